Background: an optimization exercise with open tools, aiming at small area. Do not read the settings as production practice. RTL that was checked went through simulation tests only; none was proved equivalent to the original. The runs stand in the order in which they began. Some may have run side by side, so a run need not build on the results above it, and the first need not be the original design. Not every run is shown, and edits may drop behaviour that the tests do not exercise. For runs 4, 6, 14, 17 and 18, only the layout was checked, not whether the RTL still works. Power figures rest on the tool's default switching activity, not on a simulated workload. No driver is modelled on the clock port, so clocking that relies on it looks cheaper here than on a real chip.

### flow/constraint.sdc
create_clock -name core_clock -period 18.0 [get_ports {clk}]
set_input_delay 3.6000 -clock core_clock [delete_from_list [all_inputs] [get_ports {clk}]]
set_output_delay 3.6000 -clock core_clock [all_outputs]
set_load 0.01 [all_outputs]
### flow/config.mk
export PLATFORM = sky130hd
export DESIGN_NAME = riscv_core
export DESIGN_NICKNAME = riscv_core
export VERILOG_FILES = /design/flow/design.v
export SDC_FILE = /design/flow/constraint.sdc
export NUM_CORES = 4
export LEC_CHECK = 0
export ABC_AREA = 1
export CAP_MARGIN = 20
export CORE_MARGIN = 2
export CORE_UTILIZATION = 30
export SLEW_MARGIN = 20
### flow/design.v
module riscv_core (
    input clk,
    input reset,
    output [31:0] imem_addr,
    input  [31:0] imem_rdata,
    output [31:0] dmem_addr,
    output [31:0] dmem_wdata,
    output [1:0]  dmem_size,
    output        dmem_we,
    input  [31:0] dmem_rdata
);
    reg  [1:0]  ph;       
    reg  [1:0]  pass;     
    reg         clr;      
    reg  [29:0] pc;       
    reg  [31:0] T;        
    reg  [31:0] A;        
    reg         c;        
    reg         z;        
    reg         flag;     
    reg  [31:0] rf [1:31];
    wire [31:0] ins = imem_rdata;
    wire [2:0]  f3  = ins[14:12];
    wire c_lui   = ~ins[6] &  ins[4] &  ins[2] &  ins[5];
    wire c_auipc = ~ins[6] &  ins[4] &  ins[2] & ~ins[5];
    wire c_jal   =  ins[6] &  ins[3];
    wire c_jalr  =  ins[6] & ~ins[3] &  ins[2];
    wire c_br    =  ins[6] & ~ins[2];
    wire c_ld    = ~ins[6] & ~ins[4] & ~ins[5];
    wire c_st    = ~ins[6] & ~ins[4] &  ins[5];
    wire c_opi   = ~ins[6] &  ins[4] & ~ins[2] & ~ins[5];
    wire c_op    = ~ins[6] &  ins[4] & ~ins[2] &  ins[5];
    wire c_alu   = c_opi | c_op;
    wire k_sh    = f3[1:0] == 2'b01;
    wire k_slt   = f3[2:1] == 2'b01;
    reg [31:0] imm;
    always @* begin
        if (c_lui | c_auipc)      imm = {ins[31:12], 12'b0};
        else if (c_jal)           imm = {{12{ins[31]}}, ins[19:12], ins[20], ins[30:21], 1'b0};
        else if (c_br)            imm = {{20{ins[31]}}, ins[7], ins[30:25], ins[11:8], 1'b0};
        else if (c_st)            imm = {{21{ins[31]}}, ins[30:25], ins[11:7]};
        else                      imm = {{21{ins[31]}}, ins[30:20]};
    end
    reg [7:0] imm_b, pc_b, t_b;
    always @* begin
        case (ph)
            2'd0: imm_b = imm[7:0];
            2'd1: imm_b = imm[15:8];
            2'd2: imm_b = imm[23:16];
            default: imm_b = imm[31:24];
        endcase
        case (ph)
            2'd0: pc_b = {pc[5:0], 2'b00};
            2'd1: pc_b = pc[13:6];
            2'd2: pc_b = pc[21:14];
            default: pc_b = pc[29:22];
        endcase
    end
    reg       rs2sel, rzero, opa_pc, inv, ashift, tload, wen, last, fcap;
    reg [1:0] opb;        
    reg [1:0] wsel;       
    always @* begin
        rs2sel = 1'b0; rzero = 1'b0; opa_pc = 1'b0; inv = 1'b0; ashift = 1'b0;
        tload = 1'b0; wen = 1'b0; last = 1'b0; fcap = 1'b0; opb = 2'd0; wsel = 2'd0;
        if (c_lui) begin
            rzero = 1'b1; wen = 1'b1; last = 1'b1;
        end else if (c_auipc) begin
            opa_pc = 1'b1; wen = 1'b1; last = 1'b1;
        end else if (c_jal | c_jalr) begin
            if (pass == 2'd0) begin
                opa_pc = c_jal; ashift = 1'b1;
            end else begin
                opa_pc = 1'b1; opb = 2'd2; wen = 1'b1; last = 1'b1;
            end
        end else if (c_br) begin
            if (pass == 2'd0) begin
                rs2sel = 1'b1; tload = 1'b1; opa_pc = 1'b1; ashift = 1'b1;
            end else begin
                opb = 2'd1; inv = 1'b1; last = 1'b1;
            end
        end else if (c_ld) begin
            if (pass == 2'd0) ashift = 1'b1;
            else begin wsel = 2'd2; wen = 1'b1; last = 1'b1; end
        end else if (c_st) begin
            if (pass == 2'd0) ashift = 1'b1;
            else begin rs2sel = 1'b1; tload = 1'b1; last = 1'b1; end
        end else if (c_opi) begin
            if (k_sh) begin
                if (pass == 2'd0) tload = 1'b1;
                else begin wsel = 2'd1; wen = 1'b1; last = 1'b1; end
            end else if (k_slt) begin
                if (pass == 2'd0) begin inv = 1'b1; fcap = 1'b1; end
                else begin wsel = 2'd3; wen = 1'b1; last = 1'b1; end
            end else begin
                wen = 1'b1; last = 1'b1;
            end
        end else begin  
            if (k_sh) begin
                if (pass == 2'd0) begin rs2sel = 1'b1; opb = 2'd3; ashift = 1'b1; end
                else if (pass == 2'd1) tload = 1'b1;
                else begin wsel = 2'd1; wen = 1'b1; last = 1'b1; end
            end else if (k_slt) begin
                if (pass == 2'd0) begin rs2sel = 1'b1; tload = 1'b1; end
                else if (pass == 2'd1) begin opb = 2'd1; inv = 1'b1; fcap = 1'b1; end
                else begin wsel = 2'd3; wen = 1'b1; last = 1'b1; end
            end else begin
                if (pass == 2'd0) begin rs2sel = 1'b1; tload = 1'b1; end
                else begin opb = 2'd1; inv = ~f3[2] & ins[30]; wen = 1'b1; last = 1'b1; end
            end
        end
    end
    wire [4:0] rsel = rzero ? 5'd0 : rs2sel ? ins[24:20] : ins[19:15];
    reg  [7:0] port;
    integer j;
    always @* begin
        port = 8'd0;
        for (j = 1; j < 32; j = j + 1)
            if (rsel == j) port = rf[j][7:0];
    end
    wire [7:0] opa  = opa_pc ? pc_b : port;
    wire [7:0] opbv = (opb == 2'd0) ? imm_b :
                      (opb == 2'd1) ? T[7:0] :
                      {5'b0, (opb == 2'd2) & (ph == 2'd0), 2'b00};
    wire       cin  = (ph == 2'd0) ? inv : c;
    wire [8:0] sum9 = {1'b0, opa} + {1'b0, opbv ^ {8{inv}}} + {8'b0, cin};
    wire [7:0] sum  = sum9[7:0];
    wire       co   = sum9[8];
    wire       logic_op = c_alu & f3[2];
    wire [7:0] alu_out = ~logic_op ? sum :
                         (f3[1:0] == 2'b00) ? (opa ^ opbv) :
                         (f3[1:0] == 2'b10) ? (opa | opbv) : (opa & opbv);
    wire uns = c_br ? f3[1] : f3[0];
    wire lt  = (uns | (opa[7] == opbv[7])) ? ~co : opa[7];
    wire eq  = z & (sum == 8'd0);
    wire taken = f3[2] ? (lt ^ f3[0]) : (eq ^ f3[0]);
    wire [4:0] shamt = c_op ? A[4:0] : ins[24:20];
    wire       right = f3[2];
    wire       left  = ~right & (shamt != 5'd0);
    wire [4:0] m     = left ? (5'd0 - shamt) : shamt;    
    wire [1:0] q     = m[4:3];
    wire [2:0] r     = m[2:0];
    wire [1:0] q1    = q + 2'd1;
    wire [7:0] lo_t  = T[q*8 +: 8];
    wire [7:0] hi_t  = T[q1*8 +: 8];
    wire [1:0] sidx  = 2'd3 - ph;
    wire       sign  = T[sidx*8 + 7];
    wire [2:0] kq    = {1'b0, ph} + {1'b0, q};
    wire       lo_wr = kq >= 3'd4;
    wire       hi_wr = kq >= 3'd3;
    wire [7:0] fill  = {8{right & ins[30] & sign}};
    wire [7:0] lo_b  = (lo_wr ^ left) ? fill : lo_t;
    wire [7:0] hi_b  = (hi_wr ^ left) ? fill : hi_t;
    wire [15:0] win  = {hi_b, lo_b} >> r;
    wire [7:0] sh_out = win[7:0];
    reg [7:0] ld_raw;
    always @* begin
        case (ph)
            2'd0: ld_raw = dmem_rdata[7:0];
            2'd1: ld_raw = dmem_rdata[15:8];
            2'd2: ld_raw = dmem_rdata[23:16];
            default: ld_raw = dmem_rdata[31:24];
        endcase
    end
    wire ld_in  = (ph == 2'd0) | f3[1] | (f3[0] & (ph == 2'd1));
    wire ld_sgn = ~f3[2] & (f3[0] ? dmem_rdata[15] : dmem_rdata[7]);
    wire [7:0] ld_b = ld_in ? ld_raw : {8{ld_sgn}};
    reg [7:0] wd;
    always @* begin
        case (wsel)
            2'd0: wd = alu_out;
            2'd1: wd = sh_out;
            2'd2: wd = ld_b;
            default: wd = {7'b0, flag & (ph == 2'd0)};
        endcase
        if (clr) wd = 8'd0;
    end
    wire [4:0] rd = ins[11:7];
    wire       rf_we = wen & ~clr;
    always @(posedge clk or posedge reset) begin
        if (reset) begin
            ph <= 2'd0;
            pass <= 2'd0;
            clr <= 1'b1;
            pc <= 30'd0;
        end else begin
            ph <= ph + 2'd1;
            if (ph == 2'd3) begin
                if (clr) clr <= 1'b0;
                else if (last) begin
                    pass <= 2'd0;
                    pc <= (c_jal | c_jalr | (c_br & taken)) ? A[31:2] : pc + 30'd1;
                end else
                    pass <= pass + 2'd1;
            end
        end
    end
    integer i;
    always @(posedge clk) begin
        c <= co;
        z <= ((ph == 2'd0) | z) & (sum == 8'd0);
        if (fcap & (ph == 2'd3)) flag <= lt;
        if (ashift) A <= {sum, A[31:8]};
        T <= {tload ? port : T[7:0], T[31:8]};
        for (i = 1; i < 32; i = i + 1)
            rf[i] <= {(clr | (rf_we & (rd == i))) ? wd : rf[i][7:0], rf[i][31:8]};
    end
    assign imem_addr  = {pc, 2'b00};
    assign dmem_addr  = A;
    assign dmem_wdata = {port, T[31:8]};
    assign dmem_size  = f3[1:0];
    assign dmem_we    = c_st & (pass == 2'd1) & (ph == 2'd3);
endmodule
### flow/run.sh
#!/bin/bash
# synth_recipe.tcl (not shown) runs the flow's synth.tcl, then flattens the netlist and writes it again
# the make line also repeats each setting of config.mk as NAME=value (left out here)
make -C /OpenROAD-flow-scripts/flow DESIGN_CONFIG=/design/flow/config.mk WORK_HOME=/design/flow/orfs CLKGATE_MAP_FILE= SYNTH_SCRIPT=/design/flow/synth_recipe.tcl finish
==> impl_metrics.ini, run 1 <==
[power_and_ir_drop]
power_frac_clock_pct = 29.7
p_seq_share_pct = 46.5
p_switching_mw = 2.40
p_int_mw = 4.92
combPwrFrac_pct = 23.8
leakagePower_nw = 16.7
p_per_area_nw_per_um2 = 183
switching_share_pct = 32.8
ir_drop_v = 0.000170

[synthesis]
syn-instance-count = 3373
ys_seq_elements = 1094
syn_area_um2 = 33400
async_flop_share_pct = 3.20
synth_edf_count = 33
ys_warn_count = 2
synth.distinct_cells = 66
synthTopCellsByArea = dfxtp_1 61%, nand2_1 8.4%, o21ai_0 4.7%
synth-main-ff-cell = dfxtp_1
syn_area_per_cell_um2 = 9.90
yosysSeqAreaShare_pct = 67.1
yosysTopAreaCellShare_pct = 61.5
synth_area_leader_cell = dfxtp_1

[grt]
grtUsageMet1_pct = 20.1
grtUsageTotal_pct = 15.0
antenna_found_initial = 3
top_usage_layer = met2
grt_use_met3_pct = 2.47
met2_usage_pct = 23.8
grt_first_pass_wirelength_um = 131000
grt-ovfl-total = 0
grt_pass1_vias = 21662
grt_max_degree = 54

[floorplanning]
num_io_pins = 165
core_area_um2 = 111000
die-width_um = 338
rows = 122
fp.dieH_um = 338
die_area_um2 = 114000
initial_core_util_pct = 30.2

[final_layout]
regArea_um2 = 22400
syn2layout_area_growth_pct = 19.6
final_nets = 3637
multiInputGateArea_um2 = 9260
layout_common_cells = 1026 x dfxtp_1, 748 x nand2_1, 312 x o21ai_0, 279 x inv_1, 192 x nand3_1
mostFrequentLayoutCell = dfxtp_1
finalNonFillerCells = 5100
antenna_cells = 0
drive_gt1_share_pct = 7.67
fillers = 11027

[timing]
slew_headroom_pct = 26.0
min_period_over_period_pct = 75.5
skew_ps = 43.7
fmax_mhz = 73.6
setup_ws_ps = 4420
setup_violations = 0
tightest_slew_ps = 1110
tns_ps = 0
rsz0062_at_grt = no
hold-worst-slack_ps = 290
slew_viol_final = 0
post-route-min-period_ps = 13580
hold_violations = 0

[critical_path]
cp.required_ps = 14400
endpoint_kind = primary output
startpoint_type = primary input
criticalPathCategory = primary input to primary output
cp_slowest_stage_delay_ps = 640
slowest_stage = clkdlybuf4s50_1
cp_common_cell = nand3_1
arrival_ps = 9980
crit_fanout = 39

[clocking]
cts_sinks = 1094
insertion_delay_ps = 670
cts_max_level = 3
cts_buffers = 98
cts_hold_buf = 0
cts-resized-gates = 0
cts_tree = built
cts_setup_buffers = 0
clock_path_buffers = 3
cts_root_buf = clkbuf_16
path_clk_slew_ps = 60

[hold_path]
hp-class = flop to flop

[placement]
pre_cts_slack_ps = 4020
io_buffers = 160
place_inst = 4922
dp_hpwl_um = 61100
place_congestion = 0.921

[drt]
wire_per_inst_um = 17.1
routed_wl_um = 87000
drt-initial-drc-count = 1623
dr.pass1.iters = 5
postRouteAntennaNets = 0
viasPerCell = 4.43
routed-via-count = 22578
drc = 0

[run_status]
status = finished clean

[job]
max_cap_violations = 0
==> power groups by stage <==
stage	registers [mW]	logic, mW	clock network (mW)
finish	3.41	1.74	2.17
global placement	3.43	1.75	0
floorplan	3.36	0.909	0
global route	3.47	1.90	2.31
detailed placement	3.45	1.75	0
CTS	3.41	1.76	2.22
==> cell families after synthesis <==
| kind of cell | share of synthesized area [%] |
|---|---|
| multiplexers | 0.472 |
| buffers and inverters | 5.30 |
| AND/OR/NAND/NOR | 15.3 |
| adder cells (fa/ha/maj) | 1.45 |
| XOR/XNOR | 1.05 |
| flip-flops | 67.1 |
| other | 0.0112 |
| AO/OA/AOI/OAI | 9.33 |
==> layout make-up <==
cell class	instances	area share (%)
clock buffer	146	7.46
clock inverter	32	1.16
inverter	305	2.88
multi-input combinational	1844	23.2
sequential	1094	56.1
tap	1488	4.66
timing repair buffer	191	4.59
==> path summary, 6_finish.rpt <==
path | start | to | slack, ps | cells past startpoint
worst max-delay path | imem_rdata[6] | dmem_wdata[30] | 4420 | 29
worst min-delay path | rf[28][19] | rf[28][11] | 290 | 0
worst max register to register | pass[0] | pc[12] | 7710 | 46
worst min register to register | rf[28][19] | rf[28][11] | 290 | 0
max in group asynchronous | reset | pass[0] | 14220 | 3
min in group asynchronous | reset | pc[7] | 3370 | 3
==> layer usage <==
layer	vias to the layer above	share of wire (%)
met5	-	0.041
met4	6	3.7
met3	173	5.2
met2	572	44
met1	10589	47
li1	11238	-
==> sequential cells by signal, summed over array words and instances, names as in the netlist <==
register / cells
c: 1
flag: 1
T: 32
clr: 1
z: 1
A: 32
ph: 2
rf: 992
pass: 2
pc: 30
==> per-stage QoR <==
step | power (mW) | utilization (%) | instance area, µm²
floorplan | 4.27 | - | 33400
CTS | 7.39 | 36.2 | 40000
global placement | 5.18 | 33.0 | 36500
detailed placement | 5.20 | 33.0 | 36500
finish | 7.32 | 36.2 | 40000
global route | 7.68 | 36.2 | 40000
==> synthesized netlist by cell type (6+ instances only) <==
master / number
nand3_1: 192
clkbuf_1: 79
o22ai_1: 25
nor3_1: 13
dfxtp_1: 1026
buf_2: 11
o21ai_0: 313
o2111ai_1: 6
nor2_1: 135
xor2_1: 29
dfrtp_1: 34
inv_1: 280
buf_4: 31
nor2_2: 9
nand4_1: 38
nand2_2: 10
inv_2: 20
edfxtp_1: 33
xnor2_1: 11
a31oi_1: 8
buf_1: 10
o211ai_1: 12
a211oi_1: 7
a21oi_1: 110
mux2_2: 14
ha_1: 34
nand2_1: 748
nand3_4: 7
or2_2: 6
o221ai_1: 13
o21ai_1: 39
==> critical path: cells and delay by family <==
kind | cells | cell delay (ps)
AO/OA/AOI/OAI | 8 | 1600
AND/OR/NAND/NOR | 18 | 3040
buffers and inverters | 3 | 1700
==> run 2: changes to the inputs <==
--- a/flow/config.mk
+++ b/flow/config.mk
@@ -8,5 +8,8 @@
 export ABC_AREA = 1
 export CAP_MARGIN = 20
 export CORE_MARGIN = 2
-export CORE_UTILIZATION = 30
+export CORE_UTILIZATION = 55
+export CTS_BUF_LIST = sky130_fd_sc_hd__clkbuf_4 sky130_fd_sc_hd__clkbuf_8
+export CTS_CLUSTER_DIAMETER = 60
+export CTS_CLUSTER_SIZE = 20
 export SLEW_MARGIN = 20
==> run 2 against run 1 <==
Net effect:
- highest routed layer unchanged
- still clean
- synthesized cell count is the same
- register-to-register slack gained 50 ps
- critical endpoint is now dmem_wdata[26]
- largest power group unchanged
- non-clock buffer count is the same
- die area shrank 45%
==> impl_metrics.ini, run 2 <==
[clocking]
cts-resized-gates = 0
cts_setup_buffers = 0
cts_sinks = 1094
cts_root_buf = clkbuf_8
clock_path_buffers = 3
path_clk_slew_ps = 110
cts_hold_buf = 0
cts_buffers = 70
insertion_delay_ps = 700
cts_max_level = 3
cts_tree = built

[placement]
dp_hpwl_um = 61800
place_congestion = 0.934
place_inst = 4216
io_buffers = 160

[synthesis]
synth.distinct_cells = 66
syn_area_um2 = 33400
ys_seq_elements = 1094
synth_edf_count = 33
ys_warn_count = 2
async_flop_share_pct = 3.20
synth-main-ff-cell = dfxtp_1
synth_area_leader_cell = dfxtp_1
syn_area_per_cell_um2 = 9.90
synthTopCellsByArea = dfxtp_1 61%, nand2_1 8.4%, o21ai_0 4.7%
yosysSeqAreaShare_pct = 67.1
yosys-top-cells-count = 1026 x dfxtp_1, 748 x nand2_1, 313 x o21ai_0
yosysTopAreaCellShare_pct = 61.5
synthMostInstantiatedCell = dfxtp_1
syn-instance-count = 3373

[timing]
fmax_mhz = 74.6
slew_viol_final = 0
tns_ps = 0
rsz0062_at_grt = no
setup_violations = 0
min_period_over_period_pct = 74.5
tightest_slew_ps = 1060
skew_ps = 45.7
post-route-min-period_ps = 13410
slew_headroom_pct = 29.1
hold_violations = 0

[drt]
drt-initial-drc-count = 1786
routed_wl_um = 86200
drc = 0
viasPerCell = 5.32
postRouteAntennaNets = 0
dr.pass1.iters = 5
routed-via-count = 22913
wire_per_inst_um = 20.0

[critical_path]
crit_family = simple AND/OR/NAND/NOR gates
rr_startpoint = pass[0]
startpoint_type = primary input
slowest_stage = o211ai_4
cp.required_ps = 14400
cp-startpoint = imem_rdata[2]
crit_fanout = 39
arrival_ps = 9810
endpoint_kind = primary output
cp_slowest_stage_delay_ps = 660
criticalPathCategory = primary input to primary output
cp_num_buf_inv = 5

[final_layout]
syn2layout_area_growth_pct = 10.3
final_nets = 3609
regMostFlops = rf
reg.largest.list = rf x992, A x32, T x32
mostFrequentLayoutCell = dfxtp_1
drive_gt1_share_pct = 6.01
finalNonFillerCells = 4310
largest_reg_flops = 992
layout_common_cells = 1026 x dfxtp_1, 747 x nand2_1, 312 x o21ai_0, 280 x inv_1, 192 x nand3_1

[grt]
grt-ovfl-total = 0
top_usage_layer = met2
grt_first_pass_wirelength_um = 132000
met2_usage_pct = 42.3
antenna_found_initial = 4
grt_max_degree = 57
grtUsageMet1_pct = 39.8
grtUsageTotal_pct = 27.4
grt_pass1_vias = 22117
grt_use_met3_pct = 4.92

[floorplanning]
num_io_pins = 165
core_area_um2 = 60200
die-width_um = 250
initial_core_util_pct = 55.4
fp.dieH_um = 250
rows = 90
die_area_um2 = 62700

[hold_path]
hold_start = rf[31][26]
hp-class = flop to flop

[power_and_ir_drop]
ir_drop_v = 0.000163
p_per_area_nw_per_um2 = 172
leakagePower_nw = 15.7

[job]
max_cap_violations = 0

[run_status]
status = finished clean
## run 2: cell counts after synthesis
Identical to the previous run, type by type.
## run 2: stage by stage
| stage | hold slack [ps] | power (mW) | utilization (%) | setup WS, ps | cell area, µm² |
|---|---|---|---|---|---|
| floorplan | 310 | 4.27 | - | 8070 | 33400 |
| global placement | 310 | 5.18 | 59.1 | 4310 | 35600 |
| detailed placement | 312 | 5.22 | 59.1 | 4200 | 35600 |
| CTS | 307 | 6.37 | 61.2 | 4670 | 36800 |
| global route | 312 | 6.66 | 61.2 | 4030 | 36900 |
| finish | 300 | 6.33 | 61.2 | 4590 | 36900 |
## run 2: path summary, 6_finish.rpt
path,endpoint,slack [ps],depth (start not counted)
setup / recovery,dmem_wdata[26],4590,26
hold / removal,rf[31][18],300,0
setup reg to reg,pc[18],7760,46
hold reg to reg,rf[31][18],300,0
max in group asynchronous,clr,14310,3
min in group asynchronous,pc[15],3320,3
## run 2: kinds of logic after synthesis
family / count (synthesis) / synth area share [%]
other: 1 / 0.0112
multiplexers: 14 / 0.472
adder cells (fa/ha/maj): 37 / 1.45
flip-flops: 1094 / 67.1
AO/OA/AOI/OAI: 566 / 9.33
AND/OR/NAND/NOR: 1185 / 15.3
XOR/XNOR: 40 / 1.05
buffers and inverters: 436 / 5.30
## run 2: per-layer routing
metal | vias up | share of wire [%]
met5 | - | 0.026
met4 | 4 | 2.3
met3 | 129 | 6.1
met2 | 674 | 44
met1 | 10995 | 47
li1 | 11111 | -
## run 2: final cells by class
| class | count | area (µm²) |
|---|---|---|
| timing repair buffer | 191 | 1830 |
| clock inverter | 19 | 238 |
| antenna | 3 | 7.51 |
| sequential | 1094 | 22400 |
| inverter | 305 | 1150 |
| tap | 782 | 978 |
| multi-input combinational | 1844 | 9260 |
| clock buffer | 72 | 978 |
| fill | 5149 | 23400 |
## run 2: worst reg2reg max path, delay by kind of cell (launching register included)
kind,cells,cell delay [ps]
simple gates,29,5970
xor+xnor,1,160
flops,1,420
buf+inv,5,750
compound gates,9,2140
fa+ha+maj,2,710
## run 2: report_power, final
| part | switching [mW] | total (mW) | internal (mW) |
|---|---|---|---|
| Clock | 0.749 | 1.15 | 0.399 |
| Sequential | 0.292 | 3.40 | 3.11 |
| Combinational | 1.24 | 1.78 | 0.540 |
==> run 3: changes to the inputs <==
==> flow/flow/run.sh (new file) <==
#!/bin/bash
# The standard layout, with plain buf_1 cells as the port buffers.
set -euo pipefail
bash standard.sh "BUFFER_PORTS_ARGS=-buffer_cell sky130_fd_sc_hd__buf_1" finish > standard_flow.log 2>&1
==> flow/standard.sh (new file) <==
#!/bin/bash
# synth_recipe.tcl (not shown) runs the flow's synth.tcl, then flattens the netlist and writes it again
# the make line also repeats each setting of config.mk as NAME=value (left out here)
make -C /OpenROAD-flow-scripts/flow DESIGN_CONFIG=/design/flow/config.mk WORK_HOME=/design/flow/orfs CLKGATE_MAP_FILE= SYNTH_SCRIPT=/design/flow/synth_recipe.tcl "${@:-finish}"
removed: flow/run.sh
==> run 3 against run 2 <==
Net effect:
- clock power is essentially flat
- combinational power down 7%
- final area is 2.6% lower
- clock-buffer cell count unchanged
- total power down 2.3%
- critical endpoint is now pc[12]
- highest routed layer unchanged
- largest cell class unchanged
- largest power group unchanged
- first-iteration DRC count up 4.3%
==> impl_metrics.ini, run 3 <==
[synthesis]
synthMuxAreaShare_pct = 0.472
synth_simple_gate_area_share_pct = 15.3
synth_top_family_by_area = simple AND/OR/NAND/NOR gates
syn_area_um2 = 33400
syn_area_per_cell_um2 = 9.90
synthTopCellsByArea = dfxtp_1 61%, nand2_1 8.4%, o21ai_0 4.7%
synth_edf_count = 33
yosysSeqAreaShare_pct = 67.1
synth_area_leader_cell = dfxtp_1
syn-instance-count = 3373
synthMostInstantiatedCell = dfxtp_1
ys_warn_count = 2
yosys-top-cells-count = 1026 x dfxtp_1, 748 x nand2_1, 313 x o21ai_0
synth-main-ff-cell = dfxtp_1
async_flop_share_pct = 3.20
synth_xor_area_share_pct = 1.05
ys_seq_elements = 1094
synth_compound_area_share_pct = 9.33
synthAdderAreaFrac_pct = 1.45
synth.distinct_cells = 66
yosysTopAreaCellShare_pct = 61.5

[critical_path]
arrival_ps = 13430
cp.required_ps = 18590
endpoint_kind = flop
crit_family = simple AND/OR/NAND/NOR gates
cp_slowest_stage_delay_ps = 790
crit_fanout = 31
startpoint_type = primary input
criticalPathCategory = primary input to flop
cp_num_buf_inv = 3
slowest_stage = nand2_2
cp_common_cell = nand2_1

[timing]
tns_ps = 0
tightest_slew_ps = 1060
slew_headroom_pct = 29.4
fmax_mhz = 77.8
rsz0062_at_grt = no
post-route-min-period_ps = 12850
hold_violations = 0
min_period_over_period_pct = 71.4
slew_viol_final = 0
setup_violations = 0
skew_ps = 37.0

[final_layout]
largest_reg_flops = 992
layout_common_cells = 1026 x dfxtp_1, 747 x nand2_1, 312 x o21ai_0, 280 x inv_1, 192 x nand3_1
final_nets = 3615
mostFrequentLayoutCell = dfxtp_1
fillers = 5296
regMostFlops = rf
reg.largest.list = rf x992, A x32, T x32
drive_gt1_share_pct = 6.15
syn2layout_area_growth_pct = 7.42

[power_and_ir_drop]
p_switching_mw = 2.27
p_per_area_nw_per_um2 = 172
combPwrFrac_pct = 26.8
p_seq_share_pct = 54.9
leakagePower_nw = 15.2
p_int_mw = 3.92
switching_share_pct = 36.6
power.total_mw = 6.19
power_frac_clock_pct = 18.3
ir_drop_v = 0.000125

[job]
max_cap_violations = 0

[floorplanning]
rows = 90
die-width_um = 250
core_area_um2 = 60200
die_area_um2 = 62700
fp.dieH_um = 250
num_io_pins = 165
initial_core_util_pct = 55.4

[grt]
grt_pass1_vias = 21975
grtUsageTotal_pct = 27.2
grt_first_pass_wirelength_um = 130000
grt_max_degree = 67
grt-ovfl-total = 0
antenna_found_initial = 10

[drt]
viasPerCell = 5.29
drt-initial-drc-count = 1863
postRouteAntennaNets = 0
wire_per_inst_um = 19.8
drc = 0
dr.pass1.iters = 6
routed_wl_um = 85700
routed-via-count = 22873

[run_status]
status = finished clean

[clocking]
cts_setup_buffers = 0
cts_root_buf = clkbuf_8
clock_path_buffers = 3
path_clk_slew_ps = 120
cts_max_level = 3
cts_hold_buf = 0
cts_buffers = 69
cts_tree = built
cts-resized-gates = 0
cts_sinks = 1094
insertion_delay_ps = 710

[hold_path]
hp-class = flop to flop

[placement]
place_congestion = 0.945
dp_hpwl_um = 61100
io_buffers = 160
## run 3: cell counts after synthesis
Identical to the previous run, type by type.
## run 3: cell type report
type | count | area, µm² | share of cell area (%)
multi-input combinational | 1844 | 9260 | 25.8
clock buffer | 72 | 978 | 2.73
clock inverter | 18 | 204 | 0.568
antenna | 8 | 20.0 | 0.0558
tap | 782 | 978 | 2.73
sequential | 1094 | 22400 | 62.4
inverter | 305 | 1150 | 3.20
timing repair buffer | 198 | 886 | 2.47
## run 3: worst paths after layout
kind                               start         to  slack (ps)  cells after the start
setup / recovery           imem_rdata[6]     pc[12]        5150                     43
hold / removal                rf[26][17]  rf[26][9]         320                      0
setup reg to reg                 pass[0]     pc[12]        7810                     46
hold reg to reg               rf[26][17]  rf[26][9]         320                      0
max in group asynchronous          reset        clr       14640                      3
min in group asynchronous          reset     pc[16]        3000                      3
## run 3: layer usage
| layer | vias to the layer above | routed length [µm] | track usage [%] | part of all wire (%) |
|---|---|---|---|---|
| met5 | - | 38 | 0 | 0.044 |
| met2 | 722 | 37000 | 41.0 | 43 |
| met4 | 6 | 2840 | 9.56 | 3.3 |
| met1 | 10841 | 39900 | 38.7 | 47 |
| li1 | 11138 | - | - | - |
| met3 | 166 | 5920 | 5.79 | 6.9 |
## run 3: logic make-up after synthesis
| logic type | count (synthesis) |
|---|---|
| other | 1 |
| buffers and inverters | 436 |
| AO/OA/AOI/OAI | 566 |
| adder cells (fa/ha/maj) | 37 |
| AND/OR/NAND/NOR | 1185 |
| multiplexers | 14 |
| flip-flops | 1094 |
| XOR/XNOR | 40 |
## run 3: power groups by stage
stage | registers [mW] | clock network [mW] | logic [mW]
2_1_floorplan | 3.36 | 0 | 0.909
3_3_place_gp | 3.42 | 0 | 1.64
3_5_place_dp | 3.44 | 0 | 1.65
4_1_cts | 3.40 | 1.16 | 1.66
5_1_grt | 3.46 | 1.25 | 1.81
6_report | 3.40 | 1.13 | 1.66
## run 3: per-stage QoR
| stage | instances | utilization (%) | instance area (µm²) | setup WS (ps) | hold WS, ps |
|---|---|---|---|---|---|
| 5_1_grt | 4315 | 59.5 | 35900 | 4320 | 322 |
| 2_1_floorplan | 3374 | - | 33400 | 8070 | 310 |
| 4_1_cts | 4313 | 59.5 | 35900 | 5290 | 320 |
| 3_3_place_gp | 4223 | 57.6 | 34700 | 4760 | 310 |
| 3_5_place_dp | 4223 | 57.6 | 34700 | 4550 | 312 |
| 6_report | 4321 | 59.6 | 35900 | 5150 | 319 |
==> run 4: changes to the inputs <==
--- a/flow/design.v
+++ b/flow/design.v
@@ -1,3 +1,19 @@
+module rf_wbit (input we, input we_n, input q, input wd, output d);
+    assign d = ~((we | q) & (we_n | wd));
+endmodule
+module rf_aoi3 (input [2:0] s, input [2:0] d, output y);
+    assign y = ~|(s & d);
+endmodule
+module rf_rbit (input [30:0] sel, input [30:0] d, output o);
+    wire [32:0] s = {2'b00, sel};
+    wire [32:0] x = {2'b00, d};
+    wire [10:0] y;
+    genvar g;
+    generate for (g = 0; g < 11; g = g + 1) begin : g_a
+        rf_aoi3 u (.s(s[3*g +: 3]), .d(x[3*g +: 3]), .y(y[g]));
+    end endgenerate
+    assign o = ~&y;
+endmodule
 module riscv_core (
     input clk,
     input reset,
@@ -19,6 +35,7 @@
     reg         z;        
     reg         flag;     
     reg  [31:0] rf [1:31];
+    reg         sp;       
     wire [31:0] ins = imem_rdata;
     wire [2:0]  f3  = ins[14:12];
     wire c_lui   = ~ins[6] &  ins[4] &  ins[2] &  ins[5];
@@ -110,13 +127,22 @@
         end
     end
     wire [4:0] rsel = rzero ? 5'd0 : rs2sel ? ins[24:20] : ins[19:15];
-    reg  [7:0] port;
-    integer j;
-    always @* begin
-        port = 8'd0;
-        for (j = 1; j < 32; j = j + 1)
-            if (rsel == j) port = rf[j][7:0];
-    end
+    wire [30:0] rsel_h;
+    wire [7:0]  port_raw;
+    genvar gr, gb;
+    generate
+        for (gr = 1; gr < 32; gr = gr + 1) begin : g_rsel
+            assign rsel_h[gr-1] = rsel == gr;
+        end
+        for (gb = 0; gb < 8; gb = gb + 1) begin : g_rport
+            wire [30:0] col;
+            for (gr = 1; gr < 32; gr = gr + 1) begin : g_c
+                assign col[gr-1] = rf[gr][gb];
+            end
+            rf_rbit u_r (.sel(rsel_h), .d(col), .o(port_raw[gb]));
+        end
+    endgenerate
+    wire [7:0] port = port_raw ^ {8{sp & (rsel != 5'd0)}};
     wire [7:0] opa  = opa_pc ? pc_b : port;
     wire [7:0] opbv = (opb == 2'd0) ? imm_b :
                       (opb == 2'd1) ? T[7:0] :
@@ -174,35 +200,52 @@
         endcase
         if (clr) wd = 8'd0;
     end
+    wire [7:0] wdx = wd ^ {8{sp}};
     wire [4:0] rd = ins[11:7];
+    wire [30:0] pcy; wire [29:0] pc_inc;
+    assign pcy[0] = 1'b1;
+    genvar gi;
+    generate for (gi = 0; gi < 30; gi = gi + 1) begin : g_inc
+        assign pc_inc[gi] = pc[gi] ^ pcy[gi];
+        assign pcy[gi+1] = pc[gi] & pcy[gi];
+    end endgenerate
     wire       rf_we = wen & ~clr;
+    generate
+        for (gr = 1; gr < 32; gr = gr + 1) begin : g_rf
+            wire       we = clr | (rf_we & (rd == gr));
+            wire [7:0] top;
+            for (gb = 0; gb < 8; gb = gb + 1) begin : g_w
+                rf_wbit u_w (.we(we), .we_n(~we), .q(rf[gr][gb]), .wd(wdx[gb]), .d(top[gb]));
+            end
+            always @(posedge clk) rf[gr] <= {top, rf[gr][31:8]};
+        end
+    endgenerate
     always @(posedge clk or posedge reset) begin
         if (reset) begin
             ph <= 2'd0;
             pass <= 2'd0;
             clr <= 1'b1;
             pc <= 30'd0;
+            sp <= 1'b0;
         end else begin
             ph <= ph + 2'd1;
+            if (ph == 2'd3) sp <= ~sp;
             if (ph == 2'd3) begin
                 if (clr) clr <= 1'b0;
                 else if (last) begin
                     pass <= 2'd0;
-                    pc <= (c_jal | c_jalr | (c_br & taken)) ? A[31:2] : pc + 30'd1;
+                    pc <= (c_jal | c_jalr | (c_br & taken)) ? A[31:2] : pc_inc;
                 end else
                     pass <= pass + 2'd1;
             end
         end
     end
-    integer i;
     always @(posedge clk) begin
         c <= co;
         z <= ((ph == 2'd0) | z) & (sum == 8'd0);
         if (fcap & (ph == 2'd3)) flag <= lt;
         if (ashift) A <= {sum, A[31:8]};
         T <= {tload ? port : T[7:0], T[31:8]};
-        for (i = 1; i < 32; i = i + 1)
-            rf[i] <= {(clr | (rf_we & (rd == i))) ? wd : rf[i][7:0], rf[i][31:8]};
     end
     assign imem_addr  = {pc, 2'b00};
     assign dmem_addr  = A;
--- a/flow/config.mk
+++ b/flow/config.mk
@@ -5,7 +5,7 @@
 export SDC_FILE = /design/flow/constraint.sdc
 export NUM_CORES = 4
 export LEC_CHECK = 0
-export ABC_AREA = 1
+export ABC_AREA = 0
 export CAP_MARGIN = 20
 export CORE_MARGIN = 2
 export CORE_UTILIZATION = 55
@@ -13,3 +13,4 @@
 export CTS_CLUSTER_DIAMETER = 60
 export CTS_CLUSTER_SIZE = 20
 export SLEW_MARGIN = 20
+export SYNTH_HIERARCHICAL = 1
==> run 4 against run 3 <==
Net effect:
- cell count is 20% lower
- area after synthesis is 5.1% lower
- worst setup slack better by 610 ps
- first-iteration DRC count is 4.7% lower
- critical path type is now primary input to primary output
- critical endpoint is now dmem_wdata[24]
- largest cell class unchanged
==> impl_metrics.ini, run 4 <==
[clocking]
cts_tree = built
clock_path_buffers = 3
cts_hold_buf = 0
cts_setup_buffers = 0
path_clk_slew_ps = 110
cts_buffers = 69
cts_max_level = 3
cts_root_buf = clkbuf_8
cts-resized-gates = 0
insertion_delay_ps = 690
cts_sinks = 1095

[drt]
viasPerCell = 5.73
wire_per_inst_um = 22.7
dr.pass1.iters = 6
routed_wl_um = 78000
routed-via-count = 19717
drc = 0
drt-initial-drc-count = 1776
postRouteAntennaNets = 0

[floorplanning]
fp.dieH_um = 244
die-width_um = 244
num_io_pins = 165
die_area_um2 = 59600
initial_core_util_pct = 55.3
rows = 88
core_area_um2 = 57400

[final_layout]
largest_reg_flops = 992
final_nets = 2786
layout_common_cells = 1026 x dfxtp_1, 254 x o22ai_1, 160 x buf_1, 127 x nor2_1, 102 x a222oi_1
regMostFlops = rf
drive_gt1_share_pct = 6.99
finalNonFillerCells = 3442
reg.largest.list = rf x992, A x32, T x32
mostFrequentLayoutCell = dfxtp_1
fillers = 4828
syn2layout_area_growth_pct = 8.19

[placement]
place_inst = 3351
dp_hpwl_um = 53900
io_buffers = 160
place_congestion = 0.952

[hold_path]
hp-class = flop to flop

[critical_path]
startpoint_type = primary input
crit_fanout = 20
cp.required_ps = 14400
cp_common_cell = nor2_1
criticalPathCategory = primary input to primary output
slowest_stage = o21ai_0
endpoint_kind = primary output
cp_num_buf_inv = 3
crit_chain = buf_1 > buf_4 > nor2_1 > and3_1 > nor2_1 > and3_1 > o21ai_0 > or2_2 > nor2_1 > a222oi_1 > nand4_1 > or3_1 > xnor2_1 > buf_1
cp_slowest_stage_delay_ps = 740
crit_family = simple AND/OR/NAND/NOR gates
arrival_ps = 8640

[timing]
min_period_over_period_pct = 68.0
slew_headroom_pct = 24.8
fmax_mhz = 81.7
tightest_slew_ps = 1130
skew_ps = 62.5
slew_viol_final = 0
tns_ps = 0
setup_violations = 0
post-route-min-period_ps = 12240
rsz0062_at_grt = no
hold_violations = 0

[synthesis]
syn-instance-count = 2465
syn_area_per_cell_um2 = 12.9
syn_area_um2 = 31700
synthTopCellsByArea = dfxtp_1 65%, o22ai_1 5.0%, a222oi_1 3.2%
synthMostInstantiatedCell = dfxtp_1
yosysSeqAreaShare_pct = 70.8
synth_edf_count = 33
synth-main-ff-cell = dfxtp_1
yosysTopAreaCellShare_pct = 64.8
async_flop_share_pct = 3.29
yosys-top-cells-count = 1026 x dfxtp_1, 254 x o22ai_1, 127 x nor2_1
synth_area_leader_cell = dfxtp_1
ys_warn_count = 9
ys_seq_elements = 1095
synth.distinct_cells = 90

[grt]
grt_first_pass_wirelength_um = 117000
grt_max_degree = 59
grt_pass1_vias = 19465
antenna_found_initial = 2
grtUsageTotal_pct = 25.9
grt-ovfl-total = 0

[run_status]
status = finished clean

[power_and_ir_drop]
power.total_mw = 6.14
ir_drop_v = 0.000227
leakagePower_nw = 13.6
p_per_area_nw_per_um2 = 179

[job]
max_cap_violations = 0
==> run 4: layout make-up <==
class	count	area [µm²]	share of cell area, %
antenna	2	5.00	0.0146
clock buffer	74	993	2.90
clock inverter	15	173	0.503
inverter	69	259	0.755
multi-input combinational	1231	8650	25.2
sequential	1095	22400	65.4
tap	765	957	2.79
timing repair buffer	191	833	2.43
==> run 4: logic make-up after synthesis <==
kind of cell | after synthesis | share of synthesized area, %
XOR/XNOR | 33 | 0.935
buffers and inverters | 164 | 2.41
AND/OR/NAND/NOR | 375 | 5.92
adder cells (fa/ha/maj) | 63 | 2.53
AO/OA/AOI/OAI | 629 | 14.1
flip-flops | 1095 | 70.8
multiplexers | 97 | 3.28
other | 9 | 0.107
==> run 4: path summary, 6_finish.rpt <==
kind	from	endpoint	slack (ps)	depth (start not counted)
min in group asynchronous	reset	pc[28]	3020	3
worst max-delay path	imem_rdata[2]	dmem_wdata[24]	5760	14
max in group asynchronous	reset	pc[16]	14550	3
worst min-delay path	rf[27][11]	rf[27][3]	300	0
worst min register to register	rf[27][11]	rf[27][3]	300	0
worst max register to register	pass[0]	rf[1][31]	8810	26
==> run 4: power breakdown <==
part | internal, mW | switching [mW]
logic | 0.524 | 1.10
registers | 3.11 | 0.294
clock network | 0.394 | 0.716
==> run 4: metal layers <==
metal  global-route usage, %  vias up  wire length, µm
li1                        -     9350                -
met1                    35.1     9597            34900
met2                    41.3      612            35400
met3                    4.17      158             4290
met4                    11.2        0             3360
met5                       0        -                0
==> run 4: Yosys stat by module (local to each module, per instance) <==
module,times used,cells inside,flip-flops and latches
rf_rbit,8,5,0
rf_aoi3,88,1,0
rf_wbit,248,1,0
riscv_core,1,2089,1095
==> run 4: metrics by stage <==
step,utilization [%],hold slack (ps),setup slack [ps],instance area (µm²)
4_1_cts,59.8,301,5940,34300
6_report,59.8,304,5760,34300
5_1_grt,59.8,306,5670,34300
3_5_place_dp,57.7,312,5970,33100
3_3_place_gp,57.7,310,5970,33100
2_1_floorplan,-,310,7080,31800
==> run 5: changes to the inputs <==
--- a/flow/design.v
+++ b/flow/design.v
@@ -13,6 +13,10 @@
         rf_aoi3 u (.s(s[3*g +: 3]), .d(x[3*g +: 3]), .y(y[g]));
     end endgenerate
     assign o = ~&y;
+endmodule
+module pc_bit (input pc, input cy, input jump, input a, output d, output cy_out);
+    assign d = jump ? a : pc ^ cy;
+    assign cy_out = pc & cy;
 endmodule
 module riscv_core (
     input clk,
@@ -202,12 +206,13 @@
     end
     wire [7:0] wdx = wd ^ {8{sp}};
     wire [4:0] rd = ins[11:7];
-    wire [30:0] pcy; wire [29:0] pc_inc;
-    assign pcy[0] = 1'b1;
+    wire       pc_end  = (ph == 2'd3) & ~clr & last;
+    wire       pc_jump = pc_end & (c_jal | c_jalr | (c_br & taken));
+    wire [30:0] pcy; wire [29:0] pc_nx;
+    assign pcy[0] = pc_end & ~pc_jump;
     genvar gi;
     generate for (gi = 0; gi < 30; gi = gi + 1) begin : g_inc
-        assign pc_inc[gi] = pc[gi] ^ pcy[gi];
-        assign pcy[gi+1] = pc[gi] & pcy[gi];
+        pc_bit u_pc (.pc(pc[gi]), .cy(pcy[gi]), .jump(pc_jump), .a(A[gi+2]), .d(pc_nx[gi]), .cy_out(pcy[gi+1]));
     end endgenerate
     wire       rf_we = wen & ~clr;
     generate
@@ -222,20 +227,25 @@
     endgenerate
     always @(posedge clk or posedge reset) begin
         if (reset) begin
+            pc <= 30'd0;
+        end else begin
+            pc <= pc_nx;
+        end
+    end
+    always @(posedge clk or posedge reset) begin
+        if (reset) begin
             ph <= 2'd0;
             pass <= 2'd0;
             clr <= 1'b1;
-            pc <= 30'd0;
             sp <= 1'b0;
         end else begin
             ph <= ph + 2'd1;
             if (ph == 2'd3) sp <= ~sp;
             if (ph == 2'd3) begin
                 if (clr) clr <= 1'b0;
-                else if (last) begin
+                else if (last)
                     pass <= 2'd0;
-                    pc <= (c_jal | c_jalr | (c_br & taken)) ? A[31:2] : pc_inc;
-                end else
+                else
                     pass <= pass + 2'd1;
             end
         end
==> run 5 against run 4 <==
Net effect:
- still clean
- sequential share of layout area up 0.22 points
- final area down 0.33%
- non-clock buffer count up 12
- critical path type is now primary input to flop
==> impl_metrics.ini, run 5 <==
[run_status]
status = finished clean

[timing]
hold_violations = 0
post-route-min-period_ps = 16190
fmax_mhz = 61.8
slew_headroom_pct = 27.1
tightest_slew_ps = 1090
skew_ps = 48.4
min_period_over_period_pct = 90.0
hold-worst-slack_ps = 319
tns_ps = 0
rsz0062_at_grt = no
setup_violations = 0
slew_viol_final = 0

[drt]
wire_per_inst_um = 23.0
routed_wl_um = 77800
drt-initial-drc-count = 2006
postRouteAntennaNets = 0
dr.pass1.iters = 7
viasPerCell = 5.77
drc = 0
routed-via-count = 19505

[floorplanning]
die_area_um2 = 59100
core_area_um2 = 56500
rows = 87
num_io_pins = 165
initial_core_util_pct = 55.6
fp.dieH_um = 243
die-width_um = 243

[final_layout]
multiInputGateArea_um2 = 8450
largest_reg_flops = 992
reg.largest.list = rf x992, A x32, T x32
fillers = 4614
mostFrequentLayoutCell = dfxtp_1
regArea_um2 = 22400
final_nets = 2739
drive_gt1_share_pct = 8.27
syn2layout_area_growth_pct = 8.77
regMostFlops = rf
layout_common_cells = 1026 x dfxtp_1, 251 x o22ai_1, 160 x buf_1, 102 x a222oi_1, 91 x nor2_1

[grt]
grtUsageTotal_pct = 25.8
grt_max_degree = 39
grt_pass1_vias = 18597
antenna_found_initial = 1
grt-ovfl-total = 0
grt_first_pass_wirelength_um = 115000

[power_and_ir_drop]
p_seq_share_pct = 56.6
p_per_area_nw_per_um2 = 174
switching_share_pct = 33.2
ir_drop_v = 0.000219
power_frac_clock_pct = 18.8
p_int_mw = 3.97
p_switching_mw = 1.97
leakagePower_nw = 13.6
combPwrFrac_pct = 24.6

[synthesis]
synthAdderAreaFrac_pct = 2.64
synth_area_leader_cell = dfxtp_1
ys_warn_count = 9
synthTopCellsByArea = dfxtp_1 65%, o22ai_1 5.0%, a222oi_1 3.2%
yosysSeqAreaShare_pct = 71.4
synth_xor_area_share_pct = 0.999
synth_edf_count = 33
synth_compound_area_share_pct = 14.3
syn_area_per_cell_um2 = 13.1
syn_area_um2 = 31400
synth-main-ff-cell = dfxtp_1
synth_top_family_by_area = compound AO/OA/AOI/OAI gates
synth.distinct_cells = 85
yosysTopAreaCellShare_pct = 65.4
yosys-top-cells-count = 1026 x dfxtp_1, 251 x o22ai_1, 102 x a222oi_1
syn-instance-count = 2393
synthMuxAreaShare_pct = 3.29
synthMostInstantiatedCell = dfxtp_1
async_flop_share_pct = 3.29
ys_seq_elements = 1095
synth_simple_gate_area_share_pct = 5.01

[clocking]
cts_setup_buffers = 0
cts_root_buf = clkbuf_8
cts_sinks = 1095
path_clk_slew_ps = 110
insertion_delay_ps = 710
clock_path_buffers = 3
cts_max_level = 3
cts_tree = built
cts_hold_buf = 0
cts_buffers = 69
cts-resized-gates = 0

[critical_path]
slowest_stage = a222oi_1
cp.required_ps = 18590
endpoint_kind = flop
crit_fanout = 14
criticalPathCategory = primary input to flop
cp_slowest_stage_delay_ps = 600
cp-startpoint = imem_rdata[2]
cp_common_cell = ha_1
startpoint_type = primary input
rr_startpoint = pass[1]
arrival_ps = 16780
r2r_slack_ps = 4160

[job]
max_cap_violations = 0

[hold_path]
hp-class = flop to flop
hold_start = rf[7][18]

[placement]
place_congestion = 0.974
dp_hpwl_um = 54400
io_buffers = 160
run 5: cell count changes in the layout (fill, tap and decap cells not counted), moves of 10 or more:
cell     delta
mux2_2     +10
buf_4      +12
mux2i_1    -50
a21oi_1    -20
mux2_4     +30
nor2_1     -36
nand3_1    -12
run 5: stage by stage:
step | total power, mW | cells | worst slack [ps] | instance area (µm²) | util (%)
floorplan | 4.17 | 2418 | 3830 | 31500 | -
global placement | 4.82 | 3293 | 1440 | 33000 | 58.4
detailed placement | 4.86 | 3293 | 1240 | 33000 | 58.4
CTS | 5.97 | 3380 | 1960 | 34200 | 60.5
global route | 6.21 | 3381 | 1260 | 34200 | 60.5
finish | 5.94 | 3382 | 1810 | 34200 | 60.5
run 5: layout make-up:
class / count / share of cell area [%]
antenna: 2 / 0.0146
tap: 756 / 2.77
clock buffer: 71 / 2.82
inverter: 71 / 0.780
sequential: 1095 / 65.6
multi-input combinational: 1168 / 24.7
timing repair buffer: 203 / 2.70
clock inverter: 16 / 0.597
run 5: worst max-delay path, delay by kind of cell:
kind,cells,cell delay [ps]
AND/OR/NAND/NOR,9,2580
multiplexers,2,400
XOR/XNOR,3,610
adder cells (fa/ha/maj),31,6400
AO/OA/AOI/OAI,9,2670
buffers and inverters,1,520
run 5: layer usage:
layer,wire (µm),vias to the layer above,GRT usage (%),part of all wire (%)
li1,-,9146,-,-
met1,35000,9521,35.6,45
met2,35000,704,40.6,45
met3,4580,134,4.21,5.9
met4,3100,0,10.8,4.0
met5,0,-,0,0
run 5: logic make-up (layout without fill, tap and decap cells):
kind of cell,count (synthesis),count (layout)
simple gates,319,319
buf+inv,155,361
compound gates,631,631
fa+ha+maj,65,65
flops,1095,1095
other cells,9,36
xor+xnor,35,35
mux,84,84
run 5: final timing paths:
kind	cells after the start	end
max	55	pc[29]
min	0	rf[7][10]
max reg2reg	56	pc[29]
min reg2reg	0	rf[7][10]
max in group asynchronous	3	pc[8]
min in group asynchronous	3	pc[29]
run 5: power groups by stage:
stage | Combinational [mW] | Clock, mW | Sequential, mW
floorplan | 0.840 | 0 | 3.33
global placement | 1.43 | 0 | 3.39
detailed placement | 1.45 | 0 | 3.42
CTS | 1.45 | 1.15 | 3.37
global route | 1.55 | 1.24 | 3.42
finish | 1.46 | 1.12 | 3.36
run 5: per-module statistics from Yosys, one instance, submodules excluded:
module | times used | cells inside | area (µm²)
pc_bit | 30 | 2 | 27.5
riscv_core | 1 | 1957 | 28000
rf_wbit | 248 | 1 | 6.26
rf_rbit | 8 | 5 | 27.5
rf_aoi3 | 88 | 1 | 10.0
==> run 6: changes to the inputs <==
--- a/flow/design.v
+++ b/flow/design.v
@@ -5,14 +5,20 @@
     assign y = ~|(s & d);
 endmodule
 module rf_rbit (input [30:0] sel, input [30:0] d, output o);
-    wire [32:0] s = {2'b00, sel};
-    wire [32:0] x = {2'b00, d};
     wire [10:0] y;
     genvar g;
-    generate for (g = 0; g < 11; g = g + 1) begin : g_a
-        rf_aoi3 u (.s(s[3*g +: 3]), .d(x[3*g +: 3]), .y(y[g]));
-    end endgenerate
+    generate for (g = 0; g < 10; g = g + 1) begin : g_a
+        rf_aoi3 u (.s(sel[3*g +: 3]), .d(d[3*g +: 3]), .y(y[g]));
+    end endgenerate
+    assign y[10] = ~(sel[30] & d[30]);
     assign o = ~&y;
+endmodule
+module fa_bit (input a, input b, input ci, output s, output co);
+    assign s  = a ^ b ^ ci;
+    assign co = (a & b) | (ci & (a ^ b));
+endmodule
+module sel4_bit (input [3:0] s, input [3:0] d, output y);
+    assign y = |(s & d);
 endmodule
 module pc_bit (input pc, input cy, input jump, input a, output d, output cy_out);
     assign d = jump ? a : pc ^ cy;
@@ -152,9 +158,15 @@
                       (opb == 2'd1) ? T[7:0] :
                       {5'b0, (opb == 2'd2) & (ph == 2'd0), 2'b00};
     wire       cin  = (ph == 2'd0) ? inv : c;
-    wire [8:0] sum9 = {1'b0, opa} + {1'b0, opbv ^ {8{inv}}} + {8'b0, cin};
-    wire [7:0] sum  = sum9[7:0];
-    wire       co   = sum9[8];
+    wire [7:0] opbx = opbv ^ {8{inv}};
+    wire [8:0] acy;
+    wire [7:0] sum;
+    assign acy[0] = cin;
+    genvar ga;
+    generate for (ga = 0; ga < 8; ga = ga + 1) begin : g_add
+        fa_bit u_fa (.a(opa[ga]), .b(opbx[ga]), .ci(acy[ga]), .s(sum[ga]), .co(acy[ga+1]));
+    end endgenerate
+    wire       co   = acy[8];
     wire       logic_op = c_alu & f3[2];
     wire [7:0] alu_out = ~logic_op ? sum :
                          (f3[1:0] == 2'b00) ? (opa ^ opbv) :
@@ -169,9 +181,12 @@
     wire [4:0] m     = left ? (5'd0 - shamt) : shamt;    
     wire [1:0] q     = m[4:3];
     wire [2:0] r     = m[2:0];
-    wire [1:0] q1    = q + 2'd1;
-    wire [7:0] lo_t  = T[q*8 +: 8];
-    wire [7:0] hi_t  = T[q1*8 +: 8];
+    wire [3:0] qh    = {q == 2'd3, q == 2'd2, q == 2'd1, q == 2'd0};
+    wire [7:0] lo_t, hi_t;
+    generate for (ga = 0; ga < 8; ga = ga + 1) begin : g_tap
+        sel4_bit u_lo (.s(qh), .d({T[24+ga], T[16+ga], T[8+ga], T[ga]}), .y(lo_t[ga]));
+        sel4_bit u_hi (.s(qh), .d({T[ga], T[24+ga], T[16+ga], T[8+ga]}), .y(hi_t[ga]));
+    end endgenerate
     wire [1:0] sidx  = 2'd3 - ph;
     wire       sign  = T[sidx*8 + 7];
     wire [2:0] kq    = {1'b0, ph} + {1'b0, q};
==> flow/flow/run.sh (replaced) <==
#!/bin/bash
# The standard layout, with plain buf_1 cells as the port buffers and a clock tree
# built without dummy loads.
set -euo pipefail
bash standard.sh "BUFFER_PORTS_ARGS=-buffer_cell sky130_fd_sc_hd__buf_1" \
  "CTS_ARGS=-sink_clustering_enable -repair_clock_nets -sink_clustering_size 20 -sink_clustering_max_diameter 60 -buf_list {sky130_fd_sc_hd__clkbuf_4 sky130_fd_sc_hd__clkbuf_8} -dont_use_dummy_load" \
  finish > standard_flow.log 2>&1
--- a/flow/config.mk
+++ b/flow/config.mk
@@ -8,7 +8,7 @@
 export ABC_AREA = 0
 export CAP_MARGIN = 20
 export CORE_MARGIN = 2
-export CORE_UTILIZATION = 55
+export CORE_UTILIZATION = 50
 export CTS_BUF_LIST = sky130_fd_sc_hd__clkbuf_4 sky130_fd_sc_hd__clkbuf_8
 export CTS_CLUSTER_DIAMETER = 60
 export CTS_CLUSTER_SIZE = 20
==> run 6 against run 5 <==
Net effect:
- synthesized cell count shrank 1.1%
- register-to-register slack got worse by 1500 ps
- wire length increased by 1.5%
- total power shrank 3.3%
- hold slack worse by 27 ps
- critical path type unchanged
- critical endpoint unchanged
- largest cell class unchanged
- largest power group unchanged
- highest routed layer is now met5
==> impl_metrics.ini, run 6 <==
[synthesis]
synthMostInstantiatedCell = dfxtp_1
yosysSeqAreaShare_pct = 71.4
synthTopCellsByArea = dfxtp_1 65%, o22ai_1 5.0%, edfxtp_1 3.2%
syn_area_um2 = 31400
yosysTopAreaCellShare_pct = 65.4
syn-instance-count = 2366
syn_area_per_cell_um2 = 13.3
synth.distinct_cells = 95
synth_area_leader_cell = dfxtp_1
synth-main-ff-cell = dfxtp_1
async_flop_share_pct = 3.29
yosys-top-cells-count = 1026 x dfxtp_1, 250 x o22ai_1, 94 x a222oi_1
synth_edf_count = 33
ys_seq_elements = 1095
ys_warn_count = 9

[final_layout]
largest_reg_flops = 992
regMostFlops = rf
mostFrequentLayoutCell = dfxtp_1
final_nets = 2677
layout_common_cells = 1026 x dfxtp_1, 250 x o22ai_1, 160 x buf_1, 94 x a222oi_1, 87 x nand2_1
syn2layout_area_growth_pct = 8.17
post-route-util_pct = 54.9
reg.largest.list = rf x992, A x32, T x32
drive_gt1_share_pct = 8.49
fillers = 5262

[clocking]
cts_setup_buffers = 0
cts_sinks = 1095
path_clk_slew_ps = 110
cts_buffers = 69
cts_tree = built
insertion_delay_ps = 700
cts_hold_buf = 0
cts_max_level = 3
cts-resized-gates = 0
cts_root_buf = clkbuf_8
clock_path_buffers = 3

[timing]
min_period_over_period_pct = 96.8
rsz0062_at_grt = no
slew_viol_final = 0
tns_ps = 0
hold_violations = 0
tightest_slew_ps = 1080
post-route-min-period_ps = 17420
slew_headroom_pct = 26.9
skew_ps = 117
fmax_mhz = 57.4
setup_violations = 0

[critical_path]
crit_fanout = 11
cp.required_ps = 18540
criticalPathCategory = primary input to flop
cp_slowest_stage_delay_ps = 610
startpoint_type = primary input
endpoint_kind = flop
arrival_ps = 17950
cp_common_cell = ha_1
slowest_stage = a222oi_1

[run_status]
status = finished clean

[floorplanning]
num_io_pins = 165
die_area_um2 = 64800
initial_core_util_pct = 50.7
core_area_um2 = 61900
fp.dieH_um = 255
rows = 91
die-width_um = 255

[job]
max_cap_violations = 0

[grt]
grt_first_pass_wirelength_um = 117000
antenna_found_initial = 4
grt_pass1_vias = 18919
grtUsageTotal_pct = 24.0
grt_max_degree = 57
grt-ovfl-total = 0

[drt]
dr.pass1.iters = 6
postRouteAntennaNets = 0
drc = 0
routed-via-count = 19513
wire_per_inst_um = 23.3
drt-initial-drc-count = 1892
routed_wl_um = 79000
viasPerCell = 5.75

[placement]
place_congestion = 0.932
dp_hpwl_um = 55300
io_buffers = 160

[power_and_ir_drop]
p_per_area_nw_per_um2 = 169
power.total_mw = 5.74
leakagePower_nw = 13.5
ir_drop_v = 0.000137

[hold_path]
hp-class = flop to flop
[run 6: cell count changes in the layout (fill, tap and decap cells not counted), moves of 9 or more]
| cell | previous run | this run |
|---|---|---|
| a2111o_1 | 1 | 11 |
| a21o_1 | 27 | 39 |
| a22oi_1 | 10 | 32 |
| buf_4 | 43 | 52 |
| conb_1 | 34 | 2 |
| ha_1 | 63 | 44 |
| inv_1 | 70 | 41 |
| nand3_1 | 17 | 26 |
| nor2_1 | 91 | 72 |
| nor4b_1 | 0 | 9 |
| o21ai_0 | 56 | 42 |
[run 6: area by class of cell]
class / instances / area (µm²) / area share (%)
inverters: 42 / 158 / 0.464
well taps: 837 / 1050 / 3.08
clock buffers: 69 / 950 / 2.79
repair buffers: 212 / 991 / 2.92
multi-input cells: 1138 / 8400 / 24.7
flip-flops and latches: 1095 / 22400 / 66.0
diodes: 2 / 5.00 / 0.0147
[run 6: kinds of logic (layout without fill, tap and decap cells)]
| kind of cell | Yosys count | after routing | synth area share, % |
|---|---|---|---|
| AOI/OAI and AO/OA | 641 | 641 | 14.8 |
| xor gates and xnor gates | 23 | 23 | 0.641 |
| adders and majority gates | 53 | 53 | 2.33 |
| buffers and inverters | 134 | 323 | 2.08 |
| DFF | 1095 | 1095 | 71.4 |
| muxes | 75 | 75 | 2.99 |
| other | 1 | 4 | 0.0119 |
| and+or+nand+nor | 344 | 344 | 5.78 |
[run 6: stage by stage]
step	worst slack (ps)	cell area (µm²)	std cells	hold slack [ps]
detailed placement	20.0	33000	3323	312
CTS	713	34000	3392	293
floorplan	1740	31400	2367	310
global placement	290	33000	3323	310
finish	584	34000	3395	292
global route	159	34000	3394	292
[run 6: path summary, 6_finish.rpt]
kind	cells past startpoint	end	from	slack, ps
setup / recovery	58	pc[29]	imem_rdata[6]	580
hold / removal	0	rf[29][15]	rf[29][23]	290
setup reg to reg	59	pc[29]	pass[0]	2710
hold reg to reg	0	rf[29][15]	rf[29][23]	290
max in group asynchronous	3	pc[8]	reset	14570
min in group asynchronous	3	pc[10]	reset	3040
[run 6: critical path, delay by kind of cell]
family	cells	cell delay [ps]
mux	1	260
fa+ha+maj	38	9180
simple gates	9	2500
buf+inv	3	440
compound gates	7	1960
[run 6: routing by layer]
layer	global-route usage, %	part of all wire [%]
met1	33.0	45
met2	37.7	45
met3	4.13	6.6
met4	9.79	3.8
met5	0	0.041
[run 6: Yosys stat by module (local to each module, per instance)]
module      cells  area (µm²)  flops+latches
rf_rbit         4        27.5              0
pc_bit          2        27.5              0
riscv_core   1893       27600           1095
rf_wbit         1        6.26              0
sel4_bit        3        18.8              0
fa_bit          1        20.0              0
rf_aoi3         1        10.0              0
[run 6: power breakdown]
part	switching (mW)	total [mW]	internal (mW)
combinational	0.900	1.37	0.469
sequential	0.279	3.35	3.07
clock	0.678	1.03	0.347
==> run 7: changes to the inputs <==
--- a/flow/design.v
+++ b/flow/design.v
@@ -224,7 +224,7 @@
     wire       pc_end  = (ph == 2'd3) & ~clr & last;
     wire       pc_jump = pc_end & (c_jal | c_jalr | (c_br & taken));
     wire [30:0] pcy; wire [29:0] pc_nx;
-    assign pcy[0] = pc_end & ~pc_jump;
+    assign pcy[0] = pc_end;
     genvar gi;
     generate for (gi = 0; gi < 30; gi = gi + 1) begin : g_inc
         pc_bit u_pc (.pc(pc[gi]), .cy(pcy[gi]), .jump(pc_jump), .a(A[gi+2]), .d(pc_nx[gi]), .cy_out(pcy[gi+1]));
==> run 7 against run 6 <==
Net effect:
- combinational power rose by 7%
- clock power about the same
- still clean on timing, DRC and antenna
- largest cell class unchanged
- clock skew grew 6.7 ps
- largest power group unchanged
- non-clock buffer count down 17
- synthesized cell count is 1.7% lower
- via count is 2.2% lower
- core utilization is 0.45 points lower
==> impl_metrics.ini, run 7 <==
[synthesis]
synth.distinct_cells = 80
syn_area_um2 = 31000
synth_top_family_by_area = compound AO/OA/AOI/OAI gates
ys_seq_elements = 1095
yosysTopAreaCellShare_pct = 66.3
synth_xor_area_share_pct = 0.929
synth-main-ff-cell = dfxtp_1
syn_area_per_cell_um2 = 13.3
async_flop_share_pct = 3.29
synthMuxAreaShare_pct = 2.89
synthMostInstantiatedCell = dfxtp_1
synth_area_leader_cell = dfxtp_1
synth_edf_count = 33
synthTopCellsByArea = dfxtp_1 66%, o22ai_1 5.1%, edfxtp_1 3.2%
ys_warn_count = 9
synthAdderAreaFrac_pct = 2.36
yosysSeqAreaShare_pct = 72.4
synth_compound_area_share_pct = 14.5
syn-instance-count = 2326
synth_simple_gate_area_share_pct = 5.07
yosys-top-cells-count = 1026 x dfxtp_1, 251 x o22ai_1, 94 x a222oi_1

[job]
max_cap_violations = 0

[critical_path]
startpoint_type = primary input
cp_num_buf_inv = 5
criticalPathCategory = primary input to flop
arrival_ps = 13400
slowest_stage = a211oi_1
crit_fanout = 30
cp.required_ps = 18500
cp_slowest_stage_delay_ps = 800
cp_common_cell = fa_1
endpoint_kind = flop
crit_family = adder cells

[placement]
dp_hpwl_um = 53500
io_buffers = 160
place_congestion = 0.921

[timing]
min_period_over_period_pct = 71.7
tns_ps = 0
slew_viol_final = 0
skew_ps = 124
rsz0062_at_grt = no
setup_violations = 0
fmax_mhz = 77.5
tightest_slew_ps = 1160
hold_violations = 0
post-route-min-period_ps = 12900
slew_headroom_pct = 21.7

[floorplanning]
num_io_pins = 165
fp.dieH_um = 253
rows = 91
die_area_um2 = 64000
die-width_um = 253
initial_core_util_pct = 50.4
core_area_um2 = 61500

[clocking]
cts_tree = built
path_clk_slew_ps = 110
insertion_delay_ps = 690
cts_max_level = 3
cts_root_buf = clkbuf_8
cts_buffers = 70
cts_hold_buf = 0
cts-resized-gates = 0
clock_path_buffers = 3
cts_setup_buffers = 0
cts_sinks = 1095

[drt]
wire_per_inst_um = 23.4
postRouteAntennaNets = 0
routed-via-count = 19079
drt-initial-drc-count = 1859
routed_wl_um = 77000
dr.pass1.iters = 6
drc = 0
viasPerCell = 5.80

[final_layout]
syn2layout_area_growth_pct = 7.95
drive_gt1_share_pct = 7.45
fillers = 5173
mostFrequentLayoutCell = dfxtp_1
multiInputGateArea_um2 = 8080
largest_reg_flops = 992
final_nets = 2618
post-route-util_pct = 54.4
reg.largest.list = rf x992, A x32, T x32
regArea_um2 = 22400
regMostFlops = rf
layout_common_cells = 1026 x dfxtp_1, 251 x o22ai_1, 160 x buf_1, 94 x a222oi_1, 80 x nand2_1

[hold_path]
hp-class = flop to flop

[power_and_ir_drop]
p_seq_share_pct = 57.4
p_switching_mw = 1.93
power_frac_clock_pct = 17.5
p_per_area_nw_per_um2 = 175
switching_share_pct = 32.9
p_int_mw = 3.94
leakagePower_nw = 13.3
ir_drop_v = 0.000248
combPwrFrac_pct = 25.1

[run_status]
status = finished clean

[grt]
grt_max_degree = 38
grtUsageTotal_pct = 23.7
grt_first_pass_wirelength_um = 115000
grt-ovfl-total = 0
grt_pass1_vias = 18820
antenna_found_initial = 2
==> run 7: changes by cell type after synthesis, moves of 11 or more <==
| cell | change |
|---|---|
| a21oi_1 | +20 |
| clkbuf_1 | +11 |
| inv_1 | -14 |
| o21ai_0 | +11 |
| xor2_1 | +11 |
==> run 7: worst paths after layout <==
kind / start / end / slack (ps) / depth (start not counted)
setup / recovery: imem_rdata[6] / pc[3] / 5100 / 31
hold / removal: rf[31][19] / rf[31][11] / 240 / 0
setup reg to reg: pass[1] / pc[3] / 7130 / 31
hold reg to reg: rf[31][19] / rf[31][11] / 240 / 0
max in group asynchronous: reset / clr / 14550 / 3
min in group asynchronous: reset / pc[11] / 3010 / 3
==> run 7: power groups by stage <==
stage	combinational (mW)	clock [mW]	sequential (mW)
CTS	1.46	1.06	3.37
detailed placement	1.45	0	3.43
floorplan	0.817	0	3.35
finish	1.47	1.03	3.37
global route	1.56	1.15	3.44
global placement	1.44	0	3.40
==> run 7: metrics by stage <==
step           area, µm²  power (mW)  instances  hold slack (ps)  worst slack, ps
3_3_place_gp       32500        4.84       3216              310             4170
5_1_grt            33500        6.14       3288              233             4780
3_5_place_dp       32500        4.88       3216              312             4550
4_1_cts            33400        5.90       3286              239             5210
2_1_floorplan      31000        4.16       2327              310             4260
6_report           33500        5.87       3288              242             5100
==> run 7: cell type report <==
type | count | share of cell area [%]
tap | 790 | 2.95
antenna | 1 | 0.00748
inverter | 29 | 0.325
sequential | 1095 | 67.1
multi-input combinational | 1108 | 24.1
clock buffer | 70 | 2.88
timing repair buffer | 195 | 2.64
==> run 7: kinds of logic (layout without fill, tap and decap cells) <==
logic type	Yosys count	after routing
AND/OR/NAND/NOR	315	315
XOR/XNOR	32	32
other	1	3
flip-flops	1095	1095
buffers and inverters	124	294
multiplexers	70	70
adder cells (fa/ha/maj)	53	53
AO/OA/AOI/OAI	636	636
==> run 7: worst reg2reg max path: cells and delay by family (launching register included) <==
family | cells | cell delay [ps]
xor+xnor | 2 | 410
simple gates | 9 | 2160
flops | 1 | 410
compound gates | 5 | 1830
buf+inv | 4 | 1080
fa+ha+maj | 9 | 4080
mux | 2 | 740
==> run 7: layer usage <==
metal | vias up | part of all wire (%) | global-route usage (%)
li1 | 8894 | - | -
met1 | 9382 | 45 | 32.1
met2 | 655 | 46 | 38.1
met3 | 148 | 5.1 | 3.48
met4 | 0 | 4.0 | 10.1
met5 | - | 0 | 0
==> run 7: Yosys stat by module (local to each module, per instance), a selection <==
module,flops+latches,cells,area (µm²)
rf_wbit,0,1,6.26
sel4_bit,0,3,18.8
fa_bit,0,1,20.0
rf_aoi3,0,1,10.0
riscv_core,1095,1853,27200
pc_bit,0,2,27.5
==> run 8: changes to the inputs <==
==> flow/flow/run.sh (replaced) <==
#!/bin/bash
# The standard layout, with plain buf_1 cells as the port buffers and a clock tree
# built without dummy loads.
set -euo pipefail
bash standard.sh "BUFFER_PORTS_ARGS=-buffer_cell sky130_fd_sc_hd__buf_1" \
  "CTS_ARGS=-sink_clustering_enable -repair_clock_nets -sink_clustering_size 30 -sink_clustering_max_diameter 60 -buf_list {sky130_fd_sc_hd__clkbuf_8 sky130_fd_sc_hd__clkbuf_16} -dont_use_dummy_load" \
  finish > standard_flow.log 2>&1
==> run 8 against run 7 <==
Net effect:
- sequential share of layout area fell by 0.67 points
- combinational power is essentially flat
- global-route usage decreased by 0.096 points
- synthesized cell count is the same
- still clean on timing, DRC and antenna
- core utilization rose by 0.55 points
- clock power is 17% higher
- critical path depth did not move
- first-iteration DRC count up 4.9%
- largest cell class unchanged
==> impl_metrics.ini, run 8 <==
[run_status]
status = finished clean

[floorplanning]
die-width_um = 253
fp.dieH_um = 253
initial_core_util_pct = 50.4
num_io_pins = 165
die_area_um2 = 64000
core_area_um2 = 61500
rows = 91

[critical_path]
arrival_ps = 13430
cp_common_cell = fa_1
cp.required_ps = 18460
startpoint_type = primary input
cp_slowest_stage_delay_ps = 820
endpoint_kind = flop
r2r_slack_ps = 7130
crit_fanout = 30
criticalPathCategory = primary input to flop
slowest_stage = a211oi_1

[power_and_ir_drop]
power.total_mw = 6.05
p_per_area_nw_per_um2 = 179
p_seq_share_pct = 55.7
p_int_mw = 4.10
power_frac_clock_pct = 19.9
combPwrFrac_pct = 24.4
p_switching_mw = 1.95
switching_share_pct = 32.3
leakagePower_nw = 13.4
ir_drop_v = 0.000242

[grt]
grt_first_pass_wirelength_um = 115000
grt_max_degree = 38
grt-ovfl-total = 0
grtUsageTotal_pct = 23.6
grt_pass1_vias = 18727
antenna_found_initial = 1

[drt]
dr.max_layer_used = met4
wire_per_inst_um = 23.6
routed-via-count = 18965
routed_wl_um = 77100
met1Wirelength_um = 34600
drt-initial-drc-count = 1951
wl_met3_um = 4230
drc = 0
viasPerCell = 5.80
postRouteAntennaNets = 0
dr.pass1.iters = 10
met2RoutedLength_um = 35200

[final_layout]
final_nets = 2600
largest_reg_flops = 992
antenna_cells = 0
regMostFlops = rf
mostFrequentLayoutCell = dfxtp_1
finalNonFillerCells = 3269
reg.largest.list = rf x992, A x32, T x32
layout_common_cells = 1026 x dfxtp_1, 251 x o22ai_1, 160 x buf_1, 94 x a222oi_1, 80 x nand2_1
drive_gt1_share_pct = 6.78
post-route-util_pct = 55.0
design_area_um2 = 33800
syn2layout_area_growth_pct = 9.03

[synthesis]
yosys-top-cells-count = 1026 x dfxtp_1, 251 x o22ai_1, 94 x a222oi_1
ys_warn_count = 9
syn_area_per_cell_um2 = 13.3
syn-instance-count = 2326
ys_seq_elements = 1095
synthTopCellsByArea = dfxtp_1 66%, o22ai_1 5.1%, edfxtp_1 3.2%
syn_area_um2 = 31000
synth_area_leader_cell = dfxtp_1
synth_edf_count = 33
synth-main-ff-cell = dfxtp_1
synthMostInstantiatedCell = dfxtp_1
synth.distinct_cells = 80
yosysSeqAreaShare_pct = 72.4
async_flop_share_pct = 3.29
yosysTopAreaCellShare_pct = 66.3

[placement]
io_buffers = 160
pre_cts_slack_ps = 4550
dp_hpwl_um = 53500
dpl_cell_area_um2 = 32500
place_inst = 3216
place_congestion = 0.921

[timing]
tightest_slew_ps = 1110
slew_headroom_pct = 24.8
setup_ws_ps = 5030
setup_violations = 0
post-route-min-period_ps = 12970
hold_violations = 0
hold-worst-slack_ps = 269
tns_ps = 0
fmax_mhz = 77.1
skew_ps = 111
slew_viol_final = 0
min_period_over_period_pct = 72.1
rsz0062_at_grt = no

[clocking]
cts_setup_buffers = 0
cts_tree = built
cts_hold_buf = 0
insertion_delay_ps = 650
cts_buffers = 52
cts_sinks = 1095
cts_max_level = 2
path_clk_slew_ps = 100
clock_path_buffers = 3
cts_root_buf = clkbuf_16
cts-resized-gates = 0

[job]
max_cap_violations = 0

[hold_path]
hp-class = flop to flop
==> run 8: cell counts after synthesis <==
Identical to the previous run, type by type.
==> run 8: path summary, 6_finish.rpt <==
kind                          startpoint  cells past startpoint    endpoint
max                        imem_rdata[6]                     31      pc[12]
min                           rf[24][19]                      0  rf[24][11]
max reg2reg                      pass[1]                     31      pc[12]
min reg2reg                   rf[24][19]                      0  rf[24][11]
max in group asynchronous          reset                      3         clr
min in group asynchronous          reset                      3      pc[19]
==> run 8: layer usage <==
metal,up-vias,GRT usage [%]
met5,-,0
met2,680,38.3
met3,141,2.88
met1,9286,32.3
met4,0,9.60
li1,8858,-
==> run 8: kinds of logic (layout without fill, tap and decap cells) <==
| logic type | Yosys count | after routing | synth area share [%] |
|---|---|---|---|
| other | 1 | 2 | 0.0121 |
| multiplexers | 70 | 70 | 2.89 |
| adder cells (fa/ha/maj) | 53 | 53 | 2.36 |
| buffers and inverters | 124 | 276 | 1.90 |
| XOR/XNOR | 32 | 32 | 0.929 |
| AND/OR/NAND/NOR | 315 | 315 | 5.07 |
| AO/OA/AOI/OAI | 636 | 636 | 14.5 |
| flip-flops | 1095 | 1095 | 72.4 |
==> run 8: final cells by class <==
cell class	instances	area, µm²
flip-flops and latches	1095	22400
repair buffers	195	883
well taps	790	988
clock buffers	52	1300
fillers	5113	27700
inverters	29	109
multi-input cells	1108	8080
==> run 8: power by group through the flow <==
stage,clock network (mW),logic (mW),registers (mW)
2_1_floorplan,0,0.817,3.35
3_5_place_dp,0,1.45,3.43
6_report,1.21,1.48,3.37
5_1_grt,1.33,1.56,3.44
4_1_cts,1.24,1.46,3.38
3_3_place_gp,0,1.44,3.40
==> run 8: worst max-delay path, delay by kind of cell <==
family	cells	cell delay [ps]
mux	2	720
fa+ha+maj	8	3450
compound gates	5	2140
simple gates	9	1700
xor+xnor	2	400
buf+inv	5	1380
==> run 8: modules after synthesis (local to each module, per instance) <==
module	cells	times used
pc_bit	2	30
riscv_core	1853	1
rf_wbit	1	248
rf_aoi3	1	80
rf_rbit	4	8
fa_bit	1	8
sel4_bit	3	15
==> run 9: changes to the inputs <==
==> flow/flow/run.sh (replaced) <==
#!/bin/bash
# The standard layout, with plain buf_1 cells as the port buffers and a clock tree
# built without dummy loads.
set -euo pipefail
bash standard.sh "BUFFER_PORTS_ARGS=-buffer_cell sky130_fd_sc_hd__buf_1" \
  "CTS_ARGS=-sink_clustering_enable -repair_clock_nets -sink_clustering_size 20 -sink_clustering_max_diameter 60 -buf_list {sky130_fd_sc_hd__clkbuf_4 sky130_fd_sc_hd__clkbuf_8} -dont_use_dummy_load" \
  finish > standard_flow.log 2>&1
--- a/flow/config.mk
+++ b/flow/config.mk
@@ -8,7 +8,7 @@
 export ABC_AREA = 0
 export CAP_MARGIN = 20
 export CORE_MARGIN = 2
-export CORE_UTILIZATION = 50
+export CORE_UTILIZATION = 40
 export CTS_BUF_LIST = sky130_fd_sc_hd__clkbuf_4 sky130_fd_sc_hd__clkbuf_8
 export CTS_CLUSTER_DIAMETER = 60
 export CTS_CLUSTER_SIZE = 20
==> run 9 against run 8 <==
Net effect:
- worst setup slack better by 38 ps
- first-iteration DRC count rose by 1.3%
- clock power shrank 14%
- via count increased by 0.38%
- clock-buffer cell count is 20 higher
- flip-flop and latch count stayed put
- clock skew down 12 ps
- fmax up 0.29%
- non-clock buffer count is 3 lower
- sequential power hardly changed
- largest cell class unchanged
- highest routed layer is now met5
==> impl_metrics.ini, run 9 <==
[clocking]
cts_buffers = 72
cts_hold_buf = 0
cts_setup_buffers = 0
clock_path_buffers = 3
cts_tree = built
cts-resized-gates = 0
insertion_delay_ps = 700
cts_sinks = 1095
cts_root_buf = clkbuf_8
path_clk_slew_ps = 100
cts_max_level = 3

[grt]
grt-ovfl-total = 0
grtUsageTotal_pct = 18.8
grt_pass1_vias = 18564
grt_max_degree = 61
antenna_found_initial = 1
grt_first_pass_wirelength_um = 114000

[final_layout]
finalNonFillerCells = 3536
final_nets = 2617
mostFrequentLayoutCell = dfxtp_1
layout_common_cells = 1026 x dfxtp_1, 251 x o22ai_1, 160 x buf_1, 94 x a222oi_1, 80 x nand2_1
antenna_cells = 0
regMostFlops = rf
drive_gt1_share_pct = 7.41
syn2layout_area_growth_pct = 8.98
largest_reg_flops = 992
reg.largest.list = rf x992, A x32, T x32

[critical_path]
cp_common_cell = fa_1
criticalPathCategory = primary input to flop
reg2reg_depth = 30
cp.required_ps = 18510
crit_fanout = 30
slowest_stage = a211oi_1
r2r-end = pc[13]
rr_startpoint = pass[0]
r2r_slack_ps = 7130
endpoint_kind = flop
cp_slowest_stage_delay_ps = 830
cp-startpoint = imem_rdata[6]
startpoint_type = primary input
cp-endpoint = pc[13]
arrival_ps = 13440

[synthesis]
yosysSeqAreaShare_pct = 72.4
yosys-top-cells-count = 1026 x dfxtp_1, 251 x o22ai_1, 94 x a222oi_1
syn_area_per_cell_um2 = 13.3
yosysTopAreaCellShare_pct = 66.3
synthMostInstantiatedCell = dfxtp_1
synth_edf_count = 33
ys_warn_count = 9
synth-main-ff-cell = dfxtp_1
ys_seq_elements = 1095
synthTopCellsByArea = dfxtp_1 66%, o22ai_1 5.1%, edfxtp_1 3.2%
syn_area_um2 = 31000
synth_area_leader_cell = dfxtp_1
async_flop_share_pct = 3.29
syn-instance-count = 2326
synth.distinct_cells = 80

[power_and_ir_drop]
power.total_mw = 5.88
p_per_area_nw_per_um2 = 174
leakagePower_nw = 13.3
ir_drop_v = 0.000219

[floorplanning]
core_area_um2 = 77100
rows = 102
initial_core_util_pct = 40.2
num_io_pins = 165
die-width_um = 282
die_area_um2 = 79700
fp.dieH_um = 282

[timing]
tightest_slew_ps = 1090
tns_ps = 0
skew_ps = 98.5
min_period_over_period_pct = 71.8
slew_headroom_pct = 27.3
hold_violations = 0
fmax_mhz = 77.3
rsz0062_at_grt = no
post-route-min-period_ps = 12930
slew_viol_final = 0
setup_violations = 0

[placement]
place_inst = 3463
io_buffers = 160
place_congestion = 0.955
dp_hpwl_um = 53700

[run_status]
status = finished clean

[drt]
routed-via-count = 19038
dr.pass1.iters = 6
drc = 0
drt-initial-drc-count = 1977
wire_per_inst_um = 21.8
postRouteAntennaNets = 0
viasPerCell = 5.38
routed_wl_um = 77000

[job]
max_cap_violations = 0

[hold_path]
hp-class = flop to flop
[run 9: cell counts after synthesis]
No cell type changed its count.
[run 9: cells by family (layout without fill, tap and decap cells)]
| kind of cell | Yosys count | after routing | share of synthesized area [%] |
|---|---|---|---|
| other | 1 | 2 | 0.0121 |
| multiplexers | 70 | 70 | 2.89 |
| flip-flops | 1095 | 1095 | 72.4 |
| XOR/XNOR | 32 | 32 | 0.929 |
| adder cells (fa/ha/maj) | 53 | 53 | 2.36 |
| AO/OA/AOI/OAI | 636 | 636 | 14.5 |
| buffers and inverters | 124 | 293 | 1.90 |
| AND/OR/NAND/NOR | 315 | 315 | 5.07 |
[run 9: final cells by class]
class	instances	area, µm²
fillers	7155	43300
flip-flops and latches	1095	22400
multi-input cells	1108	8080
well taps	1040	1300
clock buffers	72	991
repair buffers	192	861
inverters	29	109
[run 9: Yosys stat by module, one instance, submodules excluded]
module | cells inside | flip-flops and latches | cell area [µm²]
sel4_bit | 3 | 0 | 18.8
riscv_core | 1853 | 1095 | 27200
rf_wbit | 1 | 0 | 6.26
rf_aoi3 | 1 | 0 | 10.0
rf_rbit | 4 | 0 | 27.5
fa_bit | 1 | 0 | 20.0
pc_bit | 2 | 0 | 27.5
[run 9: per-stage QoR]
step                      worst slack, ps  utilization (%)  hold WS [ps]  area, µm²
final                                5070             43.8           252      33800
after CTS                            5250             43.8           250      33700
after global routing                 4750             43.8           254      33800
after global placement               4630             42.5           310      32700
after floorplan                      4260                -           310      31000
after detailed placement             4600             42.5           312      32700
[run 9: how the worst min path moves through the flow]
stage	slack (ps)	start	cells after the start	endpoint
2_1_floorplan	310	rf[10][8]	0	rf[10][0]
3_3_place_gp	310	rf[27][20]	0	rf[27][12]
3_5_place_dp	310	rf[16][22]	0	rf[16][14]
4_1_cts	250	rf[23][12]	0	rf[23][4]
5_1_grt	250	rf[23][12]	0	rf[23][4]
6_report	250	rf[23][12]	0	rf[23][4]
[run 9: power breakdown]
part / switching (mW) / total (mW) / internal [mW] / leakage, nW
clock: 0.680 / 1.04 / 0.361 / 0.518
combinational: 0.970 / 1.46 / 0.494 / 3.37
sequential: 0.282 / 3.37 / 3.09 / 9.37
total: 1.93 / 5.88 / 3.95 / 13.3
[run 9: routing by layer]
metal / global-route usage (%) / part of all wire (%) / vias up
met5: 0 / 0.017 / -
met4: 6.66 / 3.1 / 2
met3: 3.17 / 6.0 / 141
met2: 30.1 / 45 / 692
met1: 25.7 / 46 / 9325
li1: - / - / 8878
[run 9: worst max-delay path: cells and delay by family]
family / cells / cell delay [ps]
compound gates: 5 / 2220
mux: 2 / 710
fa+ha+maj: 8 / 3450
simple gates: 9 / 1840
buf+inv: 4 / 1130
xor+xnor: 2 / 410
==> run 10: changes to the inputs <==
--- a/flow/config.mk
+++ b/flow/config.mk
@@ -8,7 +8,7 @@
 export ABC_AREA = 0
 export CAP_MARGIN = 20
 export CORE_MARGIN = 2
-export CORE_UTILIZATION = 40
+export CORE_UTILIZATION = 62
 export CTS_BUF_LIST = sky130_fd_sc_hd__clkbuf_4 sky130_fd_sc_hd__clkbuf_8
 export CTS_CLUSTER_DIAMETER = 60
 export CTS_CLUSTER_SIZE = 20
==> run 10 against run 9 <==
Net effect:
- fmax down 3.0%
- combinational power about the same
- synthesized cell count unchanged
- sequential power about the same
- global-route usage up 11 points
- still clean on timing, DRC and antenna
- worst setup slack worse by 400 ps
- cell count down 11%
- area after synthesis unchanged
- total power about the same
- wire length about the same
- final area down 1.6%
==> impl_metrics.ini, run 10 <==
[run_status]
status = finished clean

[final_layout]
regMostFlops = rf
drive_gt1_share_pct = 7.15
reg.largest.list = rf x992, A x32, T x32
final_nets = 2611
syn2layout_area_growth_pct = 7.21
largest_reg_flops = 992
post-route-util_pct = 67.6
layout_common_cells = 1026 x dfxtp_1, 251 x o22ai_1, 160 x buf_1, 94 x a222oi_1, 80 x nand2_1
fillers = 3616
mostFrequentLayoutCell = dfxtp_1

[critical_path]
crit_fanout = 30
endpoint_kind = flop
reg2reg_depth = 30
r2r-end = pc[16]
cp.required_ps = 18560
rr_startpoint = pass[1]
criticalPathCategory = primary input to flop
startpoint_type = primary input
arrival_ps = 13890
cp_slowest_stage_delay_ps = 800
cp_common_cell = fa_1
r2r_slack_ps = 6960
slowest_stage = o21ai_0

[clocking]
cts_tree = built
path_clk_slew_ps = 110
insertion_delay_ps = 690
clock_path_buffers = 3
cts_buffers = 67
cts_setup_buffers = 0
cts_hold_buf = 0
cts_root_buf = clkbuf_8
cts_sinks = 1095
cts_max_level = 3
cts-resized-gates = 0

[timing]
skew_ps = 87.0
post-route-min-period_ps = 13330
tns_ps = 0
hold_violations = 0
min_period_over_period_pct = 74.1
slew_viol_final = 0
slew_headroom_pct = 28.2
setup_ws_ps = 4670
rsz0062_at_grt = no
fmax_mhz = 75.0
setup_violations = 0
tightest_slew_ps = 1070

[grt]
antenna_found_initial = 0
grtUsageTotal_pct = 29.7
grt_pass1_vias = 18305
grt_first_pass_wirelength_um = 114000
grt-ovfl-total = 0
grt_max_degree = 61

[floorplanning]
num_io_pins = 165
core_area_um2 = 49200
fp.dieH_um = 228
die-width_um = 228
rows = 81
die_area_um2 = 51800
initial_core_util_pct = 63.1

[synthesis]
synth_area_leader_cell = dfxtp_1
synthTopCellsByArea = dfxtp_1 66%, o22ai_1 5.1%, edfxtp_1 3.2%
syn_area_um2 = 31000
synth.distinct_cells = 80
ys_warn_count = 9
synth-main-ff-cell = dfxtp_1
synthMostInstantiatedCell = dfxtp_1
yosysTopAreaCellShare_pct = 66.3
async_flop_share_pct = 3.29
synth_edf_count = 33
yosysSeqAreaShare_pct = 72.4
syn-instance-count = 2326
ys_seq_elements = 1095
yosys-top-cells-count = 1026 x dfxtp_1, 251 x o22ai_1, 94 x a222oi_1
syn_area_per_cell_um2 = 13.3

[power_and_ir_drop]
ir_drop_v = 0.000187
power_frac_clock_pct = 17.2
leakagePower_nw = 13.2
p_seq_share_pct = 57.5
p_int_mw = 3.92
combPwrFrac_pct = 25.3
p_switching_mw = 1.96
p_per_area_nw_per_um2 = 177
switching_share_pct = 33.3

[placement]
io_buffers = 160
place_congestion = 1.02
pre_cts_slack_ps = 4130
dp_hpwl_um = 52800

[drt]
drc = 0
viasPerCell = 6.13
routed-via-count = 19352
drt-initial-drc-count = 2136
wire_per_inst_um = 24.4
postRouteAntennaNets = 0
dr.pass1.iters = 7
routed_wl_um = 77100

[hold_path]
holdPathStages = 0
hold_start = rf[31][9]
hp-class = flop to flop
hold-path-endpoint = rf[31][1]

[job]
max_cap_violations = 0
## run 10: power groups by stage
stage          Sequential, mW  Combinational [mW]  Clock, mW
6_report                 3.38                1.49       1.01
4_1_cts                  3.38                1.46       1.03
5_1_grt                  3.44                1.56       1.12
2_1_floorplan            3.35               0.817          0
3_5_place_dp             3.43                1.45          0
3_3_place_gp             3.40                1.42          0
## run 10: logic make-up after synthesis
group,synth area share [%]
flip-flops,72.4
AO/OA/AOI/OAI,14.5
AND/OR/NAND/NOR,5.07
buffers and inverters,1.90
multiplexers,2.89
adder cells (fa/ha/maj),2.36
XOR/XNOR,0.929
other,0.0121
## run 10: layer usage
layer	vias to the layer above	GRT usage (%)	wire [µm]
met1	9441	44.1	35400
met4	0	11.6	2690
li1	8871	-	-
met2	896	43.9	32800
met5	-	0	0
met3	144	4.54	6260
## run 10: stage by stage
stage	hold WS [ps]	power [mW]	area, µm²	cells
floorplan	310	4.16	31000	2327
global placement	309	4.82	32300	3086
detailed placement	312	4.88	32300	3087
CTS	233	5.87	33200	3154
global route	239	6.11	33200	3154
finish	246	5.88	33200	3156
## run 10: critical path: cells and delay by family
| family | cells | cell delay [ps] |
|---|---|---|
| multiplexers | 2 | 750 |
| XOR/XNOR | 2 | 430 |
| buffers and inverters | 3 | 1390 |
| AO/OA/AOI/OAI | 5 | 2120 |
| AND/OR/NAND/NOR | 9 | 2210 |
| adder cells (fa/ha/maj) | 8 | 3320 |
## run 10: final cells by class
class | count | area, µm² | area share [%]
Antenna cell | 2 | 5.00 | 0.0151
Clock buffer | 67 | 922 | 2.78
Inverter | 29 | 109 | 0.328
Multi-Input combinational cell | 1108 | 8080 | 24.3
Sequential cell | 1095 | 22400 | 67.5
Tap cell | 664 | 831 | 2.50
Timing Repair Buffer | 191 | 853 | 2.57
## run 10: Yosys stat by module (local to each module, per instance)
module,cell area [µm²],cells inside,copies in the design
rf_rbit,27.5,4,8
fa_bit,20.0,1,8
riscv_core,27200,1853,1
rf_aoi3,10.0,1,80
sel4_bit,18.8,3,15
rf_wbit,6.26,1,248
pc_bit,27.5,2,30
## run 10: worst max path at each step
stage	from	end	slack, ps	cells past startpoint
after floorplan	imem_rdata[4]	pc[0]	4260	29
after global placement	imem_rdata[4]	pc[18]	4140	29
after detailed placement	imem_rdata[4]	pc[11]	4130	29
after CTS	imem_rdata[4]	pc[21]	4770	29
after global routing	imem_rdata[4]	pc[21]	4220	29
final	imem_rdata[4]	pc[16]	4670	29
==> run 11: changes to the inputs <==
--- a/flow/design.v
+++ b/flow/design.v
@@ -20,8 +20,8 @@
 module sel4_bit (input [3:0] s, input [3:0] d, output y);
     assign y = |(s & d);
 endmodule
-module pc_bit (input pc, input cy, input jump, input a, output d, output cy_out);
-    assign d = jump ? a : pc ^ cy;
+module pc_bit (input pc, input cy, input jump, input jump_n, input a, output d, output cy_out);
+    assign d = (jump & a) | (jump_n & (pc ^ cy));
     assign cy_out = pc & cy;
 endmodule
 module riscv_core (
@@ -227,7 +227,7 @@
     assign pcy[0] = pc_end;
     genvar gi;
     generate for (gi = 0; gi < 30; gi = gi + 1) begin : g_inc
-        pc_bit u_pc (.pc(pc[gi]), .cy(pcy[gi]), .jump(pc_jump), .a(A[gi+2]), .d(pc_nx[gi]), .cy_out(pcy[gi+1]));
+        pc_bit u_pc (.pc(pc[gi]), .cy(pcy[gi]), .jump(pc_jump), .jump_n(~pc_jump), .a(A[gi+2]), .d(pc_nx[gi]), .cy_out(pcy[gi+1]));
     end endgenerate
     wire       rf_we = wen & ~clr;
     generate
--- a/flow/config.mk
+++ b/flow/config.mk
@@ -8,7 +8,7 @@
 export ABC_AREA = 0
 export CAP_MARGIN = 20
 export CORE_MARGIN = 2
-export CORE_UTILIZATION = 62
+export CORE_UTILIZATION = 55
 export CTS_BUF_LIST = sky130_fd_sc_hd__clkbuf_4 sky130_fd_sc_hd__clkbuf_8
 export CTS_CLUSTER_DIAMETER = 60
 export CTS_CLUSTER_SIZE = 20
==> run 11 against run 10 <==
Net effect:
- first-iteration DRC count down 13%
- fmax increased by 2.1%
- register-to-register slack improved by 110 ps
- largest power group unchanged
- wire length is 1.2% higher
- die area up 12%
- final area grew 0.28%
==> impl_metrics.ini, run 11 <==
[final_layout]
syn2layout_area_growth_pct = 8.27
mostFrequentLayoutCell = dfxtp_1
reg.largest.list = rf x992, A x32, T x32
largest_reg_flops = 992
post-route-util_pct = 60.4
layout_common_cells = 1026 x dfxtp_1, 251 x o22ai_1, 160 x buf_1, 103 x nor2_1, 95 x a222oi_1
regMostFlops = rf
fillers = 4501
finalNonFillerCells = 3271
final_nets = 2641
drive_gt1_share_pct = 6.90

[floorplanning]
core_area_um2 = 55200
num_io_pins = 165
die-width_um = 241
fp.dieH_um = 241
initial_core_util_pct = 55.8
rows = 86
die_area_um2 = 57900

[hold_path]
hold_start = rf[13][22]
hold-path-endpoint = rf[13][14]
holdPathStages = 0
hp-class = flop to flop

[job]
max_cap_violations = 0

[timing]
rsz0062_at_grt = no
tns_ps = 0
hold_violations = 0
fmax_mhz = 76.6
tightest_slew_ps = 1230
slew_headroom_pct = 17.6
skew_ps = 111
slew_viol_final = 0
min_period_over_period_pct = 72.6
setup_violations = 0
post-route-min-period_ps = 13060

[synthesis]
synth_edf_count = 33
async_flop_share_pct = 3.29
yosysSeqAreaShare_pct = 72.9
synth_area_leader_cell = dfxtp_1
syn_area_per_cell_um2 = 13.2
synthMostInstantiatedCell = dfxtp_1
syn_area_um2 = 30800
yosys-top-cells-count = 1026 x dfxtp_1, 251 x o22ai_1, 103 x nor2_1
synth-main-ff-cell = dfxtp_1
synthTopCellsByArea = dfxtp_1 67%, o22ai_1 5.1%, edfxtp_1 3.2%
ys_seq_elements = 1095
ys_warn_count = 9
syn-instance-count = 2323
yosysTopAreaCellShare_pct = 66.7
synth.distinct_cells = 86

[critical_path]
reg2reg_depth = 29
startpoint_type = primary input
cp_common_cell = fa_1
slowest_stage = o21ai_1
r2r_slack_ps = 7070
endpoint_kind = flop
cp_num_buf_inv = 4
r2r-end = rf[28][31]
crit_cells = 29
criticalPathCategory = primary input to flop
cp.required_ps = 18510
cp_slowest_stage_delay_ps = 940
arrival_ps = 13580
crit_family = adder cells
crit_fanout = 33
rr_startpoint = pass[0]

[drt]
viasPerCell = 5.87
postRouteAntennaNets = 0
routed_wl_um = 78000
met2RoutedLength_um = 33500
wl_met3_um = 5310
dr.pass1.iters = 6
dr.max_layer_used = met5
drc = 0
wire_per_inst_um = 23.9
met1Wirelength_um = 36800
drt-initial-drc-count = 1850
routed-via-count = 19213

[clocking]
cts_hold_buf = 0
cts_buffers = 67
cts_root_buf = clkbuf_8
cts_tree = built
cts-resized-gates = 0
cts_sinks = 1095
clock_path_buffers = 3
insertion_delay_ps = 700
path_clk_slew_ps = 110
cts_setup_buffers = 0
cts_max_level = 3

[power_and_ir_drop]
p_per_area_nw_per_um2 = 172
p_int_mw = 3.89
switching_share_pct = 32.3
p_switching_mw = 1.85
combPwrFrac_pct = 23.2
power_frac_clock_pct = 17.7
ir_drop_v = 0.000185
p_seq_share_pct = 59.0
leakagePower_nw = 13.3

[placement]
dp_hpwl_um = 54400
place_inst = 3201
place_congestion = 0.949
io_buffers = 160

[grt]
grt_max_degree = 37
grt-ovfl-total = 0
grt_first_pass_wirelength_um = 114000
grt_pass1_vias = 17984
grtUsageTotal_pct = 26.6
antenna_found_initial = 4

[run_status]
status = finished clean
run 11: changes by cell type after synthesis, sizes merged, moves of 8 or more:
cell,delta
a31o,-9
a22o,+30
mux2,-32
a21o,-22
clkbuf,-16
nor2,+25
inv,+26
nor3,+8
o21ai,-23
nand3,-13
run 11: area by class of cell:
class | count | area (µm²) | area share [%]
flip-flops and latches | 1095 | 22400 | 67.3
well taps | 748 | 936 | 2.81
multi-input cells | 1090 | 7810 | 23.4
clock buffers | 67 | 922 | 2.77
inverters | 53 | 199 | 0.597
repair buffers | 215 | 1010 | 3.04
diodes | 3 | 7.51 | 0.0225
run 11: through the flow:
step | worst slack [ps] | power [mW] | hold slack [ps] | instance area, µm²
after floorplan | 5200 | 4.11 | 310 | 30800
after global placement | 3910 | 4.72 | 310 | 32400
after detailed placement | 4210 | 4.76 | 312 | 32400
after CTS | 4920 | 5.77 | 275 | 33300
after global routing | 4480 | 6.00 | 271 | 33300
final | 4940 | 5.74 | 275 | 33300
run 11: how the worst max path moves through the flow:
| stage | startpoint | to | slack [ps] |
|---|---|---|---|
| final | imem_rdata[6] | rf[28][31] | 4940 |
| after floorplan | imem_rdata[5] | pc[0] | 5200 |
| after detailed placement | imem_rdata[6] | rf[11][31] | 4210 |
| after global routing | imem_rdata[6] | rf[11][31] | 4480 |
| after global placement | imem_rdata[6] | pc[6] | 3910 |
| after CTS | imem_rdata[6] | pc[5] | 4920 |
run 11: cell families (layout without fill, tap and decap cells):
kind of cell	Yosys count	in the layout	share of synthesized area, %
flip-flops	1095	1095	72.9
AO/OA/AOI/OAI	622	622	14.6
AND/OR/NAND/NOR	340	340	5.58
buffers and inverters	139	335	2.16
adder cells (fa/ha/maj)	56	56	2.47
multiplexers	42	42	1.52
XOR/XNOR	28	28	0.797
other	1	5	0.0122
run 11: Yosys stat by module, one instance, submodules excluded:
module,flops+latches,area [µm²],cells,copies in the design
sel4_bit,0,18.8,3,15
rf_rbit,0,27.5,4,8
rf_aoi3,0,10.0,1,80
rf_wbit,0,6.26,1,248
fa_bit,0,20.0,1,8
pc_bit,0,21.3,2,30
riscv_core,1095,27100,1850,1
run 11: routing by layer:
metal  vias to the layer above  GRT usage, %
met3                       120          4.86
met1                      9518          39.0
met5                         -             0
met4                         4          9.62
met2                       653          39.5
li1                       8918             -
run 11: power by group through the flow:
stage | combinational, mW | clock, mW | sequential (mW)
6_report | 1.34 | 1.02 | 3.39
5_1_grt | 1.42 | 1.13 | 3.45
4_1_cts | 1.33 | 1.05 | 3.39
3_5_place_dp | 1.32 | 0 | 3.44
3_3_place_gp | 1.31 | 0 | 3.41
2_1_floorplan | 0.748 | 0 | 3.36
==> run 12: changes to the inputs <==
--- a/flow/design.v
+++ b/flow/design.v
@@ -17,8 +17,11 @@
     assign s  = a ^ b ^ ci;
     assign co = (a & b) | (ci & (a ^ b));
 endmodule
-module sel4_bit (input [3:0] s, input [3:0] d, output y);
-    assign y = |(s & d);
+module sel4_bit (input [3:0] s, input [3:0] d, input f, output y);
+    assign y = (|(s & d)) | f;
+endmodule
+module sel2_bit (input s, input s_n, input a, input b, output y);
+    assign y = (s & a) | (s_n & b);
 endmodule
 module pc_bit (input pc, input cy, input jump, input jump_n, input a, output d, output cy_out);
     assign d = (jump & a) | (jump_n & (pc ^ cy));
@@ -123,9 +126,11 @@
             end
         end else begin  
             if (k_sh) begin
-                if (pass == 2'd0) begin rs2sel = 1'b1; opb = 2'd3; ashift = 1'b1; end
-                else if (pass == 2'd1) tload = 1'b1;
-                else begin wsel = 2'd1; wen = 1'b1; last = 1'b1; end
+                if (pass == 2'd0) tload = 1'b1;
+                else begin
+                    rs2sel = 1'b1; opb = 2'd3; ashift = ph == 2'd0;
+                    wsel = 2'd1; wen = 1'b1; last = 1'b1;
+                end
             end else if (k_slt) begin
                 if (pass == 2'd0) begin rs2sel = 1'b1; tload = 1'b1; end
                 else if (pass == 2'd1) begin opb = 2'd1; inv = 1'b1; fcap = 1'b1; end
@@ -175,26 +180,27 @@
     wire lt  = (uns | (opa[7] == opbv[7])) ? ~co : opa[7];
     wire eq  = z & (sum == 8'd0);
     wire taken = f3[2] ? (lt ^ f3[0]) : (eq ^ f3[0]);
-    wire [4:0] shamt = c_op ? A[4:0] : ins[24:20];
+    wire [4:0] shamt = ~c_op ? ins[24:20] : (ph == 2'd0) ? port[4:0] : A[28:24];
     wire       right = f3[2];
     wire       left  = ~right & (shamt != 5'd0);
     wire [4:0] m     = left ? (5'd0 - shamt) : shamt;    
     wire [1:0] q     = m[4:3];
     wire [2:0] r     = m[2:0];
     wire [3:0] qh    = {q == 2'd3, q == 2'd2, q == 2'd1, q == 2'd0};
-    wire [7:0] lo_t, hi_t;
-    generate for (ga = 0; ga < 8; ga = ga + 1) begin : g_tap
-        sel4_bit u_lo (.s(qh), .d({T[24+ga], T[16+ga], T[8+ga], T[ga]}), .y(lo_t[ga]));
-        sel4_bit u_hi (.s(qh), .d({T[ga], T[24+ga], T[16+ga], T[8+ga]}), .y(hi_t[ga]));
-    end endgenerate
     wire [1:0] sidx  = 2'd3 - ph;
     wire       sign  = T[sidx*8 + 7];
     wire [2:0] kq    = {1'b0, ph} + {1'b0, q};
     wire       lo_wr = kq >= 3'd4;
     wire       hi_wr = kq >= 3'd3;
-    wire [7:0] fill  = {8{right & ins[30] & sign}};
-    wire [7:0] lo_b  = (lo_wr ^ left) ? fill : lo_t;
-    wire [7:0] hi_b  = (hi_wr ^ left) ? fill : hi_t;
+    wire       fill  = right & ins[30] & sign;
+    wire       lo_out = lo_wr ^ left, hi_out = hi_wr ^ left;
+    wire [3:0] qlo   = qh & {4{~lo_out}};
+    wire [3:0] qhi   = qh & {4{~hi_out}};
+    wire [7:0] lo_b, hi_b;
+    generate for (ga = 0; ga < 8; ga = ga + 1) begin : g_tap
+        sel4_bit u_lo (.s(qlo), .d({T[24+ga], T[16+ga], T[8+ga], T[ga]}), .f(lo_out & fill), .y(lo_b[ga]));
+        sel4_bit u_hi (.s(qhi), .d({T[ga], T[24+ga], T[16+ga], T[8+ga]}), .f(hi_out & fill), .y(hi_b[ga]));
+    end endgenerate
     wire [15:0] win  = {hi_b, lo_b} >> r;
     wire [7:0] sh_out = win[7:0];
     reg [7:0] ld_raw;
@@ -221,6 +227,10 @@
     end
     wire [7:0] wdx = wd ^ {8{sp}};
     wire [4:0] rd = ins[11:7];
+    wire [7:0] t_top;
+    generate for (ga = 0; ga < 8; ga = ga + 1) begin : g_ttop
+        sel2_bit u_t (.s(tload), .s_n(~tload), .a(port[ga]), .b(T[ga]), .y(t_top[ga]));
+    end endgenerate
     wire       pc_end  = (ph == 2'd3) & ~clr & last;
     wire       pc_jump = pc_end & (c_jal | c_jalr | (c_br & taken));
     wire [30:0] pcy; wire [29:0] pc_nx;
@@ -270,7 +280,7 @@
         z <= ((ph == 2'd0) | z) & (sum == 8'd0);
         if (fcap & (ph == 2'd3)) flag <= lt;
         if (ashift) A <= {sum, A[31:8]};
-        T <= {tload ? port : T[7:0], T[31:8]};
+        T <= {t_top, T[31:8]};
     end
     assign imem_addr  = {pc, 2'b00};
     assign dmem_addr  = A;
--- a/flow/config.mk
+++ b/flow/config.mk
@@ -6,11 +6,11 @@
 export NUM_CORES = 4
 export LEC_CHECK = 0
 export ABC_AREA = 0
-export CAP_MARGIN = 20
+export CAP_MARGIN = 0
 export CORE_MARGIN = 2
 export CORE_UTILIZATION = 55
 export CTS_BUF_LIST = sky130_fd_sc_hd__clkbuf_4 sky130_fd_sc_hd__clkbuf_8
 export CTS_CLUSTER_DIAMETER = 60
 export CTS_CLUSTER_SIZE = 20
-export SLEW_MARGIN = 20
+export SLEW_MARGIN = 0
 export SYNTH_HIERARCHICAL = 1
==> run 12 against run 11 <==
Net effect:
- total power grew 0.60%
- die area grew 0.68%
- global-route usage shrank 0.79 points
- still clean
- combinational power grew 3%
- wire length shrank 2.8%
- cell count grew 1.6%
- fmax shrank 12%
- critical path depth grew 4
- largest cell class unchanged
- clock power is essentially flat
- via count grew 0.35%
- critical endpoint is now rf[21][31]
- first-iteration DRC count grew 3.7%
==> impl_metrics.ini, run 12 <==
[synthesis]
ys_seq_elements = 1095
synth-main-ff-cell = dfxtp_1
synth_area_leader_cell = dfxtp_1
syn_area_um2 = 31000
syn-instance-count = 2393
ys_warn_count = 9
yosysSeqAreaShare_pct = 72.4
synth_edf_count = 33
yosysTopAreaCellShare_pct = 66.3
synthTopCellsByArea = dfxtp_1 66%, o22ai_1 5.0%, a222oi_1 3.5%
syn_area_per_cell_um2 = 12.9
synthMostInstantiatedCell = dfxtp_1
synth.distinct_cells = 76
async_flop_share_pct = 3.29
yosys-top-cells-count = 1026 x dfxtp_1, 248 x o22ai_1, 162 x nor2_1

[placement]
place_congestion = 0.932
io_buffers = 160
dpl_cell_area_um2 = 32400
dp_hpwl_um = 52800

[hold_path]
hp-class = flop to flop
holdPathStages = 0

[critical_path]
cp_slowest_stage_delay_ps = 970
slowest_stage = nor4bb_2
criticalPathCategory = primary input to flop
startpoint_type = primary input
cp.required_ps = 18510
arrival_ps = 15290
crit_fanout = 28
cp_common_cell = nor2_1
reg2reg_depth = 36
endpoint_kind = flop

[clocking]
cts_buffers = 66
cts_setup_buffers = 0
cts-resized-gates = 0
cts_max_level = 3
path_clk_slew_ps = 110
cts_sinks = 1095
cts_tree = built
cts_root_buf = clkbuf_8
insertion_delay_ps = 690
clock_path_buffers = 3
cts_hold_buf = 0

[final_layout]
final_nets = 2700
layout_common_cells = 1026 x dfxtp_1, 248 x o22ai_1, 162 x nor2_1, 160 x buf_1, 109 x a222oi_1
design_area_um2 = 33300
reg.largest.list = rf x992, A x32, T x32
fillers = 4641
mostFrequentLayoutCell = dfxtp_1
regMostFlops = rf
post-route-util_pct = 59.4
largest_reg_flops = 992
syn2layout_area_growth_pct = 7.45
drive_gt1_share_pct = 6.24

[job]
max_cap_violations = 0

[timing]
post-route-min-period_ps = 14780
fmax_mhz = 67.6
min_period_over_period_pct = 82.1
hold_violations = 0
hold-worst-slack_ps = 293
skew_ps = 108
slew_headroom_pct = 30.1
tightest_slew_ps = 1040
tns_ps = 0
rsz0062_at_grt = no
slew_viol_final = 0
setup_violations = 0

[drt]
dr.pass1.iters = 10
postRouteAntennaNets = 0
wire_per_inst_um = 22.8
drt-initial-drc-count = 1918
drc = 0
routed_wl_um = 75800
viasPerCell = 5.80
routed-via-count = 19280

[floorplanning]
fp.dieH_um = 241
num_io_pins = 165
initial_core_util_pct = 55.3
rows = 87
die-width_um = 241
die_area_um2 = 58300
core_area_um2 = 56100

[run_status]
status = finished clean

[grt]
grtUsageTotal_pct = 25.8
antenna_found_initial = 3
grt-ovfl-total = 0
grt_pass1_vias = 18136
grt_max_degree = 65
grt_first_pass_wirelength_um = 112000

[power_and_ir_drop]
power.total_mw = 5.78
ir_drop_v = 0.000103
p_per_area_nw_per_um2 = 174
leakagePower_nw = 13.4
==> run 12: cell types whose count changed in the layout (fill, tap and decap cells not counted), moves of 10 or more <==
cell,previous run,this run
nor2b_1,17,4
o21ai_0,27,50
buf_4,55,28
a222oi_1,95,109
a22oi_1,39,6
nand2_1,77,104
nor3_1,24,14
ha_1,44,58
nor2_1,103,162
or2_2,7,35
==> run 12: worst paths after layout <==
kind	slack (ps)	startpoint	end
worst max-delay path	3220	imem_rdata[4]	rf[21][31]
worst min-delay path	290	rf[12][25]	rf[12][17]
worst max register to register	6140	pass[1]	rf[21][31]
worst min register to register	290	rf[12][25]	rf[12][17]
max in group asynchronous	14510	reset	pass[0]
min in group asynchronous	3020	reset	pass[1]
==> run 12: report_power, final <==
group | switching, mW | internal [mW]
combinational | 0.938 | 0.446
sequential | 0.284 | 3.11
clock | 0.670 | 0.333
==> run 12: per-layer routing <==
metal | GRT usage, % | up-vias | routed length (µm)
met5 | 0 | - | 23
met1 | 37.8 | 9412 | 36000
li1 | - | 9038 | -
met3 | 4.24 | 133 | 4780
met4 | 10.0 | 4 | 2860
met2 | 38.4 | 693 | 32100
==> run 12: layout make-up <==
| type | count | area [µm²] | share of cell area (%) |
|---|---|---|---|
| flip-flops and latches | 1095 | 22400 | 67.4 |
| multi-input cells | 1165 | 8010 | 24.0 |
| well taps | 756 | 946 | 2.84 |
| clock buffers | 66 | 908 | 2.73 |
| repair buffers | 188 | 811 | 2.43 |
| inverters | 51 | 191 | 0.575 |
| diodes | 1 | 2.50 | 0.00752 |
==> run 12: kinds of logic after synthesis <==
group / after synthesis / share of synthesized area [%]
AO/OA/AOI/OAI: 616 / 14.1
XOR/XNOR: 32 / 0.977
adder cells (fa/ha/maj): 67 / 2.92
buffers and inverters: 134 / 2.05
flip-flops: 1095 / 72.4
multiplexers: 42 / 1.44
other: 1 / 0.0121
AND/OR/NAND/NOR: 406 / 6.13
==> run 12: through the flow <==
step	std cells	setup slack [ps]
4_1_cts	3321	3470
3_5_place_dp	3255	2760
5_1_grt	3322	2620
6_report	3322	3220
3_3_place_gp	3255	2970
2_1_floorplan	2394	5590
==> run 12: Yosys stat by module (local to each module, per instance) <==
| module | cells inside | area, µm² | flip-flops and latches | times used |
|---|---|---|---|---|
| pc_bit | 2 | 21.3 | 0 | 30 |
| riscv_core | 1912 | 27300 | 1095 | 1 |
| rf_wbit | 1 | 6.26 | 0 | 248 |
| sel4_bit | 3 | 18.8 | 0 | 15 |
| fa_bit | 1 | 20.0 | 0 | 8 |
| rf_aoi3 | 1 | 10.0 | 0 | 80 |
| sel2_bit | 1 | 8.76 | 0 | 8 |
| rf_rbit | 4 | 27.5 | 0 | 8 |
==> run 12: critical path: cells and delay by family <==
family          cells  cell delay (ps)
compound gates      8             2970
xor+xnor            2              560
fa+ha+maj           3              960
buf+inv             3             1210
mux                 4             1310
simple gates       13             4650
==> run 13: changes to the inputs <==
--- a/flow/config.mk
+++ b/flow/config.mk
@@ -6,11 +6,11 @@
 export NUM_CORES = 4
 export LEC_CHECK = 0
 export ABC_AREA = 0
-export CAP_MARGIN = 0
+export CAP_MARGIN = 20
 export CORE_MARGIN = 2
 export CORE_UTILIZATION = 55
 export CTS_BUF_LIST = sky130_fd_sc_hd__clkbuf_4 sky130_fd_sc_hd__clkbuf_8
 export CTS_CLUSTER_DIAMETER = 60
 export CTS_CLUSTER_SIZE = 20
-export SLEW_MARGIN = 0
+export SLEW_MARGIN = 20
 export SYNTH_HIERARCHICAL = 1
==> run 13 against run 12 <==
Net effect:
- still clean
- clock power is essentially flat
- final area is the same
- register-to-register slack is essentially flat
- combinational power is essentially flat
- wire length is the same
- hold slack is the same
- clock skew is the same
- worst setup slack is the same
- synthesized cell count is the same
- first-iteration DRC count is the same
- critical path type unchanged
- critical endpoint unchanged
- largest cell class unchanged
- highest routed layer unchanged
==> impl_metrics.ini, run 13 <==
[run_status]
status = finished clean

[hold_path]
hp-class = flop to flop

[final_layout]
regMostFlops = rf
layout_common_cells = 1026 x dfxtp_1, 248 x o22ai_1, 162 x nor2_1, 160 x buf_1, 109 x a222oi_1
final_nets = 2700
syn2layout_area_growth_pct = 7.45
largest_reg_flops = 992
drive_gt1_share_pct = 6.24
post-route-util_pct = 59.4
mostFrequentLayoutCell = dfxtp_1
reg.largest.list = rf x992, A x32, T x32

[critical_path]
arrival_ps = 15290
cp_slowest_stage_delay_ps = 970
cp.required_ps = 18510
cp-startpoint = imem_rdata[4]
rr_startpoint = pass[1]
crit_fanout = 28
startpoint_type = primary input
crit_cells = 33
crit_family = simple AND/OR/NAND/NOR gates
cp_num_buf_inv = 3
slowest_stage = nor4bb_2
endpoint_kind = flop
r2r_slack_ps = 6140
criticalPathCategory = primary input to flop
cp_common_cell = nor2_1
cp-endpoint = rf[21][31]
reg2reg_depth = 36
r2r-end = rf[21][31]

[clocking]
cts_root_buf = clkbuf_8
cts_max_level = 3
cts-resized-gates = 0
cts_sinks = 1095
cts_buffers = 66
path_clk_slew_ps = 110
cts_setup_buffers = 0
insertion_delay_ps = 690
cts_hold_buf = 0
clock_path_buffers = 3
cts_tree = built

[power_and_ir_drop]
combPwrFrac_pct = 23.9
p_seq_share_pct = 58.7
p_int_mw = 3.89
power_frac_clock_pct = 17.4
ir_drop_v = 0.000103
p_switching_mw = 1.89
switching_share_pct = 32.7
leakagePower_nw = 13.4
p_per_area_nw_per_um2 = 174

[floorplanning]
initial_core_util_pct = 55.3
core_area_um2 = 56100
rows = 87
num_io_pins = 165
die_area_um2 = 58300
fp.dieH_um = 241
die-width_um = 241

[drt]
drc = 0
wire_per_inst_um = 22.8
drt-initial-drc-count = 1918
routed-via-count = 19280
routed_wl_um = 75800
postRouteAntennaNets = 0
dr.pass1.iters = 10
viasPerCell = 5.80

[synthesis]
syn-instance-count = 2393
synth_area_leader_cell = dfxtp_1
synthTopCellsByArea = dfxtp_1 66%, o22ai_1 5.0%, a222oi_1 3.5%
synth_edf_count = 33
synth.distinct_cells = 76
ys_warn_count = 9
yosysTopAreaCellShare_pct = 66.3
syn_area_per_cell_um2 = 12.9
yosysSeqAreaShare_pct = 72.4
async_flop_share_pct = 3.29
syn_area_um2 = 31000
yosys-top-cells-count = 1026 x dfxtp_1, 248 x o22ai_1, 162 x nor2_1
ys_seq_elements = 1095
synthMostInstantiatedCell = dfxtp_1
synth-main-ff-cell = dfxtp_1

[timing]
tightest_slew_ps = 1040
slew_viol_final = 0
tns_ps = 0
fmax_mhz = 67.6
skew_ps = 108
slew_headroom_pct = 30.1
hold_violations = 0
rsz0062_at_grt = no
min_period_over_period_pct = 82.1
post-route-min-period_ps = 14780
setup_violations = 0

[grt]
grt_first_pass_wirelength_um = 112000
grt-ovfl-total = 0
grtUsageTotal_pct = 25.8
grt_pass1_vias = 18136
antenna_found_initial = 3
grt_max_degree = 65

[placement]
dp_hpwl_um = 52800
place_congestion = 0.932
io_buffers = 160

[job]
max_cap_violations = 0
==> run 13: cell counts after synthesis <==
No cell type changed its count.
==> run 13: logic make-up after synthesis <==
group                    synth area share (%)
AO/OA/AOI/OAI                            14.1
XOR/XNOR                                0.977
adder cells (fa/ha/maj)                  2.92
buffers and inverters                    2.05
flip-flops                               72.4
multiplexers                             1.44
other                                  0.0121
AND/OR/NAND/NOR                          6.13
==> run 13: area by class of cell <==
type	count	area, µm²
fillers	4641	22800
flip-flops and latches	1095	22400
multi-input cells	1165	8010
well taps	756	946
clock buffers	66	908
repair buffers	188	811
inverters	51	191
diodes	1	2.50
==> run 13: stage by stage <==
| step | cells | area [µm²] | hold slack (ps) | setup WS [ps] | total power, mW |
|---|---|---|---|---|---|
| after CTS | 3321 | 33300 | 277 | 3470 | 5.81 |
| after global routing | 3322 | 33300 | 285 | 2620 | 6.05 |
| after detailed placement | 3255 | 32400 | 312 | 2760 | 4.81 |
| final | 3322 | 33300 | 293 | 3220 | 5.78 |
| after floorplan | 2394 | 31000 | 310 | 5590 | 4.13 |
| after global placement | 3255 | 32400 | 310 | 2970 | 4.77 |
==> run 13: per-module statistics from Yosys, one instance, submodules excluded <==
module | copies in the design | flip-flops and latches
fa_bit | 8 | 0
pc_bit | 30 | 0
rf_aoi3 | 80 | 0
rf_rbit | 8 | 0
rf_wbit | 248 | 0
riscv_core | 1 | 1095
sel2_bit | 8 | 0
sel4_bit | 15 | 0
==> run 13: worst min path at each step <==
stage	startpoint	to	cells after the start	slack [ps]
after floorplan	rf[10][8]	rf[10][0]	0	310
after global placement	rf[9][20]	rf[9][12]	0	310
after detailed placement	rf[28][10]	rf[28][2]	0	310
after CTS	rf[12][25]	rf[12][17]	0	280
after global routing	rf[2][27]	rf[2][19]	0	280
final	rf[12][25]	rf[12][17]	0	290
==> run 13: power by group through the flow <==
stage          Sequential [mW]  Clock [mW]  Combinational [mW]
6_report                  3.39        1.00                1.38
5_1_grt                   3.46        1.12                1.47
4_1_cts                   3.39        1.04                1.37
3_5_place_dp              3.45           0                1.37
3_3_place_gp              3.42           0                1.35
2_1_floorplan             3.36           0               0.766
==> run 13: routing by layer <==
metal / global-route usage (%) / wire length (µm) / share of wire [%]
met1: 37.8 / 36000 / 48
met4: 10.0 / 2860 / 3.8
met5: 0 / 23 / 0.030
met3: 4.24 / 4780 / 6.3
met2: 38.4 / 32100 / 42
==> run 13: worst register-to-register path, delay by kind of cell, from the launching register on <==
family | cells | cell delay (ps)
flops | 1 | 390
simple gates | 11 | 3220
buf+inv | 6 | 1350
compound gates | 9 | 3460
fa+ha+maj | 5 | 1830
mux | 3 | 900
xor+xnor | 2 | 560
==> run 14: changes to the inputs <==
--- a/flow/design.v
+++ b/flow/design.v
@@ -1,3 +1,10 @@
+module rf_wdec (input a, input b, input clr, output we, output we_n);
+    assign we_n = ~(clr | (a & b));
+    rf_inv u_i (.a(we_n), .y(we));
+endmodule
+module rf_inv (input a, output y);
+    assign y = ~a;
+endmodule
 module rf_wbit (input we, input we_n, input q, input wd, output d);
     assign d = ~((we | q) & (we_n | wd));
 endmodule
@@ -143,11 +150,13 @@
     end
     wire [4:0] rsel = rzero ? 5'd0 : rs2sel ? ins[24:20] : ins[19:15];
     wire [30:0] rsel_h;
+    wire [3:0] rs_lo = 4'b0001 << rsel[1:0];
+    wire [7:0] rs_hi = 8'b00000001 << rsel[4:2];
     wire [7:0]  port_raw;
     genvar gr, gb;
     generate
         for (gr = 1; gr < 32; gr = gr + 1) begin : g_rsel
-            assign rsel_h[gr-1] = rsel == gr;
+            assign rsel_h[gr-1] = rs_lo[gr % 4] & rs_hi[gr / 4];
         end
         for (gb = 0; gb < 8; gb = gb + 1) begin : g_rport
             wire [30:0] col;
@@ -227,6 +236,14 @@
     end
     wire [7:0] wdx = wd ^ {8{sp}};
     wire [4:0] rd = ins[11:7];
+    wire [31:0] a_nx;
+    generate for (ga = 0; ga < 32; ga = ga + 1) begin : g_anx
+        if (ga < 24) begin : g_lo
+            sel2_bit u_a (.s(ashift), .s_n(~ashift), .a(A[ga+8]), .b(A[ga]), .y(a_nx[ga]));
+        end else begin : g_hi
+            sel2_bit u_a (.s(ashift), .s_n(~ashift), .a(sum[ga-24]), .b(A[ga]), .y(a_nx[ga]));
+        end
+    end endgenerate
     wire [7:0] t_top;
     generate for (ga = 0; ga < 8; ga = ga + 1) begin : g_ttop
         sel2_bit u_t (.s(tload), .s_n(~tload), .a(port[ga]), .b(T[ga]), .y(t_top[ga]));
@@ -237,26 +254,23 @@
     assign pcy[0] = pc_end;
     genvar gi;
     generate for (gi = 0; gi < 30; gi = gi + 1) begin : g_inc
-        pc_bit u_pc (.pc(pc[gi]), .cy(pcy[gi]), .jump(pc_jump), .jump_n(~pc_jump), .a(A[gi+2]), .d(pc_nx[gi]), .cy_out(pcy[gi+1]));
+        pc_bit u_pc (.pc(pc[gi]), .cy(pcy[gi]), .jump(pc_jump), .jump_n(~pc_jump & ~clr), .a(A[gi+2]), .d(pc_nx[gi]), .cy_out(pcy[gi+1]));
     end endgenerate
     wire       rf_we = wen & ~clr;
+    wire [3:0] rd_lo = {4{rf_we}} & (4'b0001 << rd[1:0]);
+    wire [7:0] rd_hi = 8'b00000001 << rd[4:2];
     generate
         for (gr = 1; gr < 32; gr = gr + 1) begin : g_rf
-            wire       we = clr | (rf_we & (rd == gr));
+            wire       we, we_n;
+            rf_wdec u_d (.a(rd_lo[gr % 4]), .b(rd_hi[gr / 4]), .clr(clr), .we(we), .we_n(we_n));
             wire [7:0] top;
             for (gb = 0; gb < 8; gb = gb + 1) begin : g_w
-                rf_wbit u_w (.we(we), .we_n(~we), .q(rf[gr][gb]), .wd(wdx[gb]), .d(top[gb]));
+                rf_wbit u_w (.we(we), .we_n(we_n), .q(rf[gr][gb]), .wd(wdx[gb]), .d(top[gb]));
             end
             always @(posedge clk) rf[gr] <= {top, rf[gr][31:8]};
         end
     endgenerate
-    always @(posedge clk or posedge reset) begin
-        if (reset) begin
-            pc <= 30'd0;
-        end else begin
-            pc <= pc_nx;
-        end
-    end
+    always @(posedge clk) pc <= pc_nx;
     always @(posedge clk or posedge reset) begin
         if (reset) begin
             ph <= 2'd0;
@@ -279,7 +293,7 @@
         c <= co;
         z <= ((ph == 2'd0) | z) & (sum == 8'd0);
         if (fcap & (ph == 2'd3)) flag <= lt;
-        if (ashift) A <= {sum, A[31:8]};
+        A <= a_nx;
         T <= {t_top, T[31:8]};
     end
     assign imem_addr  = {pc, 2'b00};
==> run 14 against run 13 <==
Net effect:
- fmax is 1.7% higher
- die area about the same
- clock skew shrank 19 ps
- synthesized cell count about the same
- sequential share of layout area decreased by 1.8 points
- final area up 0.52%
- core utilization grew 0.31 points
- first-iteration DRC count is 11% lower
- still clean on timing, DRC and antenna
==> impl_metrics.ini, run 14 <==
[timing]
slew_headroom_pct = 22.4
rsz0062_at_grt = no
tightest_slew_ps = 1160
slew_viol_final = 0
fmax_mhz = 68.8
setup_violations = 0
hold_violations = 0
tns_ps = 0
min_period_over_period_pct = 80.8
post-route-min-period_ps = 14540
skew_ps = 88.8
hold-worst-slack_ps = 272
setup_ws_ps = 3460

[floorplanning]
rows = 87
num_io_pins = 165
initial_core_util_pct = 55.3
die_area_um2 = 58300
die-width_um = 241
fp.dieH_um = 241
core_area_um2 = 56100

[final_layout]
design_area_um2 = 33500
regMostFlops = rf
syn2layout_area_growth_pct = 7.95
regArea_um2 = 22000
post-route-util_pct = 59.7
layout_common_cells = 1088 x dfxtp_1, 250 x o22ai_1, 160 x buf_1, 112 x nand2_1, 109 x a222oi_1
fillers = 4620
multiInputGateArea_um2 = 8500
drive_gt1_share_pct = 7.32
final_nets = 2717
reg.largest.list = rf x992, A x32, T x32
largest_reg_flops = 992
finalNonFillerCells = 3339
mostFrequentLayoutCell = dfxtp_1

[hold_path]
hp-class = flop to flop

[critical_path]
cp-startpoint = imem_rdata[13]
criticalPathCategory = primary input to flop
cp-endpoint = rf[24][27]
crit_fanout = 31
reg2reg_depth = 36
arrival_ps = 15050
slowest_stage = o21ai_0
rr_startpoint = pass[1]
r2r-end = rf[24][27]
startpoint_type = primary input
cp_slowest_stage_delay_ps = 840
cp.required_ps = 18510
endpoint_kind = flop
r2r_slack_ps = 5760

[clocking]
cts_max_level = 3
cts-resized-gates = 0
cts_root_buf = clkbuf_8
clock_path_buffers = 3
cts_tree = built
cts_hold_buf = 0
cts_sinks = 1095
insertion_delay_ps = 670
cts_setup_buffers = 0
cts_buffers = 68
path_clk_slew_ps = 100

[drt]
wl_met3_um = 4500
viasPerCell = 5.84
postRouteAntennaNets = 0
routed_wl_um = 77100
drc = 0
met1Wirelength_um = 35100
wire_per_inst_um = 23.1
routed-via-count = 19507
drt-initial-drc-count = 1702
dr.pass1.iters = 6
met2RoutedLength_um = 34800
dr.max_layer_used = met4

[run_status]
status = finished clean

[grt]
grt_max_degree = 38
grt_pass1_vias = 19156
grt-ovfl-total = 0
antenna_found_initial = 1
grtUsageTotal_pct = 26.0
grt_first_pass_wirelength_um = 115000

[placement]
io_buffers = 160
place_congestion = 0.903
dpl_cell_area_um2 = 32500
pre_cts_slack_ps = 3170
place_inst = 3269
dp_hpwl_um = 52400

[synthesis]
ys_warn_count = 9
async_flop_share_pct = 0.548
yosysSeqAreaShare_pct = 70.8
yosysTopAreaCellShare_pct = 70.3
synthTopCellsByArea = dfxtp_1 70%, o22ai_1 5.0%, a222oi_1 3.5%
yosys-top-cells-count = 1088 x dfxtp_1, 250 x o22ai_1, 112 x nand2_1
syn-instance-count = 2394
synth.distinct_cells = 83
synth-main-ff-cell = dfxtp_1
synth_area_leader_cell = dfxtp_1
syn_area_per_cell_um2 = 13.0
synth_edf_count = 1
synthMostInstantiatedCell = dfxtp_1
syn_area_um2 = 31000
ys_seq_elements = 1095

[power_and_ir_drop]
power.total_mw = 5.41
leakagePower_nw = 13.5
ir_drop_v = 0.000161
p_per_area_nw_per_um2 = 162

[job]
max_cap_violations = 0
==> run 14: cell types whose count changed after synthesis, moves of 14 or more <==
cell,delta
inv_1,+21
nor3_1,+14
nor2_1,-65
a21oi_2,+32
dfrtp_1,-30
o21ai_0,-18
xnor2_1,-15
a21oi_1,-19
or2_2,-31
dfxtp_1,+62
a22o_1,+34
edfxtp_1,-32
==> run 14: per-layer routing <==
layer | vias up | global-route usage, %
met2 | 731 | 41.6
met4 | 0 | 10.3
met5 | - | 0
met1 | 9475 | 36.2
met3 | 145 | 3.34
li1 | 9156 | -
==> run 14: kinds of logic (layout without fill, tap and decap cells) <==
kind of cell | after synthesis | count (layout) | share of synthesized area (%)
other cells | 1 | 3 | 0.0121
fa+ha+maj | 67 | 67 | 2.92
buf+inv | 147 | 334 | 2.26
compound gates | 658 | 658 | 15.9
simple gates | 349 | 349 | 5.59
flops | 1095 | 1095 | 70.8
xor+xnor | 20 | 20 | 0.589
mux | 57 | 57 | 1.93
==> run 14: Yosys stat by module, one instance, submodules excluded <==
| module | cell area, µm² | flops+latches | cells inside |
|---|---|---|---|
| rf_inv | 3.75 | 0 | 1 |
| sel4_bit | 18.8 | 0 | 3 |
| rf_rbit | 27.5 | 0 | 4 |
| rf_wdec | 8.76 | 0 | 1 |
| sel2_bit | 8.76 | 0 | 1 |
| pc_bit | 21.3 | 0 | 2 |
| rf_wbit | 6.26 | 0 | 1 |
| fa_bit | 20.0 | 0 | 1 |
| riscv_core | 26600 | 1095 | 1819 |
| rf_aoi3 | 10.0 | 0 | 1 |
==> run 14: worst min path at each step <==
stage          startpoint  cells past startpoint         to  slack (ps)
6_report       rf[26][10]                      0  rf[26][2]         270
5_1_grt        rf[26][10]                      0  rf[26][2]         270
3_3_place_gp    rf[8][25]                      0  rf[8][17]         310
2_1_floorplan   rf[10][8]                      0  rf[10][0]         310
4_1_cts        rf[25][16]                      0  rf[25][8]         270
3_5_place_dp   rf[16][14]                      0  rf[16][6]         310
==> run 14: final cells by class <==
type                    instances  area share, %
flip-flops and latches       1095           65.6
inverters                      71          0.796
multi-input cells            1153           25.4
diodes                          1        0.00748
well taps                     756           2.83
repair buffers                195           2.57
clock buffers                  68           2.80
==> run 14: power by group <==
| group | leakage (nW) | total [mW] | internal [mW] | switching (mW) |
|---|---|---|---|---|
| logic | 3.80 | 1.27 | 0.438 | 0.829 |
| clock network | 0.489 | 1.02 | 0.343 | 0.679 |
| registers | 9.22 | 3.12 | 2.89 | 0.230 |
==> run 14: critical path, delay by kind of cell <==
family          cells  cell delay (ps)
fa+ha+maj           4             1110
xor+xnor            3             1370
mux                 5             1250
simple gates        9             3230
compound gates     10             3310
buf+inv             6             1120
==> run 15: changes to the inputs <==
--- a/flow/design.v
+++ b/flow/design.v
@@ -236,14 +236,6 @@
     end
     wire [7:0] wdx = wd ^ {8{sp}};
     wire [4:0] rd = ins[11:7];
-    wire [31:0] a_nx;
-    generate for (ga = 0; ga < 32; ga = ga + 1) begin : g_anx
-        if (ga < 24) begin : g_lo
-            sel2_bit u_a (.s(ashift), .s_n(~ashift), .a(A[ga+8]), .b(A[ga]), .y(a_nx[ga]));
-        end else begin : g_hi
-            sel2_bit u_a (.s(ashift), .s_n(~ashift), .a(sum[ga-24]), .b(A[ga]), .y(a_nx[ga]));
-        end
-    end endgenerate
     wire [7:0] t_top;
     generate for (ga = 0; ga < 8; ga = ga + 1) begin : g_ttop
         sel2_bit u_t (.s(tload), .s_n(~tload), .a(port[ga]), .b(T[ga]), .y(t_top[ga]));
@@ -254,7 +246,7 @@
     assign pcy[0] = pc_end;
     genvar gi;
     generate for (gi = 0; gi < 30; gi = gi + 1) begin : g_inc
-        pc_bit u_pc (.pc(pc[gi]), .cy(pcy[gi]), .jump(pc_jump), .jump_n(~pc_jump & ~clr), .a(A[gi+2]), .d(pc_nx[gi]), .cy_out(pcy[gi+1]));
+        pc_bit u_pc (.pc(pc[gi]), .cy(pcy[gi]), .jump(pc_jump), .jump_n(~pc_jump), .a(A[gi+2]), .d(pc_nx[gi]), .cy_out(pcy[gi+1]));
     end endgenerate
     wire       rf_we = wen & ~clr;
     wire [3:0] rd_lo = {4{rf_we}} & (4'b0001 << rd[1:0]);
@@ -270,7 +262,13 @@
             always @(posedge clk) rf[gr] <= {top, rf[gr][31:8]};
         end
     endgenerate
-    always @(posedge clk) pc <= pc_nx;
+    always @(posedge clk or posedge reset) begin
+        if (reset) begin
+            pc <= 30'd0;
+        end else begin
+            pc <= pc_nx;
+        end
+    end
     always @(posedge clk or posedge reset) begin
         if (reset) begin
             ph <= 2'd0;
@@ -293,7 +291,7 @@
         c <= co;
         z <= ((ph == 2'd0) | z) & (sum == 8'd0);
         if (fcap & (ph == 2'd3)) flag <= lt;
-        A <= a_nx;
+        if (ashift) A <= {sum, A[31:8]};
         T <= {t_top, T[31:8]};
     end
     assign imem_addr  = {pc, 2'b00};
==> run 15 against run 14 <==
Net effect:
- non-clock buffer count decreased by 6
- wire length decreased by 1.2%
- via count decreased by 2.4%
- sequential share of layout area increased by 2.0 points
- critical path depth decreased by 1
- flip-flop and latch count unchanged
- worst setup slack got worse by 60 ps
- critical path type unchanged
- largest power group unchanged
==> impl_metrics.ini, run 15 <==
[final_layout]
mostFrequentLayoutCell = dfxtp_1
post-route-util_pct = 60.1
layout_common_cells = 1026 x dfxtp_1, 249 x o22ai_1, 160 x buf_1, 124 x nand2_1, 109 x a222oi_1
syn2layout_area_growth_pct = 7.91
drive_gt1_share_pct = 6.45
reg.largest.list = rf x992, A x32, T x32
regMostFlops = rf
final_nets = 2645
largest_reg_flops = 992
fillers = 4598

[critical_path]
cp_common_cell = ha_1
arrival_ps = 15150
crit_fanout = 24
endpoint_kind = flop
r2r_slack_ps = 5930
startpoint_type = primary input
criticalPathCategory = primary input to flop
cp_slowest_stage_delay_ps = 760
slowest_stage = nor2_1
cp.required_ps = 18540

[power_and_ir_drop]
leakagePower_nw = 13.4
ir_drop_v = 0.000146
p_per_area_nw_per_um2 = 173

[synthesis]
yosysTopAreaCellShare_pct = 66.8
synthMostInstantiatedCell = dfxtp_1
syn-instance-count = 2322
yosysSeqAreaShare_pct = 73.0
synth_edf_count = 33
ys_warn_count = 9
ys_seq_elements = 1095
synth.distinct_cells = 77
syn_area_per_cell_um2 = 13.2
synthTopCellsByArea = dfxtp_1 67%, o22ai_1 5.1%, a222oi_1 3.5%
syn_area_um2 = 30700
async_flop_share_pct = 3.29
yosys-top-cells-count = 1026 x dfxtp_1, 249 x o22ai_1, 124 x nand2_1
synth_area_leader_cell = dfxtp_1
synth-main-ff-cell = dfxtp_1

[placement]
io_buffers = 160
dp_hpwl_um = 51800
pre_cts_slack_ps = 2910
place_congestion = 0.964

[timing]
min_period_over_period_pct = 81.1
setup_violations = 0
tns_ps = 0
slew_headroom_pct = 25.0
setup_ws_ps = 3400
slew_viol_final = 0
fmax_mhz = 68.5
tightest_slew_ps = 1120
skew_ps = 123
post-route-min-period_ps = 14600
hold_violations = 0
rsz0062_at_grt = no

[floorplanning]
core_area_um2 = 55200
num_io_pins = 165
die_area_um2 = 57800
rows = 86
initial_core_util_pct = 55.7
fp.dieH_um = 240
die-width_um = 240

[clocking]
insertion_delay_ps = 710
cts_hold_buf = 0
cts_sinks = 1095
cts_root_buf = clkbuf_8
path_clk_slew_ps = 110
cts_tree = built
cts-resized-gates = 0
cts_buffers = 68
clock_path_buffers = 3
cts_max_level = 3
cts_setup_buffers = 0

[grt]
grt_max_degree = 38
grt_pass1_vias = 18458
grtUsageTotal_pct = 26.2
grt-ovfl-total = 0
antenna_found_initial = 2
grt_first_pass_wirelength_um = 114000

[drt]
viasPerCell = 5.84
drt-initial-drc-count = 1847
postRouteAntennaNets = 0
wire_per_inst_um = 23.4
routed_wl_um = 76100
dr.pass1.iters = 9
drc = 0
routed-via-count = 19048

[job]
max_cap_violations = 0

[run_status]
status = finished clean

[hold_path]
hp-class = flop to flop
==> run 15: changes by cell type in the layout (fill, tap and decap cells not counted), sizes merged, moves of 13 or more <==
cell,change
xnor2,+21
o2111ai,-13
mux2,-18
dfrtp,+30
edfxtp,+32
dfxtp,-62
a22o,-32
==> run 15: logic make-up (layout without fill, tap and decap cells) <==
kind of cell	count (synthesis)	count (layout)	synth area share [%]
mux	36	36	1.19
compound gates	618	618	14.8
simple gates	326	326	4.85
flops	1095	1095	73.0
buf+inv	147	334	2.20
xor+xnor	32	32	0.985
other cells	1	3	0.0122
fa+ha+maj	67	67	2.95
==> run 15: routing by layer <==
metal,vias to the layer above,GRT usage [%],wire [µm]
met1,9316,36.5,34500
met2,719,41.1,34100
met5,-,0,15
met3,174,3.88,4470
met4,2,10.7,3100
li1,8837,-,-
==> run 15: through the flow <==
| stage | hold WS, ps | instance area, µm² | instances | power (mW) |
|---|---|---|---|---|
| after floorplan | 310 | 30800 | 2323 | 4.10 |
| after global placement | 309 | 32200 | 3189 | 4.70 |
| after detailed placement | 312 | 32200 | 3189 | 4.74 |
| after CTS | 300 | 33100 | 3257 | 5.75 |
| after global routing | 300 | 33200 | 3259 | 5.99 |
| final | 299 | 33200 | 3259 | 5.73 |
==> run 15: path summary, 6_finish.rpt <==
kind | cells after the start | end | start
setup reg to reg | 36 | rf[5][28] | pass[0]
setup / recovery | 36 | rf[5][28] | imem_rdata[12]
hold / removal | 0 | rf[27][9] | rf[27][17]
min in group asynchronous | 3 | pc[22] | reset
hold reg to reg | 0 | rf[27][9] | rf[27][17]
max in group asynchronous | 3 | sp | reset
==> run 15: area by class of cell <==
cell class,instances,area [µm²],area share [%]
antenna,1,2.50,0.00754
timing repair buffer,189,838,2.53
sequential,1095,22400,67.6
inverter,77,289,0.871
clock buffer,68,936,2.82
multi-input combinational,1081,7740,23.3
tap,748,936,2.82
==> run 15: Yosys stat by module (local to each module, per instance) <==
module      times used  cells inside  area (µm²)  flip-flops and latches
fa_bit               8             1        20.0                       0
pc_bit              30             2        21.3                       0
rf_aoi3             80             1        10.0                       0
rf_inv              31             1        3.75                       0
rf_rbit              8             4        27.5                       0
rf_wbit            248             1        6.26                       0
rf_wdec             31             1        8.76                       0
riscv_core           1          1779       26600                    1095
sel2_bit             8             1        8.76                       0
sel4_bit            15             3        18.8                       0
==> run 15: critical path: cells and delay by family <==
kind | cells | cell delay, ps
simple gates | 11 | 4160
compound gates | 9 | 3040
xor+xnor | 4 | 1480
fa+ha+maj | 5 | 1470
buf+inv | 5 | 950
mux | 2 | 380
==> run 15: power breakdown <==
group          total (mW)  internal [mW]  switching [mW]  leakage, nW
registers            3.38           3.10           0.281         9.40
clock network        1.02          0.342           0.679        0.489
logic                1.34          0.445           0.891         3.52
total                5.73           3.88            1.85         13.4
==> run 16: changes to the inputs <==
==> flow/flow/run.sh (replaced) <==
#!/bin/bash
# The standard layout, with plain buf_1 cells as the port buffers and a clock tree
# built without dummy loads.
set -euo pipefail
bash standard.sh "BUFFER_PORTS_ARGS=-buffer_cell sky130_fd_sc_hd__buf_1" \
  "CTS_ARGS=-sink_clustering_enable -repair_clock_nets -sink_clustering_size 20 -sink_clustering_max_diameter 60 -buf_list {sky130_fd_sc_hd__clkbuf_4 sky130_fd_sc_hd__clkbuf_8} -tree_buf sky130_fd_sc_hd__clkbuf_4 -dont_use_dummy_load" \
  finish > standard_flow.log 2>&1
==> run 16 against run 15 <==
Net effect:
- sequential power about the same
- combinational power hardly changed
- via count is the same
- core utilization stayed put
- synthesized cell count unchanged
- fmax unchanged
- clock skew unchanged
- flip-flop and latch count stayed put
- non-clock buffer count stayed put
- clock power is essentially flat
- register-to-register slack is essentially flat
- critical endpoint unchanged
- highest routed layer unchanged
==> impl_metrics.ini, run 16 <==
[clocking]
cts_sinks = 1095
clock_path_buffers = 3
cts_tree = built
insertion_delay_ps = 710
cts_root_buf = clkbuf_8
path_clk_slew_ps = 110
cts_hold_buf = 0
cts_setup_buffers = 0
cts_max_level = 3
cts-resized-gates = 0
cts_buffers = 68

[grt]
grtUsageTotal_pct = 26.2
grt_max_degree = 38
grt_pass1_vias = 18458
antenna_found_initial = 2
grt_first_pass_wirelength_um = 114000
grt-ovfl-total = 0

[synthesis]
ys_seq_elements = 1095
synthMostInstantiatedCell = dfxtp_1
synth_edf_count = 33
synthTopCellsByArea = dfxtp_1 67%, o22ai_1 5.1%, a222oi_1 3.5%
synth.distinct_cells = 77
syn_area_um2 = 30700
syn_area_per_cell_um2 = 13.2
syn-instance-count = 2322
async_flop_share_pct = 3.29
yosys-top-cells-count = 1026 x dfxtp_1, 249 x o22ai_1, 124 x nand2_1
ys_warn_count = 9
synth_area_leader_cell = dfxtp_1
yosysSeqAreaShare_pct = 73.0
synth-main-ff-cell = dfxtp_1
yosysTopAreaCellShare_pct = 66.8

[drt]
dr.pass1.iters = 9
drc = 0
drt-initial-drc-count = 1847
postRouteAntennaNets = 0
routed_wl_um = 76100
viasPerCell = 5.84
wire_per_inst_um = 23.4
routed-via-count = 19048

[timing]
slew_viol_final = 0
tightest_slew_ps = 1120
skew_ps = 123
tns_ps = 0
hold_violations = 0
min_period_over_period_pct = 81.1
post-route-min-period_ps = 14600
slew_headroom_pct = 25.0
setup_violations = 0
rsz0062_at_grt = no
fmax_mhz = 68.5

[floorplanning]
die-width_um = 240
fp.dieH_um = 240
num_io_pins = 165
core_area_um2 = 55200
rows = 86
initial_core_util_pct = 55.7
die_area_um2 = 57800

[final_layout]
syn2layout_area_growth_pct = 7.91
final_nets = 2645
mostFrequentLayoutCell = dfxtp_1
regArea_um2 = 22400
regMostFlops = rf
drive_gt1_share_pct = 6.45
reg.largest.list = rf x992, A x32, T x32
largest_reg_flops = 992
fillers = 4598
layout_common_cells = 1026 x dfxtp_1, 249 x o22ai_1, 160 x buf_1, 124 x nand2_1, 109 x a222oi_1
multiInputGateArea_um2 = 7740
post-route-util_pct = 60.1

[critical_path]
startpoint_type = primary input
cp_common_cell = ha_1
slowest_stage = nor2_1
crit_fanout = 24
arrival_ps = 15150
crit_family = simple AND/OR/NAND/NOR gates
cp.required_ps = 18540
reg2reg_depth = 36
cp_num_buf_inv = 5
cp_slowest_stage_delay_ps = 760
endpoint_kind = flop
criticalPathCategory = primary input to flop
crit_cells = 36

[placement]
place_congestion = 0.964
dp_hpwl_um = 51800
io_buffers = 160

[run_status]
status = finished clean

[job]
max_cap_violations = 0

[hold_path]
holdPathStages = 0
hp-class = flop to flop

[power_and_ir_drop]
p_per_area_nw_per_um2 = 173
leakagePower_nw = 13.4
power.total_mw = 5.73
ir_drop_v = 0.000146
[run 16: cell counts in the layout (fill, tap and decap cells not counted)]
Identical to the previous run, type by type.
[run 16: per-module statistics from Yosys (local to each module, per instance)]
module / flops+latches / times used
rf_wbit: 0 / 248
sel4_bit: 0 / 15
rf_aoi3: 0 / 80
rf_rbit: 0 / 8
rf_inv: 0 / 31
pc_bit: 0 / 30
fa_bit: 0 / 8
rf_wdec: 0 / 31
riscv_core: 1095 / 1
sel2_bit: 0 / 8
[run 16: cell families after synthesis]
kind of cell / count (synthesis) / share of synthesized area (%)
and+or+nand+nor: 326 / 4.85
muxes: 36 / 1.19
buffers and inverters: 147 / 2.20
other: 1 / 0.0122
xor gates and xnor gates: 32 / 0.985
adders and majority gates: 67 / 2.95
AOI/OAI and AO/OA: 618 / 14.8
DFF: 1095 / 73.0
[run 16: final cells by class]
class	instances	share of cell area, %
Inverter	77	0.871
Multi-Input combinational cell	1081	23.3
Tap cell	748	2.82
Antenna cell	1	0.00754
Sequential cell	1095	67.6
Timing Repair Buffer	189	2.53
Clock buffer	68	2.82
[run 16: metrics by stage]
step	cell area, µm²	worst slack [ps]	hold slack [ps]	instances
floorplan	30800	4070	310	2323
global placement	32200	3150	309	3189
detailed placement	32200	2910	312	3189
CTS	33100	3640	300	3257
global route	33200	2840	300	3259
finish	33200	3400	299	3259
[run 16: final timing paths]
check	startpoint	end	slack (ps)
min in group asynchronous	reset	pc[22]	3040
max in group asynchronous	reset	sp	14520
max reg2reg	pass[0]	rf[5][28]	5930
min reg2reg	rf[27][17]	rf[27][9]	300
min	rf[27][17]	rf[27][9]	300
max	imem_rdata[12]	rf[5][28]	3400
[run 16: per-layer routing]
layer  global-route usage (%)  vias to the layer above  wire, µm
met5                        0                        -        15
met4                     10.7                        2      3100
met3                     3.88                      174      4470
met2                     41.1                      719     34100
met1                     36.5                     9316     34500
li1                         -                     8837         -
[run 16: where the power goes]
group          switching, mW  leakage, nW  total, mW  internal [mW]
Sequential             0.281         9.40       3.38           3.10
Clock                  0.679        0.489       1.02          0.342
Combinational          0.891         3.52       1.34          0.445
==> run 17: changes to the inputs <==
--- a/flow/design.v
+++ b/flow/design.v
@@ -246,7 +246,7 @@
     assign pcy[0] = pc_end;
     genvar gi;
     generate for (gi = 0; gi < 30; gi = gi + 1) begin : g_inc
-        pc_bit u_pc (.pc(pc[gi]), .cy(pcy[gi]), .jump(pc_jump), .jump_n(~pc_jump), .a(A[gi+2]), .d(pc_nx[gi]), .cy_out(pcy[gi+1]));
+        pc_bit u_pc (.pc(pc[gi]), .cy(pcy[gi]), .jump(pc_jump), .jump_n(~pc_jump & ~clr), .a(A[gi+2]), .d(pc_nx[gi]), .cy_out(pcy[gi+1]));
     end endgenerate
     wire       rf_we = wen & ~clr;
     wire [3:0] rd_lo = {4{rf_we}} & (4'b0001 << rd[1:0]);
@@ -262,13 +262,7 @@
             always @(posedge clk) rf[gr] <= {top, rf[gr][31:8]};
         end
     endgenerate
-    always @(posedge clk or posedge reset) begin
-        if (reset) begin
-            pc <= 30'd0;
-        end else begin
-            pc <= pc_nx;
-        end
-    end
+    always @(posedge clk) pc <= pc_nx;
     always @(posedge clk or posedge reset) begin
         if (reset) begin
             ph <= 2'd0;
==> flow/flow/run.sh (replaced) <==
#!/bin/bash
# The standard layout, with plain buf_1 cells as the port buffers and a clock tree
# built without dummy loads.
set -euo pipefail
bash standard.sh "BUFFER_PORTS_ARGS=-buffer_cell sky130_fd_sc_hd__buf_1" \
  "CTS_ARGS=-sink_clustering_enable -repair_clock_nets -sink_clustering_size 20 -sink_clustering_max_diameter 60 -buf_list {sky130_fd_sc_hd__clkbuf_4 sky130_fd_sc_hd__clkbuf_8} -dont_use_dummy_load" \
  finish > standard_flow.log 2>&1
==> run 17 against run 16 <==
Net effect:
- still clean on timing, DRC and antenna
- cell count grew 0.31%
- wire length shrank 0.64%
- core utilization grew 0.11 points
- area after synthesis grew 0.22%
- hold slack lost 22 ps
- total power is essentially flat
- non-clock buffer count grew 2
- register-to-register slack gained 210 ps
- final area grew 0.18%
- sequential share of layout area shrank 0.57 points
- largest cell class unchanged
==> impl_metrics.ini, run 17 <==
[grt]
grt-ovfl-total = 0
antenna_found_initial = 0
grt_first_pass_wirelength_um = 112000
grt_max_degree = 39
grtUsageTotal_pct = 25.9
grt_pass1_vias = 18427

[critical_path]
cp_slowest_stage_delay_ps = 720
reg2reg_depth = 37
arrival_ps = 14620
endpoint_kind = flop
cp-startpoint = imem_rdata[13]
r2r_slack_ps = 6140
startpoint_type = primary input
r2r-end = rf[26][26]
cp_common_cell = ha_1
criticalPathCategory = primary input to flop
cp-endpoint = rf[26][26]
crit_fanout = 31
cp.required_ps = 18470
rr_startpoint = pass[1]
slowest_stage = o21ai_2

[clocking]
cts_setup_buffers = 0
cts_tree = built
cts_buffers = 68
cts_sinks = 1095
insertion_delay_ps = 680
clock_path_buffers = 3
cts_max_level = 3
cts-resized-gates = 0
cts_hold_buf = 0
cts_root_buf = clkbuf_8
path_clk_slew_ps = 110

[placement]
dp_hpwl_um = 51800
dpl_cell_area_um2 = 32300
io_buffers = 160
place_congestion = 0.930

[floorplanning]
rows = 86
die-width_um = 241
die_area_um2 = 57900
initial_core_util_pct = 55.8
core_area_um2 = 55200
num_io_pins = 165
fp.dieH_um = 241

[final_layout]
reg.largest.list = rf x992, A x32, T x32
final_nets = 2656
largest_reg_flops = 992
layout_common_cells = 1056 x dfxtp_1, 248 x o22ai_1, 160 x buf_1, 117 x nand2_1, 109 x a222oi_1
design_area_um2 = 33200
drive_gt1_share_pct = 7.06
mostFrequentLayoutCell = dfxtp_1
regMostFlops = rf
antenna_cells = 0
syn2layout_area_growth_pct = 7.86

[synthesis]
ys_seq_elements = 1095
syn_area_per_cell_um2 = 13.2
synth_area_leader_cell = dfxtp_1
synthTopCellsByArea = dfxtp_1 69%, o22ai_1 5.0%, a222oi_1 3.5%
synth_edf_count = 33
yosys-top-cells-count = 1056 x dfxtp_1, 248 x o22ai_1, 117 x nand2_1
synth-main-ff-cell = dfxtp_1
synthMostInstantiatedCell = dfxtp_1
synth.distinct_cells = 90
ys_warn_count = 9
syn_area_um2 = 30800
syn-instance-count = 2332
yosysSeqAreaShare_pct = 72.3
yosysTopAreaCellShare_pct = 68.6
async_flop_share_pct = 0.548

[drt]
dr.pass1.iters = 10
viasPerCell = 5.82
routed_wl_um = 75600
wire_per_inst_um = 23.1
postRouteAntennaNets = 0
drt-initial-drc-count = 1694
routed-via-count = 19031
drc = 0

[timing]
slew_headroom_pct = 27.4
min_period_over_period_pct = 78.6
tns_ps = 0
post-route-min-period_ps = 14140
rsz0062_at_grt = no
setup_violations = 0
tightest_slew_ps = 1090
hold_violations = 0
slew_viol_final = 0
skew_ps = 112
fmax_mhz = 70.7

[power_and_ir_drop]
switching_share_pct = 32.4
ir_drop_v = 0.000170
p_int_mw = 3.88
power_frac_clock_pct = 17.7
leakagePower_nw = 13.4
p_seq_share_pct = 59.0
p_per_area_nw_per_um2 = 172
p_switching_mw = 1.85
combPwrFrac_pct = 23.3

[hold_path]
hp-class = flop to flop

[job]
max_cap_violations = 0

[run_status]
status = finished clean
run 17: per-stage QoR:
| stage | setup slack [ps] | hold slack, ps | util (%) | cells | power (mW) |
|---|---|---|---|---|---|
| final | 3860 | 277 | 60.2 | 3269 | 5.73 |
| after global routing | 3370 | 275 | 60.2 | 3269 | 6.00 |
| after CTS | 3730 | 274 | 60.2 | 3269 | 5.76 |
| after detailed placement | 3080 | 312 | 58.5 | 3201 | 4.75 |
| after global placement | 3250 | 309 | 58.5 | 3201 | 4.71 |
| after floorplan | 5110 | 310 | - | 2333 | 4.10 |
run 17: per-module statistics from Yosys (local to each module, per instance):
module,copies in the design,flops+latches,cell area (µm²),cells inside
riscv_core,1,1095,26700,1789
rf_rbit,8,0,27.5,4
pc_bit,30,0,21.3,2
fa_bit,8,0,20.0,1
sel4_bit,15,0,18.8,3
rf_aoi3,80,0,10.0,1
rf_wdec,31,0,8.76,1
sel2_bit,8,0,8.76,1
rf_wbit,248,0,6.26,1
rf_inv,31,0,3.75,1
run 17: layer usage:
layer / vias to the layer above / part of all wire [%] / routed length [µm] / GRT usage (%)
met5: - / 0 / 0 / 0
met4: 0 / 4.5 / 3410 / 12.2
met3: 159 / 6.6 / 4960 / 4.63
met2: 707 / 44 / 33100 / 39.8
met1: 9244 / 45 / 34200 / 35.7
li1: 8921 / - / - / -
run 17: area by class of cell:
cell class | count | area [µm²]
Timing Repair Buffer | 191 | 833
Clock buffer | 68 | 936
Sequential cell | 1095 | 22300
Inverter | 72 | 275
Fill cell | 4502 | 22000
Multi-Input combinational cell | 1095 | 7980
Tap cell | 748 | 936
run 17: worst max-delay path, delay by kind of cell:
kind	cells	cell delay, ps
muxes	2	530
and+or+nand+nor	12	3500
xor gates and xnor gates	4	1250
adders and majority gates	5	1380
buffers and inverters	6	1140
AOI/OAI and AO/OA	9	3150
run 17: power groups by stage:
stage	clock, mW	sequential [mW]	combinational, mW
floorplan	0	3.35	0.753
global placement	0	3.41	1.30
detailed placement	0	3.43	1.32
CTS	1.05	3.38	1.32
global route	1.14	3.44	1.42
finish	1.02	3.38	1.34
run 17: kinds of logic (layout without fill, tap and decap cells):
group | Yosys count | count (layout) | synth area share (%)
other | 1 | 2 | 0.0122
xor gates and xnor gates | 26 | 26 | 0.788
and+or+nand+nor | 325 | 325 | 5.11
AOI/OAI and AO/OA | 630 | 630 | 15.2
adders and majority gates | 67 | 67 | 2.94
muxes | 45 | 45 | 1.49
DFF | 1095 | 1095 | 72.3
buffers and inverters | 143 | 331 | 2.17
run 17: worst min-delay path by stage:
stage	startpoint	end	slack [ps]	cells past startpoint
after floorplan	rf[10][8]	rf[10][0]	310	0
after global placement	rf[4][21]	rf[4][13]	310	0
after detailed placement	rf[19][13]	rf[19][5]	310	0
after CTS	rf[19][27]	rf[19][19]	270	0
after global routing	rf[19][27]	rf[19][19]	280	0
final	rf[19][27]	rf[19][19]	280	0
==> run 18: changes to the inputs <==
--- a/flow/design.v
+++ b/flow/design.v
@@ -70,22 +70,26 @@
     wire c_alu   = c_opi | c_op;
     wire k_sh    = f3[1:0] == 2'b01;
     wire k_slt   = f3[2:1] == 2'b01;
-    reg [31:0] imm;
+    wire       t_u  = c_lui | c_auipc;
+    wire       t_j  = c_jal;
+    wire       t_sb = c_st | c_br;           
+    wire       t_i  = ~t_u & ~t_j & ~t_sb;   
+    wire       sg   = ins[31];
+    wire       q0 = ph == 2'd0, q1 = ph == 2'd1, q2 = ph == 2'd2, q3 = ph == 2'd3;
+    wire [7:0] imm_b;
+    wire [7:0] ib0 = ({8{t_i}} & ins[27:20]) |
+                     ({8{t_sb}} & {ins[27:25], ins[11:8], ins[7] & c_st}) |
+                     ({8{t_j}} & {ins[27:21], 1'b0});
+    wire [7:0] ib1 = ({8{~t_u & ~t_j}} & {sg, sg, sg, sg, c_br ? ins[7] : sg, ins[30:28]}) |
+                     ({8{t_j}} & {ins[15:12], ins[20], ins[30:28]}) |
+                     ({8{t_u}} & {ins[15:12], 4'b0000});
+    wire [7:0] ib2 = ({8{~t_u & ~t_j}} & {8{sg}}) |
+                     ({8{t_j}} & {sg, sg, sg, sg, ins[19:16]}) |
+                     ({8{t_u}} & ins[23:16]);
+    wire [7:0] ib3 = t_u ? ins[31:24] : {8{sg}};
+    assign imm_b = ({8{q0}} & ib0) | ({8{q1}} & ib1) | ({8{q2}} & ib2) | ({8{q3}} & ib3);
+    reg [7:0] pc_b;
     always @* begin
-        if (c_lui | c_auipc)      imm = {ins[31:12], 12'b0};
-        else if (c_jal)           imm = {{12{ins[31]}}, ins[19:12], ins[20], ins[30:21], 1'b0};
-        else if (c_br)            imm = {{20{ins[31]}}, ins[7], ins[30:25], ins[11:8], 1'b0};
-        else if (c_st)            imm = {{21{ins[31]}}, ins[30:25], ins[11:7]};
-        else                      imm = {{21{ins[31]}}, ins[30:20]};
-    end
-    reg [7:0] imm_b, pc_b, t_b;
-    always @* begin
-        case (ph)
-            2'd0: imm_b = imm[7:0];
-            2'd1: imm_b = imm[15:8];
-            2'd2: imm_b = imm[23:16];
-            default: imm_b = imm[31:24];
-        endcase
         case (ph)
             2'd0: pc_b = {pc[5:0], 2'b00};
             2'd1: pc_b = pc[13:6];
@@ -246,7 +250,7 @@
     assign pcy[0] = pc_end;
     genvar gi;
     generate for (gi = 0; gi < 30; gi = gi + 1) begin : g_inc
-        pc_bit u_pc (.pc(pc[gi]), .cy(pcy[gi]), .jump(pc_jump), .jump_n(~pc_jump & ~clr), .a(A[gi+2]), .d(pc_nx[gi]), .cy_out(pcy[gi+1]));
+        pc_bit u_pc (.pc(pc[gi]), .cy(pcy[gi]), .jump(pc_jump), .jump_n(~pc_jump), .a(A[gi+2]), .d(pc_nx[gi]), .cy_out(pcy[gi+1]));
     end endgenerate
     wire       rf_we = wen & ~clr;
     wire [3:0] rd_lo = {4{rf_we}} & (4'b0001 << rd[1:0]);
@@ -262,7 +266,13 @@
             always @(posedge clk) rf[gr] <= {top, rf[gr][31:8]};
         end
     endgenerate
-    always @(posedge clk) pc <= pc_nx;
+    always @(posedge clk or posedge reset) begin
+        if (reset) begin
+            pc <= 30'd0;
+        end else begin
+            pc <= pc_nx;
+        end
+    end
     always @(posedge clk or posedge reset) begin
         if (reset) begin
             ph <= 2'd0;
==> run 18 against run 17 <==
Net effect:
- clock skew down 20 ps
- global-route usage down 0.15 points
- flip-flop and latch count unchanged
- critical path type unchanged
- critical endpoint is now rf[30][30]
- largest cell class unchanged
- highest routed layer unchanged
==> impl_metrics.ini, run 18 <==
[run_status]
status = finished clean

[timing]
hold_violations = 0
hold-worst-slack_ps = 272
min_period_over_period_pct = 80.0
slew_viol_final = 0
setup_violations = 0
fmax_mhz = 69.5
tightest_slew_ps = 1090
tns_ps = 0
rsz0062_at_grt = no
skew_ps = 92.6
slew_headroom_pct = 27.1
post-route-min-period_ps = 14400

[synthesis]
synth-main-ff-cell = dfxtp_1
yosysTopAreaCellShare_pct = 66.7
synthTopCellsByArea = dfxtp_1 67%, o22ai_1 5.1%, a222oi_1 3.5%
synthMostInstantiatedCell = dfxtp_1
ys_warn_count = 9
yosys-top-cells-count = 1026 x dfxtp_1, 250 x o22ai_1, 121 x nand2_1
synth.distinct_cells = 80
synth_area_leader_cell = dfxtp_1
synth_edf_count = 33
yosysSeqAreaShare_pct = 72.8
async_flop_share_pct = 3.29
syn_area_um2 = 30800
syn_area_per_cell_um2 = 13.3
ys_seq_elements = 1095
syn-instance-count = 2322

[final_layout]
largest_reg_flops = 992
drive_gt1_share_pct = 6.71
final_nets = 2639
reg.largest.list = rf x992, A x32, T x32
regMostFlops = rf
syn2layout_area_growth_pct = 7.64
mostFrequentLayoutCell = dfxtp_1
layout_common_cells = 1026 x dfxtp_1, 250 x o22ai_1, 160 x buf_1, 121 x nand2_1, 109 x a222oi_1

[critical_path]
slowest_stage = xnor2_2
cp.required_ps = 18510
reg2reg_depth = 37
arrival_ps = 14910
crit_fanout = 24
criticalPathCategory = primary input to flop
r2r_slack_ps = 6020
startpoint_type = primary input
cp_slowest_stage_delay_ps = 870
endpoint_kind = flop

[floorplanning]
rows = 86
core_area_um2 = 55200
die_area_um2 = 57900
num_io_pins = 165
fp.dieH_um = 241
die-width_um = 241
initial_core_util_pct = 55.8

[power_and_ir_drop]
ir_drop_v = 0.000122
combPwrFrac_pct = 24.0
p_seq_share_pct = 58.6
leakagePower_nw = 13.4
p_switching_mw = 1.91
switching_share_pct = 32.7
p_int_mw = 3.93
p_per_area_nw_per_um2 = 176
power_frac_clock_pct = 17.4

[placement]
dp_hpwl_um = 51800
io_buffers = 160
place_congestion = 0.928

[job]
max_cap_violations = 0

[clocking]
cts_sinks = 1095
cts_buffers = 67
cts-resized-gates = 0
clock_path_buffers = 3
cts_root_buf = clkbuf_8
cts_max_level = 3
cts_tree = built
insertion_delay_ps = 710
cts_hold_buf = 0
path_clk_slew_ps = 110
cts_setup_buffers = 0

[drt]
viasPerCell = 5.80
routed_wl_um = 75400
drc = 0
drt-initial-drc-count = 2014
wire_per_inst_um = 23.2
routed-via-count = 18874
postRouteAntennaNets = 0
dr.pass1.iters = 8

[grt]
met2_usage_pct = 39.6
grt_first_pass_wirelength_um = 111000
grtUsageMet1_pct = 37.8
top_usage_layer = met2
grt_max_degree = 38
grt_pass1_vias = 17863
grt_use_met3_pct = 3.83
antenna_found_initial = 1
grt-ovfl-total = 0
grtUsageTotal_pct = 25.7

[hold_path]
hp-class = flop to flop
holdPathStages = 0
==> run 18: cell count changes in the layout (fill, tap and decap cells not counted), moves of 7 or more <==
| cell | change |
|---|---|
| dfrtp_1 | +30 |
| dfxtp_1 | -30 |
| nor2_1 | -16 |
| a21o_1 | -8 |
| or3_1 | +8 |
| and2_1 | +7 |
| and3_1 | -7 |
| o21ai_0 | +7 |
==> run 18: area by class of cell <==
type                    instances  area, µm²
flip-flops and latches       1095      22400
fillers                      4515      22000
multi-input cells            1082       7780
well taps                     748        936
clock buffers                  67        922
repair buffers                190        826
inverters                      70        263
diodes                          1       2.50
==> run 18: layer usage <==
metal | wire length (µm) | up-vias | share of wire, %
met5 | 0 | - | 0
met4 | 2030 | 0 | 2.7
met3 | 4480 | 122 | 5.9
met2 | 33000 | 648 | 44
met1 | 35900 | 9266 | 48
li1 | - | 8838 | -
==> run 18: worst max-delay path, delay by kind of cell <==
kind | cells | cell delay [ps]
AO/OA/AOI/OAI | 9 | 2960
XOR/XNOR | 4 | 2320
adder cells (fa/ha/maj) | 4 | 1120
buffers and inverters | 5 | 1020
multiplexers | 2 | 340
AND/OR/NAND/NOR | 13 | 3490
==> run 18: modules after synthesis (local to each module, per instance), excerpt <==
module      cell area, µm²  copies in the design  cells inside
riscv_core           26700                     1          1779
rf_wbit               6.26                   248             1
sel2_bit              8.76                     8             1
rf_inv                3.75                    31             1
fa_bit                20.0                     8             1
rf_wdec               8.76                    31             1
sel4_bit              18.8                    15             3
pc_bit                21.3                    30             2
==> run 18: through the flow <==
| step | area [µm²] | setup slack [ps] | std cells | power [mW] | util [%] |
|---|---|---|---|---|---|
| floorplan | 30800 | 4020 | 2323 | 4.18 | - |
| global placement | 32200 | 3170 | 3185 | 4.82 | 58.4 |
| detailed placement | 32200 | 3020 | 3185 | 4.86 | 58.4 |
| CTS | 33200 | 3730 | 3252 | 5.86 | 60.1 |
| global route | 33200 | 2950 | 3253 | 6.10 | 60.1 |
| finish | 33200 | 3600 | 3253 | 5.84 | 60.1 |
==> run 18: path summary, 6_finish.rpt <==
kind,startpoint,endpoint
setup / recovery,imem_rdata[12],rf[30][30]
hold / removal,rf[30][30],rf[30][22]
setup reg to reg,pass[0],rf[30][30]
hold reg to reg,rf[30][30],rf[30][22]
max in group asynchronous,reset,pc[8]
min in group asynchronous,reset,pc[2]
==> run 18: power groups by stage <==
stage          Sequential (mW)  Combinational (mW)  Clock, mW
2_1_floorplan             3.38               0.793          0
3_3_place_gp              3.44                1.37          0
3_5_place_dp              3.47                1.39          0
4_1_cts                   3.42                1.40       1.04
5_1_grt                   3.48                1.50       1.13
6_report                  3.42                1.40       1.02
==> run 18: cell families after synthesis <==
| group | after synthesis | share of synthesized area, % |
|---|---|---|
| simple gates | 315 | 4.86 |
| mux | 37 | 1.21 |
| xor+xnor | 28 | 0.796 |
| compound gates | 633 | 15.2 |
| buf+inv | 146 | 2.21 |
| fa+ha+maj | 67 | 2.94 |
| other cells | 1 | 0.0122 |
| flops | 1095 | 72.8 |
==> run 19: changes to the inputs <==
--- a/flow/design.v
+++ b/flow/design.v
@@ -70,26 +70,22 @@
     wire c_alu   = c_opi | c_op;
     wire k_sh    = f3[1:0] == 2'b01;
     wire k_slt   = f3[2:1] == 2'b01;
-    wire       t_u  = c_lui | c_auipc;
-    wire       t_j  = c_jal;
-    wire       t_sb = c_st | c_br;           
-    wire       t_i  = ~t_u & ~t_j & ~t_sb;   
-    wire       sg   = ins[31];
-    wire       q0 = ph == 2'd0, q1 = ph == 2'd1, q2 = ph == 2'd2, q3 = ph == 2'd3;
-    wire [7:0] imm_b;
-    wire [7:0] ib0 = ({8{t_i}} & ins[27:20]) |
-                     ({8{t_sb}} & {ins[27:25], ins[11:8], ins[7] & c_st}) |
-                     ({8{t_j}} & {ins[27:21], 1'b0});
-    wire [7:0] ib1 = ({8{~t_u & ~t_j}} & {sg, sg, sg, sg, c_br ? ins[7] : sg, ins[30:28]}) |
-                     ({8{t_j}} & {ins[15:12], ins[20], ins[30:28]}) |
-                     ({8{t_u}} & {ins[15:12], 4'b0000});
-    wire [7:0] ib2 = ({8{~t_u & ~t_j}} & {8{sg}}) |
-                     ({8{t_j}} & {sg, sg, sg, sg, ins[19:16]}) |
-                     ({8{t_u}} & ins[23:16]);
-    wire [7:0] ib3 = t_u ? ins[31:24] : {8{sg}};
-    assign imm_b = ({8{q0}} & ib0) | ({8{q1}} & ib1) | ({8{q2}} & ib2) | ({8{q3}} & ib3);
-    reg [7:0] pc_b;
+    reg [31:0] imm;
     always @* begin
+        if (c_lui | c_auipc)      imm = {ins[31:12], 12'b0};
+        else if (c_jal)           imm = {{12{ins[31]}}, ins[19:12], ins[20], ins[30:21], 1'b0};
+        else if (c_br)            imm = {{20{ins[31]}}, ins[7], ins[30:25], ins[11:8], 1'b0};
+        else if (c_st)            imm = {{21{ins[31]}}, ins[30:25], ins[11:7]};
+        else                      imm = {{21{ins[31]}}, ins[30:20]};
+    end
+    reg [7:0] imm_b, pc_b, t_b;
+    always @* begin
+        case (ph)
+            2'd0: imm_b = imm[7:0];
+            2'd1: imm_b = imm[15:8];
+            2'd2: imm_b = imm[23:16];
+            default: imm_b = imm[31:24];
+        endcase
         case (ph)
             2'd0: pc_b = {pc[5:0], 2'b00};
             2'd1: pc_b = pc[13:6];
==> flow/flow/run.sh (replaced) <==
#!/bin/bash
# The standard layout, with plain buf_1 cells as the port buffers and a clock tree
# built without dummy loads.
set -euo pipefail
bash standard.sh "BUFFER_PORTS_ARGS=-buffer_cell sky130_fd_sc_hd__buf_1" \
  "CTS_ARGS=-sink_clustering_enable -repair_clock_nets -sink_clustering_size 36 -sink_clustering_max_diameter 80 -buf_list {sky130_fd_sc_hd__clkbuf_16} -dont_use_dummy_load" \
  finish > standard_flow.log 2>&1
==> run 19 against run 18 <==
Net effect:
- final area rose by 0.17%
- first-iteration DRC count decreased by 2.8%
- sequential share of layout area down 0.12 points
- critical path type unchanged
- critical endpoint is now rf[5][28]
==> impl_metrics.ini, run 19 <==
[grt]
grt-ovfl-total = 0
grt_max_degree = 38
grt_pass1_vias = 18252
antenna_found_initial = 2
grt_first_pass_wirelength_um = 113000
grtUsageTotal_pct = 25.9

[placement]
io_buffers = 160
dpl_cell_area_um2 = 32200
pre_cts_slack_ps = 2910
place_congestion = 0.964
dp_hpwl_um = 51800

[hold_path]
hp-class = flop to flop

[drt]
viasPerCell = 5.85
routed-via-count = 18883
dr.pass1.iters = 6
wire_per_inst_um = 23.4
drc = 0
drt-initial-drc-count = 1958
routed_wl_um = 75400
postRouteAntennaNets = 0

[synthesis]
synthTopCellsByArea = dfxtp_1 67%, o22ai_1 5.1%, a222oi_1 3.5%
synth_edf_count = 33
synth_area_leader_cell = dfxtp_1
yosysSeqAreaShare_pct = 73.0
ys_seq_elements = 1095
yosys-top-cells-count = 1026 x dfxtp_1, 249 x o22ai_1, 124 x nand2_1
synth-main-ff-cell = dfxtp_1
syn_area_um2 = 30700
ys_warn_count = 9
synth.distinct_cells = 77
yosysTopAreaCellShare_pct = 66.8
syn-instance-count = 2322
syn_area_per_cell_um2 = 13.2
async_flop_share_pct = 3.29
synthMostInstantiatedCell = dfxtp_1

[final_layout]
syn2layout_area_growth_pct = 8.04
regMostFlops = rf
largest_reg_flops = 992
reg.largest.list = rf x992, A x32, T x32
design_area_um2 = 33200
drive_gt1_share_pct = 5.36
layout_common_cells = 1026 x dfxtp_1, 249 x o22ai_1, 160 x buf_1, 124 x nand2_1, 109 x a222oi_1
final_nets = 2616
mostFrequentLayoutCell = dfxtp_1

[timing]
post-route-min-period_ps = 14670
min_period_over_period_pct = 81.5
hold-worst-slack_ps = 268
setup_ws_ps = 3330
hold_violations = 0
fmax_mhz = 68.2
tns_ps = 0
slew_viol_final = 0
setup_violations = 0
skew_ps = 99.2
rsz0062_at_grt = no
tightest_slew_ps = 1140
slew_headroom_pct = 23.4

[floorplanning]
die-width_um = 240
num_io_pins = 165
initial_core_util_pct = 55.7
die_area_um2 = 57800
rows = 86
fp.dieH_um = 240
core_area_um2 = 55200

[critical_path]
arrival_ps = 15140
slowest_stage = nor2_1
startpoint_type = primary input
cp_slowest_stage_delay_ps = 760
endpoint_kind = flop
cp_common_cell = ha_1
r2r_slack_ps = 5880
cp.required_ps = 18460
crit_fanout = 24
criticalPathCategory = primary input to flop

[clocking]
cts-resized-gates = 0
cts_tree = built
clock_path_buffers = 3
cts_buffers = 39
cts_max_level = 2
insertion_delay_ps = 630
cts_setup_buffers = 0
cts_sinks = 1095
path_clk_slew_ps = 120
cts_hold_buf = 0
cts_root_buf = clkbuf_16

[run_status]
status = finished clean

[power_and_ir_drop]
leakagePower_nw = 13.4
ir_drop_v = 0.000135
p_per_area_nw_per_um2 = 174

[job]
max_cap_violations = 0
run 19: kinds of logic after synthesis:
family                     Yosys count  share of synthesized area [%]
muxes                               36                           1.19
AOI/OAI and AO/OA                  618                           14.8
buffers and inverters              147                           2.20
other                                1                         0.0122
and+or+nand+nor                    326                           4.85
adders and majority gates           67                           2.95
DFF                               1095                           73.0
xor gates and xnor gates            32                          0.985
run 19: layout make-up:
| type | instances | area (µm²) |
|---|---|---|
| Tap cell | 748 | 936 |
| Fill cell | 4570 | 22000 |
| Timing Repair Buffer | 189 | 838 |
| Multi-Input combinational cell | 1081 | 7740 |
| Clock buffer | 39 | 976 |
| Sequential cell | 1095 | 22400 |
| Antenna cell | 1 | 2.50 |
| Inverter | 77 | 289 |
run 19: Yosys stat by module (local to each module, per instance), excerpt:
module / flip-flops and latches / cells inside / times used / cell area [µm²]
rf_rbit: 0 / 4 / 8 / 27.5
sel2_bit: 0 / 1 / 8 / 8.76
rf_wbit: 0 / 1 / 248 / 6.26
rf_inv: 0 / 1 / 31 / 3.75
riscv_core: 1095 / 1779 / 1 / 26600
rf_aoi3: 0 / 1 / 80 / 10.0
run 19: power by group:
group,switching (mW),leakage [nW],internal (mW)
Combinational,0.889,3.52,0.445
Sequential,0.280,9.40,3.10
Clock,0.665,0.481,0.395
run 19: final timing paths:
kind,endpoint,startpoint,cells after the start
setup / recovery,rf[5][28],imem_rdata[12],37
hold / removal,rf[27][21],rf[27][29],0
setup reg to reg,rf[5][28],pass[0],37
hold reg to reg,rf[27][21],rf[27][29],0
max in group asynchronous,ph[0],reset,3
min in group asynchronous,pc[9],reset,3
run 19: metrics by stage:
step / utilization [%] / power (mW) / cells
6_report: 60.2 / 5.77 / 3230
3_3_place_gp: 58.4 / 4.70 / 3189
3_5_place_dp: 58.4 / 4.74 / 3189
2_1_floorplan: - / 4.10 / 2323
4_1_cts: 60.1 / 5.79 / 3228
5_1_grt: 60.2 / 6.02 / 3229
run 19: layer usage:
metal	vias up	track usage [%]	routed length, µm
met5	-	0	14
met4	2	10.7	3160
met3	149	3.24	4400
met2	658	40.7	33800
met1	9293	36.2	34000
li1	8781	-	-
run 19: worst max-delay path, delay by kind of cell:
family | cells | cell delay, ps
XOR/XNOR | 4 | 1460
buffers and inverters | 5 | 930
AO/OA/AOI/OAI | 8 | 2840
adder cells (fa/ha/maj) | 5 | 1480
multiplexers | 3 | 610
AND/OR/NAND/NOR | 12 | 4190
==> run 20: changes to the inputs <==
==> flow/flow/run.sh (replaced) <==
#!/bin/bash
# The standard layout, with plain buf_1 cells as the port buffers and a clock tree
# built without dummy loads.
set -euo pipefail
bash standard.sh "BUFFER_PORTS_ARGS=-buffer_cell sky130_fd_sc_hd__buf_1" \
  "CTS_ARGS=-sink_clustering_enable -repair_clock_nets -sink_clustering_size 12 -sink_clustering_max_diameter 40 -buf_list {sky130_fd_sc_hd__clkbuf_4} -dont_use_dummy_load" \
  finish > standard_flow.log 2>&1
==> run 20 against run 19 <==
Net effect:
- synthesized cell count stayed put
- critical path type unchanged
- wire length increased by 1.2%
- sequential power hardly changed
- still clean on timing, DRC and antenna
- via count rose by 2.4%
==> impl_metrics.ini, run 20 <==
[critical_path]
crit_family = simple AND/OR/NAND/NOR gates
cp_slowest_stage_delay_ps = 760
criticalPathCategory = primary input to flop
cp.required_ps = 18720
cp_common_cell = ha_1
startpoint_type = primary input
crit_cells = 36
endpoint_kind = flop
crit_fanout = 24
cp_num_buf_inv = 5
slowest_stage = nor2_1
reg2reg_depth = 36
arrival_ps = 15100

[power_and_ir_drop]
ir_drop_v = 0.000157
leakagePower_nw = 13.4
p_per_area_nw_per_um2 = 172
power.total_mw = 5.68

[clocking]
cts-resized-gates = 0
clock_path_buffers = 3
cts_hold_buf = 0
cts_buffers = 114
cts_tree = built
cts_root_buf = clkbuf_4
insertion_delay_ps = 920
path_clk_slew_ps = 110
cts_sinks = 1095
cts_setup_buffers = 0
cts_max_level = 3

[synthesis]
synthMostInstantiatedCell = dfxtp_1
yosysSeqAreaShare_pct = 73.0
yosysTopAreaCellShare_pct = 66.8
synth_edf_count = 33
synth-main-ff-cell = dfxtp_1
ys_warn_count = 9
ys_seq_elements = 1095
syn-instance-count = 2322
yosys-top-cells-count = 1026 x dfxtp_1, 249 x o22ai_1, 124 x nand2_1
syn_area_per_cell_um2 = 13.2
syn_area_um2 = 30700
synthTopCellsByArea = dfxtp_1 67%, o22ai_1 5.1%, a222oi_1 3.5%
synth.distinct_cells = 77
async_flop_share_pct = 3.29
synth_area_leader_cell = dfxtp_1

[drt]
routed_wl_um = 76300
postRouteAntennaNets = 0
wire_per_inst_um = 23.1
viasPerCell = 5.85
drc = 0
routed-via-count = 19342
dr.pass1.iters = 6
drt-initial-drc-count = 1669

[timing]
post-route-min-period_ps = 14380
setup_violations = 0
min_period_over_period_pct = 79.9
skew_ps = 180
setup_ws_ps = 3620
slew_viol_final = 0
tightest_slew_ps = 1130
rsz0062_at_grt = no
hold-worst-slack_ps = 253
fmax_mhz = 69.6
hold_violations = 0
slew_headroom_pct = 24.7
tns_ps = 0

[grt]
grt_pass1_vias = 18913
grt_first_pass_wirelength_um = 114000
antenna_found_initial = 3
grt_max_degree = 38
grtUsageTotal_pct = 26.3
grt-ovfl-total = 0

[final_layout]
regMostFlops = rf
fillers = 4625
post-route-util_pct = 60.0
regArea_um2 = 22400
design_area_um2 = 33100
drive_gt1_share_pct = 8.14
reg.largest.list = rf x992, A x32, T x32
multiInputGateArea_um2 = 7740
finalNonFillerCells = 3308
final_nets = 2691
syn2layout_area_growth_pct = 7.67
mostFrequentLayoutCell = dfxtp_1
largest_reg_flops = 992
layout_common_cells = 1026 x dfxtp_1, 249 x o22ai_1, 160 x buf_1, 124 x nand2_1, 114 x clkbuf_4

[floorplanning]
fp.dieH_um = 240
die_area_um2 = 57800
initial_core_util_pct = 55.7
num_io_pins = 165
core_area_um2 = 55200
rows = 86
die-width_um = 240

[placement]
dpl_cell_area_um2 = 32200
place_inst = 3189
pre_cts_slack_ps = 2910
io_buffers = 160
place_congestion = 0.964
dp_hpwl_um = 51800

[hold_path]
holdPathStages = 0
hp-class = flop to flop

[run_status]
status = finished clean

[job]
max_cap_violations = 0
-- run 20: changes by cell type in the layout (fill, tap and decap cells not counted), sizes merged --
cell    change
diode       +3
clkbuf     +75
-- run 20: layout make-up --
class	instances	area share [%]
Timing Repair Buffer	189	2.53
Tap cell	748	2.83
Multi-Input combinational cell	1081	23.4
Clock buffer	114	2.59
Sequential cell	1095	67.8
Inverter	77	0.873
Antenna cell	4	0.0302
-- run 20: path summary, 6_finish.rpt --
path / slack, ps / to / from
worst min register to register: 250 / rf[29][13] / rf[29][21]
worst max-delay path: 3620 / rf[15][28] / imem_rdata[12]
worst min-delay path: 250 / rf[29][13] / rf[29][21]
worst max register to register: 5950 / rf[15][28] / pass[0]
min in group asynchronous: 2830 / pc[11] / reset
max in group asynchronous: 14690 / sp / reset
-- run 20: cells by family after synthesis --
family          Yosys count  share of synthesized area, %
buf+inv                 147                          2.20
xor+xnor                 32                         0.985
mux                      36                          1.19
other cells               1                        0.0122
compound gates          618                          14.8
fa+ha+maj                67                          2.95
flops                  1095                          73.0
simple gates            326                          4.85
-- run 20: power by group --
group	internal, mW	switching, mW	leakage (nW)
Sequential	3.10	0.281	9.40
Clock	0.290	0.685	0.525
Combinational	0.445	0.888	3.52
-- run 20: per-layer routing --
metal  wire length (µm)  vias up  share of wire, %  GRT usage (%)
li1                   -     8980                 -              -
met1              34200     9419                45           36.3
met2              34300      761                45           41.1
met3               4670      180               6.1           4.40
met4               3100        2               4.1           11.5
met5                 16        -             0.021              0
-- run 20: modules after synthesis (local to each module, per instance) --
module,flip-flops and latches,cell area (µm²),cells inside
riscv_core,1095,26600,1779
rf_rbit,0,27.5,4
pc_bit,0,21.3,2
rf_wbit,0,6.26,1
sel2_bit,0,8.76,1
sel4_bit,0,18.8,3
fa_bit,0,20.0,1
rf_aoi3,0,10.0,1
rf_wdec,0,8.76,1
rf_inv,0,3.75,1

==> port drivers added, routing unchanged <==
The results above use ideal ports. As a check the final layouts listed here were re-extracted and re-timed, cells and wires unchanged.
Step 1 (the two cells are an assumption about what drives the block):
set clk [get_ports {clk}]
set_driving_cell -lib_cell sky130_fd_sc_hd__clkbuf_16 $clk
set_driving_cell -lib_cell sky130_fd_sc_hd__buf_2 [delete_from_list [all_inputs] $clk]
Step 2 times the ports against the registers' clock, not the clock port: input delays grow and output delays shrink by t, the midpoint of the rising clock arrivals with the driver on.
Three values: ideal ports, drivers, drivers and shift; two values: the first two.
run | t, ns | slack for setup (ns) | clock arrival spread, ns
run 1 | 0.716 | 4.418 / 4.395 / 3.903 | 0.044 / 0.044
run 2 | 0.739 | 4.595 / 4.572 / 4.048 | 0.055 / 0.054
run 3 | 0.752 | 5.151 / 5.182 / 4.430 | 0.037 / 0.037
run 4 | 0.717 | 5.757 / 5.732 / 5.732 | 0.062 / 0.063
run 5 | 0.742 | 1.806 / 1.779 / 1.037 | 0.049 / 0.048
run 6 | 0.692 | 0.584 / 0.578 / -0.113 | 0.117 / 0.117
run 7 | 0.688 | 5.102 / 5.137 / 4.449 | 0.124 / 0.124
run 8 | 0.662 | 5.030 / 5.070 / 4.407 | 0.111 / 0.111
run 9 | 0.710 | 5.068 / 5.033 / 4.323 | 0.099 / 0.098
run 10 | 0.708 | 4.666 / 4.660 / 3.952 | 0.087 / 0.087
run 11 | 0.697 | 4.938 / 4.972 / 4.276 | 0.111 / 0.111
run 12 | 0.692 | 3.215 / 3.195 / 2.504 | 0.108 / 0.107
run 13 | 0.692 | 3.215 / 3.195 / 2.504 | 0.108 / 0.107
run 14 | 0.683 | 3.459 / 3.488 / 2.805 | 0.089 / 0.089
run 15 | 0.701 | 3.399 / 3.426 / 2.726 | 0.124 / 0.123
run 16 | 0.701 | 3.399 / 3.426 / 2.726 | 0.124 / 0.123
run 17 | 0.677 | 3.856 / 3.888 / 3.211 | 0.112 / 0.113
run 18 | 0.718 | 3.602 / 3.634 / 2.916 | 0.093 / 0.092
run 19 | 0.640 | 3.326 / 3.359 / 2.719 | 0.100 / 0.100
run 20 | 0.889 | 3.624 / 3.650 / 2.760 | 0.180 / 0.179
With both steps, setup timing fails in run 6, where it was met with ideal ports. For run 20, which loses most, drivers alone change the setup slack by +0.026 ns; drivers and shift together by -0.864 ns.
